Background: an optimization exercise with open tools, aiming at small area, a short achievable clock period and few clock cycles per item. Do not read the settings as production practice. RTL that was checked went through simulation tests only; none was proved equivalent to the original. Order is by start time. A run may have started before the one above it ended, and the first run may already hold edits. Some runs may be left out. An edit can pass the tests and still lose a function that they never use. Only the layout flow was run in runs 1, 3, 8 to 12, 14 and 15; the RTL was not checked for function there. Power figures rest on the tool's default switching activity, not on a simulated workload.

==> design/flow/design.v <==
`timescale 1ns/1ps
  module fallthrough_small_fifo_old
    #(parameter WIDTH = 72,
      parameter MAX_DEPTH_BITS = 3,
      parameter NEARLY_FULL = 2**MAX_DEPTH_BITS - 1)
    (
     input [WIDTH-1:0] din,      
     input          wr_en,    
     input          rd_en,    
     output [WIDTH-1:0] dout,     
     output         full,
     output         nearly_full,
     output         empty,
     input          reset,
     input          clk
     );
   parameter MAX_DEPTH = 2 ** MAX_DEPTH_BITS;
   parameter SEL_DIN   = 0;
   parameter SEL_QUEUE = 1;
   parameter SEL_KEEP  = 2;
   reg [WIDTH-1:0]                queue [MAX_DEPTH - 1 : 0];
   reg [MAX_DEPTH_BITS - 1 : 0]   rd_ptr;
   wire [MAX_DEPTH_BITS - 1 : 0]  rd_ptr_plus1 = rd_ptr+1;
   reg [MAX_DEPTH_BITS - 1 : 0]   wr_ptr;
   reg [MAX_DEPTH_BITS : 0]       depth;
   reg [WIDTH-1:0]                queue_rd;
   reg [WIDTH-1:0]                din_d1;
   reg [WIDTH-1:0]                dout_d1;
   reg [1:0]                      dout_sel;
   always @(posedge clk)
     begin
        if (wr_en)
          queue[wr_ptr] <= din;
        queue_rd <= queue[rd_ptr_plus1];
        din_d1 <= din;
	dout_d1 <= dout;
        if (rd_en && wr_en && (rd_ptr_plus1==wr_ptr)) begin
           dout_sel <= SEL_DIN;
        end
        else if(rd_en) begin
           dout_sel <= SEL_QUEUE;
        end
        else if(wr_en && (rd_ptr==wr_ptr)) begin
           dout_sel <= SEL_DIN;
        end
	else begin
	   dout_sel <= SEL_KEEP;
	end
     end
   always @(posedge clk)
     begin
        if (reset) begin
           rd_ptr <= 'h0;
           wr_ptr <= 'h0;
           depth  <= 'h0;
        end
        else begin
           if (wr_en) wr_ptr <= wr_ptr + 'h1;
           if (rd_en) rd_ptr <= rd_ptr_plus1;
           if (wr_en & ~rd_en) depth <= depth + 'h1;
           if (~wr_en & rd_en) depth <= depth - 'h1;
        end
     end
   assign dout = (dout_sel==SEL_QUEUE) ? queue_rd : ((dout_sel==SEL_DIN) ? din_d1 : dout_d1);
   assign full = depth == MAX_DEPTH;
   assign nearly_full = depth >= NEARLY_FULL;
   assign empty = depth == 'h0;
endmodule  
`timescale 1ns/1ps
module generic_regs
   #(
      parameter UDP_REG_SRC_WIDTH = 2,
      parameter TAG = 0,
      parameter REG_ADDR_WIDTH = 5,
      parameter NUM_COUNTERS = 0,
      parameter NUM_SOFTWARE_REGS = 1,
      parameter NUM_HARDWARE_REGS = 0,
      parameter CNTR_W = (NUM_COUNTERS > 0) ? NUM_COUNTERS : 1,
      parameter HW_W = (NUM_HARDWARE_REGS > 0) ? 32*NUM_HARDWARE_REGS : 1
   )
   (
      input                                  reg_req_in,
      input                                  reg_ack_in,
      input                                  reg_rd_wr_L_in,
      input  [23-1:0]       reg_addr_in,
      input  [32-1:0]      reg_data_in,
      input  [UDP_REG_SRC_WIDTH-1:0]         reg_src_in,
      output reg                             reg_req_out,
      output reg                             reg_ack_out,
      output reg                             reg_rd_wr_L_out,
      output reg [23-1:0]   reg_addr_out,
      output reg [32-1:0]  reg_data_out,
      output reg [UDP_REG_SRC_WIDTH-1:0]     reg_src_out,
      input  [CNTR_W-1:0]                    counter_updates,
      input  [CNTR_W-1:0]                    counter_decrement,
      output [32*NUM_SOFTWARE_REGS-1:0]      software_regs,
      input  [HW_W-1:0]                      hardware_regs,
      input                                  clk,
      input                                  reset
   );
   reg [32*NUM_SOFTWARE_REGS-1:0] sw_reg;
   wire tag_match = reg_addr_in[23-1:REG_ADDR_WIDTH] == TAG;
   wire [REG_ADDR_WIDTH-1:0] offset = reg_addr_in[REG_ADDR_WIDTH-1:0];
   wire hit = reg_req_in && !reg_ack_in && tag_match && (offset < NUM_SOFTWARE_REGS);
   assign software_regs = sw_reg;
   always @(posedge clk) begin
      if (reset) begin
         reg_req_out     <= 1'b0;
         reg_ack_out     <= 1'b0;
         reg_rd_wr_L_out <= 1'b0;
         reg_addr_out    <= 'h0;
         reg_data_out    <= 'h0;
         reg_src_out     <= 'h0;
         sw_reg          <= 'h0;
      end
      else begin
         reg_req_out     <= reg_req_in;
         reg_rd_wr_L_out <= reg_rd_wr_L_in;
         reg_addr_out    <= reg_addr_in;
         reg_src_out     <= reg_src_in;
         if (hit) begin
            reg_ack_out  <= 1'b1;
            if (reg_rd_wr_L_in)
               reg_data_out <= sw_reg[32*offset +: 32];
            else begin
               reg_data_out <= reg_data_in;
               sw_reg[32*offset +: 32] <= reg_data_in;
            end
         end
         else begin
            reg_ack_out  <= reg_ack_in;
            reg_data_out <= reg_data_in;
         end
      end
   end
endmodule
`timescale 1ns/1ps
module firewall
   #(
      parameter DATA_WIDTH = 64,
      parameter CTRL_WIDTH = DATA_WIDTH/8,
      parameter SRAM_ADDR_WIDTH = 19,
      parameter SRAM_DATA_WIDTH = DATA_WIDTH+CTRL_WIDTH,
      parameter UDP_REG_SRC_WIDTH = 2
   )
   (
      input  [DATA_WIDTH-1:0]             in_data,
      input  [CTRL_WIDTH-1:0]             in_ctrl,
      input                               in_wr,
      output                              in_rdy,
      output reg [DATA_WIDTH-1:0]         out_data,
      output reg [CTRL_WIDTH-1:0]         out_ctrl,
      output reg                          out_wr,
      input                               out_rdy,
      input                               reg_req_in,
      input                               reg_ack_in,
      input                               reg_rd_wr_L_in,
      input  [23-1:0]    reg_addr_in,
      input  [32-1:0]   reg_data_in,
      input  [UDP_REG_SRC_WIDTH-1:0]      reg_src_in,
      output                              reg_req_out,
      output                              reg_ack_out,
      output                              reg_rd_wr_L_out,
      output  [23-1:0]   reg_addr_out,
      output  [32-1:0]  reg_data_out,
      output  [UDP_REG_SRC_WIDTH-1:0]     reg_src_out,
      output reg                          sram_rd_req,
      output reg [SRAM_ADDR_WIDTH-1:0]    sram_rd_addr,
      input [DATA_WIDTH-1:0]              sram_rd_data,
      input                               sram_rd_ack,
      input                               sram_rd_vld,
      output reg                          sram_wr_req,
      output reg [SRAM_ADDR_WIDTH-1:0]    sram_wr_addr,
      output reg [DATA_WIDTH-1:0]         sram_wr_data,
      input                               sram_wr_ack,
      input                                reset,
      input                                clk
   );
   localparam WAIT_PACKET =1;
   localparam WORD2_CHECK_IPV4 =2;
   localparam WORD3_CHECK_TCP_TTL =3;
   localparam WORD4_ADDR_CHKSUM =4;
   localparam WORD5_TCP_PORT =5;
   localparam CHECK_RULES = 6;
   localparam CHECK_PORTS = 7;
   localparam EMPTY_OUT_FIFO = 8;
   localparam PAYLOAD =9;
   localparam SRAM_PORTS_ADDR = 'h0;
   localparam NUM_WORDS_SALVAS = 4;
   localparam ICMP = 'h01;
   localparam TCP = 'h06;
   localparam UDP = 'h11;
   localparam SCTP = 'h84;
   wire [DATA_WIDTH-1:0]         in_fifo_data;
   wire [CTRL_WIDTH-1:0]         in_fifo_ctrl;
   wire                          in_fifo_nearly_full;
   wire                          in_fifo_empty;
   reg                           in_fifo_rd_en;
   reg [3:0]                     state, state_next;
   reg                           sram_wr_req_next, sram_rd_req_next;
   reg [DATA_WIDTH-1:0]          sram_wr_data_next;
   reg [SRAM_ADDR_WIDTH-1:0]     sram_wr_addr_next, sram_rd_addr_next;
   reg [15:0]                    dst_port, dst_port_next;
   reg                           drop, drop_next;
   wire [31:0]                   dport1, dport2, dport3, dport4;
   wire                          addr_good, tag_hit;
   wire                             out_fifo_nearly_full, out_fifo_empty;
   reg                              out_fifo_rd_en, out_fifo_wr;
   wire [DATA_WIDTH+CTRL_WIDTH-1:0] out_fifo_dout;
   reg [DATA_WIDTH+CTRL_WIDTH-1:0]  in_out_fifo_dout;
   wire [15:0]                   chksum_cout;
   wire [16:0]                   chksum;
   assign in_rdy     = !in_fifo_nearly_full;
   fallthrough_small_fifo_old #(
      .WIDTH(CTRL_WIDTH+DATA_WIDTH),
      .MAX_DEPTH_BITS(3)
   ) input_fifo (
      .din           ({in_ctrl, in_data}),    
      .wr_en         (in_wr),                 
      .rd_en         (in_fifo_rd_en),         
      .dout          ({in_fifo_ctrl, in_fifo_data}),
      .full          (),
      .nearly_full   (in_fifo_nearly_full),
      .empty         (in_fifo_empty),
      .reset         (reset),
      .clk           (clk)
   );
   fallthrough_small_fifo_old #(
      .WIDTH(CTRL_WIDTH+DATA_WIDTH),
      .MAX_DEPTH_BITS(3)
   ) output_fifo (
      .din           (in_out_fifo_dout),    
      .wr_en         (out_fifo_wr),                 
      .rd_en         (out_fifo_rd_en),         
      .dout          (out_fifo_dout),
      .full          (),
      .nearly_full   (out_fifo_nearly_full),
      .empty         (out_fifo_empty),
      .reset         (reset),
      .clk           (clk)
   );
   generic_regs
   #(
      .UDP_REG_SRC_WIDTH   (UDP_REG_SRC_WIDTH),
      .TAG                 (18'h00002),                  
      .REG_ADDR_WIDTH      (5),  
      .NUM_COUNTERS        (0),                  
      .NUM_SOFTWARE_REGS   (4),                  
      .NUM_HARDWARE_REGS   (0)                   
   ) module_regs (
      .reg_req_in       (reg_req_in),
      .reg_ack_in       (reg_ack_in),
      .reg_rd_wr_L_in   (reg_rd_wr_L_in),
      .reg_addr_in      (reg_addr_in),
      .reg_data_in      (reg_data_in),
      .reg_src_in       (reg_src_in),
      .reg_req_out      (reg_req_out),
      .reg_ack_out      (reg_ack_out),
      .reg_rd_wr_L_out  (reg_rd_wr_L_out),
      .reg_addr_out     (reg_addr_out),
      .reg_data_out     (reg_data_out),
      .reg_src_out      (reg_src_out),
      .counter_updates  (),
      .counter_decrement(),
      .software_regs    ({dport1,dport2,dport3,dport4}),
      .hardware_regs    (),
      .clk              (clk),
      .reset            (reset)
    );
   assign tag_hit = reg_addr_out[23 - 1:5]
      == 18'h00002;
   assign addr_good = reg_addr_out[5-1:0] >=
      5'h0 && reg_addr_out[5] <= 5'h3;
   assign chksum = {1'b0,in_fifo_data[63:48]}+17'h100;
   assign chksum_cout = chksum[15:0]+{15'h0,chksum[16]};
   always @(*) begin
      sram_wr_data_next <= {dport4[15:0],dport3[15:0],dport2[15:0],dport1[15:0]};
      sram_wr_addr_next <= 'h0;
      if(tag_hit && addr_good && reg_ack_out) begin
         sram_wr_req_next <= 1;
      end
      else
         sram_wr_req_next <= 0;
   end
   always @(*) begin
      in_out_fifo_dout = {in_fifo_ctrl,in_fifo_data};
      {out_ctrl,out_data} = out_fifo_dout;
      in_fifo_rd_en = 0;
      out_wr = 0;
      out_fifo_wr = 0;
      out_fifo_rd_en = 0;
      sram_rd_req_next = 0;
      state_next = state;
      sram_rd_req_next = 0;
      sram_rd_addr_next = sram_rd_addr;
      dst_port_next = dst_port;
      drop_next = drop;
      case(state)
      WAIT_PACKET: begin
         if (!in_fifo_empty && out_rdy) begin
            in_fifo_rd_en = 1;
            out_fifo_wr = 1;
            if(in_fifo_ctrl == 'h0) begin
               state_next = WORD2_CHECK_IPV4;
            end else begin
               state_next = WAIT_PACKET;
            end
         end
         else
            state_next = WAIT_PACKET;
      end
      WORD2_CHECK_IPV4: begin
         if (!in_fifo_empty && out_rdy) begin
            if(in_fifo_data[31:16] != 16'h0800 ||
                  in_fifo_data[15:12] != 4'h4) begin
               state_next = EMPTY_OUT_FIFO;
            end
            else begin
               in_fifo_rd_en = 1;
               out_fifo_wr = 1;
               state_next = WORD3_CHECK_TCP_TTL;
            end
         end
         else
            state_next = WORD2_CHECK_IPV4;
      end
      EMPTY_OUT_FIFO: begin
         if(!out_rdy) 
            state_next = EMPTY_OUT_FIFO;
         else if(!out_fifo_empty) begin
            state_next = EMPTY_OUT_FIFO;
            out_wr = ~drop;
            out_fifo_rd_en = 1;
         end
         else
            state_next = PAYLOAD;
      end
      WORD3_CHECK_TCP_TTL: begin
         if (!in_fifo_empty && out_rdy) begin
            if(in_fifo_data[7:0] == TCP) begin
               in_fifo_rd_en = 1;
               out_fifo_wr = 1;
               in_out_fifo_dout = {in_fifo_ctrl,in_fifo_data[63:16],
                  in_fifo_data[15:8]-8'h1,in_fifo_data[7:0]};
               state_next = WORD4_ADDR_CHKSUM;
            end
            else begin
               state_next = EMPTY_OUT_FIFO;
            end
         end
         else
            state_next = WORD3_CHECK_TCP_TTL;
      end
      WORD4_ADDR_CHKSUM: begin
         if (!in_fifo_empty && out_rdy) begin
            in_fifo_rd_en = 1;
            out_fifo_wr = 1;
            in_out_fifo_dout = {in_fifo_ctrl,chksum_cout,in_fifo_data[47:0]};
            state_next = WORD5_TCP_PORT;
         end
         else
            state_next = WORD4_ADDR_CHKSUM;
      end
      WORD5_TCP_PORT: begin
         if (!in_fifo_empty && out_rdy) begin
            dst_port_next = in_fifo_data[31:16];
            state_next = CHECK_RULES;
         end
         else
            state_next = WORD5_TCP_PORT;
      end
      CHECK_RULES: begin
         sram_rd_req_next = 1;
         sram_rd_addr_next = SRAM_PORTS_ADDR;
         state_next = CHECK_PORTS;
      end
      CHECK_PORTS: begin
         if (sram_rd_vld) begin
            if(sram_rd_data[15:0] == dst_port ||
                   sram_rd_data[31:16] == dst_port ||
                   sram_rd_data[47:32] == dst_port ||
                   sram_rd_data[63:48] == dst_port) begin
               drop_next = 1;
            end
            else
               drop_next = 0;
            state_next = EMPTY_OUT_FIFO;
         end
         else
            state_next = CHECK_PORTS;
      end
      PAYLOAD: begin
         if (!in_fifo_empty && out_rdy) begin
            {out_ctrl,out_data} = {in_fifo_ctrl,in_fifo_data};
            in_fifo_rd_en = 1;
            out_wr = ~drop;
            if(in_fifo_ctrl != 8'hff) begin
               state_next = PAYLOAD;
            end
            else if(in_fifo_ctrl == 8'hff) begin
               out_wr = 0;
               in_fifo_rd_en = 0;
               drop_next = 0;
               state_next = WAIT_PACKET;
            end
         end
         else
            state_next = PAYLOAD;
      end
      endcase
   end
   always @(posedge clk) begin
      if(reset) begin
         sram_rd_req <= 0;
         state <= WAIT_PACKET;
         sram_wr_req <= 0;
         drop <= 0;
         dst_port <= 0;
      end
      else begin
         state <= state_next;
         sram_rd_req <= sram_rd_req_next;
         sram_rd_addr <= sram_rd_addr_next;
         sram_wr_data <= sram_wr_data_next;
         sram_wr_addr <= sram_wr_addr_next;
         sram_wr_req <= sram_wr_req_next;
         dst_port <= dst_port_next;
         drop <= drop_next;
      end
   end
endmodule
==> design/flow/run.sh <==
#!/bin/bash
# synth_recipe.tcl (not shown) runs the flow's synth.tcl, then flattens the netlist and writes it again
# the make line also repeats each setting of config.mk as NAME=value (left out here)
make -C /OpenROAD-flow-scripts/flow DESIGN_CONFIG=/design/flow/config.mk WORK_HOME=/design/flow/orfs CLKGATE_MAP_FILE= SYNTH_SCRIPT=/design/flow/synth_recipe.tcl finish
==> design/flow/config.mk <==
export PLATFORM = sky130hd
export DESIGN_NAME = firewall
export DESIGN_NICKNAME = firewall
export VERILOG_FILES = /design/flow/design.v
export SDC_FILE = /design/flow/constraint.sdc
export NUM_CORES = 4
export LEC_CHECK = 0
export CAP_MARGIN = 20
export CORE_MARGIN = 2
export CORE_UTILIZATION = 40
export PLACE_DENSITY = 0.6
export SLEW_MARGIN = 20
==> design/flow/constraint.sdc <==
create_clock -name core_clock -period 5.5 [get_ports {clk}]
set_input_delay 1.1000 -clock core_clock [delete_from_list [all_inputs] [get_ports {clk}]]
set_output_delay 1.1000 -clock core_clock [all_outputs]
set_load 0.01 [all_outputs]
==> flow_summary.yaml, run 1 <==
die:
  die_area_sq_um: 174000
  core_sq_um: 169000
  placementRows: 151
  die_x_um: 417
  start_util_pct: 40.3
  ios: 441
  die_y_um: 417
setup_path:
  critical_path.max_stage_delay_ns: 0.63
  path_max_fanout: 18
  crit_path_cell_trace: "buf_4 -> buf_4 -> mux2i_1 -> o21ai_0 -> mux2_2 -> clkdlybuf4s50_1"
  required_ns: 4.40
  r2r_slack_ns: 0.91
  crit_slowest_cell: "dfxtp_4"
  rr_endpoint: "output_fifo.queue[6][58]$_DFFE_PP_"
  crit_top_cell: "buf_4"
  critPathKind: "reg2out"
  arrival_ns: 4.10
  rr_worst_depth: 15
  crit_path_end_kind: "output port"
  start_kind: "flop"
  r2r_start: "input_fifo.dout_sel[1]$_SDFF_PP0_"
placement:
  gp_congestion: 0.851
  port_buffers: 400
  post-place-ws_ns: 0.714
  dp_hpwl_mm: 101
hold_path:
  holdPathStages: 0
  min_path_type: "reg2reg"
  whs_endpoint: "sram_wr_data[57]$_DFFE_PN_"
  hold_start: "module_regs.sw_reg[9]$_SDFFE_PP0P_"
flow_run:
  cap_violations: 0
timing:
  hold_viol: 0
  rsz0062_at_grt: "no"
  min_period_ns: 5.20
  skew_ns: 0.0546
  worst_slew_pin_slew_ns: 1.14
  fin_setup_tns_ns: 0
  maxSlewHeadroom_pct: 24.0
  fin_crit_sh_pct: 94.5
  finalWorstSetupSlack_ns: 0.300
  hold_slack_ns: 0.444
  drv_slew: 0
  setup_viol: 0
  fmax_mhz: 192
synthesis:
  ys.flop_type: "edfxtp_1"
  yosys.area.top_type_share_pct: 53.5
  synthTopCellsByArea: "edfxtp_1 53%, dfxtp_1 18%, mux4_2 11%"
  synth.distinct_cells: 74
  synth_edf_count: 1216
  ys_warn_count: 3
  synth_area_sq_um: 68300
  synth_area_leader_cell: "edfxtp_1"
  syn_area_per_cell_sq_um: 16.6
  yosysSeqAreaShare_pct: 71.6
  async_flop_share_pct: 0
  ys_ff_latch: 1835
  netlist_instances: 4120
routing:
  first_pass_iters: 6
  drt_iter0_drc: 3122
  routed_wl_mm: 168
  dr_total_vias: 36500
  post-route-drc-count: 0
  routedWlPerCell_um: 24.1
  ant_nets: 0
  via_per_inst: 5.23
global_route:
  grt_use_total_pct: 19.1
  grt_pass1_vias: 36700
  grt_max_degree: 206
  grt.overflow.total: 0
  grt_pass1_wl_mm: 247
  grt_antenna_before_repair: 44
power_and_ir_drop:
  swShare_pct: 27.6
  pwr-share-seq_pct: 47.7
  p_per_area_nw_per_um2: 458
  p_leak_nw: 27.4
  internal_power_mw: 27.0
  clock_power_share_pct: 32.9
  pwr-share-comb_pct: 19.4
  p_sw_mw: 10.3
  peakVddDrop_mv: 0.270
clock_tree:
  htreeDepth: 4
  postCtsHoldBufs: 0
  cts_root_buffer: "clkbuf_16"
  cts_buffers: 185
  cts_repair_resize_count: 0
  cts_tree: "yes"
  clk_pin_slew_ns: 0.06
  clk_latency_ns: 0.84
  postCtsSetupBuffers: 0
  clockBufferDepth: 3
  cts.sinks: 1835
cells_and_area:
  fin_nets: 4813
  nFillCells: 14200
  postLayoutCoreUtil_pct: 48.1
  synthToLayoutAreaGrowth_pct: 19.3
  layout-drive-gt1-share_pct: 20.6
outcome:
  outcome: "timing/DRC/antenna clean"
## final cells by class
cell class	instances	area, sq um	share of cell area, %
clock inverters	74	622	0.764
well taps	2218	2780	3.41
multi-input cells	1985	18300	22.4
inverters	62	235	0.289
repair buffers	520	5230	6.42
flip-flops and latches	1835	48900	60.1
diodes	10	25.0	0.0307
clock buffers	278	5370	6.59
## cell usage after synthesis, drive strengths merged (14+ instances only)
| library cell | count |
|---|---|
| nand4 | 20 |
| a21oi | 174 |
| xor2 | 80 |
| mux2i | 180 |
| o21ai | 156 |
| edfxtp | 1216 |
| nor2 | 121 |
| o21a | 14 |
| inv | 62 |
| ha | 19 |
| clkbuf | 177 |
| nand3 | 46 |
| nand2 | 426 |
| nor4 | 32 |
| nor3 | 22 |
| dfxtp | 619 |
| mux2 | 201 |
| xnor2 | 30 |
| nor2b | 30 |
| mux4 | 320 |
| buf | 98 |
## power groups by stage
| stage | logic [mW] | registers [mW] | clock network (mW) |
|---|---|---|---|
| final | 7.26 | 17.8 | 12.3 |
| after global routing | 7.87 | 17.9 | 13.1 |
| after CTS | 7.35 | 17.8 | 12.5 |
| after detailed placement | 7.31 | 18.1 | 0 |
| after global placement | 7.22 | 18.0 | 0 |
| after floorplan | 4.16 | 17.8 | 0 |
## layer usage
| metal | up-vias | share of wire (%) | global-route usage (%) |
|---|---|---|---|
| met3 | 271 | 5.7 | 3.52 |
| met2 | 979 | 47 | 30.1 |
| li1 | 16400 | - | - |
| met4 | 28 | 2.7 | 6.30 |
| met1 | 18800 | 44 | 26.9 |
| met5 | - | 0.11 | 0 |
## worst max-delay path: cells and delay by family (launching register included)
| kind | cells | cell delay [ns] |
|---|---|---|
| AO/OA/AOI/OAI | 1 | 0.52 |
| flip-flops | 1 | 0.63 |
| buffers and inverters | 3 | 1.08 |
| multiplexers | 2 | 1.05 |
## through the flow
stage	area [sq um]	std cells	power (mW)
6_report	81400	6982	37.3
5_1_grt	81400	6980	38.9
4_1_cts	81400	6972	37.7
3_5_place_dp	75400	6620	25.4
3_3_place_gp	75400	6620	25.3
2_1_floorplan	68400	4157	21.9
## how the worst max path moves through the flow
stage                                              endpoint                         startpoint  slack, ns  cells after the start
after CTS                                      out_data[46]  input_fifo.dout_sel[0]$_SDFF_PP0_       0.21                      6
after detailed placement                        out_data[8]                            out_rdy       0.71                      6
after global routing                           out_data[42]  input_fifo.dout_sel[0]$_SDFF_PP0_       0.08                      6
after global placement                          out_ctrl[5]                            out_rdy       0.73                      5
final                                          out_data[39]  input_fifo.dout_sel[0]$_SDFF_PP0_       0.30                      6
after floorplan           output_fifo.queue[1][0]$_DFFE_PP_  input_fifo.dout_sel[0]$_SDFF_PP0_      -1.24                      9
## placed cells by master, fill, tap and decap left out, types with 10 or more instances in the layout
cell             Yosys  layout
edfxtp_1          1216    1216
dfxtp_1            619     613
nand2_1            426     425
clkdlybuf4s50_1      0     398
mux4_2             320     320
mux2_2             197     197
clkbuf_16            0     190
mux2i_1            180     180
a21oi_1            173     173
o21ai_0            149     146
nor2_1             120     113
buf_4               42      94
xor2_1              80      78
clkbuf_1           177      60
inv_1               59      58
nand3_1             46      45
conb_1               1      38
clkinv_2             0      34
nor2b_1             30      30
xnor2_1             30      30
nor4_1              29      28
clkbuf_8             0      28
buf_12               0      26
nand4_1             19      19
ha_1                19      17
nor3_1              21      15
clkinv_1             0      15
o21a_1              13      13
diode_2              0      10
## cell families after synthesis
logic type | count (synthesis) | share of synthesized area, %
compound gates | 373 | 2.96
xor+xnor | 110 | 1.41
fa+ha+maj | 21 | 0.407
buf+inv | 337 | 2.17
flops | 1835 | 71.6
mux | 701 | 16.5
other cells | 1 | 0.00549
simple gates | 742 | 4.89
==> run 2, diff against run 1 <==
==> design/flow/design.v (replaced) <==
`timescale 1ns/1ps
module generic_regs
   #(
      parameter UDP_REG_SRC_WIDTH = 2,
      parameter TAG = 0,
      parameter REG_ADDR_WIDTH = 5,
      parameter NUM_SOFTWARE_REGS = 4
   )
   (
      input                                  reg_req_in,
      input                                  reg_ack_in,
      input                                  reg_rd_wr_L_in,
      input  [23-1:0]       reg_addr_in,
      input  [32-1:0]      reg_data_in,
      input  [UDP_REG_SRC_WIDTH-1:0]         reg_src_in,
      output reg                             reg_req_out,
      output reg                             reg_ack_out,
      output reg                             reg_rd_wr_L_out,
      output reg [23-1:0]   reg_addr_out,
      output reg [32-1:0]  reg_data_out,
      output reg [UDP_REG_SRC_WIDTH-1:0]     reg_src_out,
      output [32*NUM_SOFTWARE_REGS-1:0]      software_regs,
      output reg                             sw_access,
      input                                  clk,
      input                                  reset
   );
   reg [31:0] sw_reg [0:NUM_SOFTWARE_REGS-1];
   wire tag_match = reg_addr_in[23-1:REG_ADDR_WIDTH] == TAG;
   wire [REG_ADDR_WIDTH-1:0] offset = reg_addr_in[REG_ADDR_WIDTH-1:0];
   wire hit = reg_req_in && !reg_ack_in && tag_match && (offset < NUM_SOFTWARE_REGS);
   genvar g;
   generate
      for (g = 0; g < NUM_SOFTWARE_REGS; g = g + 1) begin : sw
         assign software_regs[32*g +: 32] = sw_reg[g];
         always @(posedge clk)
            if (reset)
               sw_reg[g] <= 32'h0;
            else if (hit && !reg_rd_wr_L_in && offset == g)
               sw_reg[g] <= reg_data_in;
      end
   endgenerate
   always @(posedge clk) begin
      reg_rd_wr_L_out <= reg_rd_wr_L_in;
      reg_addr_out    <= reg_addr_in;
      reg_src_out     <= reg_src_in;
      reg_ack_out     <= reg_ack_in | hit;
      reg_data_out    <= (hit && reg_rd_wr_L_in) ? sw_reg[offset[1:0]] : reg_data_in;
   end
   always @(posedge clk) begin
      if (reset) begin
         reg_req_out <= 1'b0;
         sw_access   <= 1'b0;
      end
      else begin
         reg_req_out <= reg_req_in;
         sw_access   <= hit;
      end
   end
endmodule
`timescale 1ns/1ps
module firewall
   #(
      parameter DATA_WIDTH = 64,
      parameter CTRL_WIDTH = DATA_WIDTH/8,
      parameter SRAM_ADDR_WIDTH = 19,
      parameter SRAM_DATA_WIDTH = DATA_WIDTH+CTRL_WIDTH,
      parameter UDP_REG_SRC_WIDTH = 2
   )
   (
      input  [DATA_WIDTH-1:0]             in_data,
      input  [CTRL_WIDTH-1:0]             in_ctrl,
      input                               in_wr,
      output                              in_rdy,
      output reg [DATA_WIDTH-1:0]         out_data,
      output reg [CTRL_WIDTH-1:0]         out_ctrl,
      output reg                          out_wr,
      input                               out_rdy,
      input                               reg_req_in,
      input                               reg_ack_in,
      input                               reg_rd_wr_L_in,
      input  [23-1:0]    reg_addr_in,
      input  [32-1:0]   reg_data_in,
      input  [UDP_REG_SRC_WIDTH-1:0]      reg_src_in,
      output                              reg_req_out,
      output                              reg_ack_out,
      output                              reg_rd_wr_L_out,
      output  [23-1:0]   reg_addr_out,
      output  [32-1:0]  reg_data_out,
      output  [UDP_REG_SRC_WIDTH-1:0]     reg_src_out,
      output reg                          sram_rd_req,
      output reg [SRAM_ADDR_WIDTH-1:0]    sram_rd_addr,
      input [DATA_WIDTH-1:0]              sram_rd_data,
      input                               sram_rd_ack,
      input                               sram_rd_vld,
      output reg                          sram_wr_req,
      output reg [SRAM_ADDR_WIDTH-1:0]    sram_wr_addr,
      output reg [DATA_WIDTH-1:0]         sram_wr_data,
      input                               sram_wr_ack,
      input                                reset,
      input                                clk
   );
   localparam W = DATA_WIDTH+CTRL_WIDTH;
   localparam TCP = 8'h06;
   wire [31:0] reg0, reg1, reg2, reg3;
   wire        sw_access;
   generic_regs
   #(
      .UDP_REG_SRC_WIDTH   (UDP_REG_SRC_WIDTH),
      .TAG                 (18'h00002),
      .REG_ADDR_WIDTH      (5),
      .NUM_SOFTWARE_REGS   (4)
   ) module_regs (
      .reg_req_in       (reg_req_in),
      .reg_ack_in       (reg_ack_in),
      .reg_rd_wr_L_in   (reg_rd_wr_L_in),
      .reg_addr_in      (reg_addr_in),
      .reg_data_in      (reg_data_in),
      .reg_src_in       (reg_src_in),
      .reg_req_out      (reg_req_out),
      .reg_ack_out      (reg_ack_out),
      .reg_rd_wr_L_out  (reg_rd_wr_L_out),
      .reg_addr_out     (reg_addr_out),
      .reg_data_out     (reg_data_out),
      .reg_src_out      (reg_src_out),
      .software_regs    ({reg3, reg2, reg1, reg0}),
      .sw_access        (sw_access),
      .clk              (clk),
      .reset            (reset)
    );
   always @(*) begin
      sram_wr_req  = sw_access;
      sram_wr_addr = 'h0;
      sram_wr_data = {reg0[15:0], reg1[15:0], reg2[15:0], reg3[15:0]};
   end
   reg [2:0]   wc;
   reg         ipv4, tcp;
   reg [15:0]  dport;
   reg         dv, dd;       
   wire        tcp_now = ipv4 && in_data[7:0] == TCP;
   wire [16:0] chksum = {1'b0, in_data[63:48]} + 17'h100;
   wire [15:0] chksum_cout = chksum[15:0] + {15'h0, chksum[16]};
   reg [W-1:0] win;
   always @(*) begin
      win = {in_ctrl, in_data};
      if (wc == 3'd3 && tcp_now)
         win[15:8] = in_data[15:8] - 8'h1;
      if (wc == 3'd4 && tcp)
         win[63:48] = chksum_cout;
      sram_rd_req  = in_wr && wc == 3'd5 && tcp;
      sram_rd_addr = 'h0;
   end
   wire match = sram_rd_data[15:0]  == dport || sram_rd_data[31:16] == dport ||
                sram_rd_data[47:32] == dport || sram_rd_data[63:48] == dport;
   always @(posedge clk) begin
      if (reset) begin
         wc <= 3'd0;
         dv <= 1'b0;
      end
      else begin
         if (in_wr)
            case (wc)
               3'd0: if (in_ctrl == 8'hff) begin wc <= 3'd1; dv <= 1'b0; end
               3'd1: if (in_ctrl == 8'h00) wc <= 3'd2;
               3'd2: wc <= 3'd3;
               3'd3: begin
                  wc <= 3'd4;
                  if (!tcp_now) dv <= 1'b1;
               end
               3'd4: wc <= 3'd5;
               default: wc <= 3'd0;
            endcase
         if (sram_rd_vld)
            dv <= 1'b1;
      end
   end
   always @(posedge clk) begin
      if (in_wr && wc == 3'd2)
         ipv4 <= in_data[31:16] == 16'h0800 && in_data[15:12] == 4'h4;
      if (in_wr && wc == 3'd3)
         tcp <= tcp_now;
      if (in_wr && wc == 3'd5)
         dport <= in_data[31:16];
      if (in_wr && wc == 3'd3)
         dd <= 1'b0;
      else if (sram_rd_vld)
         dd <= match;
   end
   reg [W-1:0] s0, s1, s2, s3, s4, s5, s6;
   reg [6:0]   v;
   reg         hd_drop;      
   wire        hdr0    = s0[W-1:DATA_WIDTH] == 8'hff;
   wire        ready0  = v[0] && (!hdr0 || dv);
   wire        drop0   = hdr0 ? dd : hd_drop;
   wire        consume = ready0 && (drop0 || out_rdy);
   wire [5:0]  en      = {6{consume}} | ~{&v[5:0], &v[4:0], &v[3:0], &v[2:0], &v[1:0], v[0]};
   assign in_rdy = !v[6] || en[5];
   always @(*) begin
      {out_ctrl, out_data} = s0;
      out_wr = out_rdy && ready0 && !drop0;
   end
   always @(posedge clk) begin
      if (en[0]) s0 <= s1;
      if (en[1]) s1 <= s2;
      if (en[2]) s2 <= s3;
      if (en[3]) s3 <= s4;
      if (en[4]) s4 <= s5;
      if (en[5]) s5 <= s6;
      if (in_wr) s6 <= win;
      if (consume && hdr0) hd_drop <= dd;
   end
   always @(posedge clk) begin
      if (reset)
         v <= 7'h0;
      else begin
         v[5:0] <= (en & v[6:1]) | (~en & v[5:0]);
         v[6]   <= in_wr || (v[6] && !en[5]);
      end
   end
endmodule
==> run 2 against run 1 <==
Against the previous run:
- still clean
- via count down 64%
- register-to-register slack better by 1.7 ns
- routed wire length shrank 68%
- non-clock buffer count is 102 lower
- cell count decreased by 60%
- global-route usage fell by 2.9 points
- total power fell by 68%
- hold slack worse by 0.038 ns
- first-iteration DRC count down 77%
- largest cell class unchanged
- largest power group unchanged
==> flow_summary.yaml, run 2 <==
placement:
  dp_cells: 2645
  port_buffers: 400
  gp_congestion: 0.831
  dp_hpwl_mm: 37.1
  placed_area_sq_um: 29900
setup_path:
  critPathTopFamily: "buffers and inverters"
  arrival_ns: 2.88
  crit_path_end_kind: "output port"
  path_max_fanout: 9
  crit_slowest_cell: "clkdlybuf4s50_1"
  critical_path.max_stage_delay_ns: 0.52
  start_kind: "input pin"
  r2r_start: "s0[70]$_DFFE_PP_"
  crit_buf_inv: 2
  setup.worst_path.start: "out_rdy"
  crit_path_cell_trace: "clkdlybuf4s50_1 -> o21ai_0 -> mux2_2 -> nand3_1 -> clkdlybuf4s50_1"
  critPathKind: "in2out"
  required_ns: 4.40
  crit_top_cell: "clkdlybuf4s50_1"
timing:
  setup_viol: 0
  min_period_ns: 3.98
  drv_slew: 0
  skew_ns: 0.0238
  hold_slack_ns: 0.407
  worst_slew_pin_slew_ns: 0.996
  fin_setup_tns_ns: 0
  fmax_mhz: 251
  hold_viol: 0
  fin_crit_sh_pct: 72.4
  maxSlewHeadroom_pct: 33.4
  rsz0062_at_grt: "no"
die:
  die_area_sq_um: 66300
  start_util_pct: 40.6
  placementRows: 92
  core_sq_um: 63300
  ios: 441
  die_y_um: 257
  die_x_um: 257
synthesis:
  ys_warn_count: 3
  synth_area_leader_cell: "edfxtp_1"
  synth_area_sq_um: 25700
  ys_ff_latch: 724
  synth.distinct_cells: 49
  ys.flop_type: "edfxtp_1"
  synth.most_common_cell: "edfxtp_1"
  synthTopCellsByCount: "523 x edfxtp_1, 201 x dfxtp_1, 160 x nor2_1, 128 x mux2i_1, 103 x buf_4"
  yosysSeqAreaShare_pct: 76.8
  synthTopCellsByArea: "edfxtp_1 61%, dfxtp_1 16%, mux2i_1 5.0%"
  netlist_instances: 1513
  async_flop_share_pct: 0
  yosys.area.top_type_share_pct: 61.1
  syn_area_per_cell_sq_um: 17.0
  synth_edf_count: 523
cells_and_area:
  fin_nets: 2086
  synthToLayoutAreaGrowth_pct: 26.8
  layout_common_cells: "523 x edfxtp_1, 397 x clkdlybuf4s50_1, 201 x dfxtp_1, 160 x nor2_1, 128 x mux2i_1"
  postLayoutCoreUtil_pct: 51.4
  finalNonFillerCells: 2781
  area.sequential_sq_um: 19700
  layout-drive-gt1-share_pct: 9.15
  largest_register_ffs: 128
  diodes: 0
  finalInstanceArea_sq_um: 32600
  multi_input_area_sq_um: 4970
  final_common_cell: "edfxtp_1"
  nFillCells: 5247
clock_tree:
  cts_tree: "yes"
  postCtsSetupBuffers: 0
  cts.sinks: 724
  clockBufferDepth: 3
  clk_latency_ns: 0.60
  cts_repair_resize_count: 0
  htreeDepth: 3
  postCtsHoldBufs: 0
  cts_buffers: 76
  clk_pin_slew_ns: 0.06
  cts_root_buffer: "clkbuf_16"
routing:
  first_pass_iters: 4
  drt_iter0_drc: 720
  met1_length_mm: 23.6
  wl_met3_mm: 1.99
  met2_length_mm: 27.4
  dr_total_vias: 13000
  routedWlPerCell_um: 19.6
  ant_nets: 0
  routed_wl_mm: 54.5
  routed.top_layer: "met5"
  post-route-drc-count: 0
  via_per_inst: 4.68
global_route:
  grt.overflow.total: 0
  grt_use_total_pct: 16.3
  grt_antenna_before_repair: 2
  grt_pass1_wl_mm: 82.0
  grt_pass1_vias: 13500
  grt_max_degree: 110
power_and_ir_drop:
  p_per_area_nw_per_um2: 370
  p_leak_nw: 12.3
  peakVddDrop_mv: 0.209
flow_run:
  cap_violations: 0
hold_path:
  hold_start: "s2[16]$_DFFE_PP_"
  min_path_type: "reg2reg"
outcome:
  outcome: "timing/DRC/antenna clean"
## run 2: changes by cell type after synthesis, sizes merged, moves of 52 or more
cell,delta
nand2,-400
mux2,-168
clkbuf,-136
xor2,-67
mux2i,-52
inv,-53
dfxtp,-418
mux4,-288
a21oi,-158
edfxtp,-693
o21ai,-149
## run 2: final timing paths
check                     end  slack, ns  depth (start not counted)
min          s1[16]$_DFFE_PP_       0.41                          0
max reg2reg  s2[22]$_DFFE_PP_       2.60                          5
max                    in_rdy       1.52                          5
min reg2reg  s1[16]$_DFFE_PP_       0.41                          0
## run 2: logic make-up (layout without fill, tap and decap cells)
| group | after synthesis | count (layout) | share of synthesized area, % |
|---|---|---|---|
| AO/OA/AOI/OAI | 33 | 33 | 0.755 |
| XOR/XNOR | 87 | 87 | 2.97 |
| adder cells (fa/ha/maj) | 6 | 6 | 0.292 |
| buffers and inverters | 178 | 563 | 4.53 |
| flip-flops | 724 | 724 | 76.8 |
| multiplexers | 193 | 193 | 9.24 |
| other | 1 | 38 | 0.0146 |
| AND/OR/NAND/NOR | 291 | 291 | 5.40 |
## run 2: per-stage QoR
step	total power, mW	setup slack (ns)
final	12.0	1.52
after floorplan	6.50	0.848
after CTS	12.2	1.50
after global routing	12.4	1.35
after detailed placement	6.88	1.10
after global placement	6.86	1.18
## run 2: worst reg2reg max path: stages (launching register included)
cell and delay, ns:
edfxtp_1 0.43, nand4_1 0.18, nor2_1 0.20, mux2_2 0.40
nand4_1 0.84, buf_4 0.56
## run 2: per-layer routing
metal  vias up  global-route usage, %
li1       6131                      -
met1      6472                   21.1
met2       297                   27.7
met3       104                   2.56
met4         4                   6.13
met5         -                      0
## run 2: area by class of cell
| cell class | count | share of cell area, % |
|---|---|---|
| Tap cell | 846 | 3.25 |
| Sequential cell | 724 | 60.6 |
| Clock inverter | 42 | 1.77 |
| Inverter | 9 | 0.104 |
| Multi-Input combinational cell | 648 | 15.3 |
| Timing Repair Buffer | 418 | 12.8 |
| Clock buffer | 94 | 6.24 |
## run 2: where the power goes
part | switching [mW] | internal (mW) | total [mW] | leakage (nW)
Clock | 2.07 | 3.21 | 5.28 | 1.27
Combinational | 0.217 | 0.277 | 0.494 | 3.91
Sequential | 0.0851 | 6.17 | 6.26 | 7.10
Total | 2.37 | 9.66 | 12.0 | 12.3
Testbench counts for the RTL of run 2, summed over its fixed seeds: cycles 44,773, packets 1,920.
==> run 3, diff against run 2 <==
--- a/design/flow/design.v
+++ b/design/flow/design.v
@@ -28,15 +28,14 @@
    wire tag_match = reg_addr_in[23-1:REG_ADDR_WIDTH] == TAG;
    wire [REG_ADDR_WIDTH-1:0] offset = reg_addr_in[REG_ADDR_WIDTH-1:0];
    wire hit = reg_req_in && !reg_ack_in && tag_match && (offset < NUM_SOFTWARE_REGS);
+   wire [31:0] wdata = reg_data_in & {32{!reset}};
    genvar g;
    generate
       for (g = 0; g < NUM_SOFTWARE_REGS; g = g + 1) begin : sw
          assign software_regs[32*g +: 32] = sw_reg[g];
          always @(posedge clk)
-            if (reset)
-               sw_reg[g] <= 32'h0;
-            else if (hit && !reg_rd_wr_L_in && offset == g)
-               sw_reg[g] <= reg_data_in;
+            if (reset || (hit && !reg_rd_wr_L_in && offset == g))
+               sw_reg[g] <= wdata;
       end
    endgenerate
    always @(posedge clk) begin
@@ -151,53 +150,55 @@
    end
    wire match = sram_rd_data[15:0]  == dport || sram_rd_data[31:16] == dport ||
                 sram_rd_data[47:32] == dport || sram_rd_data[63:48] == dport;
+   wire        hdr_in = in_wr && wc == 3'd0 && in_ctrl == 8'hff;
+   wire        w3_in  = in_wr && wc == 3'd3;
+   wire        dv_n   = !hdr_in && (dv || (w3_in && !tcp_now) || sram_rd_vld);
+   wire        dd_n   = w3_in ? 1'b0 : sram_rd_vld ? match : dd;
    always @(posedge clk) begin
       if (reset) begin
          wc <= 3'd0;
          dv <= 1'b0;
       end
       else begin
+         dv <= dv_n;
          if (in_wr)
             case (wc)
-               3'd0: if (in_ctrl == 8'hff) begin wc <= 3'd1; dv <= 1'b0; end
+               3'd0: if (in_ctrl == 8'hff) wc <= 3'd1;
                3'd1: if (in_ctrl == 8'h00) wc <= 3'd2;
                3'd2: wc <= 3'd3;
-               3'd3: begin
-                  wc <= 3'd4;
-                  if (!tcp_now) dv <= 1'b1;
-               end
+               3'd3: wc <= 3'd4;
                3'd4: wc <= 3'd5;
                default: wc <= 3'd0;
             endcase
-         if (sram_rd_vld)
-            dv <= 1'b1;
       end
    end
    always @(posedge clk) begin
       if (in_wr && wc == 3'd2)
          ipv4 <= in_data[31:16] == 16'h0800 && in_data[15:12] == 4'h4;
-      if (in_wr && wc == 3'd3)
+      if (w3_in)
          tcp <= tcp_now;
       if (in_wr && wc == 3'd5)
          dport <= in_data[31:16];
-      if (in_wr && wc == 3'd3)
-         dd <= 1'b0;
-      else if (sram_rd_vld)
-         dd <= match;
+      dd <= dd_n;
    end
    reg [W-1:0] s0, s1, s2, s3, s4, s5, s6;
    reg [6:0]   v;
    reg         hd_drop;      
-   wire        hdr0    = s0[W-1:DATA_WIDTH] == 8'hff;
-   wire        ready0  = v[0] && (!hdr0 || dv);
-   wire        drop0   = hdr0 ? dd : hd_drop;
-   wire        consume = ready0 && (drop0 || out_rdy);
+   reg         go, skip, free;
+   wire        consume = skip || (go && out_rdy);
    wire [5:0]  en      = {6{consume}} | ~{&v[5:0], &v[4:0], &v[3:0], &v[2:0], &v[1:0], v[0]};
-   assign in_rdy = !v[6] || en[5];
+   assign in_rdy = free || (go && out_rdy);
    always @(*) begin
       {out_ctrl, out_data} = s0;
-      out_wr = out_rdy && ready0 && !drop0;
-   end
+      out_wr = go && out_rdy;
+   end
+   wire [W-1:0] s0_n   = en[0] ? s1 : s0;
+   wire [6:0]   v_n    = {in_wr || (v[6] && !en[5]), (en & v[6:1]) | (~en & v[5:0])};
+   wire         hdr0   = s0[W-1:DATA_WIDTH] == 8'hff;
+   wire         hdr0_n = s0_n[W-1:DATA_WIDTH] == 8'hff;
+   wire         hd_drop_n = (consume && hdr0) ? dd : hd_drop;
+   wire         ready0_n  = v_n[0] && (!hdr0_n || dv_n);
+   wire         drop0_n   = hdr0_n ? dd_n : hd_drop_n;
    always @(posedge clk) begin
       if (en[0]) s0 <= s1;
       if (en[1]) s1 <= s2;
@@ -206,14 +207,20 @@
       if (en[4]) s4 <= s5;
       if (en[5]) s5 <= s6;
       if (in_wr) s6 <= win;
-      if (consume && hdr0) hd_drop <= dd;
-   end
-   always @(posedge clk) begin
-      if (reset)
-         v <= 7'h0;
+      hd_drop <= hd_drop_n;
+   end
+   always @(posedge clk) begin
+      if (reset) begin
+         v    <= 7'h0;
+         go   <= 1'b0;
+         skip <= 1'b0;
+         free <= 1'b1;
+      end
       else begin
-         v[5:0] <= (en & v[6:1]) | (~en & v[5:0]);
-         v[6]   <= in_wr || (v[6] && !en[5]);
+         v    <= v_n;
+         go   <= ready0_n && !drop0_n;
+         skip <= ready0_n && drop0_n;
+         free <= !v_n[6] || !(&v_n[5:0]) || (ready0_n && drop0_n);
       end
    end
 endmodule
==> design/flow/flow/run.sh (new file) <==
#!/bin/bash
# The standard layout (standard.sh: the standard flow's synthesis and ORFS flow, unchanged
# scripts) with two placement/CTS choices passed through ORFS variables:
#  - every input and output port still gets its own buffer, but a small
#    sky130_fd_sc_hd__buf_1 instead of the default clkdlybuf4s50_1 delay cell;
#  - clock tree synthesis without dummy loads.
# The whole make output goes to flow.log in this folder; ORFS's own per-step
# logs stay under orfs/logs/.
set -euo pipefail
cd "$(dirname "$0")/.."
export BUFFER_PORTS_ARGS="-buffer_cell sky130_fd_sc_hd__buf_1"
export CTS_ARGS="-sink_clustering_enable -repair_clock_nets -dont_use_dummy_load"
bash standard.sh > flow.log 2>&1
==> design/flow/standard.sh (new file) <==
#!/bin/bash
# synth_recipe.tcl (not shown) runs the flow's synth.tcl, then flattens the netlist and writes it again
# the make line also repeats each setting of config.mk as NAME=value (left out here)
make -C /OpenROAD-flow-scripts/flow DESIGN_CONFIG=/design/flow/config.mk WORK_HOME=/design/flow/orfs CLKGATE_MAP_FILE= SYNTH_SCRIPT=/design/flow/synth_recipe.tcl "${@:-finish}"
removed: design/flow/run.sh
==> run 3 against run 2 <==
Against the previous run:
- largest power group unchanged
- hold slack worse by 0.029 ns
- still clean on timing, DRC and antenna
- critical endpoint is now sram_rd_req
- utilization down 4.9 points
- combinational power down 7.7%
- clock power down about 20%
==> flow_summary.yaml, run 3 <==
outcome:
  outcome: "timing/DRC/antenna clean"
cells_and_area:
  postLayoutCoreUtil_pct: 46.5
  synthToLayoutAreaGrowth_pct: 15.4
  largest_register_ffs: 128
  area.sequential_sq_um: 21000
  fin_nets: 1880
  nFillCells: 5333
  layout_common_cells: "642 x edfxtp_1, 396 x buf_1, 85 x dfxtp_1, 77 x xnor2_1, 77 x clkbuf_16"
  multi_input_area_sq_um: 3490
  final_common_cell: "edfxtp_1"
  layout-drive-gt1-share_pct: 10.7
  finalInstanceArea_sq_um: 29200
synthesis:
  synth.most_common_cell: "edfxtp_1"
  synthTopCellsByCount: "642 x edfxtp_1, 102 x buf_4, 85 x dfxtp_1, 77 x xnor2_1, 49 x nand2_1"
  synth_edf_count: 642
  yosysSeqAreaShare_pct: 83.0
  ys_warn_count: 3
  synth_area_sq_um: 25300
  synth_area_leader_cell: "edfxtp_1"
  yosys.area.top_type_share_pct: 76.3
  synth.distinct_cells: 54
  async_flop_share_pct: 0
  syn_area_per_cell_sq_um: 19.7
  netlist_instances: 1283
  synthTopCellsByArea: "edfxtp_1 76%, dfxtp_1 6.7%, buf_4 3.0%"
  ys_ff_latch: 727
  ys.flop_type: "edfxtp_1"
routing:
  ant_nets: 0
  routed_wl_mm: 48.0
  dr_total_vias: 11800
  via_per_inst: 4.68
  first_pass_iters: 5
  post-route-drc-count: 0
  routedWlPerCell_um: 19.0
  drt_iter0_drc: 838
timing:
  fmax_mhz: 279
  setup_viol: 0
  worst_slew_pin_slew_ns: 1.03
  rsz0062_at_grt: "no"
  fin_crit_sh_pct: 65.1
  drv_slew: 0
  maxSlewHeadroom_pct: 31.2
  hold_viol: 0
  skew_ns: 0.0474
  fin_setup_tns_ns: 0
  min_period_ns: 3.58
setup_path:
  rr_endpoint: "s4[50]$_DFFE_PN_"
  rr_worst_depth: 4
  crit_end: "sram_rd_req"
  setup.worst_path.start: "in_wr"
  r2r_slack_ns: 2.68
  arrival_ns: 2.48
  start_kind: "input pin"
  critPathKind: "in2out"
  r2r_start: "v[1]$_SDFF_PP0_"
  crit_path_end_kind: "output port"
  path_max_fanout: 32
  required_ns: 4.40
placement:
  dp_hpwl_mm: 32.3
  placed_area_sq_um: 27200
  port_buffers: 400
  gp_congestion: 0.866
die:
  placementRows: 92
  die_y_um: 255
  core_sq_um: 62700
  die_area_sq_um: 65200
  die_x_um: 255
  start_util_pct: 40.3
  ios: 441
clock_tree:
  postCtsSetupBuffers: 0
  cts.sinks: 727
  htreeDepth: 3
  postCtsHoldBufs: 0
  cts_buffers: 77
  clk_latency_ns: 0.58
  clockBufferDepth: 3
  cts_repair_resize_count: 0
  cts_tree: "yes"
  cts_root_buffer: "clkbuf_16"
  clk_pin_slew_ns: 0.05
power_and_ir_drop:
  p_leak_nw: 9.99
  power_mw: 11.3
  peakVddDrop_mv: 0.219
  p_per_area_nw_per_um2: 386
global_route:
  grt_pass1_vias: 11900
  grt_antenna_before_repair: 12
  grt.overflow.total: 0
  grt_use_total_pct: 14.5
  grt_max_degree: 74
  grt_pass1_wl_mm: 71.5
hold_path:
  min_path_type: "reg2reg"
flow_run:
  cap_violations: 0
==> run 3: cell types whose count changed in the layout (fill, tap and decap cells not counted), moves of 13 or more <==
cell	change
mux2_2	+30
clkbuf_1	-13
nor2b_1	+32
buf_1	+396
mux2i_1	-128
mux2_1	-30
clkinv_1	-14
edfxtp_1	+119
nand2_1	+23
clkdlybuf4s50_1	-397
dfxtp_1	-116
nor2_1	-137
==> run 3: where the power goes <==
part / switching, mW / leakage, nW / total (mW) / internal (mW)
sequential: 0.115 / 7.30 / 6.55 / 6.43
combinational: 0.285 / 1.74 / 0.456 / 0.171
clock: 1.80 / 0.949 / 4.25 / 2.45
total: 2.20 / 9.99 / 11.3 / 9.05
==> run 3: routing by layer <==
layer | up-vias | track usage (%) | part of all wire (%)
met2 | 389 | 23.1 | 48
met5 | - | 0 | 0.048
met4 | 4 | 6.68 | 3.8
met1 | 5839 | 19.0 | 42
li1 | 5462 | - | -
met3 | 118 | 3.49 | 5.7
==> run 3: how the worst min path moves through the flow <==
stage / start / to / cells after the start
after floorplan: s1[0]$_DFFE_PP_ / s0[0]$_DFFE_PN_ / 0
after global placement: s2[37]$_DFFE_PP_ / s1[37]$_DFFE_PP_ / 0
after detailed placement: s1[10]$_DFFE_PP_ / s0[10]$_DFFE_PN_ / 0
after CTS: s2[27]$_DFFE_PP_ / s1[27]$_DFFE_PP_ / 0
after global routing: s2[20]$_DFFE_PP_ / s1[20]$_DFFE_PP_ / 0
final: s2[20]$_DFFE_PP_ / s1[20]$_DFFE_PP_ / 0
==> run 3: area by class of cell <==
type	count	area share, %
timing repair buffer	415	5.60
multi-input combinational	437	12.0
inverter	14	0.184
tap	846	3.63
sequential	727	71.9
antenna	9	0.0772
clock buffer	77	6.61
==> run 3: stage by stage <==
stage                     std cells  worst slack, ns  hold slack, ns
after floorplan                1320            0.904           0.400
after global placement         2439             1.54           0.400
after detailed placement       2439             1.43           0.405
after CTS                      2516             1.86           0.376
after global routing           2521             1.77           0.382
final                          2525             1.92           0.377
==> run 3: kinds of logic after synthesis <==
| group | share of synthesized area, % |
|---|---|
| flip-flops | 83.0 |
| AND/OR/NAND/NOR | 4.38 |
| multiplexers | 4.32 |
| other | 0.0148 |
| buffers and inverters | 3.92 |
| adder cells (fa/ha/maj) | 0.327 |
| AO/OA/AOI/OAI | 1.02 |
| XOR/XNOR | 2.98 |
==> run 3: critical path, cell delays in order <==
cell and delay (ns):
clkbuf_4 0.39, nand2_1 0.16, nor3b_2 0.19, buf_4 0.26, and2_1 0.17, buf_1 0.15
==> run 4, diff against run 3 <==
--- a/design/flow/design.v
+++ b/design/flow/design.v
@@ -133,6 +133,7 @@
    end
    reg [2:0]   wc;
    reg         ipv4, tcp;
+   reg         rq;           
    reg [15:0]  dport;
    reg         dv, dd;       
    wire        tcp_now = ipv4 && in_data[7:0] == TCP;
@@ -145,7 +146,7 @@
          win[15:8] = in_data[15:8] - 8'h1;
       if (wc == 3'd4 && tcp)
          win[63:48] = chksum_cout;
-      sram_rd_req  = in_wr && wc == 3'd5 && tcp;
+      sram_rd_req  = in_wr && rq;
       sram_rd_addr = 'h0;
    end
    wire match = sram_rd_data[15:0]  == dport || sram_rd_data[31:16] == dport ||
@@ -158,9 +159,12 @@
       if (reset) begin
          wc <= 3'd0;
          dv <= 1'b0;
+         rq <= 1'b0;
       end
       else begin
          dv <= dv_n;
+         if (in_wr)
+            rq <= wc == 3'd4 && tcp;
          if (in_wr)
             case (wc)
                3'd0: if (in_ctrl == 8'hff) wc <= 3'd1;
--- a/design/flow/flow/run.sh
+++ b/design/flow/flow/run.sh
@@ -9,5 +9,5 @@
 set -euo pipefail
 cd "$(dirname "$0")/.."
 export BUFFER_PORTS_ARGS="-buffer_cell sky130_fd_sc_hd__buf_1"
-export CTS_ARGS="-sink_clustering_enable -repair_clock_nets -dont_use_dummy_load"
+export CTS_ARGS="-sink_clustering_enable -repair_clock_nets -dont_use_dummy_load -buf_list sky130_fd_sc_hd__clkbuf_4 -sink_clustering_size 10 -sink_clustering_max_diameter 40"
 bash standard.sh > flow.log 2>&1
==> run 4 against run 3 <==
Against the previous run:
- register-to-register slack better by 0.06 ns
- routed wire length is 2.3% higher
- clock skew is 0.038 ns higher
- die area is 0.33% higher
- critical path depth is 3 lower
- worst setup slack better by 0.25 ns
- utilization is 1.7 points lower
- global-route usage is 0.45 points higher
- synthesized area is 0.33% higher
==> flow_summary.yaml, run 4 <==
outcome:
  outcome: "timing/DRC/antenna clean"
clock_tree:
  postCtsSetupBuffers: 0
  cts.sinks: 728
  cts_repair_resize_count: 0
  postCtsHoldBufs: 0
  cts_tree: "yes"
  clk_pin_slew_ns: 0.10
  cts_root_buffer: "clkbuf_4"
  htreeDepth: 3
  cts_buffers: 98
  clockBufferDepth: 3
  clk_latency_ns: 0.84
timing:
  hold_slack_ns: 0.367
  hold_viol: 0
  fin_setup_tns_ns: 0
  worst_slew_pin_slew_ns: 1.05
  rsz0062_at_grt: "no"
  fin_crit_sh_pct: 60.6
  drv_slew: 0
  maxSlewHeadroom_pct: 30.3
  fmax_mhz: 300
  finalWorstSetupSlack_ns: 2.17
  min_period_ns: 3.33
  skew_ns: 0.0849
  setup_viol: 0
routing:
  ant_nets: 0
  post-route-drc-count: 0
  drt_iter0_drc: 648
  routed_wl_mm: 49.1
  first_pass_iters: 5
  routedWlPerCell_um: 19.3
  via_per_inst: 4.66
  dr_total_vias: 11900
cells_and_area:
  multi_input_area_sq_um: 3580
  fin_nets: 1913
  largest_register_ffs: 128
  finalNonFillerCells: 2552
  layout-drive-gt1-share_pct: 11.7
  area.sequential_sq_um: 21000
  synthToLayoutAreaGrowth_pct: 10.9
  nFillCells: 5554
  final_common_cell: "edfxtp_1"
  layout_common_cells: "642 x edfxtp_1, 396 x buf_1, 99 x clkbuf_4, 86 x dfxtp_1, 77 x xnor2_1"
placement:
  gp_congestion: 0.887
  post-place-ws_ns: 1.59
  port_buffers: 400
  dp_cells: 2451
  dp_hpwl_mm: 33.5
synthesis:
  yosys.area.top_type_share_pct: 76.1
  ys.flop_type: "edfxtp_1"
  synthTopCellsByCount: "642 x edfxtp_1, 102 x buf_4, 86 x dfxtp_1, 77 x xnor2_1, 49 x nand2_1"
  synth.most_common_cell: "edfxtp_1"
  yosysSeqAreaShare_pct: 82.8
  netlist_instances: 1294
  synthTopCellsByArea: "edfxtp_1 76%, dfxtp_1 6.8%, buf_4 3.0%"
  synth_area_leader_cell: "edfxtp_1"
  synth_edf_count: 642
  syn_area_per_cell_sq_um: 19.6
  synth_area_sq_um: 25300
  synth.distinct_cells: 58
  ys_ff_latch: 728
  ys_warn_count: 3
  async_flop_share_pct: 0
die:
  core_sq_um: 62900
  placementRows: 92
  start_util_pct: 40.3
  ios: 441
  die_x_um: 256
  die_area_sq_um: 65400
  die_y_um: 256
setup_path:
  path_max_fanout: 56
  rr_worst_depth: 4
  rr_endpoint: "s2[33]$_DFFE_PP_"
  start_kind: "input pin"
  crit_path_end_kind: "output port"
  critPathKind: "in2out"
  r2r_slack_ns: 2.74
  required_ns: 4.40
  arrival_ns: 2.23
  r2r_start: "go$_SDFF_PP0_"
hold_path:
  min_path_type: "reg2reg"
  whs_endpoint: "s0[29]$_DFFE_PN_"
  holdPathStages: 0
  hold_start: "s1[29]$_DFFE_PP_"
power_and_ir_drop:
  peakVddDrop_mv: 0.126
  p_leak_nw: 9.57
  p_per_area_nw_per_um2: 334
global_route:
  grt_pass1_wl_mm: 74.4
  grt.overflow.total: 0
  grt_antenna_before_repair: 9
  grt_pass1_vias: 12500
  grt_max_degree: 74
  grt_use_total_pct: 15.0
flow_run:
  cap_violations: 0
## run 4: cell count changes after synthesis, sizes merged, moves of 3 or more
cell,delta
a21oi,+4
and3,+3
buf,-4
clkbuf,+6
nand3,-6
nor4,+4
## run 4: cell type report
type / instances / area share (%)
antenna: 3 / 0.0267
clock buffer: 98 / 2.62
inverter: 14 / 0.196
multi-input combinational: 445 / 12.7
sequential: 728 / 74.7
tap: 846 / 3.76
timing repair buffer: 418 / 5.99
## run 4: stage by stage
stage | util (%) | total power [mW] | instance area (sq um)
CTS | 44.7 | 9.54 | 28100
global route | 44.7 | 9.81 | 28100
floorplan | - | 6.92 | 25500
global placement | 43.5 | 7.11 | 27300
detailed placement | 43.6 | 7.14 | 27400
finish | 44.7 | 9.38 | 28100
## run 4: routing by layer
| metal | routed length (um) | vias up | track usage (%) |
|---|---|---|---|
| met5 | 51 | - | 0 |
| met4 | 1640 | 8 | 6.71 |
| met3 | 3320 | 108 | 4.42 |
| met2 | 24300 | 380 | 25.0 |
| met1 | 19800 | 5839 | 18.0 |
| li1 | - | 5566 | - |
## run 4: worst max-delay path, cell delays in order
cell      delay, ns
clkbuf_4       0.61
and2_1         0.24
buf_1          0.17
## run 4: worst max-delay path by stage
stage | startpoint | endpoint | slack, ns | cells after the start
floorplan | out_rdy | s3[0]$_DFFE_PP_ | 0.64 | 4
global placement | in_data[57] | s6[61]$_DFFE_PP_ | 1.57 | 12
detailed placement | in_data[57] | s6[61]$_DFFE_PP_ | 1.59 | 12
CTS | in_wr | sram_rd_req | 2.16 | 3
global route | in_wr | sram_rd_req | 2.11 | 3
finish | in_wr | sram_rd_req | 2.17 | 3
## run 4: cells by family after synthesis
logic type               count (synthesis)  synth area share (%)
flip-flops                             728                  82.8
other                                    1                0.0148
AND/OR/NAND/NOR                        204                  4.43
multiplexers                            68                  4.43
XOR/XNOR                                87                  3.01
buffers and inverters                  158                  3.87
adder cells (fa/ha/maj)                  7                 0.326
AO/OA/AOI/OAI                           41                  1.08
## run 4: power breakdown
part	switching [mW]	leakage, nW	internal [mW]
combinational	0.284	1.81	0.175
sequential	0.113	7.31	6.43
clock	1.57	0.451	0.816
total	1.96	9.57	7.42
Testbench counts for the RTL of run 4, summed over its fixed seeds: cycles 44,773, packets 1,920.
==> run 5, diff against run 4 <==
--- a/design/flow/flow/run.sh
+++ b/design/flow/flow/run.sh
@@ -9,5 +9,5 @@
 set -euo pipefail
 cd "$(dirname "$0")/.."
 export BUFFER_PORTS_ARGS="-buffer_cell sky130_fd_sc_hd__buf_1"
-export CTS_ARGS="-sink_clustering_enable -repair_clock_nets -dont_use_dummy_load -buf_list sky130_fd_sc_hd__clkbuf_4 -sink_clustering_size 10 -sink_clustering_max_diameter 40"
+export CTS_ARGS="-sink_clustering_enable -repair_clock_nets -dont_use_dummy_load"
 bash standard.sh > flow.log 2>&1
--- a/design/flow/config.mk
+++ b/design/flow/config.mk
@@ -9,4 +9,5 @@
 export CORE_MARGIN = 2
 export CORE_UTILIZATION = 40
 export PLACE_DENSITY = 0.6
+export SETUP_SLACK_MARGIN = 2.8
 export SLEW_MARGIN = 20
==> run 5 against run 4 <==
Against the previous run:
- total power up 19%
- routed wire length down 0.55%
- combinational power up 3%
- design area grew 5.0%
- die area did not move
- via count decreased by 0.35%
- largest cell class unchanged
- largest power group unchanged
- sequential share of layout area down 3.6 points
- still clean on timing, DRC and antenna
- utilization increased by 2.3 points
- critical endpoint unchanged
- non-clock buffer count is 11 higher
- sequential cell count stayed put
- global-route usage down 0.19 points
==> flow_summary.yaml, run 5 <==
synthesis:
  syn_area_per_cell_sq_um: 19.6
  ys_ff_latch: 728
  netlist_instances: 1294
  synth_edf_count: 642
  synthTopCellsByCount: "642 x edfxtp_1, 102 x buf_4, 86 x dfxtp_1, 77 x xnor2_1, 49 x nand2_1"
  yosysSeqAreaShare_pct: 82.8
  synthTopCellsByArea: "edfxtp_1 76%, dfxtp_1 6.8%, buf_4 3.0%"
  synth_area_leader_cell: "edfxtp_1"
  synth.most_common_cell: "edfxtp_1"
  synth.distinct_cells: 58
  ys.flop_type: "edfxtp_1"
  synth_area_sq_um: 25300
  yosys.area.top_type_share_pct: 76.1
  async_flop_share_pct: 0
  ys_warn_count: 3
routing:
  ant_nets: 0
  post-route-drc-count: 0
  routed_wl_mm: 48.9
  drt_iter0_drc: 705
  via_per_inst: 4.67
  routedWlPerCell_um: 19.2
  dr_total_vias: 11900
  first_pass_iters: 7
global_route:
  grt_pass1_vias: 12300
  grt_max_degree: 73
  grt_pass1_wl_mm: 73.1
  grt_antenna_before_repair: 7
  grt_use_total_pct: 14.8
  grt.overflow.total: 0
timing:
  fmax_mhz: 349
  rsz0062_at_grt: "yes"
  min_period_ns: 2.86
  hold_viol: 0
  drv_slew: 0
  fin_setup_tns_ns: 0
  fin_crit_sh_pct: 52.0
  worst_slew_pin_slew_ns: 1.03
  maxSlewHeadroom_pct: 31.4
  skew_ns: 0.0400
  setup_viol: 0
die:
  ios: 441
  core_sq_um: 62900
  die_area_sq_um: 65400
  placementRows: 92
  die_y_um: 256
  start_util_pct: 40.3
  die_x_um: 256
setup_path:
  crit_slowest_cell: "buf_12"
  path_max_fanout: 55
  start_kind: "input pin"
  crit_path_cell_trace: "buf_12 -> and2_1 -> buf_1"
  crit_path_end_kind: "output port"
  critical_path.max_stage_delay_ns: 0.27
  arrival_ns: 1.76
  critPathKind: "in2out"
  required_ns: 4.40
clock_tree:
  cts_buffers: 74
  postCtsHoldBufs: 0
  clk_pin_slew_ns: 0.06
  cts_tree: "yes"
  clk_latency_ns: 0.59
  cts.sinks: 728
  cts_root_buffer: "clkbuf_16"
  htreeDepth: 3
  clockBufferDepth: 3
cells_and_area:
  fin_nets: 1900
  synthToLayoutAreaGrowth_pct: 16.5
  largest_register_ffs: 128
  layout-drive-gt1-share_pct: 13.0
  layout_common_cells: "642 x edfxtp_1, 388 x buf_1, 86 x dfxtp_1, 77 x xnor2_1, 74 x clkbuf_16"
  finalNonFillerCells: 2540
  final_common_cell: "edfxtp_1"
hold_path:
  min_path_type: "reg2reg"
outcome:
  outcome: "timing/DRC/antenna clean"
placement:
  dp_cells: 2449
  dp_hpwl_mm: 32.5
  port_buffers: 400
  gp_congestion: 0.847
power_and_ir_drop:
  peakVddDrop_mv: 0.177
  p_per_area_nw_per_um2: 378
  p_leak_nw: 10.2
flow_run:
  cap_violations: 0
-- run 5: final timing paths --
check / from / end / slack, ns / cells after the start
worst max register to register: wc[0]$_SDFFE_PP0P_ / s6[15]$_DFFE_PP_ / 3.06 / 6
worst min register to register: s5[38]$_DFFE_PN_ / s4[38]$_DFFE_PN_ / 0.39 / 0
worst min-delay path: s5[38]$_DFFE_PN_ / s4[38]$_DFFE_PN_ / 0.39 / 0
worst max-delay path: in_wr / sram_rd_req / 2.64 / 3
-- run 5: layer usage --
layer | GRT usage [%] | part of all wire (%)
met1 | 18.1 | 41
met2 | 24.4 | 50
met3 | 3.76 | 5.3
met4 | 7.34 | 3.8
met5 | 0 | 0.080
-- run 5: final cells by class --
class	count	area [sq um]
flip-flops and latches	728	21000
well taps	846	1060
repair buffers	429	1820
diodes	4	10.0
multi-input cells	445	3740
inverters	14	57.6
fillers	5402	33300
clock buffers	74	1850
-- run 5: critical path, delay by kind of cell --
kind | cells | cell delay (ns)
buffers and inverters | 2 | 0.43
and+or+nand+nor | 1 | 0.20
-- run 5: kinds of logic after synthesis --
kind of cell             Yosys count  synth area share, %
XOR/XNOR                          87                 3.01
buffers and inverters            158                 3.87
adder cells (fa/ha/maj)            7                0.326
AND/OR/NAND/NOR                  204                 4.43
multiplexers                      68                 4.43
flip-flops                       728                 82.8
other                              1               0.0148
AO/OA/AOI/OAI                     41                 1.08
-- run 5: power breakdown --
group	internal (mW)	total, mW	switching (mW)
Sequential	6.44	6.55	0.111
Clock	2.36	4.14	1.78
Combinational	0.181	0.471	0.289
Total	8.98	11.2	2.18
-- run 5: metrics by stage --
| step | utilization (%) | worst slack, ns | total power [mW] | hold WS (ns) | cell area [sq um] |
|---|---|---|---|---|---|
| after floorplan | - | 0.820 | 6.92 | 0.400 | 25700 |
| after global placement | 43.6 | 1.60 | 7.11 | 0.400 | 27400 |
| after detailed placement | 43.7 | 1.60 | 7.13 | 0.405 | 27500 |
| after CTS | 46.8 | 2.46 | 11.3 | 0.393 | 29400 |
| after global routing | 47.0 | 2.58 | 11.6 | 0.384 | 29500 |
| final | 47.0 | 2.64 | 11.2 | 0.390 | 29500 |
-- run 5: repair_timing --
action,in CTS,in global routing
pin swaps,8,0
endpoints found under the setup margin,234,170
gates resized for setup,19,19
setup buffers,10,3
==> run 6, diff against run 5 <==
--- a/design/flow/flow/run.sh
+++ b/design/flow/flow/run.sh
@@ -9,5 +9,5 @@
 set -euo pipefail
 cd "$(dirname "$0")/.."
 export BUFFER_PORTS_ARGS="-buffer_cell sky130_fd_sc_hd__buf_1"
-export CTS_ARGS="-sink_clustering_enable -repair_clock_nets -dont_use_dummy_load"
+export CTS_ARGS="-sink_clustering_enable -repair_clock_nets -dont_use_dummy_load -buf_list sky130_fd_sc_hd__clkbuf_4 -sink_clustering_size 10 -sink_clustering_max_diameter 40"
 bash standard.sh > flow.log 2>&1
==> run 6 against run 5 <==
Against the previous run:
- utilization fell by 1.8 points
- sequential share of layout area rose by 2.8 points
- combinational power barely moved
==> flow_summary.yaml, run 6 <==
synthesis:
  synth_mux_area_share_pct: 4.43
  ys.flop_type: "edfxtp_1"
  synth_top_family_by_area: "multiplexers"
  synthTopCellsByCount: "642 x edfxtp_1, 102 x buf_4, 86 x dfxtp_1, 77 x xnor2_1, 49 x nand2_1"
  ys_ff_latch: 728
  async_flop_share_pct: 0
  synth.most_common_cell: "edfxtp_1"
  synth_area_sq_um: 25300
  synthTopCellsByArea: "edfxtp_1 76%, dfxtp_1 6.8%, buf_4 3.0%"
  synth_area_leader_cell: "edfxtp_1"
  ys_warn_count: 3
  synth_compound_area_share_pct: 1.08
  syn_area_per_cell_sq_um: 19.6
  synth.distinct_cells: 58
  synthXorXnorAreaFrac_pct: 3.01
  yosys.area.top_type_share_pct: 76.1
  synthSimpleGateAreaFrac_pct: 4.43
  yosys.area_share.adder_pct: 0.326
  yosysSeqAreaShare_pct: 82.8
  synth_edf_count: 642
  netlist_instances: 1294
timing:
  maxSlewHeadroom_pct: 30.1
  rsz0062_at_grt: "yes"
  fin_crit_sh_pct: 50.7
  skew_ns: 0.0855
  min_period_ns: 2.79
  drv_slew: 0
  fmax_mhz: 359
  worst_slew_pin_slew_ns: 1.05
  fin_setup_tns_ns: 0
  setup_viol: 0
  hold_viol: 0
placement:
  dp_hpwl_mm: 32.5
  gp_congestion: 0.847
  port_buffers: 400
cells_and_area:
  layout-drive-gt1-share_pct: 14.5
  fin_nets: 1925
  largest_register_ffs: 128
  synthToLayoutAreaGrowth_pct: 12.0
  final_common_cell: "edfxtp_1"
  layout_common_cells: "642 x edfxtp_1, 382 x buf_1, 100 x clkbuf_4, 85 x dfxtp_1, 77 x xnor2_1"
setup_path:
  arrival_ns: 1.69
  critPathKind: "in2out"
  required_ns: 4.40
  path_max_fanout: 3
  start_kind: "input pin"
  crit_path_end_kind: "output port"
die:
  core_sq_um: 62900
  die_x_um: 256
  ios: 441
  start_util_pct: 40.3
  die_y_um: 256
  placementRows: 92
  die_area_sq_um: 65400
power_and_ir_drop:
  peakVddDrop_mv: 0.129
  p_per_area_nw_per_um2: 332
  power_mw: 9.42
  p_leak_nw: 9.70
global_route:
  grt.overflow.total: 0
  grt_pass1_wl_mm: 73.2
  grt_max_degree: 73
  grt_use_total_pct: 14.8
  grt_pass1_vias: 12500
  grt_antenna_before_repair: 11
routing:
  post-route-drc-count: 0
  drt_iter0_drc: 609
  via_per_inst: 4.69
  ant_nets: 0
  first_pass_iters: 5
  routedWlPerCell_um: 19.2
  dr_total_vias: 12000
  routed_wl_mm: 49.4
hold_path:
  min_path_type: "reg2reg"
flow_run:
  cap_violations: 0
clock_tree:
  cts.sinks: 728
  clk_pin_slew_ns: 0.10
  cts_buffers: 100
  cts_tree: "yes"
  postCtsHoldBufs: 0
  htreeDepth: 3
  clk_latency_ns: 0.81
  cts_root_buffer: "clkbuf_4"
  clockBufferDepth: 3
outcome:
  outcome: "timing/DRC/antenna clean"
run 6: path summary, 6_finish.rpt:
path | startpoint | depth (start not counted) | slack, ns | to
worst min register to register | s4[71]$_DFFE_PN_ | 0 | 0.35 | s3[71]$_DFFE_PP_
worst max register to register | go$_SDFF_PP0_ | 5 | 2.97 | s3[64]$_DFFE_PP_
worst max-delay path | out_rdy | 4 | 2.71 | in_rdy
worst min-delay path | s4[71]$_DFFE_PN_ | 0 | 0.35 | s3[71]$_DFFE_PP_
run 6: worst max-delay path: stages:
cell,delay [ns]
buf_1,0.10
and2_4,0.14
or2_4,0.22
buf_6,0.13
run 6: cell families (layout without fill, tap and decap cells):
kind of cell,Yosys count,in the layout
other cells,1,45
mux,68,68
buf+inv,158,542
xor+xnor,87,87
simple gates,204,204
fa+ha+maj,7,7
flops,728,728
compound gates,41,41
run 6: repair_timing:
action | in CTS | in global routing
cloned | 0 | 2
resized for setup | 14 | 16
setup buffers | 7 | 3
pin swaps | 5 | 5
setup endpoints to repair | 91 | 98
run 6: cell type report:
type                       count  area [sq um]
fill                        5554         34400
sequential                   728         21000
multi-input combinational    445          3730
timing repair buffer         428          1790
tap                          846          1060
clock buffer                 100           751
inverter                      14          55.1
antenna                        7          17.5
run 6: where the power goes:
group	internal, mW	total, mW	switching (mW)	leakage, nW
registers	6.43	6.54	0.110	7.31
clock network	0.831	2.41	1.58	0.460
logic	0.181	0.471	0.291	1.94
run 6: routing by layer:
| layer | global-route usage (%) | vias to the layer above | wire length (um) |
|---|---|---|---|
| met5 | 0 | - | 39 |
| met4 | 7.72 | 6 | 1800 |
| met3 | 3.96 | 108 | 3040 |
| met2 | 24.2 | 381 | 24200 |
| met1 | 18.0 | 5954 | 20300 |
| li1 | - | 5594 | - |
run 6: metrics by stage:
stage | std cells | util (%) | instance area (sq um) | hold slack [ns] | worst slack (ns)
floorplan | 1331 | - | 25700 | 0.400 | 0.820
global placement | 2448 | 43.6 | 27400 | 0.400 | 1.60
detailed placement | 2449 | 43.7 | 27500 | 0.405 | 1.60
CTS | 2556 | 45.0 | 28300 | 0.238 | 2.63
global route | 2568 | 45.2 | 28400 | 0.294 | 2.65
finish | 2568 | 45.2 | 28400 | 0.351 | 2.71
==> run 7, diff against run 6 <==
--- a/design/flow/config.mk
+++ b/design/flow/config.mk
@@ -7,7 +7,7 @@
 export LEC_CHECK = 0
 export CAP_MARGIN = 20
 export CORE_MARGIN = 2
-export CORE_UTILIZATION = 40
-export PLACE_DENSITY = 0.6
+export CORE_UTILIZATION = 65
+export PLACE_DENSITY = 0.75
 export SETUP_SLACK_MARGIN = 2.8
 export SLEW_MARGIN = 20
==> run 7 against run 6 <==
Against the previous run:
- total power decreased by 2.2%
- global-route usage is 7.0 points higher
- utilization increased by 27 points
- routed wire length decreased by 10%
- synthesized area unchanged
- clock power fell by 8.7%
- hold slack improved by 0.037 ns
- non-clock buffer count up 1
- sequential power hardly changed
- design area decreased by 1.5%
- first-iteration DRC count up 41%
==> flow_summary.yaml, run 7 <==
synthesis:
  yosysSeqAreaShare_pct: 82.8
  async_flop_share_pct: 0
  ys_ff_latch: 728
  ys.flop_type: "edfxtp_1"
  yosys.area.top_type_share_pct: 76.1
  syn_area_per_cell_sq_um: 19.6
  synth.distinct_cells: 58
  ys_warn_count: 3
  netlist_instances: 1294
  synthTopCellsByArea: "edfxtp_1 76%, dfxtp_1 6.8%, buf_4 3.0%"
  synth.most_common_cell: "edfxtp_1"
  synth_area_leader_cell: "edfxtp_1"
  synth_area_sq_um: 25300
  synthTopCellsByCount: "642 x edfxtp_1, 102 x buf_4, 86 x dfxtp_1, 77 x xnor2_1, 49 x nand2_1"
  synth_edf_count: 642
routing:
  routed_wl_mm: 44.3
  drt_iter0_drc: 859
  routedWlPerCell_um: 19.9
  dr_total_vias: 12000
  post-route-drc-count: 0
  via_per_inst: 5.41
  ant_nets: 0
  first_pass_iters: 6
placement:
  placed_area_sq_um: 27100
  dp_hpwl_mm: 30.2
  gp_congestion: 0.897
  port_buffers: 400
setup_path:
  r2r_slack_ns: 3.14
  rr_worst_depth: 4
  crit_path_end_kind: "output port"
  required_ns: 4.40
  critPathKind: "in2out"
  path_max_fanout: 3
  r2r_start: "go$_SDFF_PP0_"
  start_kind: "input pin"
  rr_endpoint: "s2[18]$_DFFE_PP_"
  arrival_ns: 1.67
cells_and_area:
  layout_common_cells: "642 x edfxtp_1, 387 x buf_1, 86 x clkbuf_4, 85 x dfxtp_1, 77 x xnor2_1"
  fin_nets: 1911
  final_common_cell: "edfxtp_1"
  largest_register_ffs: 128
  synthToLayoutAreaGrowth_pct: 10.3
  layout-drive-gt1-share_pct: 13.7
  nFillCells: 2445
  finalInstanceArea_sq_um: 28000
power_and_ir_drop:
  p_per_area_nw_per_um2: 329
  p_leak_nw: 9.65
  power_mw: 9.21
  peakVddDrop_mv: 0.124
timing:
  setup_viol: 0
  maxSlewHeadroom_pct: 31.5
  fin_crit_sh_pct: 50.4
  drv_slew: 0
  skew_ns: 0.0596
  fmax_mhz: 360
  rsz0062_at_grt: "yes"
  fin_setup_tns_ns: 0
  hold_viol: 0
  min_period_ns: 2.77
  worst_slew_pin_slew_ns: 1.03
die:
  ios: 441
  die_y_um: 201
  placementRows: 72
  core_sq_um: 38600
  start_util_pct: 65.7
  die_area_sq_um: 40600
  die_x_um: 201
hold_path:
  hold_start: "s4[64]$_DFFE_PN_"
  whs_endpoint: "s3[64]$_DFFE_PP_"
  holdPathStages: 0
  min_path_type: "reg2reg"
clock_tree:
  cts_root_buffer: "clkbuf_4"
  clk_latency_ns: 0.77
  clk_pin_slew_ns: 0.10
  cts_buffers: 85
  postCtsHoldBufs: 0
  clockBufferDepth: 3
  htreeDepth: 3
  cts.sinks: 728
  cts_tree: "yes"
global_route:
  grt_max_degree: 74
  grt_use_total_pct: 21.7
  grt.overflow.total: 0
  grt_pass1_vias: 11900
  grt_antenna_before_repair: 4
  grt_pass1_wl_mm: 66.0
flow_run:
  cap_violations: 0
outcome:
  outcome: "timing/DRC/antenna clean"
==> run 7: cell count changes in the layout (fill, tap and decap cells not counted), moves of 3 or more <==
cell	before	now
buf_1	382	387
clkbuf_4	100	86
diode_2	7	3
buf_8	0	3
clkbuf_2	11	5
==> run 7: layout make-up <==
class / instances / area [sq um] / share of cell area (%)
flip-flops and latches: 728 / 21000 / 75.1
well taps: 518 / 648 / 2.32
inverters: 14 / 58.8 / 0.210
diodes: 3 / 7.51 / 0.0268
clock buffers: 85 / 638 / 2.28
repair buffers: 429 / 1870 / 6.68
multi-input cells: 445 / 3750 / 13.4
==> run 7: critical path: stages <==
cell and delay (ns):
buf_6 0.10, and2_4 0.13, or2_4 0.22, buf_6 0.12
==> run 7: logic make-up (layout without fill, tap and decap cells) <==
logic type / count (synthesis) / in the layout / share of synthesized area [%]
buffers and inverters: 158 / 528 / 3.87
muxes: 68 / 68 / 4.43
AOI/OAI and AO/OA: 41 / 41 / 1.08
and+or+nand+nor: 204 / 204 / 4.43
DFF: 728 / 728 / 82.8
adders and majority gates: 7 / 7 / 0.326
xor gates and xnor gates: 87 / 87 / 3.01
other: 1 / 41 / 0.0148
==> run 7: routing by layer <==
metal / part of all wire (%) / GRT usage, % / vias to the layer above
met5: 0 / 0 / -
met4: 3.7 / 10.4 / 0
met3: 6.4 / 4.63 / 103
met2: 50 / 35.3 / 485
met1: 40 / 28.5 / 5892
li1: - / - / 5552
==> run 7: report_power, final <==
part | total [mW] | leakage, nW | switching (mW) | internal [mW]
logic | 0.469 | 1.96 | 0.282 | 0.187
registers | 6.54 | 7.31 | 0.114 | 6.42
clock network | 2.20 | 0.391 | 1.49 | 0.713
==> run 7: repair_timing <==
action                     CTS  global route
resized for setup           15            25
setup endpoints to repair   23           154
pin swaps                    1            14
buffers inserted             0            15
==> run 7: through the flow <==
| stage | hold WS [ns] | utilization, % | instances | worst slack (ns) |
|---|---|---|---|---|
| global placement | 0.400 | 70.0 | 2114 | 1.76 |
| floorplan | 0.400 | - | 1331 | 0.820 |
| detailed placement | 0.405 | 70.2 | 2118 | 1.75 |
| CTS | 0.356 | 72.0 | 2203 | 2.73 |
| finish | 0.388 | 72.5 | 2222 | 2.73 |
| global route | 0.367 | 72.5 | 2222 | 2.69 |
==> run 7: how the worst max path moves through the flow <==
stage                        startpoint                to  slack [ns]  cells after the start
after floorplan                 out_rdy   s3[0]$_DFFE_PP_        0.82                      4
after global placement      in_data[56]  s6[61]$_DFFE_PP_        1.76                     12
after detailed placement    in_data[56]  s6[61]$_DFFE_PP_        1.75                     12
after CTS                 go$_SDFF_PP0_            in_rdy        2.73                      3
after global routing        in_data[57]  s6[61]$_DFFE_PP_        2.69                     12
final                           out_rdy            in_rdy        2.73                      4
==> run 8, diff against run 7 <==
--- a/design/flow/design.v
+++ b/design/flow/design.v
@@ -137,15 +137,7 @@
    reg [15:0]  dport;
    reg         dv, dd;       
    wire        tcp_now = ipv4 && in_data[7:0] == TCP;
-   wire [16:0] chksum = {1'b0, in_data[63:48]} + 17'h100;
-   wire [15:0] chksum_cout = chksum[15:0] + {15'h0, chksum[16]};
-   reg [W-1:0] win;
-   always @(*) begin
-      win = {in_ctrl, in_data};
-      if (wc == 3'd3 && tcp_now)
-         win[15:8] = in_data[15:8] - 8'h1;
-      if (wc == 3'd4 && tcp)
-         win[63:48] = chksum_cout;
+   always @(*) begin
       sram_rd_req  = in_wr && rq;
       sram_rd_addr = 'h0;
    end
@@ -203,14 +195,32 @@
    wire         hd_drop_n = (consume && hdr0) ? dd : hd_drop;
    wire         ready0_n  = v_n[0] && (!hdr0_n || dv_n);
    wire         drop0_n   = hdr0_n ? dd_n : hd_drop_n;
+   reg          m3, m4;
+   wire         tcp6   = m3 && s6[7:0] == TCP;
+   wire [16:0]  chksum = {1'b0, s6[63:48]} + 17'h100;
+   wire [15:0]  chksum_cout = chksum[15:0] + {15'h0, chksum[16]};
+   reg  [W-1:0] s6_mod;
+   always @(*) begin
+      s6_mod = s6;
+      if (tcp6)
+         s6_mod[15:8] = s6[15:8] - 8'h1;
+      if (m4)
+         s6_mod[63:48] = chksum_cout;
+   end
+   always @(posedge clk) begin
+      if (in_wr) begin
+         m3 <= wc == 3'd3 && ipv4;
+         m4 <= wc == 3'd4 && tcp;
+      end
+   end
    always @(posedge clk) begin
       if (en[0]) s0 <= s1;
       if (en[1]) s1 <= s2;
       if (en[2]) s2 <= s3;
       if (en[3]) s3 <= s4;
       if (en[4]) s4 <= s5;
-      if (en[5]) s5 <= s6;
-      if (in_wr) s6 <= win;
+      if (en[5]) s5 <= s6_mod;
+      if (in_wr) s6 <= {in_ctrl, in_data};
       hd_drop <= hd_drop_n;
    end
    always @(posedge clk) begin
==> run 8 against run 7 <==
Against the previous run:
- total power rose by 0.79%
- largest power group unchanged
- fmax fell by 0.48%
- cell count rose by 0.27%
- count of clock-buffer cells in the layout rose by 1
- synthesized cell count barely moved
- critical path depth did not move
==> flow_summary.yaml, run 8 <==
power_and_ir_drop:
  clock_power_share_pct: 23.8
  pwr-share-comb_pct: 5.0
  power_mw: 9.28
  peakVddDrop_mv: 0.186
  pwr-share-seq_pct: 71.1
  p_leak_nw: 9.56
  internal_power_mw: 7.37
  swShare_pct: 20.6
  p_sw_mw: 1.91
  p_per_area_nw_per_um2: 333
global_route:
  grt_pass1_wl_mm: 66.5
  grt_pass1_vias: 11800
  grt_max_degree: 78
  grt.overflow.total: 0
  grt_use_total_pct: 21.9
  grt_antenna_before_repair: 1
flow_run:
  cap_violations: 0
cells_and_area:
  synthToLayoutAreaGrowth_pct: 9.53
  final_common_cell: "edfxtp_1"
  largest_register_ffs: 128
  layout_common_cells: "644 x edfxtp_1, 392 x buf_1, 87 x clkbuf_4, 85 x dfxtp_1, 77 x xnor2_1"
  layout-drive-gt1-share_pct: 13.1
  finalNonFillerCells: 2228
  nFillCells: 2459
  fin_nets: 1917
routing:
  drt_iter0_drc: 850
  ant_nets: 0
  routedWlPerCell_um: 20.2
  routed_wl_mm: 45.0
  first_pass_iters: 5
  dr_total_vias: 12000
  via_per_inst: 5.38
  post-route-drc-count: 0
placement:
  dp_hpwl_mm: 29.8
  dp_cells: 2120
  port_buffers: 400
  post-place-ws_ns: 1.87
  gp_congestion: 0.930
timing:
  maxSlewHeadroom_pct: 32.9
  setup_viol: 0
  rsz0062_at_grt: "yes"
  fmax_mhz: 359
  min_period_ns: 2.79
  drv_slew: 0
  finalWorstSetupSlack_ns: 2.71
  skew_ns: 0.0451
  worst_slew_pin_slew_ns: 1.01
  hold_viol: 0
  fin_setup_tns_ns: 0
  fin_crit_sh_pct: 50.7
synthesis:
  ys.flop_type: "edfxtp_1"
  synthSimpleGateAreaFrac_pct: 4.48
  async_flop_share_pct: 0
  synth_compound_area_share_pct: 0.896
  synth_mux_area_share_pct: 4.46
  synth_top_family_by_area: "simple AND/OR/NAND/NOR gates"
  yosys.area_share.adder_pct: 0.325
  synth.most_common_cell: "edfxtp_1"
  synthXorXnorAreaFrac_pct: 2.96
  synth_area_leader_cell: "edfxtp_1"
  synthTopCellsByArea: "edfxtp_1 76%, dfxtp_1 6.8%, buf_4 3.1%"
  syn_area_per_cell_sq_um: 19.6
  synth_area_sq_um: 25400
  ys_warn_count: 3
  synth_edf_count: 644
  yosys.area.top_type_share_pct: 76.1
  netlist_instances: 1295
  yosysSeqAreaShare_pct: 82.9
  ys_ff_latch: 730
  synthTopCellsByCount: "644 x edfxtp_1, 106 x buf_4, 86 x dfxtp_1, 77 x xnor2_1, 51 x nand2_1"
  synth.distinct_cells: 54
clock_tree:
  clockBufferDepth: 3
  cts_root_buffer: "clkbuf_4"
  clk_latency_ns: 0.76
  clk_pin_slew_ns: 0.10
  htreeDepth: 3
  cts_buffers: 86
  cts.sinks: 730
  cts_tree: "yes"
setup_path:
  crit_path_end_kind: "output port"
  required_ns: 4.40
  critPathKind: "in2out"
  start_kind: "input pin"
  arrival_ns: 1.69
  path_max_fanout: 3
die:
  die_area_sq_um: 40700
  placementRows: 72
  core_sq_um: 38600
  start_util_pct: 65.8
  ios: 441
  die_x_um: 202
  die_y_um: 202
outcome:
  outcome: "timing/DRC/antenna clean"
hold_path:
  min_path_type: "reg2reg"
==> run 8: routing by layer <==
| layer | vias to the layer above | routed length [um] | global-route usage [%] |
|---|---|---|---|
| met5 | - | 0 | 0 |
| met2 | 478 | 22600 | 36.0 |
| li1 | 5578 | - | - |
| met1 | 5861 | 18200 | 29.2 |
| met3 | 59 | 3240 | 4.96 |
| met4 | 0 | 939 | 8.22 |
==> run 8: cells by family after synthesis <==
family,after synthesis
adder cells (fa/ha/maj),7
flip-flops,730
XOR/XNOR,86
AO/OA/AOI/OAI,38
multiplexers,69
AND/OR/NAND/NOR,207
other,1
buffers and inverters,157
==> run 8: worst paths after layout <==
kind	startpoint	end	slack, ns	cells past startpoint
max reg2reg	s6[57]$_DFFE_PP_	s5[61]$_DFFE_PN_	2.88	11
max	out_rdy	in_rdy	2.71	4
min	s1[53]$_DFFE_PP_	s0[53]$_DFFE_PN_	0.39	0
min reg2reg	s1[53]$_DFFE_PP_	s0[53]$_DFFE_PN_	0.39	0
==> run 8: worst max-delay path, stage by stage <==
cell and delay [ns]:
buf_6 0.10, and2_4 0.13, or2_4 0.24, buf_6 0.12
==> run 8: layout make-up <==
class	count	area, sq um	share of cell area, %
tap	518	648	2.33
antenna	3	7.51	0.0270
multi-input combinational	450	3690	13.3
clock buffer	86	646	2.32
sequential	730	21100	75.6
timing repair buffer	427	1730	6.21
inverter	14	57.6	0.207
==> run 8: power groups by stage <==
| stage | sequential, mW | clock [mW] | combinational, mW |
|---|---|---|---|
| after global placement | 6.70 | 0 | 0.446 |
| after global routing | 6.64 | 2.52 | 0.504 |
| after detailed placement | 6.73 | 0 | 0.457 |
| after CTS | 6.60 | 2.32 | 0.463 |
| after floorplan | 6.71 | 0 | 0.272 |
| final | 6.60 | 2.21 | 0.468 |
==> run 8: metrics by stage <==
step                      util [%]  hold WS [ns]  area [sq um]
after CTS                     71.7         0.337         27700
after global routing          72.0         0.369         27800
after global placement        69.8         0.400         27000
after floorplan                  -         0.400         25700
after detailed placement      69.8         0.405         27000
final                         72.0         0.391         27800
==> run 8: timing repair <==
action / 4_1_cts / 5_1_grt
endpoints found under the setup margin: 147 / 142
pin swaps: 3 / 7
resized for setup: 12 / 6
setup buffers: 2 / 12
gates cloned: 3 / 2
hold buffers: 0 / 0
==> run 9, diff against run 8 <==
--- a/design/flow/design.v
+++ b/design/flow/design.v
@@ -21,6 +21,7 @@
       output reg [UDP_REG_SRC_WIDTH-1:0]     reg_src_out,
       output [32*NUM_SOFTWARE_REGS-1:0]      software_regs,
       output reg                             sw_access,
+      output reg                             sw_done,
       input                                  clk,
       input                                  reset
    );
@@ -28,13 +29,14 @@
    wire tag_match = reg_addr_in[23-1:REG_ADDR_WIDTH] == TAG;
    wire [REG_ADDR_WIDTH-1:0] offset = reg_addr_in[REG_ADDR_WIDTH-1:0];
    wire hit = reg_req_in && !reg_ack_in && tag_match && (offset < NUM_SOFTWARE_REGS);
-   wire [31:0] wdata = reg_data_in & {32{!reset}};
+   wire        wr_now = sw_access && !reg_rd_wr_L_out;
+   wire [31:0] wdata  = reg_data_out & {32{!reset}};
    genvar g;
    generate
       for (g = 0; g < NUM_SOFTWARE_REGS; g = g + 1) begin : sw
          assign software_regs[32*g +: 32] = sw_reg[g];
          always @(posedge clk)
-            if (reset || (hit && !reg_rd_wr_L_in && offset == g))
+            if (reset || (wr_now && reg_addr_out[1:0] == g))
                sw_reg[g] <= wdata;
       end
    endgenerate
@@ -49,10 +51,12 @@
       if (reset) begin
          reg_req_out <= 1'b0;
          sw_access   <= 1'b0;
+         sw_done     <= 1'b0;
       end
       else begin
          reg_req_out <= reg_req_in;
          sw_access   <= hit;
+         sw_done     <= sw_access;
       end
    end
 endmodule
@@ -101,7 +105,7 @@
    localparam W = DATA_WIDTH+CTRL_WIDTH;
    localparam TCP = 8'h06;
    wire [31:0] reg0, reg1, reg2, reg3;
-   wire        sw_access;
+   wire        sw_done;
    generic_regs
    #(
       .UDP_REG_SRC_WIDTH   (UDP_REG_SRC_WIDTH),
@@ -122,12 +126,13 @@
       .reg_data_out     (reg_data_out),
       .reg_src_out      (reg_src_out),
       .software_regs    ({reg3, reg2, reg1, reg0}),
-      .sw_access        (sw_access),
+      .sw_access        (),
+      .sw_done          (sw_done),
       .clk              (clk),
       .reset            (reset)
     );
    always @(*) begin
-      sram_wr_req  = sw_access;
+      sram_wr_req  = sw_done;
       sram_wr_addr = 'h0;
       sram_wr_data = {reg0[15:0], reg1[15:0], reg2[15:0], reg3[15:0]};
    end
==> run 9 against run 8 <==
Against the previous run:
- global-route usage decreased by 0.15 points
- fmax increased by 0.24%
- design area decreased by 0.45%
- total power decreased by 0.24%
- hold slack got worse by 0.023 ns
- sequential cell count increased by 1
- clock power about the same
- worst setup slack improved by 0.0068 ns
- clock skew increased by 0.021 ns
- critical path type unchanged
- critical endpoint unchanged
==> flow_summary.yaml, run 9 <==
outcome:
  outcome: "timing/DRC/antenna clean"
setup_path:
  crit_path_end_kind: "output port"
  crit_path_cell_trace: "buf_8 -> and2_4 -> or2_4 -> buf_6"
  critPathKind: "in2out"
  arrival_ns: 1.68
  critical_path.max_stage_delay_ns: 0.23
  crit_slowest_cell: "or2_4"
  path_max_fanout: 2
  crit_buf_inv: 2
  start_kind: "input pin"
  critPathTopFamily: "simple AND/OR/NAND/NOR gates"
  required_ns: 4.40
die:
  core_sq_um: 38600
  die_x_um: 202
  die_area_sq_um: 40600
  placementRows: 72
  start_util_pct: 65.8
  ios: 441
  die_y_um: 202
timing:
  maxSlewHeadroom_pct: 30.1
  rsz0062_at_grt: "yes"
  fmax_mhz: 360
  setup_viol: 0
  worst_slew_pin_slew_ns: 1.05
  skew_ns: 0.0665
  finalWorstSetupSlack_ns: 2.72
  drv_slew: 0
  hold_slack_ns: 0.368
  hold_viol: 0
  fin_setup_tns_ns: 0
  min_period_ns: 2.78
  fin_crit_sh_pct: 50.6
cells_and_area:
  postLayoutCoreUtil_pct: 71.9
  layout-drive-gt1-share_pct: 12.4
  layout_common_cells: "644 x edfxtp_1, 393 x buf_1, 87 x clkbuf_4, 86 x dfxtp_1, 76 x xnor2_1"
  final_common_cell: "edfxtp_1"
  synthToLayoutAreaGrowth_pct: 9.19
  fin_nets: 1876
  largest_register_ffs: 128
hold_path:
  min_path_type: "reg2reg"
synthesis:
  synth.distinct_cells: 52
  ys_warn_count: 3
  yosys.area.top_type_share_pct: 76.2
  netlist_instances: 1266
  ys_ff_latch: 731
  synth_area_sq_um: 25400
  yosysSeqAreaShare_pct: 83.1
  async_flop_share_pct: 0
  syn_area_per_cell_sq_um: 20.0
  synth_edf_count: 644
  synthTopCellsByArea: "edfxtp_1 76%, dfxtp_1 6.9%, buf_4 3.0%"
  synth.most_common_cell: "edfxtp_1"
  ys.flop_type: "edfxtp_1"
  synthTopCellsByCount: "644 x edfxtp_1, 102 x buf_4, 87 x dfxtp_1, 76 x xnor2_1, 41 x mux2_2"
  synth_area_leader_cell: "edfxtp_1"
placement:
  dp_hpwl_mm: 29.8
  port_buffers: 400
  gp_congestion: 0.930
  post-place-ws_ns: 1.89
clock_tree:
  cts.sinks: 731
  htreeDepth: 3
  cts_root_buffer: "clkbuf_4"
  clk_pin_slew_ns: 0.10
  clk_latency_ns: 0.77
  cts_buffers: 87
  cts_tree: "yes"
  clockBufferDepth: 3
flow_run:
  cap_violations: 0
power_and_ir_drop:
  internal_power_mw: 7.37
  peakVddDrop_mv: 0.232
  p_per_area_nw_per_um2: 334
  p_leak_nw: 9.58
  swShare_pct: 20.4
  clock_power_share_pct: 24.0
  pwr-share-comb_pct: 4.8
  p_sw_mw: 1.89
  pwr-share-seq_pct: 71.2
routing:
  ant_nets: 0
  via_per_inst: 5.38
  first_pass_iters: 5
  routedWlPerCell_um: 20.1
  post-route-drc-count: 0
  routed_wl_mm: 43.9
  drt_iter0_drc: 825
  dr_total_vias: 11800
global_route:
  grt_pass1_vias: 11600
  grt.overflow.total: 0
  grt_pass1_wl_mm: 66.1
  grt_use_total_pct: 21.8
  grt_antenna_before_repair: 4
  grt_max_degree: 74
==> run 9: cell count changes after synthesis, sizes merged, moves of 4 or more <==
cell / before / now
mux2: 35 / 41
and4: 0 / 4
nor4: 13 / 17
o21ai: 16 / 11
nand2: 52 / 23
nor2: 22 / 15
nor3: 12 / 7
==> run 9: worst register-to-register path, delay by kind of cell (launching register included) <==
kind | cells | cell delay (ns)
AOI/OAI and AO/OA | 2 | 0.50
xor gates and xnor gates | 1 | 0.15
adders and majority gates | 2 | 0.47
DFF | 1 | 0.42
and+or+nand+nor | 4 | 0.73
==> run 9: cell type report <==
cell class | instances | area [sq um]
multi-input cells | 422 | 3580
flip-flops and latches | 731 | 21100
fillers | 2476 | 10800
well taps | 518 | 648
clock buffers | 87 | 653
inverters | 11 | 41.3
diodes | 3 | 7.51
repair buffers | 415 | 1700
==> run 9: what timing repair did <==
| item | 4_1_cts | 5_1_grt |
|---|---|---|
| endpoints found under the setup margin | 22 | 6 |
| gates resized for setup | 14 | 3 |
| hold buffers | 0 | 0 |
| cloned | 0 | 1 |
| buffers inserted | 3 | 2 |
| pin swaps | 1 | 2 |
==> run 9: cells by family after synthesis <==
group                    after synthesis  synth area share (%)
buffers and inverters                150                  3.74
AND/OR/NAND/NOR                      178                  4.22
flip-flops                           731                  83.1
adder cells (fa/ha/maj)                6                 0.286
multiplexers                          75                  4.74
other                                  1                0.0148
AO/OA/AOI/OAI                         39                 0.976
XOR/XNOR                              86                  2.97
==> run 9: path summary, 6_finish.rpt <==
check	startpoint	endpoint	slack, ns	depth (start not counted)
setup / recovery	out_rdy	in_rdy	2.72	4
hold / removal	s3[21]$_DFFE_PP_	s2[21]$_DFFE_PP_	0.37	0
setup reg to reg	s6[57]$_DFFE_PP_	s5[61]$_DFFE_PN_	2.99	9
hold reg to reg	s3[21]$_DFFE_PP_	s2[21]$_DFFE_PP_	0.37	0
==> run 9: power groups by stage <==
stage	registers, mW	clock network [mW]	logic (mW)
after floorplan	6.71	0	0.247
after global placement	6.70	0	0.425
after detailed placement	6.73	0	0.440
after CTS	6.60	2.32	0.444
after global routing	6.64	2.51	0.478
final	6.59	2.22	0.443
==> run 9: through the flow <==
| stage | std cells | area (sq um) | power [mW] |
|---|---|---|---|
| 2_1_floorplan | 1303 | 25500 | 6.96 |
| 3_3_place_gp | 2089 | 26900 | 7.12 |
| 3_5_place_dp | 2091 | 26900 | 7.17 |
| 4_1_cts | 2181 | 27700 | 9.37 |
| 5_1_grt | 2187 | 27700 | 9.63 |
| 6_report | 2187 | 27700 | 9.26 |
==> run 9: layer usage <==
metal,up-vias,GRT usage [%],routed length [um]
li1,5472,-,-
met1,5741,29.8,18000
met2,464,34.7,21500
met3,93,4.60,2920
met4,2,9.27,1520
met5,-,0,9
==> run 10, diff against run 9 <==
--- a/design/flow/design.v
+++ b/design/flow/design.v
@@ -186,9 +186,10 @@
    reg [6:0]   v;
    reg         hd_drop;      
    reg         go, skip, free;
+   reg         go_nf;        
    wire        consume = skip || (go && out_rdy);
    wire [5:0]  en      = {6{consume}} | ~{&v[5:0], &v[4:0], &v[3:0], &v[2:0], &v[1:0], v[0]};
-   assign in_rdy = free || (go && out_rdy);
+   assign in_rdy = free || (go_nf && out_rdy);
    always @(*) begin
       {out_ctrl, out_data} = s0;
       out_wr = go && out_rdy;
@@ -200,6 +201,7 @@
    wire         hd_drop_n = (consume && hdr0) ? dd : hd_drop;
    wire         ready0_n  = v_n[0] && (!hdr0_n || dv_n);
    wire         drop0_n   = hdr0_n ? dd_n : hd_drop_n;
+   wire         free_n    = !v_n[6] || !(&v_n[5:0]) || (ready0_n && drop0_n);
    reg          m3, m4;
    wire         tcp6   = m3 && s6[7:0] == TCP;
    wire [16:0]  chksum = {1'b0, s6[63:48]} + 17'h100;
@@ -234,12 +236,14 @@
          go   <= 1'b0;
          skip <= 1'b0;
          free <= 1'b1;
+         go_nf <= 1'b0;
       end
       else begin
          v    <= v_n;
          go   <= ready0_n && !drop0_n;
          skip <= ready0_n && drop0_n;
-         free <= !v_n[6] || !(&v_n[5:0]) || (ready0_n && drop0_n);
+         free <= free_n;
+         go_nf <= ready0_n && !drop0_n && !free_n;
       end
    end
 endmodule
==> run 10 against run 9 <==
Against the previous run:
- non-clock buffer count down 7
- utilization down 0.20 points
- worst setup slack better by 0.080 ns
- combinational power down 0.9%
- clock skew down 0.011 ns
- sequential share of layout area up 0.10 points
- design area about the same
- first-iteration DRC count down 11%
- routed wire length up 0.44%
- cell count about the same
- fmax up 3.0%
- count of clock-buffer cells in the layout up 1
- largest power group unchanged
==> flow_summary.yaml, run 10 <==
outcome:
  outcome: "timing/DRC/antenna clean"
setup_path:
  critPathKind: "in2out"
  crit_slowest_cell: "buf_8"
  required_ns: 4.40
  critical_path.max_stage_delay_ns: 0.18
  path_max_fanout: 25
  start_kind: "input pin"
  arrival_ns: 1.60
  crit_buf_inv: 2
  crit_path_cell_trace: "buf_8 -> and2_1 -> buf_2"
  crit_path_end_kind: "output port"
  critPathTopFamily: "buffers and inverters"
synthesis:
  ys_warn_count: 3
  synth.most_common_cell: "edfxtp_1"
  synth_area_sq_um: 25500
  ys.flop_type: "edfxtp_1"
  async_flop_share_pct: 0
  ys_ff_latch: 732
  yosys.area.top_type_share_pct: 75.9
  synthTopCellsByArea: "edfxtp_1 76%, dfxtp_1 6.9%, buf_4 3.1%"
  synthTopCellsByCount: "644 x edfxtp_1, 106 x buf_4, 88 x dfxtp_1, 78 x xnor2_1, 44 x mux2_2"
  synth.distinct_cells: 58
  synth_area_leader_cell: "edfxtp_1"
  netlist_instances: 1268
  yosysSeqAreaShare_pct: 82.8
  syn_area_per_cell_sq_um: 20.1
  synth_edf_count: 644
cells_and_area:
  area.sequential_sq_um: 21100
  synthToLayoutAreaGrowth_pct: 8.66
  multi_input_area_sq_um: 3620
  fin_nets: 1872
  finalNonFillerCells: 2188
  layout_common_cells: "644 x edfxtp_1, 392 x buf_1, 88 x clkbuf_4, 88 x dfxtp_1, 78 x xnor2_1"
  largest_register_ffs: 128
  final_common_cell: "edfxtp_1"
  nFillCells: 2416
  layout-drive-gt1-share_pct: 12.3
placement:
  dp_cells: 2090
  gp_congestion: 0.883
  dp_hpwl_mm: 30.3
  port_buffers: 400
hold_path:
  min_path_type: "reg2reg"
power_and_ir_drop:
  p_leak_nw: 9.58
  peakVddDrop_mv: 0.243
  p_per_area_nw_per_um2: 335
global_route:
  grt_pass1_wl_mm: 67.1
  grt_max_degree: 73
  grt_use_total_pct: 22.1
  grt_antenna_before_repair: 5
  grt.overflow.total: 0
  grt_pass1_vias: 12000
routing:
  post-route-drc-count: 0
  routed_wl_mm: 44.1
  routedWlPerCell_um: 20.2
  ant_nets: 0
  drt_iter0_drc: 736
  dr_total_vias: 11700
  via_per_inst: 5.32
  first_pass_iters: 5
clock_tree:
  cts_root_buffer: "clkbuf_4"
  cts.sinks: 732
  cts_buffers: 88
  clk_latency_ns: 0.79
  clk_pin_slew_ns: 0.11
  clockBufferDepth: 3
  cts_tree: "yes"
  htreeDepth: 3
timing:
  rsz0062_at_grt: "yes"
  setup_viol: 0
  min_period_ns: 2.70
  hold_viol: 0
  fin_crit_sh_pct: 49.1
  skew_ns: 0.0556
  fin_setup_tns_ns: 0
  maxSlewHeadroom_pct: 28.8
  drv_slew: 0
  fmax_mhz: 370
  worst_slew_pin_slew_ns: 1.07
die:
  ios: 441
  start_util_pct: 66.0
  core_sq_um: 38600
  die_area_sq_um: 40800
  die_y_um: 202
  die_x_um: 202
  placementRows: 72
flow_run:
  cap_violations: 0
run 10: cell types whose count changed after synthesis, sizes merged, moves of 3 or more:
cell | previous run | this run
nand3 | 13 | 7
o21ai | 11 | 7
mux2 | 41 | 44
nand4 | 24 | 28
nor2 | 15 | 23
run 10: worst paths after layout:
| check | to | start | slack (ns) | cells past startpoint |
|---|---|---|---|---|
| max | sram_rd_req | in_wr | 2.80 | 3 |
| min | s3[67]$_DFFE_PP_ | s4[67]$_DFFE_PN_ | 0.38 | 0 |
| max reg2reg | free$_SDFF_PP1_ | dport[0]$_DFFE_PP_ | 2.96 | 6 |
| min reg2reg | s3[67]$_DFFE_PP_ | s4[67]$_DFFE_PN_ | 0.38 | 0 |
run 10: what timing repair did:
action | CTS | global route
buffers inserted | 0 | 0
resized for setup | 5 | 3
pin swaps | 1 | 0
hold endpoints to repair | 0 | 0
endpoints found under the setup margin | 75 | 4
hold buffers | 0 | 0
cloned | 1 | 0
run 10: kinds of logic (layout without fill, tap and decap cells):
| family | after synthesis | after routing | share of synthesized area (%) |
|---|---|---|---|
| other cells | 1 | 46 | 0.0147 |
| flops | 732 | 732 | 82.8 |
| fa+ha+maj | 6 | 6 | 0.285 |
| buf+inv | 151 | 507 | 3.88 |
| mux | 78 | 78 | 4.85 |
| compound gates | 36 | 36 | 0.957 |
| simple gates | 178 | 179 | 4.30 |
| xor+xnor | 86 | 86 | 2.95 |
run 10: worst reg2reg max path: stages, from the launching register on:
cell	delay [ns]
edfxtp_1	0.57
xnor2_1	0.20
nand4_1	0.14
nor4_1	0.08
nor4_1	0.89
o31ai_2	0.23
a311o_1	0.31
run 10: per-stage QoR:
stage               hold slack [ns]  util [%]  power [mW]  cell area, sq um  setup WS [ns]
finish                        0.381      71.7        9.29             27700           2.80
global route                  0.375      71.7        9.68             27700           2.76
CTS                           0.379      71.5        9.39             27700           2.73
detailed placement            0.405      69.8        7.18             27000           1.82
global placement              0.400      69.7        7.14             27000           1.85
floorplan                     0.400         -        6.97             25700           1.42
run 10: layer usage:
layer  global-route usage [%]  up-vias  share of wire [%]
met5                        0        -                  0
met4                     8.74        0                3.5
met3                     5.32       96                7.1
met2                     36.3      461                 50
met1                     29.1     5628                 40
li1                         -     5466                  -
run 10: cell type report:
type,instances,area share [%]
Inverter,11,0.158
Clock buffer,88,2.38
Tap cell,518,2.34
Sequential cell,732,76.2
Timing Repair Buffer,408,5.83
Multi-Input combinational cell,423,13.1
Antenna cell,8,0.0723
run 10: power breakdown:
| group | switching [mW] | internal, mW | leakage, nW |
|---|---|---|---|
| combinational | 0.263 | 0.176 | 1.79 |
| sequential | 0.134 | 6.47 | 7.39 |
| clock | 1.51 | 0.737 | 0.405 |
| total | 1.91 | 7.38 | 9.58 |
==> run 11, diff against run 10 <==
--- a/design/flow/design.v
+++ b/design/flow/design.v
@@ -139,13 +139,13 @@
    reg [2:0]   wc;
    reg         ipv4, tcp;
    reg         rq;           
-   reg [15:0]  dport;
    reg         dv, dd;       
    wire        tcp_now = ipv4 && in_data[7:0] == TCP;
    always @(*) begin
       sram_rd_req  = in_wr && rq;
       sram_rd_addr = 'h0;
    end
+   wire [15:0] dport;
    wire match = sram_rd_data[15:0]  == dport || sram_rd_data[31:16] == dport ||
                 sram_rd_data[47:32] == dport || sram_rd_data[63:48] == dport;
    wire        hdr_in = in_wr && wc == 3'd0 && in_ctrl == 8'hff;
@@ -178,30 +178,34 @@
          ipv4 <= in_data[31:16] == 16'h0800 && in_data[15:12] == 4'h4;
       if (w3_in)
          tcp <= tcp_now;
-      if (in_wr && wc == 3'd5)
-         dport <= in_data[31:16];
       dd <= dd_n;
    end
    reg [W-1:0] s0, s1, s2, s3, s4, s5, s6;
    reg [6:0]   v;
    reg         hd_drop;      
    reg         go, skip, free;
-   reg         go_nf;        
+   reg         go_nf, hole_f, frz;
+   assign      dport   = s6[31:16];
    wire        consume = skip || (go && out_rdy);
-   wire [5:0]  en      = {6{consume}} | ~{&v[5:0], &v[4:0], &v[3:0], &v[2:0], &v[1:0], v[0]};
-   assign in_rdy = free || (go_nf && out_rdy);
+   wire [5:0]  en_low  = {6{consume}} | ~{&v[5:0], &v[4:0], &v[3:0], &v[2:0], &v[1:0], v[0]};
+   wire [5:0]  en      = {en_low[5] && (!frz || sram_rd_vld), en_low[4:0]};
+   assign in_rdy = free || (go_nf && out_rdy) || (hole_f && sram_rd_vld);
    always @(*) begin
       {out_ctrl, out_data} = s0;
       out_wr = go && out_rdy;
    end
    wire [W-1:0] s0_n   = en[0] ? s1 : s0;
-   wire [6:0]   v_n    = {in_wr || (v[6] && !en[5]), (en & v[6:1]) | (~en & v[5:0])};
+   wire [6:0]   v_n    = {in_wr || (v[6] && !en[5]),
+                          en[5] ? v[6] : v[5] && !en[4],
+                          (en[4:0] & v[5:1]) | (~en[4:0] & v[4:0])};
    wire         hdr0   = s0[W-1:DATA_WIDTH] == 8'hff;
    wire         hdr0_n = s0_n[W-1:DATA_WIDTH] == 8'hff;
    wire         hd_drop_n = (consume && hdr0) ? dd : hd_drop;
    wire         ready0_n  = v_n[0] && (!hdr0_n || dv_n);
    wire         drop0_n   = hdr0_n ? dd_n : hd_drop_n;
-   wire         free_n    = !v_n[6] || !(&v_n[5:0]) || (ready0_n && drop0_n);
+   wire         frz_n     = (in_wr && rq) || (frz && !sram_rd_vld);
+   wire         below_n   = !(&v_n[5:0]) || (ready0_n && drop0_n);
+   wire         free_n    = !v_n[6] || (below_n && !frz_n);
    reg          m3, m4;
    wire         tcp6   = m3 && s6[7:0] == TCP;
    wire [16:0]  chksum = {1'b0, s6[63:48]} + 17'h100;
@@ -237,13 +241,17 @@
          skip <= 1'b0;
          free <= 1'b1;
          go_nf <= 1'b0;
+         hole_f <= 1'b0;
+         frz  <= 1'b0;
       end
       else begin
          v    <= v_n;
          go   <= ready0_n && !drop0_n;
          skip <= ready0_n && drop0_n;
          free <= free_n;
-         go_nf <= ready0_n && !drop0_n && !free_n;
+         go_nf <= ready0_n && !drop0_n && !free_n && !frz_n;
+         hole_f <= frz_n && below_n;
+         frz  <= frz_n;
       end
    end
 endmodule
==> run 11 against run 10 <==
Against the previous run:
- routed wire length shrank 0.40%
- still clean on timing, DRC and antenna
- largest power group unchanged
- via count grew 3.6%
- total power down 0.67%
- synthesized cell count down 0.24%
- sequential cell count shrank 14
- highest routed layer unchanged
- critical path depth stayed put
- utilization up 0.27 points
- register-to-register slack got worse by 0.11 ns
- hold slack lost 0.041 ns
==> flow_summary.yaml, run 11 <==
outcome:
  outcome: "timing/DRC/antenna clean"
routing:
  drt_iter0_drc: 773
  post-route-drc-count: 0
  routedWlPerCell_um: 19.8
  dr_total_vias: 12100
  ant_nets: 0
  via_per_inst: 5.45
  routed_wl_mm: 43.9
  first_pass_iters: 6
clock_tree:
  cts_root_buffer: "clkbuf_4"
  clockBufferDepth: 3
  cts_buffers: 90
  cts.sinks: 718
  clk_pin_slew_ns: 0.10
  htreeDepth: 3
  clk_latency_ns: 0.75
  cts_tree: "yes"
  postCtsHoldBufs: 0
placement:
  dp_hpwl_mm: 29.4
  port_buffers: 400
  gp_congestion: 0.913
global_route:
  grt_pass1_wl_mm: 66.5
  grt_max_degree: 74
  grt.overflow.total: 0
  grt_use_total_pct: 21.8
  grt_pass1_vias: 12100
  grt_antenna_before_repair: 3
timing:
  fmax_mhz: 361
  skew_ns: 0.0766
  worst_slew_pin_slew_ns: 1.06
  maxSlewHeadroom_pct: 29.6
  hold_viol: 0
  fin_setup_tns_ns: 0
  setup_viol: 0
  fin_crit_sh_pct: 50.4
  rsz0062_at_grt: "yes"
  min_period_ns: 2.77
  drv_slew: 0
cells_and_area:
  largest_register_ffs: 128
  final_common_cell: "edfxtp_1"
  synthToLayoutAreaGrowth_pct: 9.80
  layout-drive-gt1-share_pct: 14.2
  postLayoutCoreUtil_pct: 72.0
  layout_common_cells: "628 x edfxtp_1, 391 x buf_1, 90 x clkbuf_4, 90 x dfxtp_1, 68 x xor2_1"
  area.sequential_sq_um: 20700
  fin_nets: 1903
  nFillCells: 2431
  multi_input_area_sq_um: 3850
die:
  ios: 441
  placementRows: 72
  die_y_um: 201
  die_x_um: 201
  start_util_pct: 65.5
  core_sq_um: 38500
  die_area_sq_um: 40400
setup_path:
  arrival_ns: 1.67
  crit_path_end_kind: "output port"
  crit_path_cell_trace: "buf_8 -> a221o_2 -> buf_6"
  path_max_fanout: 2
  start_kind: "input pin"
  critPathKind: "in2out"
  required_ns: 4.40
  critical_path.max_stage_delay_ns: 0.35
  crit_slowest_cell: "a221o_2"
power_and_ir_drop:
  p_per_area_nw_per_um2: 333
  p_leak_nw: 9.75
  peakVddDrop_mv: 0.194
  power_mw: 9.23
synthesis:
  async_flop_share_pct: 0
  synth.distinct_cells: 71
  netlist_instances: 1265
  ys_ff_latch: 718
  ys.flop_type: "edfxtp_1"
  syn_area_per_cell_sq_um: 19.9
  yosysSeqAreaShare_pct: 82.0
  synth_edf_count: 628
  synth_area_leader_cell: "edfxtp_1"
  ys_warn_count: 3
  synth_area_sq_um: 25200
  yosys.area.top_type_share_pct: 74.8
  synthTopCellsByCount: "628 x edfxtp_1, 106 x buf_4, 90 x dfxtp_1, 68 x xor2_1, 43 x mux2_2"
  synth.most_common_cell: "edfxtp_1"
  synthTopCellsByArea: "edfxtp_1 75%, dfxtp_1 7.1%, buf_4 3.2%"
flow_run:
  cap_violations: 0
hold_path:
  min_path_type: "reg2reg"
==> run 11: changes by cell type in the layout (fill, tap and decap cells not counted), moves of 11 or more <==
cell	previous run	this run
edfxtp_1	644	628
nor4_1	14	25
xnor2_1	78	18
nand4_1	27	14
buf_4	6	24
xor2_1	8	68
==> run 11: cells by family (layout without fill, tap and decap cells) <==
kind of cell,count (synthesis),count (layout),synth area share [%]
fa+ha+maj,6,6,0.288
mux,79,79,4.96
xor+xnor,86,86,2.99
flops,718,718,82.0
other cells,1,42,0.0149
simple gates,189,189,4.72
compound gates,46,46,1.38
buf+inv,140,531,3.69
==> run 11: worst paths after layout <==
| check | end | cells past startpoint | from | slack, ns |
|---|---|---|---|---|
| max reg2reg | s5[60]$_DFFE_PP_ | 11 | s6[56]$_DFFE_PP_ | 2.85 |
| min reg2reg | s3[68]$_DFFE_PN_ | 0 | s4[68]$_DFFE_PP_ | 0.34 |
| max | in_rdy | 3 | out_rdy | 2.73 |
| min | s3[68]$_DFFE_PN_ | 0 | s4[68]$_DFFE_PP_ | 0.34 |
==> run 11: per-layer routing <==
metal	track usage (%)	wire length [um]	share of wire [%]	up-vias
met2	37.2	22500	51	480
met4	8.76	1270	2.9	0
met1	27.0	17200	39	5957
li1	-	-	-	5546
met5	0	0	0	-
met3	5.23	2950	6.7	93
==> run 11: stage by stage <==
stage	hold WS (ns)	setup WS [ns]	instance area [sq um]	cells
floorplan	0.400	-0.168	25400	1302
finish	0.340	2.73	27700	2215
detailed placement	0.405	2.09	26800	2107
global route	0.349	2.68	27700	2213
CTS	0.330	2.73	27600	2204
global placement	0.400	2.14	26800	2107
==> run 11: worst max-delay path, delay by kind of cell <==
family / cells / cell delay [ns]
compound gates: 1 / 0.35
buf+inv: 2 / 0.22
==> run 11: final cells by class <==
cell class	instances	share of cell area (%)
multi-input combinational	444	13.9
antenna	4	0.0362
timing repair buffer	426	6.41
sequential	718	74.6
clock buffer	90	2.44
tap	518	2.34
inverter	15	0.226
==> run 11: repair_timing <==
| action | 4_1_cts | 5_1_grt |
|---|---|---|
| pin swaps | 2 | 2 |
| gates cloned | 1 | 1 |
| setup endpoints to repair | 9 | 12 |
| gates resized for setup | 23 | 5 |
| buffers inserted | 6 | 6 |
==> run 11: power by group <==
group	internal [mW]	switching, mW
registers	6.35	0.157
logic	0.198	0.283
clock network	0.753	1.49
total	7.30	1.93
==> run 12, diff against run 11 <==
==> design/flow/design.v (replaced) <==
`timescale 1ns/1ps
module generic_regs
   #(
      parameter UDP_REG_SRC_WIDTH = 2,
      parameter TAG = 0,
      parameter REG_ADDR_WIDTH = 5,
      parameter NUM_SOFTWARE_REGS = 4
   )
   (
      input                                  reg_req_in,
      input                                  reg_ack_in,
      input                                  reg_rd_wr_L_in,
      input  [23-1:0]       reg_addr_in,
      input  [32-1:0]      reg_data_in,
      input  [UDP_REG_SRC_WIDTH-1:0]         reg_src_in,
      output reg                             reg_req_out,
      output reg                             reg_ack_out,
      output reg                             reg_rd_wr_L_out,
      output reg [23-1:0]   reg_addr_out,
      output reg [32-1:0]  reg_data_out,
      output reg [UDP_REG_SRC_WIDTH-1:0]     reg_src_out,
      output [63:0]                          rule_word,
      output                                 sw_done,
      input                                  clk,
      input                                  reset
   );
   wire tag_match = reg_addr_in[23-1:REG_ADDR_WIDTH] == TAG;
   wire [REG_ADDR_WIDTH-1:0] offset = reg_addr_in[REG_ADDR_WIDTH-1:0];
   wire hit = reg_req_in && !reg_ack_in && tag_match && (offset < NUM_SOFTWARE_REGS);
   reg [31:0] q0, q1, q2, q3;
   reg [1:0]  ph;
   reg [1:0]  clr;         
   reg        wr_pend;     
   reg [1:0]  wr_off;
   reg        wb_pend;     
   wire       clearing = reset || clr != 2'd0;
   wire       wr_go    = wr_pend && ph == wr_off && !clearing;
   assign rule_word = {q0[15:0], q1[15:0], q2[15:0], q3[15:0]};
   assign sw_done   = wb_pend && ph == 2'd0;
   wire [1:0]  rsel = offset[1:0] - ph;
   reg  [31:0] rd_val;
   always @(*) begin
      case (rsel)
         2'd0: rd_val = q0;
         2'd1: rd_val = q1;
         2'd2: rd_val = q2;
         default: rd_val = q3;
      endcase
      if (clearing)
         rd_val = 32'h0;
   end
   always @(posedge clk) begin
      q0 <= q1;
      q1 <= q2;
      q2 <= q3;
      q3 <= clearing ? 32'h0 : wr_go ? reg_data_out : q0;
      if (hit && !reg_rd_wr_L_in)
         wr_off <= offset[1:0];
   end
   always @(posedge clk) begin
      if (reset) begin
         ph      <= 2'd0;
         clr     <= 2'd3;
         wr_pend <= 1'b0;
         wb_pend <= 1'b0;
      end
      else begin
         ph      <= ph + 2'd1;
         if (clr != 2'd0)
            clr <= clr - 2'd1;
         wr_pend <= (hit && !reg_rd_wr_L_in) || (wr_pend && !wr_go);
         wb_pend <= wr_go || (wb_pend && !sw_done);
      end
   end
   always @(posedge clk) begin
      reg_rd_wr_L_out <= reg_rd_wr_L_in;
      reg_addr_out    <= reg_addr_in;
      reg_src_out     <= reg_src_in;
      reg_ack_out     <= reg_ack_in | hit;
      if (reg_req_in)
         reg_data_out <= (hit && reg_rd_wr_L_in) ? rd_val : reg_data_in;
   end
   always @(posedge clk) begin
      if (reset)
         reg_req_out <= 1'b0;
      else
         reg_req_out <= reg_req_in;
   end
endmodule
`timescale 1ns/1ps
module firewall
   #(
      parameter DATA_WIDTH = 64,
      parameter CTRL_WIDTH = DATA_WIDTH/8,
      parameter SRAM_ADDR_WIDTH = 19,
      parameter SRAM_DATA_WIDTH = DATA_WIDTH+CTRL_WIDTH,
      parameter UDP_REG_SRC_WIDTH = 2
   )
   (
      input  [DATA_WIDTH-1:0]             in_data,
      input  [CTRL_WIDTH-1:0]             in_ctrl,
      input                               in_wr,
      output                              in_rdy,
      output reg [DATA_WIDTH-1:0]         out_data,
      output reg [CTRL_WIDTH-1:0]         out_ctrl,
      output reg                          out_wr,
      input                               out_rdy,
      input                               reg_req_in,
      input                               reg_ack_in,
      input                               reg_rd_wr_L_in,
      input  [23-1:0]    reg_addr_in,
      input  [32-1:0]   reg_data_in,
      input  [UDP_REG_SRC_WIDTH-1:0]      reg_src_in,
      output                              reg_req_out,
      output                              reg_ack_out,
      output                              reg_rd_wr_L_out,
      output  [23-1:0]   reg_addr_out,
      output  [32-1:0]  reg_data_out,
      output  [UDP_REG_SRC_WIDTH-1:0]     reg_src_out,
      output reg                          sram_rd_req,
      output reg [SRAM_ADDR_WIDTH-1:0]    sram_rd_addr,
      input [DATA_WIDTH-1:0]              sram_rd_data,
      input                               sram_rd_ack,
      input                               sram_rd_vld,
      output reg                          sram_wr_req,
      output reg [SRAM_ADDR_WIDTH-1:0]    sram_wr_addr,
      output reg [DATA_WIDTH-1:0]         sram_wr_data,
      input                               sram_wr_ack,
      input                                reset,
      input                                clk
   );
   localparam W = DATA_WIDTH+CTRL_WIDTH;
   localparam TCP = 8'h06;
   wire [63:0] rule_word;
   wire        sw_done;
   generic_regs
   #(
      .UDP_REG_SRC_WIDTH   (UDP_REG_SRC_WIDTH),
      .TAG                 (18'h00002),
      .REG_ADDR_WIDTH      (5),
      .NUM_SOFTWARE_REGS   (4)
   ) module_regs (
      .reg_req_in       (reg_req_in),
      .reg_ack_in       (reg_ack_in),
      .reg_rd_wr_L_in   (reg_rd_wr_L_in),
      .reg_addr_in      (reg_addr_in),
      .reg_data_in      (reg_data_in),
      .reg_src_in       (reg_src_in),
      .reg_req_out      (reg_req_out),
      .reg_ack_out      (reg_ack_out),
      .reg_rd_wr_L_out  (reg_rd_wr_L_out),
      .reg_addr_out     (reg_addr_out),
      .reg_data_out     (reg_data_out),
      .reg_src_out      (reg_src_out),
      .rule_word        (rule_word),
      .sw_done          (sw_done),
      .clk              (clk),
      .reset            (reset)
    );
   always @(*) begin
      sram_wr_req  = sw_done;
      sram_wr_addr = 'h0;
      sram_wr_data = rule_word;
   end
   reg [2:0]   wc;
   reg         ipv4, tcp;
   reg         rq;           
   reg [15:0]  dport;
   wire        tcp_now = ipv4 && in_data[7:0] == TCP;
   always @(*) begin
      sram_rd_req  = in_wr && rq;
      sram_rd_addr = 'h0;
   end
   wire match = sram_rd_data[15:0]  == dport || sram_rd_data[31:16] == dport ||
                sram_rd_data[47:32] == dport || sram_rd_data[63:48] == dport;
   wire        hdr_in = in_wr && wc == 3'd0 && in_ctrl == 8'hff;
   wire        w3_in  = in_wr && wc == 3'd3;
   always @(posedge clk) begin
      if (reset) begin
         wc <= 3'd0;
         rq <= 1'b0;
      end
      else begin
         if (in_wr)
            rq <= wc == 3'd4 && tcp;
         if (in_wr)
            case (wc)
               3'd0: if (in_ctrl == 8'hff) wc <= 3'd1;
               3'd1: if (in_ctrl == 8'h00) wc <= 3'd2;
               3'd2: wc <= 3'd3;
               3'd3: wc <= 3'd4;
               3'd4: wc <= 3'd5;
               default: wc <= 3'd0;
            endcase
      end
   end
   always @(posedge clk) begin
      if (in_wr && wc == 3'd2)
         ipv4 <= in_data[31:16] == 16'h0800 && in_data[15:12] == 4'h4;
      if (w3_in)
         tcp <= tcp_now;
      if (in_wr && wc == 3'd5)
         dport <= in_data[31:16];
   end
   reg [W-1:0] r0, r1, r2, r3, r4, r5, r6, r7, r8, r9;
   reg [9:0]   rv;           
   reg [3:0]   sup;          
   reg [3:0]   tp;           
   reg         hd_drop;      
   reg         a_use, a_dv, a_dd;
   reg         b_use, b_dv, b_dd;
   reg         go, skip, in_f, in_g;
   wire        cons9 = skip || (go && out_rdy);
   assign in_rdy = in_f || (in_g && out_rdy);
   always @(*) begin
      {out_ctrl, out_data} = r9;
      out_wr = go && out_rdy;
   end
   wire        hdr8  = r8[W-1:DATA_WIDTH] == 8'hff;
   wire        hdr9  = r9[W-1:DATA_WIDTH] == 8'hff;
   wire        cons_hdr = cons9 && hdr9;
   reg          m3, m4;
   wire         tcp0   = m3 && r0[7:0] == TCP;
   wire [16:0]  chksum = {1'b0, r0[63:48]} + 17'h100;
   wire [15:0]  chksum_cout = chksum[15:0] + {15'h0, chksum[16]};
   reg  [W-1:0] r0_mod;
   always @(*) begin
      r0_mod = r0;
      if (tcp0)
         r0_mod[15:8] = r0[15:8] - 8'h1;
      if (m4)
         r0_mod[63:48] = chksum_cout;
   end
   always @(posedge clk) begin
      m3 <= in_wr && wc == 3'd3 && ipv4;
      m4 <= in_wr && wc == 3'd4 && tcp;
      r0 <= in_wr ? {in_ctrl, in_data} : r9;
      r1 <= r0_mod;
      r2 <= r1;
      r3 <= r2;
      r4 <= r3;
      r5 <= r4;
      r6 <= r5;
      r7 <= r6;
      r8 <= r7;
      r9 <= r8;
   end
   reg          a_use_n, a_dv_n, a_dd_n, b_use_n, b_dv_n, b_dd_n;
   always @(*) begin
      a_use_n = a_use; a_dv_n = a_dv; a_dd_n = a_dd;
      b_use_n = b_use; b_dv_n = b_dv; b_dd_n = b_dd;
      if (cons_hdr) begin
         a_use_n = b_use; a_dv_n = b_dv; a_dd_n = b_dd;
         b_use_n = 1'b0;
      end
      if (hdr_in) begin
         if (!a_use_n) begin
            a_use_n = 1'b1; a_dv_n = 1'b0;
         end
         else begin
            b_use_n = 1'b1; b_dv_n = 1'b0;
         end
      end
      if (w3_in && !tcp_now) begin
         if (b_use_n) begin
            b_dv_n = 1'b1; b_dd_n = 1'b0;
         end
         else begin
            a_dv_n = 1'b1; a_dd_n = 1'b0;
         end
      end
      if (sram_rd_vld) begin
         if (!a_dv_n) begin
            a_dv_n = 1'b1; a_dd_n = match;
         end
         else begin
            b_dv_n = 1'b1; b_dd_n = match;
         end
      end
   end
   wire         head9   = rv[9] && sup == 4'd0;
   wire [3:0]   sup_n   = (head9 && !cons9) ? 4'd9 : (sup != 4'd0) ? sup - 4'd1 : 4'd0;
   wire [9:0]   rv_n    = {rv[8:0], in_wr || (rv[9] && !cons9)};
   wire [3:0]   tp_n    = (in_wr || tp == 4'd9) ? 4'd0 : tp + 4'd1;
   wire         hd_drop_n = cons_hdr ? a_dd : hd_drop;
   wire         head_n  = rv[8] && sup_n == 4'd0;
   wire         go_n    = head_n && (hdr8 ? a_dv_n && !a_dd_n : !hd_drop_n);
   wire         skip_n  = head_n && (hdr8 ? a_dv_n && a_dd_n : hd_drop_n);
   wire         behind_n = tp_n == 4'd0 || rv_n == 10'h0;
   always @(posedge clk) begin
      hd_drop <= hd_drop_n;
      a_dv <= a_dv_n; a_dd <= a_dd_n;
      b_dv <= b_dv_n; b_dd <= b_dd_n;
      tp   <= tp_n;
   end
   always @(posedge clk) begin
      if (reset) begin
         rv    <= 10'h0;
         sup   <= 4'd0;
         a_use <= 1'b0;
         b_use <= 1'b0;
         go    <= 1'b0;
         skip  <= 1'b0;
         in_f  <= 1'b1;
         in_g  <= 1'b0;
      end
      else begin
         rv    <= rv_n;
         sup   <= sup_n;
         a_use <= a_use_n;
         b_use <= b_use_n;
         go    <= go_n;
         skip  <= skip_n;
         in_f  <= behind_n && (!rv_n[9] || skip_n);
         in_g  <= behind_n && go_n;
      end
   end
endmodule
==> run 12 against run 11 <==
Against the previous run:
- sequential cell count increased by 251
- still clean
- critical path type unchanged
- design area increased by 1.1%
- highest routed layer unchanged
- sequential share of layout area decreased by 3.5 points
- total power increased by 23%
- critical path depth unchanged
- fmax increased by 3.1%
==> flow_summary.yaml, run 12 <==
outcome:
  outcome: "timing/DRC/antenna clean"
cells_and_area:
  fin_nets: 2333
  layout_common_cells: "915 x dfxtp_1, 395 x buf_1, 109 x clkbuf_4, 92 x nand2_1, 79 x xnor2_1"
  final_common_cell: "dfxtp_1"
  layout-drive-gt1-share_pct: 12.6
  synthToLayoutAreaGrowth_pct: 9.33
placement:
  post-place-ws_ns: 1.73
  gp_congestion: 0.912
  dp_hpwl_mm: 31.8
  port_buffers: 400
global_route:
  grt_max_degree: 48
  grt_pass1_vias: 13200
  grt.overflow.total: 0
  grt_pass1_wl_mm: 69.9
  grt_use_total_pct: 22.1
  grt_antenna_before_repair: 4
flow_run:
  cap_violations: 0
clock_tree:
  clk_pin_slew_ns: 0.10
  cts.sinks: 969
  cts_buffers: 109
  cts_tree: "yes"
  clk_latency_ns: 0.81
  cts_root_buffer: "clkbuf_4"
  htreeDepth: 3
  clockBufferDepth: 3
timing:
  fmax_mhz: 372
  drv_slew: 0
  rsz0062_at_grt: "yes"
  setup_viol: 0
  min_period_ns: 2.69
  hold_viol: 0
  skew_ns: 0.0674
  fin_crit_sh_pct: 48.9
  maxSlewHeadroom_pct: 31.5
  worst_slew_pin_slew_ns: 1.03
  fin_setup_tns_ns: 0
  finalWorstSetupSlack_ns: 2.81
synthesis:
  yosys.area_share.adder_pct: 0.538
  synthTopCellsByArea: "dfxtp_1 72%, edfxtp_1 6.1%, mux2_2 3.3%"
  synth_area_leader_cell: "dfxtp_1"
  synth_compound_area_share_pct: 3.15
  netlist_instances: 1710
  yosysSeqAreaShare_pct: 77.8
  ys_ff_latch: 969
  synth_mux_area_share_pct: 6.20
  ys_warn_count: 2
  ys.flop_type: "dfxtp_1"
  yosys.area.top_type_share_pct: 71.7
  synth_top_family_by_area: "multiplexers"
  synth_edf_count: 52
  synthXorXnorAreaFrac_pct: 3.15
  synth.distinct_cells: 61
  synth_area_sq_um: 25600
  synth.most_common_cell: "dfxtp_1"
  synthTopCellsByCount: "917 x dfxtp_1, 106 x buf_4, 92 x nand2_1, 80 x xnor2_1, 76 x mux2_2"
  async_flop_share_pct: 0
  synthSimpleGateAreaFrac_pct: 5.04
  syn_area_per_cell_sq_um: 15.0
setup_path:
  crit_slowest_cell: "and2_1"
  arrival_ns: 1.59
  rr_endpoint: "r1[63]$_DFF_P_"
  crit_buf_inv: 2
  r2r_slack_ns: 3.00
  critPathKind: "in2out"
  crit_path_cell_trace: "clkbuf_16 -> and2_1 -> clkbuf_2"
  required_ns: 4.40
  r2r_start: "r0[57]$_DFF_P_"
  critPathTopFamily: "buffers and inverters"
  critical_path.max_stage_delay_ns: 0.19
  path_max_fanout: 18
  rr_worst_depth: 10
  start_kind: "input pin"
  crit_path_end_kind: "output port"
die:
  ios: 441
  die_area_sq_um: 41000
  die_y_um: 202
  die_x_um: 202
  placementRows: 72
  core_sq_um: 38700
  start_util_pct: 66.1
routing:
  routedWlPerCell_um: 17.5
  via_per_inst: 5.00
  dr_total_vias: 13200
  drt_iter0_drc: 463
  first_pass_iters: 5
  routed_wl_mm: 46.1
  post-route-drc-count: 0
  ant_nets: 0
power_and_ir_drop:
  p_leak_nw: 10.8
  p_per_area_nw_per_um2: 405
  peakVddDrop_mv: 0.293
  power_mw: 11.3
hold_path:
  hold_start: "r6[47]$_DFF_P_"
  whs_endpoint: "r7[47]$_DFF_P_"
  holdPathStages: 0
  min_path_type: "reg2reg"
-- run 12: worst max-delay path by stage --
stage                                      start                                endpoint  slack, ns  depth (start not counted)
floorplan                         reg_addr_in[0]  module_regs.reg_data_out[10]$_DFFE_PP_       2.60                          7
global placement                  reg_addr_in[0]  module_regs.reg_data_out[25]$_DFFE_PP_       1.76                          8
detailed placement                reg_addr_in[0]  module_regs.reg_data_out[15]$_DFFE_PP_       1.73                          8
finish                                     in_wr                             sram_rd_req       2.81                          3
global route        module_regs.ph[1]$_SDFF_PP0_                             sram_wr_req       2.72                          4
CTS                                        in_wr                             sram_rd_req       2.71                          3
-- run 12: per-layer routing --
layer	GRT usage [%]	up-vias	part of all wire, %
met2	35.5	489	47
met4	8.94	0	2.7
met3	5.55	83	7.0
met5	0	-	0
li1	-	6386	-
met1	29.1	6237	43
-- run 12: cell families (layout without fill, tap and decap cells) --
kind of cell | Yosys count | after routing
flip-flops | 969 | 969
AND/OR/NAND/NOR | 247 | 247
AO/OA/AOI/OAI | 111 | 111
other | 1 | 41
adder cells (fa/ha/maj) | 11 | 11
multiplexers | 109 | 109
buffers and inverters | 170 | 540
XOR/XNOR | 92 | 92
-- run 12: worst reg2reg max path: cells and delay by family (launching register included) --
kind	cells	cell delay, ns
simple gates	6	0.87
fa+ha+maj	2	0.50
flops	1	0.42
compound gates	1	0.41
xor+xnor	1	0.22
-- run 12: metrics by stage --
stage | util, % | instances | hold WS [ns] | instance area, sq um
after global placement | 69.8 | 2520 | 0.310 | 27000
after global routing | 72.3 | 2638 | 0.286 | 28000
after floorplan | - | 1747 | 0.310 | 25800
after CTS | 72.2 | 2634 | 0.284 | 28000
after detailed placement | 69.8 | 2520 | 0.312 | 27000
final | 72.3 | 2638 | 0.284 | 28000
-- run 12: where the power goes --
| part | switching [mW] | total (mW) | internal, mW |
|---|---|---|---|
| Combinational | 0.326 | 0.601 | 0.275 |
| Sequential | 0.205 | 7.88 | 7.67 |
| Clock | 1.94 | 2.85 | 0.911 |
| Total | 2.47 | 11.3 | 8.86 |
-- run 12: repair_timing --
item                       CTS  global route
gates resized for setup     16             5
hold endpoints to repair     0             0
hold buffers                 0             0
buffers inserted             5             0
gates cloned                 0             1
setup endpoints to repair   27            26
pin swaps                    2             1
-- run 12: cell type report --
type                       instances  area [sq um]
clock buffer                     109           818
multi-input combinational        608          4850
tap                              518           648
sequential                       969         19900
fill                            2610         10700
timing repair buffer             416          1670
antenna                            3          7.51
inverter                          15          71.3
==> run 13, diff against run 12 <==
--- a/design/flow/design.v
+++ b/design/flow/design.v
@@ -19,72 +19,45 @@
       output reg [23-1:0]   reg_addr_out,
       output reg [32-1:0]  reg_data_out,
       output reg [UDP_REG_SRC_WIDTH-1:0]     reg_src_out,
-      output [63:0]                          rule_word,
-      output                                 sw_done,
+      output [32*NUM_SOFTWARE_REGS-1:0]      software_regs,
+      output reg                             sw_access,
+      output reg                             sw_done,
       input                                  clk,
       input                                  reset
    );
+   reg [31:0] sw_reg [0:NUM_SOFTWARE_REGS-1];
    wire tag_match = reg_addr_in[23-1:REG_ADDR_WIDTH] == TAG;
    wire [REG_ADDR_WIDTH-1:0] offset = reg_addr_in[REG_ADDR_WIDTH-1:0];
    wire hit = reg_req_in && !reg_ack_in && tag_match && (offset < NUM_SOFTWARE_REGS);
-   reg [31:0] q0, q1, q2, q3;
-   reg [1:0]  ph;
-   reg [1:0]  clr;         
-   reg        wr_pend;     
-   reg [1:0]  wr_off;
-   reg        wb_pend;     
-   wire       clearing = reset || clr != 2'd0;
-   wire       wr_go    = wr_pend && ph == wr_off && !clearing;
-   assign rule_word = {q0[15:0], q1[15:0], q2[15:0], q3[15:0]};
-   assign sw_done   = wb_pend && ph == 2'd0;
-   wire [1:0]  rsel = offset[1:0] - ph;
-   reg  [31:0] rd_val;
-   always @(*) begin
-      case (rsel)
-         2'd0: rd_val = q0;
-         2'd1: rd_val = q1;
-         2'd2: rd_val = q2;
-         default: rd_val = q3;
-      endcase
-      if (clearing)
-         rd_val = 32'h0;
-   end
-   always @(posedge clk) begin
-      q0 <= q1;
-      q1 <= q2;
-      q2 <= q3;
-      q3 <= clearing ? 32'h0 : wr_go ? reg_data_out : q0;
-      if (hit && !reg_rd_wr_L_in)
-         wr_off <= offset[1:0];
-   end
-   always @(posedge clk) begin
-      if (reset) begin
-         ph      <= 2'd0;
-         clr     <= 2'd3;
-         wr_pend <= 1'b0;
-         wb_pend <= 1'b0;
+   wire        wr_now = sw_access && !reg_rd_wr_L_out;
+   wire [31:0] wdata  = reg_data_out & {32{!reset}};
+   genvar g;
+   generate
+      for (g = 0; g < NUM_SOFTWARE_REGS; g = g + 1) begin : sw
+         assign software_regs[32*g +: 32] = sw_reg[g];
+         always @(posedge clk)
+            if (reset || (wr_now && reg_addr_out[1:0] == g))
+               sw_reg[g] <= wdata;
       end
-      else begin
-         ph      <= ph + 2'd1;
-         if (clr != 2'd0)
-            clr <= clr - 2'd1;
-         wr_pend <= (hit && !reg_rd_wr_L_in) || (wr_pend && !wr_go);
-         wb_pend <= wr_go || (wb_pend && !sw_done);
-      end
-   end
+   endgenerate
    always @(posedge clk) begin
       reg_rd_wr_L_out <= reg_rd_wr_L_in;
       reg_addr_out    <= reg_addr_in;
       reg_src_out     <= reg_src_in;
       reg_ack_out     <= reg_ack_in | hit;
-      if (reg_req_in)
-         reg_data_out <= (hit && reg_rd_wr_L_in) ? rd_val : reg_data_in;
+      reg_data_out    <= (hit && reg_rd_wr_L_in) ? sw_reg[offset[1:0]] : reg_data_in;
    end
    always @(posedge clk) begin
-      if (reset)
+      if (reset) begin
          reg_req_out <= 1'b0;
-      else
+         sw_access   <= 1'b0;
+         sw_done     <= 1'b0;
+      end
+      else begin
          reg_req_out <= reg_req_in;
+         sw_access   <= hit;
+         sw_done     <= sw_access;
+      end
    end
 endmodule
 `timescale 1ns/1ps
@@ -131,7 +104,7 @@
    );
    localparam W = DATA_WIDTH+CTRL_WIDTH;
    localparam TCP = 8'h06;
-   wire [63:0] rule_word;
+   wire [31:0] reg0, reg1, reg2, reg3;
    wire        sw_done;
    generic_regs
    #(
@@ -152,7 +125,8 @@
       .reg_addr_out     (reg_addr_out),
       .reg_data_out     (reg_data_out),
       .reg_src_out      (reg_src_out),
-      .rule_word        (rule_word),
+      .software_regs    ({reg3, reg2, reg1, reg0}),
+      .sw_access        (),
       .sw_done          (sw_done),
       .clk              (clk),
       .reset            (reset)
@@ -160,7 +134,7 @@
    always @(*) begin
       sram_wr_req  = sw_done;
       sram_wr_addr = 'h0;
-      sram_wr_data = rule_word;
+      sram_wr_data = {reg0[15:0], reg1[15:0], reg2[15:0], reg3[15:0]};
    end
    reg [2:0]   wc;
    reg         ipv4, tcp;
==> run 13 against run 12 <==
Against the previous run:
- sequential share of layout area rose by 1.8 points
- total power rose by 1.4%
- largest cell class unchanged
- highest routed layer unchanged
- sequential power rose by 2%
- routed wire length fell by 0.58%
- design area rose by 1.6%
- worst setup slack improved by 0.017 ns
- critical path depth did not move
- synthesized cell count fell by 6.4%
==> flow_summary.yaml, run 13 <==
timing:
  maxSlewHeadroom_pct: 28.4
  drv_slew: 0
  rsz0062_at_grt: "yes"
  min_period_ns: 2.67
  skew_ns: 0.0809
  fin_setup_tns_ns: 0
  hold_viol: 0
  finalWorstSetupSlack_ns: 2.83
  fin_crit_sh_pct: 48.6
  setup_viol: 0
  fmax_mhz: 374
  worst_slew_pin_slew_ns: 1.07
clock_tree:
  cts.sinks: 963
  cts_tree: "yes"
  cts_root_buffer: "clkbuf_4"
  postCtsHoldBufs: 0
  htreeDepth: 3
  clk_pin_slew_ns: 0.10
  clockBufferDepth: 3
  clk_latency_ns: 0.84
  cts_buffers: 109
  postCtsSetupBuffers: 0
placement:
  dp_hpwl_mm: 31.5
  dp_cells: 2439
  port_buffers: 400
  gp_congestion: 0.887
  post-place-ws_ns: 2.12
synthesis:
  synth.distinct_cells: 57
  netlist_instances: 1600
  synthTopCellsByCount: "817 x dfxtp_1, 146 x edfxtp_1, 105 x mux2_2, 102 x buf_4, 76 x xor2_1"
  ys_warn_count: 3
  synthTopCellsByArea: "dfxtp_1 63%, edfxtp_1 17%, mux2_2 4.5%"
  synth_area_sq_um: 26000
  ys.flop_type: "dfxtp_1"
  synth_edf_count: 146
  synth_area_leader_cell: "dfxtp_1"
  ys_ff_latch: 963
  yosysSeqAreaShare_pct: 79.7
  synth.most_common_cell: "dfxtp_1"
  async_flop_share_pct: 0
  yosys.area.top_type_share_pct: 62.8
  syn_area_per_cell_sq_um: 16.3
setup_path:
  critPathTopFamily: "buffers and inverters"
  crit_slowest_cell: "clkbuf_16"
  critical_path.max_stage_delay_ns: 0.18
  start_kind: "input pin"
  r2r_slack_ns: 3.00
  path_max_fanout: 21
  crit_buf_inv: 2
  crit_path_end_kind: "output port"
  crit_path_cell_trace: "clkbuf_16 -> and2_4 -> clkbuf_2"
  required_ns: 4.40
  arrival_ns: 1.57
  critPathKind: "in2out"
routing:
  ant_nets: 0
  routed_wl_mm: 45.8
  first_pass_iters: 5
  dr_total_vias: 12800
  via_per_inst: 5.03
  post-route-drc-count: 0
  drt_iter0_drc: 525
  routedWlPerCell_um: 17.9
cells_and_area:
  final_common_cell: "dfxtp_1"
  nFillCells: 2644
  synthToLayoutAreaGrowth_pct: 9.25
  fin_nets: 2237
  largest_register_ffs: 128
  layout-drive-gt1-share_pct: 13.9
  finalNonFillerCells: 2552
  layout_common_cells: "816 x dfxtp_1, 393 x buf_1, 146 x edfxtp_1, 109 x clkbuf_4, 105 x mux2_2"
die:
  die_y_um: 204
  die_x_um: 204
  start_util_pct: 65.7
  core_sq_um: 39600
  die_area_sq_um: 41700
  placementRows: 73
  ios: 441
global_route:
  grt_use_met3_pct: 5.13
  grt_antenna_before_repair: 3
  use_met1_pct: 29.3
  top_usage_layer: "met2"
  grt_pass1_wl_mm: 68.3
  grt_use_total_pct: 21.8
  grt_use_met2_pct: 34.9
  grt.overflow.total: 0
  grt_max_degree: 57
  grt_pass1_vias: 12600
power_and_ir_drop:
  peakVddDrop_mv: 0.284
  p_leak_nw: 11.0
  p_per_area_nw_per_um2: 404
hold_path:
  min_path_type: "reg2reg"
outcome:
  outcome: "timing/DRC/antenna clean"
flow_run:
  cap_violations: 0
[run 13: cell types whose count changed after synthesis, moves of 29 or more]
cell | before | now
dfxtp_1 | 917 | 817
edfxtp_1 | 52 | 146
a21oi_1 | 44 | 11
nand2_1 | 92 | 28
mux2_2 | 76 | 105
xnor2_1 | 80 | 11
a22o_1 | 33 | 2
xor2_1 | 12 | 76
nor2b_1 | 13 | 43
[run 13: timing repair]
item,4_1_cts,5_1_grt
cloned,1,0
resized for setup,4,5
pin swaps,0,0
endpoints found under the setup margin,3,8
[run 13: final timing paths]
path | cells after the start | startpoint | endpoint
hold / removal | 0 | r5[6]$_DFF_P_ | r6[6]$_DFF_P_
setup reg to reg | 9 | r0[57]$_DFF_P_ | r1[61]$_DFF_P_
setup / recovery | 3 | in_wr | sram_rd_req
hold reg to reg | 0 | r5[6]$_DFF_P_ | r6[6]$_DFF_P_
[run 13: stage by stage]
step                total power [mW]  cell area, sq um  hold WS [ns]  util [%]
floorplan                       8.56             26200         0.310         -
global placement                8.76             27600         0.310      69.5
detailed placement              8.81             27600         0.312      69.5
CTS                             11.6             28400         0.245      71.7
global route                    12.0             28400         0.261      71.7
finish                          11.5             28400         0.298      71.7
[run 13: cell type report]
cell class / instances / area [sq um] / share of cell area [%]
diodes: 3 / 7.51 / 0.0264
clock buffers: 109 / 818 / 2.88
inverters: 15 / 56.3 / 0.198
multi-input cells: 528 / 4550 / 16.0
flip-flops and latches: 963 / 20700 / 72.9
well taps: 525 / 657 / 2.31
repair buffers: 409 / 1600 / 5.64
[run 13: logic make-up after synthesis]
family          synth area share, %
flops                          79.7
other cells                  0.0144
simple gates                   4.57
xor+xnor                       2.93
mux                            7.39
fa+ha+maj                     0.385
buf+inv                        3.61
compound gates                 1.41
[run 13: power by group]
group	leakage, nW	internal [mW]	switching, mW
sequential	8.28	7.81	0.228
clock	0.502	0.910	1.92
combinational	2.19	0.270	0.347
[run 13: metal layers]
layer | vias to the layer above | share of wire, %
met5 | - | 0
met4 | 0 | 2.3
met3 | 76 | 6.2
met2 | 431 | 47
met1 | 6177 | 44
li1 | 6147 | -
Testbench counts for the RTL of run 13, summed over its fixed seeds: cycles 42,052, packets 1,920.
==> run 14, diff against run 13 <==
--- a/design/flow/design.v
+++ b/design/flow/design.v
@@ -19,45 +19,72 @@
       output reg [23-1:0]   reg_addr_out,
       output reg [32-1:0]  reg_data_out,
       output reg [UDP_REG_SRC_WIDTH-1:0]     reg_src_out,
-      output [32*NUM_SOFTWARE_REGS-1:0]      software_regs,
-      output reg                             sw_access,
-      output reg                             sw_done,
+      output [63:0]                          rule_word,
+      output                                 sw_done,
       input                                  clk,
       input                                  reset
    );
-   reg [31:0] sw_reg [0:NUM_SOFTWARE_REGS-1];
    wire tag_match = reg_addr_in[23-1:REG_ADDR_WIDTH] == TAG;
    wire [REG_ADDR_WIDTH-1:0] offset = reg_addr_in[REG_ADDR_WIDTH-1:0];
    wire hit = reg_req_in && !reg_ack_in && tag_match && (offset < NUM_SOFTWARE_REGS);
-   wire        wr_now = sw_access && !reg_rd_wr_L_out;
-   wire [31:0] wdata  = reg_data_out & {32{!reset}};
-   genvar g;
-   generate
-      for (g = 0; g < NUM_SOFTWARE_REGS; g = g + 1) begin : sw
-         assign software_regs[32*g +: 32] = sw_reg[g];
-         always @(posedge clk)
-            if (reset || (wr_now && reg_addr_out[1:0] == g))
-               sw_reg[g] <= wdata;
+   reg [31:0] q0, q1, q2, q3;
+   reg [1:0]  ph;
+   reg [1:0]  clr;         
+   reg        wr_pend;     
+   reg [1:0]  wr_off;
+   reg        wb_pend;     
+   wire       clearing = reset || clr != 2'd0;
+   wire       wr_go    = wr_pend && ph == wr_off && !clearing;
+   assign rule_word = {q0[15:0], q1[15:0], q2[15:0], q3[15:0]};
+   assign sw_done   = wb_pend && ph == 2'd0;
+   wire [1:0]  rsel = offset[1:0] - ph;
+   reg  [31:0] rd_val;
+   always @(*) begin
+      case (rsel)
+         2'd0: rd_val = q0;
+         2'd1: rd_val = q1;
+         2'd2: rd_val = q2;
+         default: rd_val = q3;
+      endcase
+      if (clearing)
+         rd_val = 32'h0;
+   end
+   always @(posedge clk) begin
+      q0 <= q1;
+      q1 <= q2;
+      q2 <= q3;
+      q3 <= clearing ? 32'h0 : wr_go ? reg_data_out : q0;
+      if (hit && !reg_rd_wr_L_in)
+         wr_off <= offset[1:0];
+   end
+   always @(posedge clk) begin
+      if (reset) begin
+         ph      <= 2'd0;
+         clr     <= 2'd3;
+         wr_pend <= 1'b0;
+         wb_pend <= 1'b0;
       end
-   endgenerate
+      else begin
+         ph      <= ph + 2'd1;
+         if (clr != 2'd0)
+            clr <= clr - 2'd1;
+         wr_pend <= (hit && !reg_rd_wr_L_in) || (wr_pend && !wr_go);
+         wb_pend <= wr_go || (wb_pend && !sw_done);
+      end
+   end
    always @(posedge clk) begin
       reg_rd_wr_L_out <= reg_rd_wr_L_in;
       reg_addr_out    <= reg_addr_in;
       reg_src_out     <= reg_src_in;
       reg_ack_out     <= reg_ack_in | hit;
-      reg_data_out    <= (hit && reg_rd_wr_L_in) ? sw_reg[offset[1:0]] : reg_data_in;
+      if (reg_req_in)
+         reg_data_out <= (hit && reg_rd_wr_L_in) ? rd_val : reg_data_in;
    end
    always @(posedge clk) begin
-      if (reset) begin
+      if (reset)
          reg_req_out <= 1'b0;
-         sw_access   <= 1'b0;
-         sw_done     <= 1'b0;
-      end
-      else begin
+      else
          reg_req_out <= reg_req_in;
-         sw_access   <= hit;
-         sw_done     <= sw_access;
-      end
    end
 endmodule
 `timescale 1ns/1ps
@@ -104,7 +131,7 @@
    );
    localparam W = DATA_WIDTH+CTRL_WIDTH;
    localparam TCP = 8'h06;
-   wire [31:0] reg0, reg1, reg2, reg3;
+   wire [63:0] rule_word;
    wire        sw_done;
    generic_regs
    #(
@@ -125,8 +152,7 @@
       .reg_addr_out     (reg_addr_out),
       .reg_data_out     (reg_data_out),
       .reg_src_out      (reg_src_out),
-      .software_regs    ({reg3, reg2, reg1, reg0}),
-      .sw_access        (),
+      .rule_word        (rule_word),
       .sw_done          (sw_done),
       .clk              (clk),
       .reset            (reset)
@@ -134,7 +160,7 @@
    always @(*) begin
       sram_wr_req  = sw_done;
       sram_wr_addr = 'h0;
-      sram_wr_data = {reg0[15:0], reg1[15:0], reg2[15:0], reg3[15:0]};
+      sram_wr_data = rule_word;
    end
    reg [2:0]   wc;
    reg         ipv4, tcp;
@@ -185,6 +211,7 @@
    reg         b_use, b_dv, b_dd;
    reg         go, skip, in_f, in_g;
    wire        cons9 = skip || (go && out_rdy);
+   wire        keep9 = rv[9] && !cons9;
    assign in_rdy = in_f || (in_g && out_rdy);
    always @(*) begin
       {out_ctrl, out_data} = r9;
@@ -208,7 +235,7 @@
    always @(posedge clk) begin
       m3 <= in_wr && wc == 3'd3 && ipv4;
       m4 <= in_wr && wc == 3'd4 && tcp;
-      r0 <= in_wr ? {in_ctrl, in_data} : r9;
+      r0 <= ({W{in_wr}} & {in_ctrl, in_data}) | ({W{keep9}} & r9);
       r1 <= r0_mod;
       r2 <= r1;
       r3 <= r2;
@@ -254,7 +281,7 @@
    end
    wire         head9   = rv[9] && sup == 4'd0;
    wire [3:0]   sup_n   = (head9 && !cons9) ? 4'd9 : (sup != 4'd0) ? sup - 4'd1 : 4'd0;
-   wire [9:0]   rv_n    = {rv[8:0], in_wr || (rv[9] && !cons9)};
+   wire [9:0]   rv_n    = {rv[8:0], in_wr || keep9};
    wire [3:0]   tp_n    = (in_wr || tp == 4'd9) ? 4'd0 : tp + 4'd1;
    wire         hd_drop_n = cons_hdr ? a_dd : hd_drop;
    wire         head_n  = rv[8] && sup_n == 4'd0;
==> run 14 against run 13 <==
Against the previous run:
- synthesized cell count up 7.5%
- cell count up 3.4%
- sequential power down 6.1%
- largest cell class unchanged
- highest routed layer is now met5
- still clean on timing, DRC and antenna
- critical path type is now in2reg
- first-iteration DRC count up 21%
- sequential share of layout area down 1.3 points
==> flow_summary.yaml, run 14 <==
outcome:
  outcome: "timing/DRC/antenna clean"
routing:
  post-route-drc-count: 0
  first_pass_iters: 5
  routed_wl_mm: 48.5
  dr_total_vias: 13600
  ant_nets: 0
  via_per_inst: 5.15
  drt_iter0_drc: 637
  routedWlPerCell_um: 18.4
hold_path:
  hold_start: "r4[17]$_DFF_P_"
  min_path_type: "reg2reg"
  whs_endpoint: "r5[17]$_DFF_P_"
  holdPathStages: 0
setup_path:
  rr_worst_depth: 6
  crit_slowest_cell: "o31ai_1"
  crit_path_end_kind: "flop"
  start_kind: "input pin"
  critPathTopFamily: "compound AO/OA/AOI/OAI gates"
  required_ns: 6.13
  path_max_fanout: 4
  critPathKind: "in2reg"
  cp_num_cells: 7
  critical_path.max_stage_delay_ns: 0.56
  crit_buf_inv: 1
  arrival_ns: 3.37
  r2r_start: "wc[2]$_SDFFE_PP0P_"
  rr_endpoint: "in_f$_SDFF_PP1_"
  r2r_slack_ns: 2.85
  crit_path_cell_trace: "buf_1 -> or3_1 -> o31ai_1 -> a22oi_1 -> or3_4 -> o311a_1 -> o41ai_2"
global_route:
  grt_pass1_wl_mm: 73.4
  grt_use_total_pct: 23.6
  grt_antenna_before_repair: 5
  grt_pass1_vias: 13600
  grt.overflow.total: 0
  grt_max_degree: 47
cells_and_area:
  synthToLayoutAreaGrowth_pct: 9.57
  layout_common_cells: "910 x dfxtp_1, 395 x buf_1, 111 x clkbuf_4, 104 x a22o_1, 93 x nand2_1"
  fin_nets: 2336
  final_common_cell: "dfxtp_1"
  layout-drive-gt1-share_pct: 9.29
  finalNonFillerCells: 2640
synthesis:
  synth_edf_count: 52
  synth_area_sq_um: 25400
  yosys.area.top_type_share_pct: 72.3
  synth_compound_area_share_pct: 5.59
  yosys.area_share.adder_pct: 0.542
  syn_area_per_cell_sq_um: 14.8
  netlist_instances: 1720
  async_flop_share_pct: 0
  ys_ff_latch: 969
  ys_warn_count: 2
  synth_mux_area_share_pct: 3.05
  synth_area_leader_cell: "dfxtp_1"
  synth_top_family_by_area: "compound AO/OA/AOI/OAI gates"
  yosysSeqAreaShare_pct: 78.5
  synth.most_common_cell: "dfxtp_1"
  synthTopCellsByCount: "917 x dfxtp_1, 104 x a22o_1, 102 x buf_4, 94 x nand2_1, 80 x xnor2_1"
  synthXorXnorAreaFrac_pct: 3.21
  synthTopCellsByArea: "dfxtp_1 72%, edfxtp_1 6.2%, a22o_1 3.6%"
  ys.flop_type: "dfxtp_1"
  synth.distinct_cells: 61
  synthSimpleGateAreaFrac_pct: 4.90
timing:
  setup_viol: 0
  hold_viol: 0
  fin_crit_sh_pct: 49.7
  skew_ns: 0.0891
  maxSlewHeadroom_pct: 37.3
  worst_slew_pin_slew_ns: 0.927
  min_period_ns: 2.73
  fin_setup_tns_ns: 0
  drv_slew: 0
  fmax_mhz: 366
  rsz0062_at_grt: "yes"
power_and_ir_drop:
  p_per_area_nw_per_um2: 392
  clock_power_share_pct: 26.3
  peakVddDrop_mv: 0.291
  p_leak_nw: 10.6
  pwr-share-seq_pct: 69.0
  power_mw: 10.9
  swShare_pct: 21.6
  p_sw_mw: 2.36
  internal_power_mw: 8.56
  pwr-share-comb_pct: 4.6
clock_tree:
  clk_latency_ns: 0.81
  cts_root_buffer: "clkbuf_4"
  postCtsHoldBufs: 0
  cts_buffers: 111
  clockBufferDepth: 3
  clk_pin_slew_ns: 0.10
  cts_tree: "yes"
  htreeDepth: 3
  cts.sinks: 969
die:
  die_x_um: 202
  placementRows: 72
  ios: 441
  core_sq_um: 38600
  start_util_pct: 65.8
  die_y_um: 202
  die_area_sq_um: 40600
placement:
  dp_hpwl_mm: 33.6
  gp_congestion: 0.902
  dp_cells: 2523
  port_buffers: 400
flow_run:
  cap_violations: 0
==> run 14: area by class of cell <==
class / count / area, sq um
fillers: 2594 / 10800
multi-input cells: 608 / 4630
well taps: 518 / 648
inverters: 16 / 75.1
repair buffers: 416 / 1680
flip-flops and latches: 969 / 19900
diodes: 2 / 5.00
clock buffers: 111 / 833
==> run 14: metrics by stage <==
step                      utilization [%]  instance area, sq um  hold slack (ns)  setup WS, ns
after floorplan                         -                 25600            0.310          2.38
after global placement               69.5                 26800            0.310          1.60
after detailed placement             69.5                 26800            0.312          1.56
after CTS                            71.9                 27700            0.277          2.70
after global routing                 72.1                 27800            0.290          2.68
final                                72.1                 27800            0.275          2.77
==> run 14: power by group through the flow <==
stage	clock [mW]	combinational [mW]	sequential [mW]
2_1_floorplan	0	0.312	7.68
3_3_place_gp	0	0.473	7.68
3_5_place_dp	0	0.491	7.70
4_1_cts	2.98	0.501	7.54
5_1_grt	3.27	0.550	7.57
6_report	2.87	0.506	7.54
==> run 14: how the worst max path moves through the flow <==
stage | start | end | slack (ns)
after global routing | module_regs.ph[0]$_SDFF_PP0_ | sram_wr_req | 2.68
final | in_data[7] | in_f$_SDFF_PP1_ | 2.77
after global placement | reg_addr_in[0] | module_regs.reg_data_out[10]$_DFFE_PP_ | 1.60
after floorplan | in_wr | in_f$_SDFF_PP1_ | 2.38
after CTS | module_regs.ph[0]$_SDFF_PP0_ | sram_wr_req | 2.70
after detailed placement | reg_addr_in[0] | module_regs.reg_data_out[10]$_DFFE_PP_ | 1.56
==> run 14: layer usage <==
layer  share of wire, %  vias up  global-route usage [%]
met5              0.045        -                       0
met4                3.7        4                    11.8
met3                6.2      108                    5.49
met2                 49      536                    39.4
met1                 41     6503                    29.1
li1                   -     6443                       -
==> run 14: logic make-up after synthesis <==
family          Yosys count
flops                   969
buf+inv                 180
simple gates            245
mux                      37
compound gates          184
fa+ha+maj                11
other cells               1
xor+xnor                 93
==> run 14: repair_timing <==
action | in CTS | in global routing
pin swaps | 6 | 5
hold endpoints to repair | 0 | 0
endpoints found under the setup margin | 40 | 39
gates cloned | 0 | 1
setup buffers | 2 | 1
resized for setup | 27 | 9
==> run 15, diff against run 14 <==
--- a/design/flow/design.v
+++ b/design/flow/design.v
@@ -129,7 +129,7 @@
       input                                reset,
       input                                clk
    );
-   localparam W = DATA_WIDTH+CTRL_WIDTH;
+   localparam W = DATA_WIDTH+4;
    localparam TCP = 8'h06;
    wire [63:0] rule_word;
    wire        sw_done;
@@ -213,12 +213,21 @@
    wire        cons9 = skip || (go && out_rdy);
    wire        keep9 = rv[9] && !cons9;
    assign in_rdy = in_f || (in_g && out_rdy);
+   wire        is_ff = in_ctrl == 8'hff;
+   wire        is_h2 = wc == 3'd1 && in_ctrl != 8'h00 && !is_ff;
+   wire [2:0]  last_bit = {|in_ctrl[7:4], |{in_ctrl[7:6], in_ctrl[3:2]},
+                           |{in_ctrl[7], in_ctrl[5], in_ctrl[3], in_ctrl[1]}};
+   wire [3:0]  code_in = is_ff ? 4'b0001 : is_h2 ? 4'b0010 :
+                         in_ctrl != 8'h00 ? {1'b1, last_bit} : 4'b0000;
+   reg  [7:0]  h2;
    always @(*) begin
-      {out_ctrl, out_data} = r9;
+      out_data = r9[DATA_WIDTH-1:0];
+      out_ctrl = r9[W-1] ? 8'h01 << r9[W-2:DATA_WIDTH] :
+                 {8{r9[DATA_WIDTH]}} | ({8{r9[DATA_WIDTH+1]}} & h2);
       out_wr = go && out_rdy;
    end
-   wire        hdr8  = r8[W-1:DATA_WIDTH] == 8'hff;
-   wire        hdr9  = r9[W-1:DATA_WIDTH] == 8'hff;
+   wire        hdr8  = !r8[W-1] && r8[DATA_WIDTH];
+   wire        hdr9  = !r9[W-1] && r9[DATA_WIDTH];
    wire        cons_hdr = cons9 && hdr9;
    reg          m3, m4;
    wire         tcp0   = m3 && r0[7:0] == TCP;
@@ -235,7 +244,9 @@
    always @(posedge clk) begin
       m3 <= in_wr && wc == 3'd3 && ipv4;
       m4 <= in_wr && wc == 3'd4 && tcp;
-      r0 <= ({W{in_wr}} & {in_ctrl, in_data}) | ({W{keep9}} & r9);
+      r0 <= ({W{in_wr}} & {code_in, in_data}) | ({W{keep9}} & r9);
+      if (in_wr && is_h2)
+         h2 <= in_ctrl;
       r1 <= r0_mod;
       r2 <= r1;
       r3 <= r2;
==> run 15 against run 14 <==
Against the previous run:
- largest power group unchanged
- routed wire length grew 4.3%
- fmax down 3.0%
- sequential cell count down 32
- largest cell class unchanged
- critical path type is now reg2out
==> flow_summary.yaml, run 15 <==
clock_tree:
  htreeDepth: 3
  clockBufferDepth: 3
  cts_root_buffer: "clkbuf_4"
  cts_tree: "yes"
  cts.sinks: 937
  postCtsHoldBufs: 0
  clk_latency_ns: 0.79
  cts_buffers: 108
  clk_pin_slew_ns: 0.09
power_and_ir_drop:
  p_leak_nw: 10.7
  p_per_area_nw_per_um2: 383
  peakVddDrop_mv: 0.294
cells_and_area:
  layout-drive-gt1-share_pct: 10.9
  fin_nets: 2366
  final_common_cell: "dfxtp_1"
  synthToLayoutAreaGrowth_pct: 8.27
  layout_common_cells: "868 x dfxtp_1, 385 x buf_1, 108 x clkbuf_4, 99 x nand2_1, 98 x a22o_1"
routing:
  post-route-drc-count: 0
  drt_iter0_drc: 678
  via_per_inst: 5.14
  routedWlPerCell_um: 18.9
  ant_nets: 0
  dr_total_vias: 13700
  routed_wl_mm: 50.6
  first_pass_iters: 5
global_route:
  grt.overflow.total: 0
  grt_antenna_before_repair: 8
  grt_pass1_vias: 13600
  grt_max_degree: 78
  grt_pass1_wl_mm: 75.0
  grt_use_total_pct: 24.1
synthesis:
  ys.flop_type: "dfxtp_1"
  synth_edf_count: 60
  yosysSeqAreaShare_pct: 75.7
  synthTopCellsByArea: "dfxtp_1 69%, edfxtp_1 7.0%, buf_4 4.9%"
  async_flop_share_pct: 0
  synth_area_leader_cell: "dfxtp_1"
  netlist_instances: 1812
  synth.distinct_cells: 62
  synthTopCellsByCount: "877 x dfxtp_1, 166 x buf_4, 100 x nand2_1, 98 x a22o_1, 87 x xnor2_1"
  ys_ff_latch: 937
  syn_area_per_cell_sq_um: 14.1
  synth_area_sq_um: 25600
  synth.most_common_cell: "dfxtp_1"
  ys_warn_count: 2
  yosys.area.top_type_share_pct: 68.6
setup_path:
  start_kind: "flop"
  crit_slowest_cell: "dfxtp_4"
  required_ns: 4.40
  critPathKind: "reg2out"
  crit_buf_inv: 2
  crit_path_cell_trace: "buf_6 -> o21ai_1 -> a22o_1 -> buf_2"
  arrival_ns: 1.72
  critical_path.max_stage_delay_ns: 0.41
  path_max_fanout: 6
  critPathTopFamily: "flip-flops"
  crit_path_end_kind: "output port"
placement:
  port_buffers: 400
  post-place-ws_ns: 1.69
  gp_congestion: 0.907
  dp_hpwl_mm: 34.3
die:
  die_area_sq_um: 41000
  placementRows: 72
  die_y_um: 202
  ios: 441
  die_x_um: 202
  core_sq_um: 38700
  start_util_pct: 66.0
timing:
  setup_viol: 0
  fin_setup_tns_ns: 0
  hold_viol: 0
  rsz0062_at_grt: "yes"
  maxSlewHeadroom_pct: 42.6
  worst_slew_pin_slew_ns: 0.849
  fin_crit_sh_pct: 51.2
  skew_ns: 0.0582
  min_period_ns: 2.82
  fmax_mhz: 355
  finalWorstSetupSlack_ns: 2.68
  drv_slew: 0
hold_path:
  min_path_type: "reg2reg"
outcome:
  outcome: "timing/DRC/antenna clean"
flow_run:
  cap_violations: 0
-- run 15: path summary, 6_finish.rpt --
kind	from	end	slack, ns	cells past startpoint
worst max-delay path	r9[67]$_DFF_P_	out_ctrl[1]	2.68	4
worst min-delay path	r8[25]$_DFF_P_	r9[25]$_DFF_P_	0.28	0
worst max register to register	r0[56]$_DFF_P_	r1[61]$_DFF_P_	2.97	11
worst min register to register	r8[25]$_DFF_P_	r9[25]$_DFF_P_	0.28	0
-- run 15: layout make-up --
| type | count | area (sq um) |
|---|---|---|
| diodes | 6 | 15.0 |
| clock buffers | 108 | 811 |
| fillers | 2643 | 11000 |
| inverters | 27 | 124 |
| multi-input cells | 652 | 4940 |
| flip-flops and latches | 937 | 19400 |
| well taps | 518 | 648 |
| repair buffers | 426 | 1770 |
-- run 15: logic make-up after synthesis --
group	synth area share [%]
XOR/XNOR	3.25
multiplexers	3.02
AND/OR/NAND/NOR	5.40
AO/OA/AOI/OAI	5.79
adder cells (fa/ha/maj)	0.577
buffers and inverters	6.28
flip-flops	75.7
other	0.0147
-- run 15: timing repair --
action                                  CTS  global route
endpoints found under the setup margin   47            48
resized for setup                        53            23
cloned                                    0             2
pin swaps                                 4             6
setup buffers                            12             1
-- run 15: through the flow --
step / cell area [sq um] / power (mW) / cells / hold WS [ns] / utilization [%]
after floorplan: 25800 / 7.75 / 1849 / 0.310 / -
after global placement: 26500 / 7.90 / 2544 / 0.310 / 68.4
after detailed placement: 26500 / 7.93 / 2544 / 0.312 / 68.4
after CTS: 27600 / 10.7 / 2664 / 0.271 / 71.1
after global routing: 27700 / 11.1 / 2673 / 0.250 / 71.5
final: 27700 / 10.6 / 2674 / 0.283 / 71.5
-- run 15: metal layers --
layer / up-vias / wire, um / track usage, %
met5: - / 24 / 0
li1: 6556 / - / -
met4: 4 / 2140 / 13.3
met3: 125 / 3440 / 5.76
met1: 6539 / 20400 / 29.6
met2: 521 / 24600 / 39.2
-- run 15: power by group --
group / switching [mW] / internal, mW
clock network: 1.91 / 0.902
registers: 0.118 / 7.17
logic: 0.290 / 0.229
total: 2.31 / 8.30
==> run 16, diff against run 15 <==
--- a/design/flow/design.v
+++ b/design/flow/design.v
@@ -129,7 +129,7 @@
       input                                reset,
       input                                clk
    );
-   localparam W = DATA_WIDTH+4;
+   localparam W = DATA_WIDTH+CTRL_WIDTH;
    localparam TCP = 8'h06;
    wire [63:0] rule_word;
    wire        sw_done;
@@ -175,6 +175,7 @@
                 sram_rd_data[47:32] == dport || sram_rd_data[63:48] == dport;
    wire        hdr_in = in_wr && wc == 3'd0 && in_ctrl == 8'hff;
    wire        w3_in  = in_wr && wc == 3'd3;
+   reg         nontcp;       
    always @(posedge clk) begin
       if (reset) begin
          wc <= 3'd0;
@@ -199,6 +200,7 @@
          ipv4 <= in_data[31:16] == 16'h0800 && in_data[15:12] == 4'h4;
       if (w3_in)
          tcp <= tcp_now;
+      nontcp <= w3_in && !tcp_now;
       if (in_wr && wc == 3'd5)
          dport <= in_data[31:16];
    end
@@ -213,21 +215,12 @@
    wire        cons9 = skip || (go && out_rdy);
    wire        keep9 = rv[9] && !cons9;
    assign in_rdy = in_f || (in_g && out_rdy);
-   wire        is_ff = in_ctrl == 8'hff;
-   wire        is_h2 = wc == 3'd1 && in_ctrl != 8'h00 && !is_ff;
-   wire [2:0]  last_bit = {|in_ctrl[7:4], |{in_ctrl[7:6], in_ctrl[3:2]},
-                           |{in_ctrl[7], in_ctrl[5], in_ctrl[3], in_ctrl[1]}};
-   wire [3:0]  code_in = is_ff ? 4'b0001 : is_h2 ? 4'b0010 :
-                         in_ctrl != 8'h00 ? {1'b1, last_bit} : 4'b0000;
-   reg  [7:0]  h2;
    always @(*) begin
-      out_data = r9[DATA_WIDTH-1:0];
-      out_ctrl = r9[W-1] ? 8'h01 << r9[W-2:DATA_WIDTH] :
-                 {8{r9[DATA_WIDTH]}} | ({8{r9[DATA_WIDTH+1]}} & h2);
+      {out_ctrl, out_data} = r9;
       out_wr = go && out_rdy;
    end
-   wire        hdr8  = !r8[W-1] && r8[DATA_WIDTH];
-   wire        hdr9  = !r9[W-1] && r9[DATA_WIDTH];
+   wire        hdr8  = r8[W-1:DATA_WIDTH] == 8'hff;
+   wire        hdr9  = r9[W-1:DATA_WIDTH] == 8'hff;
    wire        cons_hdr = cons9 && hdr9;
    reg          m3, m4;
    wire         tcp0   = m3 && r0[7:0] == TCP;
@@ -244,9 +237,7 @@
    always @(posedge clk) begin
       m3 <= in_wr && wc == 3'd3 && ipv4;
       m4 <= in_wr && wc == 3'd4 && tcp;
-      r0 <= ({W{in_wr}} & {code_in, in_data}) | ({W{keep9}} & r9);
-      if (in_wr && is_h2)
-         h2 <= in_ctrl;
+      r0 <= ({W{in_wr}} & {in_ctrl, in_data}) | ({W{keep9}} & r9);
       r1 <= r0_mod;
       r2 <= r1;
       r3 <= r2;
@@ -273,7 +264,7 @@
             b_use_n = 1'b1; b_dv_n = 1'b0;
          end
       end
-      if (w3_in && !tcp_now) begin
+      if (nontcp) begin
          if (b_use_n) begin
             b_dv_n = 1'b1; b_dd_n = 1'b0;
          end
--- a/design/flow/config.mk
+++ b/design/flow/config.mk
@@ -9,5 +9,5 @@
 export CORE_MARGIN = 2
 export CORE_UTILIZATION = 65
 export PLACE_DENSITY = 0.75
-export SETUP_SLACK_MARGIN = 2.8
+export SETUP_SLACK_MARGIN = 3.0
 export SLEW_MARGIN = 20
==> run 16 against run 15 <==
Against the previous run:
- utilization up 3.4 points
- hold slack worse by 0.017 ns
- combinational power up 14%
- design area up 4.5%
- critical path type unchanged
==> flow_summary.yaml, run 16 <==
timing:
  fin_setup_tns_ns: 0
  skew_ns: 0.0984
  rsz0062_at_grt: "yes"
  hold_viol: 0
  hold_slack_ns: 0.266
  finalWorstSetupSlack_ns: 2.85
  setup_viol: 0
  drv_slew: 0
  fmax_mhz: 377
  maxSlewHeadroom_pct: 44.5
  min_period_ns: 2.65
  worst_slew_pin_slew_ns: 0.832
  fin_crit_sh_pct: 48.2
cells_and_area:
  finalInstanceArea_sq_um: 29000
  synthToLayoutAreaGrowth_pct: 13.9
  finalNonFillerCells: 2718
  layout_common_cells: "845 x dfxtp_1, 251 x buf_1, 112 x clkbuf_4, 104 x a22o_1, 97 x buf_2"
  final_common_cell: "dfxtp_1"
  layout-drive-gt1-share_pct: 22.3
  fin_nets: 2414
  postLayoutCoreUtil_pct: 74.9
power_and_ir_drop:
  clock_power_share_pct: 26.2
  p_per_area_nw_per_um2: 381
  pwr-share-comb_pct: 5.4
  p_leak_nw: 11.8
  power_mw: 11.0
  swShare_pct: 21.8
  p_sw_mw: 2.40
  pwr-share-seq_pct: 68.4
  internal_power_mw: 8.64
  peakVddDrop_mv: 0.335
routing:
  routedWlPerCell_um: 18.2
  dr_total_vias: 13800
  routed_wl_mm: 49.5
  first_pass_iters: 5
  post-route-drc-count: 0
  drt_iter0_drc: 617
  via_per_inst: 5.09
  ant_nets: 0
hold_path:
  min_path_type: "reg2reg"
  hold_start: "r1[62]$_DFF_P_"
  holdPathStages: 0
synthesis:
  synth_area_sq_um: 25400
  synth.most_common_cell: "dfxtp_1"
  yosysSeqAreaShare_pct: 78.4
  synthTopCellsByArea: "dfxtp_1 72%, edfxtp_1 6.1%, a22o_1 3.6%"
  ys_warn_count: 2
  synth_area_leader_cell: "dfxtp_1"
  synth.distinct_cells: 59
  yosys.area.top_type_share_pct: 72.3
  ys.flop_type: "dfxtp_1"
  syn_area_per_cell_sq_um: 14.9
  synthTopCellsByCount: "918 x dfxtp_1, 104 x a22o_1, 102 x buf_4, 86 x nand2_1, 77 x xor2_1"
  netlist_instances: 1709
  synth_edf_count: 52
  async_flop_share_pct: 0
  ys_ff_latch: 970
placement:
  dp_hpwl_mm: 32.4
  dp_cells: 2525
  port_buffers: 400
  gp_congestion: 0.888
  post-place-ws_ns: 1.57
  placed_area_sq_um: 26900
setup_path:
  crit_path_cell_trace: "inv_2 -> ha_4 -> and2_4 -> buf_6"
  crit_path_end_kind: "output port"
  arrival_ns: 1.55
  cp_num_cells: 4
  required_ns: 4.40
  critPathTopFamily: "flip-flops"
  critical_path.max_stage_delay_ns: 0.36
  path_max_fanout: 2
  crit_slowest_cell: "dfxtp_4"
  crit_buf_inv: 2
  setup.worst_path.start: "module_regs.ph[0]$_SDFF_PP0_"
  critPathKind: "reg2out"
  r2r_start: "r0[60]$_DFF_P_"
  rr_worst_depth: 9
  start_kind: "flop"
clock_tree:
  clk_latency_ns: 0.83
  clk_pin_slew_ns: 0.10
  clockBufferDepth: 3
  cts_buffers: 112
  postCtsHoldBufs: 0
  htreeDepth: 3
  cts_tree: "yes"
  cts.sinks: 970
  cts_root_buffer: "clkbuf_4"
global_route:
  grt_use_total_pct: 23.8
  grt_pass1_wl_mm: 74.5
  grt.overflow.total: 0
  grt_pass1_vias: 13800
  grt_antenna_before_repair: 3
  grt_max_degree: 56
die:
  placementRows: 72
  die_area_sq_um: 40700
  ios: 441
  die_y_um: 202
  core_sq_um: 38600
  start_util_pct: 65.8
  die_x_um: 202
outcome:
  outcome: "timing/DRC/antenna clean"
flow_run:
  cap_violations: 0
-- run 16: routing by layer --
metal  wire length [um]  track usage (%)  vias up
met3               3330             5.56       95
met1              21100             30.9     6645
met5                 13                0        -
met4               1530             10.2        2
li1                   -                -     6609
met2              23500             38.6      489
-- run 16: area by class of cell --
cell class	instances	area, sq um
Inverter	18	82.6
Timing Repair Buffer	489	2580
Fill cell	2469	9690
Clock buffer	112	841
Tap cell	518	648
Antenna cell	2	5.00
Multi-Input combinational cell	609	4740
Sequential cell	970	20100
-- run 16: final timing paths --
path | to | slack [ns]
min reg2reg | r2[62]$_DFF_P_ | 0.27
min | r2[62]$_DFF_P_ | 0.27
max | sram_wr_req | 2.85
max reg2reg | r1[59]$_DFF_P_ | 3.06
-- run 16: cells by family after synthesis --
logic type	share of synthesized area (%)
AO/OA/AOI/OAI	5.55
XOR/XNOR	3.20
adder cells (fa/ha/maj)	0.541
buffers and inverters	4.02
flip-flops	78.4
multiplexers	3.25
other	0.0148
AND/OR/NAND/NOR	4.99
-- run 16: what timing repair did --
action	CTS	global route
pin swaps	5	8
gates cloned	1	0
setup buffers	42	35
setup endpoints to repair	210	107
gates resized for setup	239	57
-- run 16: power by group through the flow --
stage	registers (mW)	logic [mW]	clock network (mW)
floorplan	7.69	0.321	0
global placement	7.70	0.484	0
detailed placement	7.72	0.498	0
CTS	7.56	0.559	3.00
global route	7.59	0.637	3.29
finish	7.56	0.592	2.89
-- run 16: worst reg2reg max path, delay by kind of cell (launching register included) --
kind	cells	cell delay, ns
AO/OA/AOI/OAI	1	0.35
adder cells (fa/ha/maj)	1	0.14
buffers and inverters	1	0.17
XOR/XNOR	1	0.13
AND/OR/NAND/NOR	5	1.14
flip-flops	1	0.38
Testbench counts for the RTL of run 16, summed over its fixed seeds: cycles 42,052, packets 1,920.
==> run 17, diff against run 16 <==
--- a/design/flow/config.mk
+++ b/design/flow/config.mk
@@ -7,7 +7,7 @@
 export LEC_CHECK = 0
 export CAP_MARGIN = 20
 export CORE_MARGIN = 2
-export CORE_UTILIZATION = 65
-export PLACE_DENSITY = 0.75
-export SETUP_SLACK_MARGIN = 3.0
+export CORE_UTILIZATION = 75
+export PLACE_DENSITY = 0.85
+export SETUP_SLACK_MARGIN = 2.8
 export SLEW_MARGIN = 20
==> run 17 against run 16 <==
Against the previous run:
- first-iteration DRC count increased by 33%
- fmax decreased by 0.35%
- combinational power decreased by about 10%
- synthesized cell count unchanged
- via count about the same
- sequential share of layout area increased by 2.5 points
- synthesized area unchanged
- register-to-register slack got worse by 0.05 ns
==> flow_summary.yaml, run 17 <==
outcome:
  outcome: "timing/DRC/antenna clean"
routing:
  dr_total_vias: 13800
  via_per_inst: 5.38
  post-route-drc-count: 0
  ant_nets: 0
  first_pass_iters: 5
  drt_iter0_drc: 819
  routed_wl_mm: 50.6
  routedWlPerCell_um: 19.7
synthesis:
  netlist_instances: 1709
  yosysSeqAreaShare_pct: 78.4
  syn_area_per_cell_sq_um: 14.9
  synthSimpleGateAreaFrac_pct: 4.99
  yosys.area_share.adder_pct: 0.541
  synth.most_common_cell: "dfxtp_1"
  synth_edf_count: 52
  synth_compound_area_share_pct: 5.55
  synthTopCellsByArea: "dfxtp_1 72%, edfxtp_1 6.1%, a22o_1 3.6%"
  synth.distinct_cells: 59
  synthTopCellsByCount: "918 x dfxtp_1, 104 x a22o_1, 102 x buf_4, 86 x nand2_1, 77 x xor2_1"
  synth_area_sq_um: 25400
  yosys.area.top_type_share_pct: 72.3
  synth_area_leader_cell: "dfxtp_1"
  ys_ff_latch: 970
  async_flop_share_pct: 0
  ys_warn_count: 2
  ys.flop_type: "dfxtp_1"
  synth_top_family_by_area: "compound AO/OA/AOI/OAI gates"
  synth_mux_area_share_pct: 3.25
  synthXorXnorAreaFrac_pct: 3.20
setup_path:
  path_max_fanout: 22
  arrival_ns: 1.56
  critical_path.max_stage_delay_ns: 0.16
  critPathKind: "in2out"
  crit_path_end_kind: "output port"
  required_ns: 4.40
  crit_path_cell_trace: "buf_16 -> and2_1 -> buf_1"
  start_kind: "input pin"
  crit_slowest_cell: "buf_1"
clock_tree:
  clk_pin_slew_ns: 0.10
  htreeDepth: 3
  cts.sinks: 970
  cts_tree: "yes"
  cts_buffers: 108
  clockBufferDepth: 3
  clk_latency_ns: 0.81
  cts_root_buffer: "clkbuf_4"
  postCtsHoldBufs: 0
global_route:
  grt_use_total_pct: 28.3
  grt.overflow.total: 0
  grt_pass1_vias: 14300
  grt_max_degree: 52
  grt_pass1_wl_mm: 76.1
  grt_antenna_before_repair: 3
timing:
  maxSlewHeadroom_pct: 48.3
  worst_slew_pin_slew_ns: 0.775
  rsz0062_at_grt: "yes"
  min_period_ns: 2.66
  setup_viol: 0
  fmax_mhz: 376
  fin_setup_tns_ns: 0
  hold_viol: 0
  drv_slew: 0
  fin_crit_sh_pct: 48.4
  skew_ns: 0.0803
cells_and_area:
  layout-drive-gt1-share_pct: 8.96
  final_common_cell: "dfxtp_1"
  synthToLayoutAreaGrowth_pct: 9.25
  fin_nets: 2336
  finalInstanceArea_sq_um: 27800
  layout_common_cells: "916 x dfxtp_1, 395 x buf_1, 108 x clkbuf_4, 104 x a22o_1, 86 x nand2_1"
die:
  die_x_um: 188
  die_area_sq_um: 35400
  die_y_um: 188
  ios: 441
  placementRows: 67
  start_util_pct: 76.0
  core_sq_um: 33400
placement:
  dp_hpwl_mm: 35.3
  port_buffers: 400
  placed_area_sq_um: 26800
  gp_congestion: 1.03
power_and_ir_drop:
  p_per_area_nw_per_um2: 394
  peakVddDrop_mv: 0.392
  p_leak_nw: 10.8
hold_path:
  min_path_type: "reg2reg"
flow_run:
  cap_violations: 0
==> run 17: cell types whose count changed in the layout (fill, tap and decap cells not counted), sizes merged <==
cell and change:
diode +1, buf -55, clkbuf -23
==> run 17: cell families (layout without fill, tap and decap cells) <==
kind of cell / Yosys count / in the layout
multiplexers: 42 / 42
other: 1 / 41
adder cells (fa/ha/maj): 11 / 11
flip-flops: 970 / 970
AND/OR/NAND/NOR: 245 / 245
buffers and inverters: 167 / 541
XOR/XNOR: 93 / 93
AO/OA/AOI/OAI: 180 / 180
==> run 17: path summary, 6_finish.rpt <==
path / startpoint / endpoint / slack [ns] / cells after the start
worst max register to register: r0[59]$_DFF_P_ / r1[63]$_DFF_P_ / 3.01 / 9
worst max-delay path: in_wr / sram_rd_req / 2.84 / 3
worst min register to register: r2[19]$_DFF_P_ / r3[19]$_DFF_P_ / 0.27 / 0
worst min-delay path: r2[19]$_DFF_P_ / r3[19]$_DFF_P_ / 0.27 / 0
==> run 17: worst max-delay path, delay by kind of cell <==
kind          cells  cell delay, ns
buf+inv           2            0.31
simple gates      1            0.14
==> run 17: final cells by class <==
class,instances,area [sq um]
sequential,970,19900
fill,1677,5680
multi-input combinational,609,4690
timing repair buffer,415,1670
clock buffer,108,811
tap,448,561
inverter,18,82.6
antenna,3,7.51
==> run 17: what timing repair did <==
| item | in CTS | in global routing |
|---|---|---|
| buffers inserted | 3 | 1 |
| gates cloned | 0 | 1 |
| gates resized for setup | 20 | 7 |
| hold endpoints to repair | 0 | 0 |
| endpoints found under the setup margin | 40 | 31 |
| pin swaps | 0 | 1 |
==> run 17: per-layer routing <==
metal | track usage [%] | up-vias | wire length (um)
met3 | 5.88 | 111 | 3570
met2 | 49.0 | 596 | 25700
li1 | - | 6460 | -
met4 | 12.7 | 0 | 1740
met5 | 0 | - | 0
met1 | 34.3 | 6663 | 19600
==> run 17: through the flow <==
| stage | hold slack [ns] | util, % | instances | power, mW | setup slack (ns) |
|---|---|---|---|---|---|
| floorplan | 0.310 | - | 1746 | 8.01 | 2.61 |
| global placement | 0.310 | 80.1 | 2455 | 8.18 | 1.73 |
| detailed placement | 0.312 | 80.1 | 2455 | 8.24 | 1.68 |
| CTS | 0.294 | 82.8 | 2566 | 11.0 | 2.75 |
| global route | 0.289 | 83.0 | 2570 | 11.4 | 2.76 |
| finish | 0.274 | 83.0 | 2571 | 11.0 | 2.84 |
==> run 17: power by group <==
part | switching, mW | internal (mW) | total [mW] | leakage (nW)
combinational | 0.300 | 0.229 | 0.530 | 2.21
sequential | 0.149 | 7.42 | 7.57 | 8.11
clock | 1.95 | 0.903 | 2.85 | 0.497
total | 2.40 | 8.55 | 11.0 | 10.8
==> run 18, diff against run 17 <==
--- a/design/flow/config.mk
+++ b/design/flow/config.mk
@@ -7,7 +7,7 @@
 export LEC_CHECK = 0
 export CAP_MARGIN = 20
 export CORE_MARGIN = 2
-export CORE_UTILIZATION = 75
-export PLACE_DENSITY = 0.85
+export CORE_UTILIZATION = 65
+export PLACE_DENSITY = 0.75
 export SETUP_SLACK_MARGIN = 2.8
 export SLEW_MARGIN = 20
==> run 18 against run 17 <==
Against the previous run:
- sequential share of layout area down 0.30 points
- non-clock buffer count up 1
- sequential power about the same
- clock power about the same
==> flow_summary.yaml, run 18 <==
outcome:
  outcome: "timing/DRC/antenna clean"
synthesis:
  synthTopCellsByArea: "dfxtp_1 72%, edfxtp_1 6.1%, a22o_1 3.6%"
  yosysSeqAreaShare_pct: 78.4
  ys_warn_count: 2
  synth.most_common_cell: "dfxtp_1"
  ys_ff_latch: 970
  ys.flop_type: "dfxtp_1"
  synth_compound_area_share_pct: 5.55
  synthXorXnorAreaFrac_pct: 3.20
  synth_top_family_by_area: "compound AO/OA/AOI/OAI gates"
  syn_area_per_cell_sq_um: 14.9
  synth_mux_area_share_pct: 3.25
  synth_area_sq_um: 25400
  synthSimpleGateAreaFrac_pct: 4.99
  synth_area_leader_cell: "dfxtp_1"
  yosys.area_share.adder_pct: 0.541
  yosys.area.top_type_share_pct: 72.3
  synth_edf_count: 52
  synthTopCellsByCount: "918 x dfxtp_1, 104 x a22o_1, 102 x buf_4, 86 x nand2_1, 77 x xor2_1"
  async_flop_share_pct: 0
  synth.distinct_cells: 59
  netlist_instances: 1709
global_route:
  grt_pass1_wl_mm: 71.7
  grt_use_met2_pct: 37.6
  grt_use_total_pct: 23.0
  grt_pass1_vias: 13400
  use_met1_pct: 29.6
  grt_max_degree: 54
  grt.overflow.total: 0
  grt_antenna_before_repair: 5
  top_usage_layer: "met2"
  grt_use_met3_pct: 5.36
setup_path:
  r2r_slack_ns: 3.03
  crit_slowest_cell: "and2_4"
  crit_path_end_kind: "output port"
  rr_endpoint: "r1[62]$_DFF_P_"
  setup.worst_path.start: "in_wr"
  critPathKind: "in2out"
  start_kind: "input pin"
  critical_path.max_stage_delay_ns: 0.18
  required_ns: 4.40
  crit_buf_inv: 2
  path_max_fanout: 23
  r2r_start: "r0[56]$_DFF_P_"
  rr_worst_depth: 10
  crit_path_cell_trace: "buf_16 -> and2_4 -> clkbuf_2"
  critPathTopFamily: "buffers and inverters"
  arrival_ns: 1.57
timing:
  worst_slew_pin_slew_ns: 0.777
  fin_setup_tns_ns: 0
  setup_viol: 0
  rsz0062_at_grt: "yes"
  fmax_mhz: 375
  skew_ns: 0.110
  fin_crit_sh_pct: 48.5
  hold_slack_ns: 0.263
  drv_slew: 0
  maxSlewHeadroom_pct: 48.2
  hold_viol: 0
  min_period_ns: 2.67
cells_and_area:
  fin_nets: 2339
  synthToLayoutAreaGrowth_pct: 9.73
  finalNonFillerCells: 2646
  finalInstanceArea_sq_um: 27900
  final_common_cell: "dfxtp_1"
  nFillCells: 2623
  postLayoutCoreUtil_pct: 72.2
  layout-drive-gt1-share_pct: 9.42
  layout_common_cells: "913 x dfxtp_1, 393 x buf_1, 111 x clkbuf_4, 104 x a22o_1, 86 x nand2_1"
flow_run:
  cap_violations: 0
routing:
  ant_nets: 0
  routedWlPerCell_um: 17.8
  post-route-drc-count: 0
  first_pass_iters: 4
  drt_iter0_drc: 626
  dr_total_vias: 13400
  via_per_inst: 5.06
  routed_wl_mm: 47.1
die:
  die_area_sq_um: 40700
  start_util_pct: 65.8
  ios: 441
  die_y_um: 202
  die_x_um: 202
  placementRows: 72
  core_sq_um: 38600
power_and_ir_drop:
  pwr-share-comb_pct: 4.7
  p_sw_mw: 2.36
  clock_power_share_pct: 26.1
  peakVddDrop_mv: 0.296
  p_per_area_nw_per_um2: 392
  pwr-share-seq_pct: 69.1
  p_leak_nw: 10.8
  internal_power_mw: 8.57
  swShare_pct: 21.6
clock_tree:
  htreeDepth: 3
  cts_tree: "yes"
  cts.sinks: 970
  clk_latency_ns: 0.83
  postCtsHoldBufs: 0
  clk_pin_slew_ns: 0.10
  cts_buffers: 110
  cts_root_buffer: "clkbuf_4"
  clockBufferDepth: 3
placement:
  gp_congestion: 0.858
  dp_cells: 2526
  placed_area_sq_um: 26900
  port_buffers: 400
  dp_hpwl_mm: 32.4
hold_path:
  min_path_type: "reg2reg"
  whs_endpoint: "r5[30]$_DFF_P_"
  holdPathStages: 0
  hold_start: "r4[30]$_DFF_P_"
-- run 18: cells by family after synthesis --
family	Yosys count
AO/OA/AOI/OAI	180
XOR/XNOR	93
adder cells (fa/ha/maj)	11
buffers and inverters	167
flip-flops	970
multiplexers	42
other	1
AND/OR/NAND/NOR	245
-- run 18: layer usage --
layer  vias up  share of wire [%]
li1       6483                  -
met1      6368                 43
met2       434                 48
met3        91                5.6
met4         2                3.6
met5         -              0.038
-- run 18: worst max path at each step --
stage,to,depth (start not counted)
final,sram_rd_req,3
after CTS,sram_rd_req,3
after floorplan,module_regs.reg_data_out[10]$_DFFE_PP_,7
after detailed placement,module_regs.reg_data_out[31]$_DFFE_PP_,8
after global placement,module_regs.reg_data_out[19]$_DFFE_PP_,8
after global routing,r1[61]$_DFF_P_,9
-- run 18: per-stage QoR --
step / worst slack, ns / total power [mW]
after floorplan: 2.61 / 8.01
after global placement: 1.66 / 8.19
after detailed placement: 1.63 / 8.22
after CTS: 2.55 / 11.0
after global routing: 2.68 / 11.4
final: 2.83 / 10.9
-- run 18: final cells by class --
type	count	area, sq um	share of cell area [%]
Clock buffer	110	826	2.96
Inverter	18	85.1	0.305
Timing Repair Buffer	416	1690	6.05
Multi-Input combinational cell	609	4690	16.8
Antenna cell	5	12.5	0.0449
Sequential cell	970	19900	71.5
Tap cell	518	648	2.32
-- run 18: worst reg2reg max path, cell delays in order (launching register included) --
cell and delay, ns:
dfxtp_1 0.47, ha_2 0.29, and4_1 0.23, ha_1 0.22, ha_1 0.21, nand2_1 0.10
nor4_2 0.32, o2111ai_1 0.16, nand2_1 0.15, nand3_1 0.10, xnor2_1 0.14
-- run 18: repair_timing --
item / 4_1_cts / 5_1_grt
gates resized for setup: 15 / 19
setup buffers: 4 / 0
cloned: 0 / 1
setup endpoints to repair: 24 / 64
pin swaps: 2 / 0
-- run 18: power by group through the flow --
| stage | Combinational, mW | Sequential [mW] | Clock (mW) |
|---|---|---|---|
| 3_5_place_dp | 0.501 | 7.72 | 0 |
| 5_1_grt | 0.565 | 7.60 | 3.28 |
| 3_3_place_gp | 0.486 | 7.70 | 0 |
| 2_1_floorplan | 0.321 | 7.69 | 0 |
| 6_report | 0.518 | 7.56 | 2.85 |
| 4_1_cts | 0.515 | 7.56 | 2.97 |
==> run 19, diff against run 18 <==
--- a/design/flow/config.mk
+++ b/design/flow/config.mk
@@ -9,5 +9,6 @@
 export CORE_MARGIN = 2
 export CORE_UTILIZATION = 65
 export PLACE_DENSITY = 0.75
-export SETUP_SLACK_MARGIN = 2.8
+export SETUP_SLACK_MARGIN = 3.0
 export SLEW_MARGIN = 20
+export TNS_END_PERCENT = 5
==> run 19 against run 18 <==
Against the previous run:
- sequential cell count is the same
- critical path depth is 1 higher
- design area up 0.37%
- synthesized cell count unchanged
- routed wire length up 0.52%
- worst setup slack got worse by 0.039 ns
- sequential power barely moved
- die area did not move
- count of clock-buffer cells in the layout unchanged
- hold slack better by 0.017 ns
- critical path type is now reg2out
==> flow_summary.yaml, run 19 <==
routing:
  routed.top_layer: "met5"
  wl_met3_mm: 2.78
  post-route-drc-count: 0
  routedWlPerCell_um: 17.9
  met1_length_mm: 20.0
  ant_nets: 0
  drt_iter0_drc: 565
  met2_length_mm: 23.0
  via_per_inst: 5.11
  routed_wl_mm: 47.4
  first_pass_iters: 5
  dr_total_vias: 13500
synthesis:
  async_flop_share_pct: 0
  ys.flop_type: "dfxtp_1"
  netlist_instances: 1709
  yosysSeqAreaShare_pct: 78.4
  synth_area_leader_cell: "dfxtp_1"
  synth_edf_count: 52
  synth_area_sq_um: 25400
  ys_ff_latch: 970
  synth.most_common_cell: "dfxtp_1"
  synthTopCellsByArea: "dfxtp_1 72%, edfxtp_1 6.1%, a22o_1 3.6%"
  syn_area_per_cell_sq_um: 14.9
  synth.distinct_cells: 59
  yosys.area.top_type_share_pct: 72.3
  ys_warn_count: 2
  synthTopCellsByCount: "918 x dfxtp_1, 104 x a22o_1, 102 x buf_4, 86 x nand2_1, 77 x xor2_1"
clock_tree:
  cts_tree: "yes"
  clk_latency_ns: 0.82
  htreeDepth: 3
  clk_pin_slew_ns: 0.10
  clockBufferDepth: 3
  cts_buffers: 110
  cts_root_buffer: "clkbuf_4"
  postCtsHoldBufs: 0
  cts.sinks: 970
global_route:
  grt_use_total_pct: 22.9
  grt_pass1_wl_mm: 71.5
  grt_max_degree: 53
  grt_pass1_vias: 13500
  grt_antenna_before_repair: 5
  grt.overflow.total: 0
timing:
  maxSlewHeadroom_pct: 45.9
  hold_slack_ns: 0.280
  rsz0062_at_grt: "yes"
  hold_viol: 0
  fmax_mhz: 369
  drv_slew: 0
  fin_setup_tns_ns: 0
  fin_crit_sh_pct: 49.2
  worst_slew_pin_slew_ns: 0.812
  setup_viol: 0
  skew_ns: 0.0701
  min_period_ns: 2.71
cells_and_area:
  finalNonFillerCells: 2649
  layout-drive-gt1-share_pct: 9.74
  final_common_cell: "dfxtp_1"
  fin_nets: 2342
  synthToLayoutAreaGrowth_pct: 10.1
  layout_common_cells: "911 x dfxtp_1, 393 x buf_1, 110 x clkbuf_4, 104 x a22o_1, 86 x nand2_1"
  finalInstanceArea_sq_um: 28000
power_and_ir_drop:
  p_leak_nw: 10.9
  p_sw_mw: 2.36
  pwr-share-seq_pct: 69.1
  peakVddDrop_mv: 0.282
  clock_power_share_pct: 26.1
  p_per_area_nw_per_um2: 391
  internal_power_mw: 8.57
  swShare_pct: 21.6
  pwr-share-comb_pct: 4.8
die:
  die_area_sq_um: 40700
  ios: 441
  die_x_um: 202
  core_sq_um: 38600
  start_util_pct: 65.8
  placementRows: 72
  die_y_um: 202
setup_path:
  critPathKind: "reg2out"
  required_ns: 4.40
  r2r_slack_ns: 3.11
  path_max_fanout: 2
  crit_path_end_kind: "output port"
  arrival_ns: 1.61
  start_kind: "flop"
flow_run:
  cap_violations: 0
placement:
  dp_hpwl_mm: 32.8
  port_buffers: 400
  gp_congestion: 0.884
  placed_area_sq_um: 26900
  dp_cells: 2525
hold_path:
  min_path_type: "reg2reg"
outcome:
  outcome: "timing/DRC/antenna clean"
[run 19: cell counts after synthesis]
Identical to the previous run, type by type.
[run 19: path summary, 6_finish.rpt]
path                                     start             end  depth (start not counted)
setup / recovery  module_regs.ph[1]$_SDFF_PP0_     sram_wr_req                          4
hold / removal                  r2[26]$_DFF_P_  r3[26]$_DFF_P_                          0
setup reg to reg                r0[59]$_DFF_P_  r1[61]$_DFF_P_                          9
hold reg to reg                 r2[26]$_DFF_P_  r3[26]$_DFF_P_                          0
[run 19: final cells by class]
cell class	instances	area, sq um
fill	2619	10700
timing repair buffer	419	1750
sequential	970	20000
tap	518	648
inverter	18	82.6
clock buffer	110	826
antenna	5	12.5
multi-input combinational	609	4720
[run 19: timing repair]
| action | 4_1_cts | 5_1_grt |
|---|---|---|
| setup endpoints to repair | 216 | 230 |
| resized for setup | 18 | 35 |
| gates cloned | 0 | 2 |
| buffers inserted | 5 | 2 |
| pin swaps | 1 | 4 |
[run 19: logic make-up after synthesis]
family,Yosys count,share of synthesized area [%]
buf+inv,167,4.02
mux,42,3.25
flops,970,78.4
simple gates,245,4.99
compound gates,180,5.55
xor+xnor,93,3.20
fa+ha+maj,11,0.541
other cells,1,0.0148
[run 19: worst max-delay path, stage by stage (launching register included)]
cell and delay [ns]:
dfxtp_2 0.37, inv_4 0.04, ha_4 0.15, and2_4 0.13, buf_6 0.12
[run 19: per-stage QoR]
stage          utilization, %  worst slack [ns]  total power [mW]
4_1_cts                  72.0              2.68              11.0
2_1_floorplan               -              2.61              8.01
6_report                 72.4              2.79              10.9
3_5_place_dp             69.6              1.56              8.22
3_3_place_gp             69.6              1.60              8.19
5_1_grt                  72.4              2.66              11.4
[run 19: metal layers]
metal  vias to the layer above  track usage [%]
met3                        83             5.25
met1                      6496             28.5
met2                       468             38.0
met4                         2             10.8
met5                         -                0
li1                       6483                -
[run 19: power by group through the flow]
| stage | Clock (mW) | Sequential (mW) | Combinational [mW] |
|---|---|---|---|
| 2_1_floorplan | 0 | 7.69 | 0.321 |
| 3_3_place_gp | 0 | 7.70 | 0.486 |
| 3_5_place_dp | 0 | 7.72 | 0.503 |
| 4_1_cts | 2.97 | 7.56 | 0.517 |
| 5_1_grt | 3.27 | 7.59 | 0.573 |
| 6_report | 2.85 | 7.56 | 0.524 |
==> run 20, diff against run 19 <==
--- a/design/flow/design.v
+++ b/design/flow/design.v
@@ -20,7 +20,7 @@
       output reg [32-1:0]  reg_data_out,
       output reg [UDP_REG_SRC_WIDTH-1:0]     reg_src_out,
       output [63:0]                          rule_word,
-      output                                 sw_done,
+      output reg                             sw_done,
       input                                  clk,
       input                                  reset
    );
@@ -36,7 +36,7 @@
    wire       clearing = reset || clr != 2'd0;
    wire       wr_go    = wr_pend && ph == wr_off && !clearing;
    assign rule_word = {q0[15:0], q1[15:0], q2[15:0], q3[15:0]};
-   assign sw_done   = wb_pend && ph == 2'd0;
+   wire       wb_pend_n = wr_go || (wb_pend && !sw_done);
    wire [1:0]  rsel = offset[1:0] - ph;
    reg  [31:0] rd_val;
    always @(*) begin
@@ -63,13 +63,15 @@
          clr     <= 2'd3;
          wr_pend <= 1'b0;
          wb_pend <= 1'b0;
+         sw_done <= 1'b0;
       end
       else begin
          ph      <= ph + 2'd1;
          if (clr != 2'd0)
             clr <= clr - 2'd1;
          wr_pend <= (hit && !reg_rd_wr_L_in) || (wr_pend && !wr_go);
-         wb_pend <= wr_go || (wb_pend && !sw_done);
+         wb_pend <= wb_pend_n;
+         sw_done <= wb_pend_n && ph == 2'd3;
       end
    end
    always @(posedge clk) begin
--- a/design/flow/config.mk
+++ b/design/flow/config.mk
@@ -9,6 +9,5 @@
 export CORE_MARGIN = 2
 export CORE_UTILIZATION = 65
 export PLACE_DENSITY = 0.75
-export SETUP_SLACK_MARGIN = 3.0
+export SETUP_SLACK_MARGIN = 2.9
 export SLEW_MARGIN = 20
-export TNS_END_PERCENT = 5
==> run 20 against run 19 <==
Against the previous run:
- still clean
- design area about the same
- routed wire length up 4.2%
- sequential power about the same
- critical path depth down 1
- utilization about the same
- sequential share of layout area up 0.084 points
- count of clock-buffer cells in the layout up 1
- register-to-register slack worse by 0.10 ns
- total power down 0.40%
- first-iteration DRC count up 2.7%
- hold slack worse by 0.014 ns
- synthesized area about the same
==> flow_summary.yaml, run 20 <==
outcome:
  outcome: "timing/DRC/antenna clean"
timing:
  fin_crit_sh_pct: 48.3
  worst_slew_pin_slew_ns: 1.01
  skew_ns: 0.0947
  hold_slack_ns: 0.267
  rsz0062_at_grt: "yes"
  maxSlewHeadroom_pct: 32.6
  fmax_mhz: 376
  hold_viol: 0
  drv_slew: 0
  min_period_ns: 2.66
  fin_setup_tns_ns: 0
  setup_viol: 0
synthesis:
  synthTopCellsByCount: "919 x dfxtp_1, 104 x a22o_1, 102 x buf_4, 91 x nand2_1, 75 x xor2_1"
  synth.most_common_cell: "dfxtp_1"
  synth_area_leader_cell: "dfxtp_1"
  netlist_instances: 1716
  yosysSeqAreaShare_pct: 78.4
  yosys.area.top_type_share_pct: 72.3
  syn_area_per_cell_sq_um: 14.8
  ys_ff_latch: 971
  ys.flop_type: "dfxtp_1"
  ys_warn_count: 2
  synth.distinct_cells: 60
  async_flop_share_pct: 0
  synth_area_sq_um: 25400
  synth_edf_count: 52
  synthTopCellsByArea: "dfxtp_1 72%, edfxtp_1 6.1%, a22o_1 3.6%"
setup_path:
  critPathKind: "in2out"
  crit_slowest_cell: "a21o_1"
  start_kind: "input pin"
  critPathTopFamily: "buffers and inverters"
  r2r_start: "dport[3]$_DFFE_PP_"
  crit_path_end_kind: "output port"
  rr_endpoint: "in_f$_SDFF_PP1_"
  r2r_slack_ns: 3.01
  arrival_ns: 1.56
  crit_buf_inv: 2
  crit_path_cell_trace: "buf_8 -> a21o_1 -> buf_2"
  required_ns: 4.40
  critical_path.max_stage_delay_ns: 0.21
  rr_worst_depth: 7
  path_max_fanout: 3
power_and_ir_drop:
  peakVddDrop_mv: 0.248
  p_leak_nw: 10.9
  p_per_area_nw_per_um2: 389
  pwr-share-comb_pct: 4.5
  clock_power_share_pct: 26.2
  pwr-share-seq_pct: 69.3
  p_sw_mw: 2.33
  internal_power_mw: 8.56
  swShare_pct: 21.4
routing:
  ant_nets: 0
  post-route-drc-count: 0
  first_pass_iters: 5
  routedWlPerCell_um: 18.6
  dr_total_vias: 13700
  via_per_inst: 5.16
  routed_wl_mm: 49.4
  drt_iter0_drc: 580
placement:
  dp_hpwl_mm: 33.8
  gp_congestion: 0.876
  port_buffers: 400
  dp_cells: 2530
  placed_area_sq_um: 26900
die:
  die_y_um: 202
  start_util_pct: 65.8
  die_x_um: 202
  core_sq_um: 38600
  placementRows: 72
  ios: 441
  die_area_sq_um: 40700
global_route:
  use_met1_pct: 29.9
  grt_pass1_wl_mm: 75.7
  grt_use_met3_pct: 6.32
  grt_max_degree: 43
  grt_pass1_vias: 13900
  grt_use_met2_pct: 40.8
  grt_antenna_before_repair: 9
  top_usage_layer: "met2"
  grt_use_total_pct: 24.3
  grt.overflow.total: 0
clock_tree:
  cts_buffers: 111
  htreeDepth: 3
  cts_root_buffer: "clkbuf_4"
  clockBufferDepth: 3
  clk_pin_slew_ns: 0.09
  clk_latency_ns: 0.86
  cts_tree: "yes"
  postCtsHoldBufs: 0
  cts.sinks: 971
flow_run:
  cap_violations: 0
cells_and_area:
  final_common_cell: "dfxtp_1"
  fin_nets: 2345
  layout-drive-gt1-share_pct: 11.1
  layout_common_cells: "901 x dfxtp_1, 374 x buf_1, 111 x clkbuf_4, 104 x a22o_1, 89 x nand2_1"
  postLayoutCoreUtil_pct: 72.5
  finalNonFillerCells: 2654
  synthToLayoutAreaGrowth_pct: 10.1
  finalInstanceArea_sq_um: 28000
hold_path:
  min_path_type: "reg2reg"
  hold_start: "r0[70]$_DFF_P_"
  holdPathStages: 0
  whs_endpoint: "r1[70]$_DFF_P_"
==> run 20: layout make-up <==
cell class | count | area (sq um)
well taps | 518 | 648
fillers | 2590 | 10600
clock buffers | 111 | 833
inverters | 16 | 72.6
diodes | 7 | 17.5
multi-input cells | 616 | 4740
repair buffers | 415 | 1720
flip-flops and latches | 971 | 20000
==> run 20: cell families after synthesis <==
| kind of cell | Yosys count | synth area share, % |
|---|---|---|
| flops | 971 | 78.4 |
| other cells | 1 | 0.0147 |
| compound gates | 181 | 5.58 |
| simple gates | 254 | 5.12 |
| xor+xnor | 94 | 3.24 |
| buf+inv | 166 | 3.97 |
| mux | 38 | 3.08 |
| fa+ha+maj | 11 | 0.541 |
==> run 20: per-layer routing <==
metal,part of all wire [%],wire length (um)
met1,40,19900
met2,49,24300
met3,7.3,3590
met4,3.0,1500
met5,0.069,34
==> run 20: power groups by stage <==
| stage | Clock, mW | Sequential [mW] | Combinational, mW |
|---|---|---|---|
| detailed placement | 0 | 7.71 | 0.477 |
| finish | 2.85 | 7.54 | 0.495 |
| floorplan | 0 | 7.69 | 0.291 |
| CTS | 2.97 | 7.55 | 0.490 |
| global route | 3.27 | 7.58 | 0.542 |
| global placement | 0 | 7.69 | 0.461 |
==> run 20: worst max-delay path by stage <==
| stage | start | end | slack (ns) | cells past startpoint |
|---|---|---|---|---|
| finish | out_rdy | in_rdy | 2.84 | 3 |
| global route | r0[57]$_DFF_P_ | r1[63]$_DFF_P_ | 2.83 | 11 |
| CTS | in_wr | sram_rd_req | 2.83 | 3 |
| detailed placement | reg_addr_in[0] | module_regs.reg_data_out[25]$_DFFE_PP_ | 1.63 | 8 |
| global placement | reg_addr_in[0] | module_regs.reg_data_out[8]$_DFFE_PP_ | 1.66 | 8 |
| floorplan | reg_addr_in[0] | module_regs.reg_data_out[10]$_DFFE_PP_ | 2.60 | 7 |
==> run 20: repair_timing <==
action,in CTS,in global routing
endpoints found under the setup margin,86,62
resized for setup,30,35
pin swaps,1,0
endpoints found under the hold margin,0,0
buffers inserted,1,2
gates cloned,2,1
==> run 20: metrics by stage <==
step	total power [mW]	setup slack, ns
floorplan	7.98	2.60
global placement	8.15	1.66
detailed placement	8.18	1.63
CTS	11.0	2.83
global route	11.4	2.83
finish	10.9	2.84
Testbench counts for the RTL of run 20, summed over its fixed seeds: cycles 42,052, packets 1,920.
==> run 21, diff against run 20 <==
--- a/design/flow/config.mk
+++ b/design/flow/config.mk
@@ -11,3 +11,4 @@
 export PLACE_DENSITY = 0.75
 export SETUP_SLACK_MARGIN = 2.9
 export SLEW_MARGIN = 20
+export TNS_END_PERCENT = 5
==> run 21 against run 20 <==
Against the previous run:
- still clean
- combinational power shrank 1%
- via count fell by 1.6%
- first-iteration DRC count rose by 8.1%
- largest cell class unchanged
- largest power group unchanged
==> flow_summary.yaml, run 21 <==
setup_path:
  crit_path_cell_trace: "buf_1 -> a21o_1 -> buf_1"
  critical_path.max_stage_delay_ns: 0.22
  crit_buf_inv: 2
  required_ns: 4.40
  cp_num_cells: 3
  crit_path_end_kind: "output port"
  crit_top_cell: "buf_1"
  arrival_ns: 1.58
  rr_endpoint: "r1[63]$_DFF_P_"
  crit_slowest_cell: "buf_1"
  setup.worst_path.start: "out_rdy"
  critPathTopFamily: "buffers and inverters"
  critPathKind: "in2out"
  start_kind: "input pin"
  rr_worst_depth: 11
  path_max_fanout: 3
  crit_end: "in_rdy"
  r2r_slack_ns: 3.00
  r2r_start: "r0[56]$_DFF_P_"
die:
  die_x_um: 202
  die_area_sq_um: 40700
  die_y_um: 202
  placementRows: 72
  core_sq_um: 38600
  start_util_pct: 65.8
  ios: 441
routing:
  first_pass_iters: 5
  routedWlPerCell_um: 17.7
  ant_nets: 0
  via_per_inst: 5.08
  post-route-drc-count: 0
  drt_iter0_drc: 627
  dr_total_vias: 13500
  routed_wl_mm: 46.9
global_route:
  grt_use_total_pct: 22.9
  grt_pass1_vias: 13500
  grt_max_degree: 75
  grt_pass1_wl_mm: 72.3
  grt_antenna_before_repair: 3
  grt.overflow.total: 0
power_and_ir_drop:
  clock_power_share_pct: 26.5
  pwr-share-comb_pct: 4.5
  p_sw_mw: 2.35
  pwr-share-seq_pct: 69.0
  internal_power_mw: 8.59
  p_per_area_nw_per_um2: 393
  swShare_pct: 21.5
  p_leak_nw: 10.8
  peakVddDrop_mv: 0.301
synthesis:
  synthTopCellsByCount: "919 x dfxtp_1, 104 x a22o_1, 102 x buf_4, 91 x nand2_1, 75 x xor2_1"
  syn_area_per_cell_sq_um: 14.8
  synth_area_sq_um: 25400
  synth.distinct_cells: 60
  netlist_instances: 1716
  synth.most_common_cell: "dfxtp_1"
  async_flop_share_pct: 0
  synth_area_leader_cell: "dfxtp_1"
  synthTopCellsByArea: "dfxtp_1 72%, edfxtp_1 6.1%, a22o_1 3.6%"
  ys_ff_latch: 971
  ys_warn_count: 2
  yosysSeqAreaShare_pct: 78.4
  synth_edf_count: 52
  ys.flop_type: "dfxtp_1"
  yosys.area.top_type_share_pct: 72.3
hold_path:
  min_path_type: "reg2reg"
  holdPathStages: 0
cells_and_area:
  postLayoutCoreUtil_pct: 72.1
  layout_common_cells: "918 x dfxtp_1, 396 x buf_1, 114 x clkbuf_4, 104 x a22o_1, 91 x nand2_1"
  finalNonFillerCells: 2652
  finalInstanceArea_sq_um: 27900
  final_common_cell: "dfxtp_1"
  synthToLayoutAreaGrowth_pct: 9.47
  layout-drive-gt1-share_pct: 8.97
  fin_nets: 2346
flow_run:
  cap_violations: 0
clock_tree:
  cts_tree: "yes"
  cts_buffers: 114
  htreeDepth: 3
  clk_latency_ns: 0.83
  cts_root_buffer: "clkbuf_4"
  clk_pin_slew_ns: 0.10
  cts.sinks: 971
  clockBufferDepth: 3
  postCtsHoldBufs: 0
placement:
  dp_hpwl_mm: 32.8
  port_buffers: 400
  dp_cells: 2531
  placed_area_sq_um: 26900
  gp_congestion: 0.899
timing:
  drv_slew: 0
  fin_crit_sh_pct: 48.7
  setup_viol: 0
  fmax_mhz: 374
  rsz0062_at_grt: "yes"
  worst_slew_pin_slew_ns: 0.874
  fin_setup_tns_ns: 0
  min_period_ns: 2.68
  skew_ns: 0.0995
  hold_viol: 0
  maxSlewHeadroom_pct: 41.7
outcome:
  outcome: "timing/DRC/antenna clean"
run 21: worst min path at each step:
stage	start	endpoint	slack, ns
2_1_floorplan	r0[16]$_DFF_P_	r1[16]$_DFF_P_	0.31
3_3_place_gp	r2[13]$_DFF_P_	r3[13]$_DFF_P_	0.31
3_5_place_dp	r8[41]$_DFF_P_	r9[41]$_DFF_P_	0.31
4_1_cts	r2[57]$_DFF_P_	r3[57]$_DFF_P_	0.24
5_1_grt	r2[31]$_DFF_P_	r3[31]$_DFF_P_	0.26
6_report	r2[57]$_DFF_P_	r3[57]$_DFF_P_	0.26
run 21: cell families after synthesis:
family,share of synthesized area [%]
AO/OA/AOI/OAI,5.58
XOR/XNOR,3.24
adder cells (fa/ha/maj),0.541
buffers and inverters,3.97
flip-flops,78.4
multiplexers,3.08
other,0.0147
AND/OR/NAND/NOR,5.12
run 21: power groups by stage:
stage               sequential, mW  clock [mW]  combinational (mW)
floorplan                     7.69           0               0.289
global placement              7.69           0               0.464
detailed placement            7.71           0               0.483
CTS                           7.55        3.01               0.493
global route                  7.58        3.30               0.535
finish                        7.54        2.90               0.490
run 21: what timing repair did:
| item | CTS | global route |
|---|---|---|
| resized for setup | 0 | 14 |
| buffers inserted | 3 | 0 |
| endpoints found under the setup margin | 49 | 85 |
| pin swaps | 1 | 2 |
run 21: metal layers:
metal / wire length [um] / vias to the layer above / GRT usage [%]
li1: - / 6483 / -
met4: 1030 / 0 / 7.35
met2: 22500 / 459 / 37.9
met5: 0 / - / 0
met3: 3130 / 82 / 6.00
met1: 20200 / 6456 / 29.7
run 21: area by class of cell:
cell class | instances | area (sq um)
Fill cell | 2654 | 10800
Timing Repair Buffer | 413 | 1640
Tap cell | 518 | 648
Multi-Input combinational cell | 616 | 4670
Sequential cell | 971 | 20000
Inverter | 16 | 72.6
Antenna cell | 4 | 10.0
Clock buffer | 114 | 856
run 21: stage by stage:
step	hold slack, ns	total power [mW]	setup slack, ns
global route	0.257	11.4	2.77
floorplan	0.310	7.98	2.60
global placement	0.310	8.15	1.65
detailed placement	0.312	8.19	1.63
CTS	0.245	11.0	2.67
finish	0.265	10.9	2.82

separate check: timing with driven ports:
How much do the figures lean on ideal ports? The routed layouts below were timed once more, with nothing changed but the port constraints. Step 1: set_driving_cell puts a clkbuf_16 on clk and a buf_2 on each other input, an assumption about the parent block. Step 2, shift: input delay + t, output delay - t, t = (earliest + latest rising clock arrival at the registers) / 2. This alone moves slack from input paths to output paths. a / b / c = no drivers / after step 1 / after step 2; a / b = the first two.
| run | t (ns) | slack for setup (ns) | hold WS [ns] |
|---|---|---|---|
| run 1 | 0.889 | 0.300 / 0.219 / 0.602 | 0.444 / 0.444 / 0.444 |
| run 2 | 0.635 | 1.516 / 1.494 / 0.990 | 0.407 / 0.407 / 0.407 |
| run 3 | 0.627 | 1.920 / 1.891 / 1.723 | 0.377 / 0.377 / 0.377 |
| run 4 | 0.857 | 2.165 / 2.140 / 1.548 | 0.367 / 0.362 / 0.367 |
| run 5 | 0.624 | 2.638 / 2.574 / 2.175 | 0.390 / 0.390 / 0.390 |
| run 6 | 0.838 | 2.711 / 2.613 / 1.959 | 0.351 / 0.351 / 0.351 |
| run 7 | 0.794 | 2.726 / 2.680 / 1.949 | 0.388 / 0.388 / 0.388 |
| run 8 | 0.789 | 2.712 / 2.664 / 2.019 | 0.391 / 0.391 / 0.391 |
| run 9 | 0.774 | 2.719 / 2.664 / 2.124 | 0.368 / 0.368 / 0.368 |
| run 10 | 0.804 | 2.799 / 2.743 / 2.221 | 0.381 / 0.381 / 0.381 |
| run 11 | 0.771 | 2.727 / 2.677 / 2.217 | 0.340 / 0.340 / 0.340 |
| run 12 | 0.823 | 2.812 / 2.687 / 2.167 | 0.284 / 0.284 / 0.284 |
| run 13 | 0.829 | 2.829 / 2.621 / 2.384 | 0.298 / 0.298 / 0.298 |
| run 14 | 0.807 | 2.767 / 2.645 / 1.990 | 0.275 / 0.275 / 0.275 |
| run 15 | 0.823 | 2.683 / 2.619 / 2.110 | 0.283 / 0.283 / 0.283 |
| run 16 | 0.828 | 2.847 / 2.778 / 2.111 | 0.266 / 0.266 / 0.266 |
| run 17 | 0.802 | 2.838 / 2.627 / 2.083 | 0.274 / 0.274 / 0.274 |
| run 18 | 0.824 | 2.831 / 2.616 / 2.052 | 0.263 / 0.263 / 0.263 |
| run 19 | 0.811 | 2.792 / 2.659 / 2.077 | 0.280 / 0.280 / 0.280 |
| run 20 | 0.846 | 2.842 / 2.722 / 2.128 | 0.267 / 0.267 / 0.267 |
| run 21 | 0.836 | 2.823 / 2.743 / 2.011 | 0.265 / 0.265 / 0.265 |
After both steps every run listed still meets setup and hold. For run 21, which loses most, drivers alone change the setup slack by -0.080 ns; drivers and shift together by -0.812 ns.
